Background: an optimization exercise with open tools, aiming at small area. Do not read the settings as production practice. In this exercise RTL edits were held to simulation tests only and were not proved equivalent to the original. Runs are listed by start time; runs that overlapped did not see each other's results, and the first one shown may already differ from the original design. The series may have gaps, and a smaller design here may also do less where the tests do not look.

--- flow/design.v ---
`timescale 1ns / 1ps
module Reg_n# (parameter size=19)
	(
		input wire [size-1:0] In,
		input wire rst, clk, EN,
		output wire [size-1:0] Out
    );
reg [size-1:0] Reg;
always @(posedge clk or posedge rst)
begin
	if (rst) begin      
		Reg <= {size{1'b0}};
	end
	else if (EN) begin     
		Reg <= In;
	end
end
assign Out=Reg;
endmodule
`timescale 1ns / 1ps
module Sumador #(parameter size=21, parameter sign=1, parameter pf=15, parameter mag=5)
	(
		input wire signed [size-1:0] A,B,
		output wire signed [size-1:0] D  
    );
reg signed [size-1:0] R;
always @ *
begin
	R=A+B;
	if(A[size-1]==1'b0 && B[size-1]==1'b0 && R[size-1]==1'b1) begin
		R={{sign{1'b0}},{(size-1){1'b1}}}; end
	else if (A[size-1]==1'b1 && B[size-1]==1'b1 && R[size-1]==1'b0) begin
		R={{sign{1'b1}},{(size-1){1'b0}}}; end
end
assign D=R;
endmodule
`timescale 1ns / 1ps
module Multiplicacion #(parameter size=21, parameter sign=1, parameter pf=15, parameter mag=5)
	(
		input wire signed [size-1:0] A, B,
		output wire signed [size-1:0] Multi  
    );
reg signed[size*2-1:0] Multg;
always @ *
begin
	Multg=A*B;
	if (A=={size{1'b0}} | B=={size{1'b0}})
		Multg={(size*2){1'b0}};
	else
	begin
		if(A[size-1]==B[size-1]) 
		begin
			if(|Multg[size*2-1:size*2-1-sign*2-mag+1])
				Multg[size*2-sign*2-mag:pf]={1'b0,{(size-1){1'b1}}};
		end
		else 
		begin
			if(~&Multg[size*2-1:size*2-1-sign*2-mag+1])
				Multg[size*2-sign*2-mag:pf]={1'b1,{(size-1){1'b0}}};
		end
	end
end
assign Multi=Multg[size*2-sign*2-mag:pf];
endmodule
`timescale 1ns / 1ps
module Filtro #(parameter size=19, parameter sign=1, parameter pf=14, parameter mag=4)
	(
		input wire signed [size-1:0] u, a1, a2, b0, b1, b2,
		input clk, rst, EN,
		output wire signed [size-1:0] y
    );
wire signed [size-1:0] ma1, ma2, mb0, mb1, mb2, yk, fk, sa1, sb1, fk1, fk2;
Sumador #(size,sign,pf,mag)
	Sumador_uk(
    .A(u), 
    .B(sa1),
    .D(fk)
    );
Sumador #(size,sign,pf,mag)
	Sumador_a1(
    .A(ma1), 
    .B(ma2),
    .D(sa1)
    );
Sumador #(size,sign,pf,mag)
	Sumador_b0(
    .A(mb0), 
    .B(sb1), 
    .D(yk)
    );
Sumador #(size,sign,pf,mag)
	Sumador_b1(
    .A(mb1), 
    .B(mb2), 
    .D(sb1)
    );
Multiplicacion #(size,sign,pf,mag) 
	Multiplicacion_a1(
    .A(a1), 
    .B(fk1), 
    .Multi(ma1)
    );
Multiplicacion #(size,sign,pf,mag) 
	Multiplicacion_a2(
    .A(a2), 
    .B(fk2), 
    .Multi(ma2)
    );
Multiplicacion #(size,sign,pf,mag) 
	Multiplicacion_b0(
    .A(b0), 
    .B(fk), 
    .Multi(mb0)
    );
Multiplicacion #(size,sign,pf,mag) 
	Multiplicacion_b1(
    .A(b1), 
    .B(fk1), 
    .Multi(mb1)
    );
Multiplicacion #(size,sign,pf,mag) 
	Multiplicacion_b2(
    .A(b2), 
    .B(fk2), 
    .Multi(mb2)
    );
Reg_n # (size)
	Reg_fk1(
    .In(fk), 
    .rst(rst), 
    .clk(clk), 
    .EN(EN), 
    .Out(fk1)
    );
Reg_n # (size)
	Reg_fk2(
    .In(fk1), 
    .rst(rst), 
    .clk(clk), 
    .EN(EN), 
    .Out(fk2)
    );
Reg_n # (size)
	Reg_yk(
    .In(yk), 
    .rst(rst), 
    .clk(clk), 
    .EN(EN), 
    .Out(y)
    );
endmodule
`timescale 1ns / 1ps
module Paso_Banda #(parameter size=21, parameter sign=1, parameter pf=15, parameter mag=5)
	(
		input wire signed [size-1:0] u,
		input wire clk, rst, EN,
		output wire signed [size-1:0] y1,y2,y3
    );
wire signed [size-1:0] cy1;
wire signed [size-1:0] cy2;
wire signed [size-1:0] cy3;
localparam [size-1:0]
			a1_b1=21'h00FAE1,  
			a2_b1=21'hFF850E,  
			b0_b1=21'h000007,  
			b1_b1=21'h00000D,  
			b2_b1=21'h000007,  
			a1_a1=21'h00FF7D,  
			a2_a1=21'hFF8083,  
			b0_a1=21'h007fBE,  
			b1_a1=21'hFF00FF,  
			b2_a1=21'h007FBE,  
		   a1_b2=21'h00847B,   
			a2_b2=21'hFFD0EC,   
			b0_b2=21'h000AA5,   
			b1_b2=21'h001549,   
			b2_b2=21'h000AA5,   
			a1_a2=21'h00FAE1,   
			a2_a2=21'hFF850E,   
			b0_a2=21'h008000,   
			b1_a2=21'hFF0000,   
			b2_a2=21'h008000,   
			a1_b3=21'hFF345A,   
			a2_b3=21'hFFAB4D,   
			b0_b3=21'h006817,   
			b1_b3=21'h00D021,   
			b2_b3=21'h006817,   
			a1_a3=21'h00847B,   
			a2_a3=21'hFFD0EC,   
			b0_a3=21'h004CE4,   
			b1_a3=21'hFF6646,   
			b2_a3=21'h004CE4;   
Filtro #(size, sign, pf, mag)
	BPaso_Bajo (
    .u(u), 
    .a1(a1_b1), 
    .a2(a2_b1), 
    .b0(b0_b1), 
    .b1(b1_b1), 
    .b2(b2_b1), 
    .clk(clk), 
    .rst(rst), 
    .EN(EN), 
    .y(cy1)
    );
Filtro #(size, sign, pf, mag)
	BPaso_Alto (
    .u(cy1), 
    .a1(a1_a1), 
    .a2(a2_a1), 
    .b0(b0_a1), 
    .b1(b1_a1), 
    .b2(b2_a1), 
    .clk(clk), 
    .rst(rst), 
    .EN(EN), 
    .y(y1)
    );
Filtro #(size, sign, pf, mag)
	MPaso_Bajo (
    .u(u), 
    .a1(a1_b2), 
    .a2(a2_b2), 
    .b0(b0_b2), 
    .b1(b1_b2), 
    .b2(b2_b2), 
    .clk(clk), 
    .rst(rst), 
    .EN(EN), 
    .y(cy2)
    );
Filtro #(size, sign, pf, mag)
	MPaso_Alto (
    .u(cy2), 
    .a1(a1_a2), 
    .a2(a2_a2), 
    .b0(b0_a2), 
    .b1(b1_a2), 
    .b2(b2_a2), 
    .clk(clk), 
    .rst(rst), 
    .EN(EN), 
    .y(y2)
    );
Filtro #(size, sign, pf, mag)
	APaso_Bajo (
    .u(u), 
    .a1(a1_b3), 
    .a2(a2_b3), 
    .b0(b0_b3), 
    .b1(b1_b3), 
    .b2(b2_b3), 
    .clk(clk), 
    .rst(rst), 
    .EN(EN), 
    .y(cy3)
    );
Filtro #(size, sign, pf, mag)
	APaso_Alto (
    .u(cy3), 
    .a1(a1_a3), 
    .a2(a2_a3), 
    .b0(b0_a3), 
    .b1(b1_a3), 
    .b2(b2_a3), 
    .clk(clk), 
    .rst(rst), 
    .EN(EN), 
    .y(y3)
    );
endmodule
--- flow/run.sh ---
#!/bin/bash
# synth_recipe.tcl (not shown) runs the flow's synth.tcl, then flattens the netlist and writes it again
# the make line also repeats each setting of config.mk as NAME=value (left out here)
make -C /OpenROAD-flow-scripts/flow DESIGN_CONFIG=/design/flow/config.mk WORK_HOME=/design/flow/orfs CLKGATE_MAP_FILE= SYNTH_SCRIPT=/design/flow/synth_recipe.tcl finish
--- flow/config.mk ---
export PLATFORM = sky130hd
export DESIGN_NAME = Paso_Banda
export DESIGN_NICKNAME = Paso_Banda
export VERILOG_FILES = /design/flow/design.v
export SDC_FILE = /design/flow/constraint.sdc
export NUM_CORES = 4
export LEC_CHECK = 0
export CAP_MARGIN = 20
export CORE_MARGIN = 2
export CORE_UTILIZATION = 40
export SLEW_MARGIN = 20
--- flow/constraint.sdc ---
create_clock -name core_clock -period 25.0 [get_ports {clk}]
set_input_delay 5.0000 -clock core_clock [delete_from_list [all_inputs] [get_ports {clk}]]
set_output_delay 5.0000 -clock core_clock [all_outputs]
set_load 0.01 [all_outputs]
==> results.ini, run 1 <==
[status]
status=no timing/DRC/antenna violations

[yosys]
avgSynthCellArea_sq_um=8.94
ys_ff_latch=378
synthArstFlopShare=1.00
synth.distinct_cells=104
netlist_area_sq_mm=0.174
syn_inst=19500
synth_edf_count=0
ys_seq_area_frac=0.0543
synthFlopType=dfrtp_1
yosysWarnings=13
synth_nets=25900

[final_layout]
fillers=43300
fin_area_sq_mm=0.185
nets=25900
areaGrowthSynthToFinish_pct=6.29
layout_common_cells=4867 x inv_1, 3788 x ha_1, 2615 x fa_1, 1202 x a21oi_1, 900 x nor2_1
final_common_cell=inv_1
drive_gt1_frac=0.0294
instances_no_fill=25300

[grt]
grt_max_degree=148
antenna_found_initial=7
grt_util_all_layers=0.213
grtUsageMet1=0.305
met3_usage=0.0220
grt-ovfl-total=0
grt_pass1_wl_mm=749
busiest_layer=met2
grt_pass1_vias=134000
met2_usage=0.350

[detailed_routing]
wl_mm=462
viasPerCell=5.07
final_antenna_net_count=0
post_drt_wl_per_cell_um=18.3
via_count=128000
drc=0
drt-initial-drc-count=7316
detail_route.first_pass.iterations=6

[placed_design]
place_area_sq_mm=0.182
dp_hpwl_mm=403
gp_congestion=0.953
port_buffers=86
dp_cells=25100

[timing]
slew_headroom=0.241
worst_pin_slew_ns=1.13
clock_skew_ns=0.0509
tns_ns=0
finalSetupViolCount=0
fmax_mhz=42.2
final_hold_viol_count=0
min_period_ns=23.72
timing.final.crit_share=0.949
drv_slew=0

[critical_path]
cp_max_fo=20
path_delay_family=compound AO/OA/AOI/OAI gates
critPathLaunch=BPaso_Alto.Reg_fk1.Reg[11]$_DFFE_PP0P_
cp_slowest_cell=fa_1
max_stage_delay_ns=0.63
rr_endpoint=BPaso_Alto.Reg_yk.Reg[5]$_DFFE_PP0P_
crit_buf_inv=9
cp.depth=95
regToRegSetupSlack_ns=1.28
crit_type=flip-flop to flip-flop
critPathArrivalTime_ns=24.36
cp.required_ns=25.64
rr_worst_depth=95
path_common_cell=fa_1
critPathLaunchType=flip-flop
r2r_start=BPaso_Alto.Reg_fk1.Reg[11]$_DFFE_PP0P_
crit_path_end=BPaso_Alto.Reg_yk.Reg[5]$_DFFE_PP0P_
critPathCaptureType=flip-flop

[die]
die-area_sq_mm=0.441
start_util=0.401
die_w_um=664
core_area_sq_mm=0.434
rows=242
boundaryPins=87
die_y_um=664

[clocking]
postCtsHoldBufs=0
cts_root_buffer=clkbuf_16
cts_made_buffers=58
clock_latency_ns=0.80
path_clk_slew_ns=0.06
tritoncts=done
cts.htree.levels=2
cts_buffer_depth=3
clkSinkCount=378

[run]
timing.max_cap.violations=0

[min_path]
hp-class=flip-flop to flip-flop

==> how the worst min path moves through the flow <==
stage                                                from                                     to  slack (ns)  cells past startpoint
floorplan           BPaso_Bajo.Reg_yk.Reg[12]$_DFFE_PP0P_  BPaso_Bajo.Reg_yk.Reg[12]$_DFFE_PP0P_        0.50                      2
global placement    MPaso_Alto.Reg_yk.Reg[17]$_DFFE_PP0P_  MPaso_Alto.Reg_yk.Reg[17]$_DFFE_PP0P_        0.51                      2
detailed placement   MPaso_Alto.Reg_yk.Reg[7]$_DFFE_PP0P_   MPaso_Alto.Reg_yk.Reg[7]$_DFFE_PP0P_        0.51                      2
CTS                  MPaso_Alto.Reg_yk.Reg[7]$_DFFE_PP0P_   MPaso_Alto.Reg_yk.Reg[7]$_DFFE_PP0P_        0.52                      2
global route        APaso_Alto.Reg_yk.Reg[14]$_DFFE_PP0P_  APaso_Alto.Reg_yk.Reg[14]$_DFFE_PP0P_        0.54                      2
finish               MPaso_Alto.Reg_yk.Reg[0]$_DFFE_PP0P_   MPaso_Alto.Reg_yk.Reg[0]$_DFFE_PP0P_        0.52                      2
==> area by class of cell <==
| class | count | area [sq um] | area share |
|---|---|---|---|
| Antenna cell | 4 | 10.0 | 0.0000541 |
| Clock buffer | 68 | 1540 | 0.00831 |
| Clock inverter | 41 | 614 | 0.00332 |
| Inverter | 4881 | 18300 | 0.0990 |
| Multi-Input combinational cell | 13900 | 146000 | 0.786 |
| Sequential cell | 378 | 9520 | 0.0514 |
| Tap cell | 5734 | 7170 | 0.0387 |
| Timing Repair Buffer | 282 | 2380 | 0.0128 |
==> what timing repair did <==
item | 4_1_cts | 5_1_grt
setup endpoints to repair | 47 | 95
cloned | 0 | 3
pin swaps | 0 | 7
endpoints found under the hold margin | 0 | 0
gates resized for setup | 8 | 125
setup buffers | 0 | 15
==> synthesized netlist by cell type (25+ instances only) <==
| library cell | instances | area, sq um |
|---|---|---|
| nand2b_1 | 136 | 851 |
| xnor2_1 | 727 | 6370 |
| nor2b_1 | 146 | 913 |
| and2_1 | 77 | 482 |
| a31oi_1 | 107 | 669 |
| inv_1 | 4876 | 18300 |
| o21ai_0 | 811 | 4060 |
| a31o_2 | 25 | 219 |
| o21a_1 | 349 | 2620 |
| nor4_1 | 28 | 175 |
| clkbuf_1 | 304 | 1140 |
| a21o_1 | 357 | 2680 |
| nand2_1 | 710 | 2670 |
| o21bai_1 | 84 | 631 |
| a211oi_1 | 53 | 398 |
| nand3_1 | 184 | 921 |
| a21boi_0 | 43 | 323 |
| or3_1 | 58 | 363 |
| a21oi_1 | 1225 | 6130 |
| dfrtp_1 | 378 | 9460 |
| or2_2 | 56 | 350 |
| o31ai_1 | 48 | 360 |
| a211o_1 | 27 | 236 |
| mux2i_1 | 45 | 450 |
| and3_1 | 87 | 544 |
| xor2_1 | 421 | 3690 |
| ha_1 | 3790 | 47400 |
| o211ai_1 | 44 | 330 |
| fa_1 | 2619 | 52400 |
| nand4_1 | 99 | 619 |
| nor3_1 | 204 | 1020 |
| nor2_1 | 901 | 3380 |
==> kinds of logic after synthesis <==
kind of cell,count (synthesis),share of synthesized area
AOI/OAI and AO/OA,3485,0.124
xor gates and xnor gates,1149,0.0578
adders and majority gates,6414,0.573
buffers and inverters,5226,0.113
DFF,378,0.0543
muxes,52,0.00305
and+or+nand+nor,2779,0.0750
==> per-stage QoR <==
stage / setup slack, ns / util / hold WS (ns)
floorplan: 1.23 / - / 0.495
global placement: 0.317 / 0.420 / 0.508
detailed placement: -0.189 / 0.420 / 0.511
CTS: 0.0802 / 0.425 / 0.524
global route: -0.0388 / 0.426 / 0.543
finish: 1.28 / 0.426 / 0.521
==> routing by layer <==
metal | vias to the layer above | routed length, um
li1 | 62400 | -
met1 | 63100 | 220000
met2 | 2307 | 212000
met3 | 373 | 21600
met4 | 2 | 9250
met5 | - | 13
==> worst register-to-register path, delay by kind of cell (launching register included) <==
family | cells | cell delay [ns]
compound gates | 50 | 10.48
xor+xnor | 2 | 0.28
fa+ha+maj | 20 | 8.55
buf+inv | 9 | 1.44
flops | 1 | 0.46
simple gates | 14 | 2.37
Power of run 1 is left out: the tool's default activity adds up to more than one toggle a clock period on the data nets, which glitch-free logic cannot reach.
## Run 2: large edit since run 1, in outline
flow/design.v: 271 -> 6829 lines; modules unchanged: 0
  Sumador: edited, 16 -> 7 lines
  Filtro_low1: new, 810 lines, not shown
  Filtro_low2: new, 993 lines, not shown
  Filtro_mid1: new, 1277 lines, not shown
  Filtro_mid2: new, 687 lines, not shown
  Filtro_hi1: new, 1612 lines, shown in part
  Filtro_hi2: new, 1428 lines, not shown
  Paso_Banda: edited, 119 -> 15 lines
  removed: Reg_n, Multiplicacion, Filtro
  code outside the modules changed too, not shown
==> module Sumador as of run 2 <==
module Sumador (
  input  wire a, b, c,
  output wire s, co
);
  assign s = a ^ b ^ c;
  assign co = (a & b) | (a & c) | (b & c);
endmodule
==> module Filtro_hi1 as of run 2, first 49 of 1612 lines <==
module Filtro_hi1 (
  input  wire clk, rst, EN,
  input  wire [20:0] x,
  output wire [20:0] y
);
  reg [20:0] f1, f2;
  reg [20:0] t;
  wire hi1_n0 = ({~f1[20], f1[19:0]} <= 21'h5F186);
  wire hi1_n1 = ({~f1[20], f1[19:0]} >= 21'h1A0E7A);
  wire hi1_n2 = ~(hi1_n0 | hi1_n1);
  wire hi1_n3 = f1[0] & hi1_n2;
  wire hi1_n4 = f1[1] & hi1_n2;
  wire hi1_n5 = f1[2] & hi1_n2;
  wire hi1_n6 = f1[3] & hi1_n2;
  wire hi1_n7 = f1[4] & hi1_n2;
  wire hi1_n8 = f1[5] & hi1_n2;
  wire hi1_n9 = f1[6] & hi1_n2;
  wire hi1_n10 = f1[7] & hi1_n2;
  wire hi1_n11 = f1[8] & hi1_n2;
  wire hi1_n12 = f1[9] & hi1_n2;
  wire hi1_n13 = f1[10] & hi1_n2;
  wire hi1_n14 = f1[11] & hi1_n2;
  wire hi1_n15 = f1[12] & hi1_n2;
  wire hi1_n16 = f1[13] & hi1_n2;
  wire hi1_n17 = f1[14] & hi1_n2;
  wire hi1_n18 = f1[15] & hi1_n2;
  wire hi1_n19 = f1[16] & hi1_n2;
  wire hi1_n20 = f1[17] & hi1_n2;
  wire hi1_n21 = f1[18] & hi1_n2;
  wire hi1_n22 = f1[19] & hi1_n2;
  wire hi1_n23 = f1[20] & hi1_n2;
  wire hi1_n24 = hi1_n5 ^ hi1_n3;
  wire hi1_n25 = hi1_n5 | ~hi1_n3;
  wire hi1_n26 = ~hi1_n4;
  wire hi1_n27, hi1_n28;
  assign hi1_n28 = (hi1_n6 & hi1_n26) | (hi1_n6 & hi1_n25) | (hi1_n26 & hi1_n25);
  wire hi1_n29 = hi1_n7 ^ hi1_n5;
  wire hi1_n30 = hi1_n7 | ~hi1_n5;
  wire hi1_n31 = ~hi1_n3;
  wire hi1_n32, hi1_n33;
  assign hi1_n33 = (hi1_n31 & hi1_n29) | (hi1_n31 & hi1_n28) | (hi1_n29 & hi1_n28);
  wire hi1_n34, hi1_n35;
  Sumador u_hi1_n34 (.a(hi1_n8), .b(hi1_n30), .c(hi1_n33), .s(hi1_n34), .co(hi1_n35));
  wire hi1_n36 = ~hi1_n34;
  wire hi1_n37, hi1_n38;
  assign hi1_n38 = (hi1_n6 & hi1_n4) | (hi1_n6 & hi1_n36) | (hi1_n4 & hi1_n36);
  wire hi1_n39, hi1_n40;
  Sumador u_hi1_n39 (.a(hi1_n9), .b(hi1_n3), .c(hi1_n35), .s(hi1_n39), .co(hi1_n40));
  wire hi1_n41, hi1_n42;
==> module Paso_Banda as of run 2 <==
module Paso_Banda (
  input  wire signed [20:0] u,
  input  wire clk, rst, EN,
  output wire signed [20:0] y1, y2, y3
);
  wire [10:0] c_low;
  Filtro_low1 s_low1 (.clk(clk), .rst(rst), .EN(EN), .x(u), .y(c_low));
  Filtro_low2 s_low2 (.clk(clk), .rst(rst), .EN(EN), .x(c_low), .y(y1));
  wire [19:0] c_mid;
  Filtro_mid1 s_mid1 (.clk(clk), .rst(rst), .EN(EN), .x(u), .y(c_mid));
  Filtro_mid2 s_mid2 (.clk(clk), .rst(rst), .EN(EN), .x(c_mid), .y(y2));
  wire [20:0] c_hi;
  Filtro_hi1 s_hi1 (.clk(clk), .rst(rst), .EN(EN), .x(u), .y(c_hi));
  Filtro_hi2 s_hi2 (.clk(clk), .rst(rst), .EN(EN), .x(c_hi), .y(y3));
endmodule
--- a/flow/config.mk
+++ b/flow/config.mk
@@ -11 +11,2 @@
 export SLEW_MARGIN = 20
+export SYNTH_HIERARCHICAL = 1
==> run 2 against run 1 <==
Synthesized cell count shrank 67%. Die area is 55% lower. Maximum frequency rose by 17%. Via count is 63% lower. Setup slack gained 3.4 ns. Core utilization up 0.52 points. Sequential share of layout area increased by 5.9 points. Final cell count shrank 64%. Non-clock buffer count decreased by 68. Critical endpoint is now s_hi2.f1[13]$_DFFE_PP0P_. Largest cell class unchanged.
==> results.ini, run 2 <==
[clocking]
cts_root_buffer=clkbuf_16
postCtsHoldBufs=0  ; unchanged
cts_setup_buffers=0  ; unchanged
clkSinkCount=366  ; -3.2%
cts.htree.levels=2  ; unchanged
post_cts_resize_count=0  ; -8
cts_made_buffers=52  ; -10%
tritoncts=done
cts_buffer_depth=3  ; unchanged
clock_latency_ns=0.69  ; -0.11 ns
path_clk_slew_ns=0.06  ; about the same

[timing]
final_hold_viol_count=0  ; unchanged
finalSetupViolCount=0  ; unchanged
clock_skew_ns=0.0389  ; -0.0120 ns
timing.final.crit_share=0.812  ; -0.136
rsz0062_at_grt=no
slew_headroom=0.238  ; -0.00329
min_period_ns=20.31  ; -3.41 ns
worst_pin_slew_ns=1.14  ; +0.0168 ns
fmax_mhz=49.2  ; +17%
drv_slew=0  ; unchanged
tns_ns=0  ; unchanged

[min_path]
hold_depth=1  ; -1
min_from=s_mid1.t[8]$_DFFE_PP0P_
hold_end=s_mid1.t[8]$_DFFE_PP0P_
hp-class=flip-flop to flip-flop

[yosys]
synth_nets=9075  ; -65%
yosysWarnings=12  ; -1
synthTopCellsByCount=2192 x fa_1, 1124 x inv_1, 461 x ha_1, 366 x dfrtp_1, 306 x nand2_1
post-synth-top-count-cell=fa_1
avgSynthCellArea_sq_um=12.1  ; +35%
ys_ff_latch=366  ; -3.2%
synthFlopType=dfrtp_1
netlist_area_sq_mm=0.0771  ; -56%
synth.distinct_cells=101  ; -2.9%
synth_top_cell_by_area=fa_1
yosys-top-cells-area=fa_1 57%, dfrtp_1 12%, ha_1 7.5%
synth_top_cell_area_share=0.569  ; +0.268
synth_edf_count=0  ; unchanged
synthArstFlopShare=1.00  ; unchanged
ys_seq_area_frac=0.119  ; +0.0645
syn_inst=6398  ; -67%

[critical_path]
crit_buf_inv=4  ; -5
cp_max_fo=20  ; unchanged
r2r_start=s_hi1.f1[3]$_DFFE_PP0P_
crit_type=flip-flop to flip-flop
cp.required_ns=25.60  ; -0.04 ns
critPathCaptureType=flip-flop
rr_endpoint=s_hi2.f1[13]$_DFFE_PP0P_
rr_worst_depth=61  ; -36%
path_delay_family=adder cells
max_stage_delay_ns=0.81  ; +0.18 ns
critPathArrivalTime_ns=20.90  ; -3.46 ns
critPathLaunchType=flip-flop
path_common_cell=fa_1
regToRegSetupSlack_ns=4.69  ; +3.41 ns
cp_slowest_cell=dfrtp_1

[placed_design]
gp_congestion=0.895  ; -6.0%
port_buffers=86  ; unchanged
dp_hpwl_mm=161  ; -60%

[final_layout]
drive_gt1_frac=0.0623  ; +0.0329
nets=9104  ; -65%
layout_common_cells=2191 x fa_1, 1118 x inv_1, 461 x ha_1, 366 x dfrtp_1, 306 x nand2_1
areaGrowthSynthToFinish_pct=7.46
final_common_cell=fa_1
post-route-util=0.432  ; +0.00518

[die]
boundaryPins=87  ; unchanged
rows=161  ; -33%
core_area_sq_mm=0.192  ; -56%
die_w_um=443  ; -33%
die-area_sq_mm=0.196  ; -55%
die_y_um=443  ; -33%
start_util=0.402  ; +0.000446

[detailed_routing]
viasPerCell=5.29  ; +4.2%
via_count=47600  ; -63%
detail_route.first_pass.iterations=6  ; unchanged
drc=0  ; unchanged
post_drt_wl_per_cell_um=22.3  ; +22%
wl_mm=201  ; -57%
drt-initial-drc-count=3525  ; -52%
final_antenna_net_count=0  ; unchanged

[run]
timing.max_cap.violations=0  ; unchanged

[grt]
antenna_found_initial=6  ; -1
grt_max_degree=173  ; +17%
grt_util_all_layers=0.214  ; +0.000991
grt_pass1_vias=53900  ; -60%
grt-ovfl-total=0  ; unchanged
grt_pass1_wl_mm=323  ; -57%

[status]
status=no timing/DRC/antenna violations

## run 2: cell types whose count changed after synthesis, sizes merged, moves of 322 or more
cell | previous run | this run
a21oi | 1226 | 129
o21a | 349 | 27
a21o | 357 | 8
o21ai | 828 | 265
xor2 | 421 | 3
xnor2 | 728 | 11
fa | 2619 | 2192
nor2 | 901 | 187
nand2 | 711 | 309
ha | 3790 | 461
inv | 4877 | 1129
## run 2: worst register-to-register path, delay by kind of cell, from the launching register on
family / cells / cell delay [ns]
DFF: 1 / 0.81
adders and majority gates: 49 / 17.06
and+or+nand+nor: 1 / 0.09
buffers and inverters: 4 / 0.59
AOI/OAI and AO/OA: 6 / 1.54
muxes: 1 / 0.17
## run 2: through the flow
step	worst slack, ns	instance area (sq um)	hold WS (ns)	std cells
2_1_floorplan	6.69	77100	0.477	6398
6_report	4.69	82900	0.506	8997
3_5_place_dp	4.55	81000	0.498	8897
5_1_grt	3.64	82900	0.534	8996
3_3_place_gp	4.53	81000	0.488	8897
4_1_cts	4.54	82800	0.510	8993
## run 2: per-layer routing
layer	part of all wire	track usage	wire (um)
met5	0.00035	0	70
met4	0.028	0.0546	5560
met3	0.057	0.0390	11600
met2	0.48	0.345	96500
met1	0.43	0.300	87300
## run 2: logic make-up (layout without fill, tap and decap cells)
group,count (synthesis),in the layout,share of synthesized area
DFF,366,366,0.119
AOI/OAI and AO/OA,776,776,0.0659
adders and majority gates,2778,2778,0.660
other,0,2,0
xor gates and xnor gates,14,14,0.00193
and+or+nand+nor,924,924,0.0588
muxes,171,171,0.0245
buffers and inverters,1369,1440,0.0698
## run 2: final cells by class
cell class | instances | area, sq um
tap | 2526 | 3160
fill | 17900 | 109000
inverter | 1130 | 4240
multi-input combinational | 4663 | 62600
antenna | 2 | 5.00
sequential | 366 | 9160
clock buffer | 66 | 1460
timing repair buffer | 214 | 1840
clock inverter | 30 | 412
## run 2: worst max-delay path by stage
stage	from	endpoint	cells past startpoint
3_3_place_gp	s_hi1.f1[3]$_DFFE_PP0P_	s_hi2.f1[15]$_DFFE_PP0P_	61
2_1_floorplan	s_hi1.f1[8]$_DFFE_PP0P_	s_hi2.f1[15]$_DFFE_PP0P_	61
3_5_place_dp	s_hi1.f1[3]$_DFFE_PP0P_	s_hi2.f1[19]$_DFFE_PP0P_	61
6_report	s_hi1.f1[3]$_DFFE_PP0P_	s_hi2.f1[13]$_DFFE_PP0P_	61
5_1_grt	s_hi1.f1[3]$_DFFE_PP0P_	s_hi2.f1[13]$_DFFE_PP0P_	61
4_1_cts	s_hi1.f1[3]$_DFFE_PP0P_	s_hi2.f1[19]$_DFFE_PP0P_	61
## run 2: Yosys stat by module (local to each module, per instance), excerpt
module       cells  cell area [sq um]  times used
Filtro_mid1    538               4820           1
Sumador          1               20.0        2192
Filtro_low1    559               4460           1
Filtro_hi2     752               5900           1
Filtro_mid2    635               5100           1
Filtro_hi1     895               6760           1
Filtro_low2    827               6190           1
Power of run 2 is left out for the same reason.
--- run 3: outline of the changes from run 2 ---
flow/design.v: 6829 -> 5916 lines; modules unchanged: 2
  Filtro_low1: edited, 810 -> 812 lines, not shown
  Filtro_low2: edited, 993 -> 993 lines, not shown
  Filtro_mid1: edited, 1277 -> 963 lines, not shown
  Filtro_mid2: edited, 687 -> 689 lines, not shown
  Filtro_hi1: edited, 1612 -> 1236 lines, shown in part
  Filtro_hi2: edited, 1428 -> 1201 lines, not shown
==> module Filtro_hi1, changes in run 3, first 50 of 2654 lines <==
@@ -5,769 +5,684 @@
 );
-  reg [20:0] f1, f2;
+  reg [20:0] f1;
+  reg [20:0] f2;
   reg [20:0] t;
-  wire hi1_n0 = ({~f1[20], f1[19:0]} <= 21'h5F186);
-  wire hi1_n1 = ({~f1[20], f1[19:0]} >= 21'h1A0E7A);
-  wire hi1_n2 = ~(hi1_n0 | hi1_n1);
-  wire hi1_n3 = f1[0] & hi1_n2;
-  wire hi1_n4 = f1[1] & hi1_n2;
-  wire hi1_n5 = f1[2] & hi1_n2;
-  wire hi1_n6 = f1[3] & hi1_n2;
-  wire hi1_n7 = f1[4] & hi1_n2;
-  wire hi1_n8 = f1[5] & hi1_n2;
-  wire hi1_n9 = f1[6] & hi1_n2;
-  wire hi1_n10 = f1[7] & hi1_n2;
-  wire hi1_n11 = f1[8] & hi1_n2;
-  wire hi1_n12 = f1[9] & hi1_n2;
-  wire hi1_n13 = f1[10] & hi1_n2;
-  wire hi1_n14 = f1[11] & hi1_n2;
-  wire hi1_n15 = f1[12] & hi1_n2;
-  wire hi1_n16 = f1[13] & hi1_n2;
-  wire hi1_n17 = f1[14] & hi1_n2;
-  wire hi1_n18 = f1[15] & hi1_n2;
-  wire hi1_n19 = f1[16] & hi1_n2;
-  wire hi1_n20 = f1[17] & hi1_n2;
-  wire hi1_n21 = f1[18] & hi1_n2;
-  wire hi1_n22 = f1[19] & hi1_n2;
-  wire hi1_n23 = f1[20] & hi1_n2;
-  wire hi1_n24 = hi1_n5 ^ hi1_n3;
-  wire hi1_n25 = hi1_n5 | ~hi1_n3;
-  wire hi1_n26 = ~hi1_n4;
+  reg [20:0] mcr;
+  wire hi1_n0 = f1[1] ^ f1[0];
+  wire hi1_n1 = f1[1] | f1[0];
+  wire hi1_n2 = ~f1[0];
+  wire hi1_n3, hi1_n4;
+  Sumador u_hi1_n3 (.a(f1[2]), .b(hi1_n2), .c(hi1_n1), .s(hi1_n3), .co(hi1_n4));
+  wire hi1_n5 = ~f1[1];
+  wire hi1_n6, hi1_n7;
+  Sumador u_hi1_n6 (.a(f1[3]), .b(hi1_n5), .c(hi1_n4), .s(hi1_n6), .co(hi1_n7));
+  wire hi1_n8 = ~f1[2];
+  wire hi1_n9, hi1_n10;
+  Sumador u_hi1_n9 (.a(f1[4]), .b(hi1_n8), .c(hi1_n7), .s(hi1_n9), .co(hi1_n10));
+  wire hi1_n11 = ~f1[3];
+  wire hi1_n12, hi1_n13;
+  Sumador u_hi1_n12 (.a(f1[5]), .b(hi1_n11), .c(hi1_n10), .s(hi1_n12), .co(hi1_n13));
+  wire hi1_n14 = ~f1[4];
+  wire hi1_n15, hi1_n16;
==> run 3 against run 2 <==
Still clean on timing, DRC and antenna. Synthesized cell count shrank 3.3%. Flip-flop and latch count grew 60. Wire length shrank 11%. Clock-buffer cell count grew 7. Non-clock buffer count shrank 64. Sequential share of layout area grew 3.2 points. Maximum frequency shrank 12%. Critical endpoint is now s_hi2.f1[17]$_DFFE_PP0P_.
==> results.ini, run 3 <==
[die]
die-area_sq_mm=0.177  ; -10%
die_y_um=420  ; -5.1%
start_util=0.403  ; +0.00166
boundaryPins=87  ; unchanged
rows=152  ; -5.6%
die_w_um=420  ; -5.1%
core_area_sq_mm=0.172  ; -10%

[critical_path]
critPathCaptureType=flip-flop
critPathLaunchType=flip-flop
max_stage_delay_ns=0.65  ; -0.16 ns
critPathArrivalTime_ns=23.62  ; +2.72 ns
cp.required_ns=25.60  ; about the same
critPathLaunch=s_hi1.f1[0]$_DFFE_PP0P_
r2r_start=s_hi1.f1[0]$_DFFE_PP0P_
cp_max_fo=20  ; unchanged
crit_type=flip-flop to flip-flop
path_common_cell=fa_1
cp_slowest_cell=fa_1

[yosys]
synthTopCellsByCount=1666 x fa_1, 1201 x inv_1, 525 x ha_1, 426 x dfrtp_1, 382 x nand2_1
synth.distinct_cells=108  ; +6.9%
ys_seq_area_frac=0.154  ; +0.0350
netlist_area_sq_mm=0.0693  ; -10%
avgSynthCellArea_sq_um=11.2  ; -7.0%
synth_top_cell_area_share=0.481  ; -0.0881
yosys-top-cells-area=fa_1 48%, dfrtp_1 15%, ha_1 9.5%
synth_edf_count=0  ; unchanged
synthArstFlopShare=1.00  ; unchanged
synth_nets=8403  ; -7.4%
synthFlopType=dfrtp_1
yosysWarnings=12  ; unchanged
post-synth-top-count-cell=fa_1
ys_ff_latch=426  ; +16%
synth_top_cell_by_area=fa_1
syn_inst=6188  ; -3.3%

[timing]
final_hold_viol_count=0  ; unchanged
finalSetupViolCount=0  ; unchanged
slew_headroom=0.282  ; +0.0438
tns_ns=0  ; unchanged
timing.final.crit_share=0.921  ; +0.108
min_period_ns=23.02  ; +2.71 ns
holdWs_ns=0.518  ; +0.0124 ns
clock_skew_ns=0.0199  ; -0.0190 ns
rsz0062_at_grt=no
worst_pin_slew_ns=1.07  ; -0.0739 ns
fmax_mhz=43.4  ; -12%
drv_slew=0  ; unchanged

[clocking]
postCtsHoldBufs=0  ; unchanged
tritoncts=done
path_clk_slew_ns=0.06  ; about the same
clock_latency_ns=0.67  ; -0.02 ns
clkSinkCount=426  ; +16%
cts_buffer_depth=3  ; unchanged
cts.htree.levels=2  ; unchanged
cts_setup_buffers=0  ; unchanged
cts_made_buffers=56  ; +7.7%
post_cts_resize_count=0  ; unchanged
cts_root_buffer=clkbuf_16

[run]
timing.max_cap.violations=0  ; unchanged

[detailed_routing]
wl_mm=179  ; -11%
final_antenna_net_count=0  ; unchanged
post_drt_wl_per_cell_um=21.0  ; -6.0%
drc=0  ; unchanged
detail_route.first_pass.iterations=5  ; -1
viasPerCell=5.26  ; -0.61%
drt-initial-drc-count=3049  ; -14%
via_count=44700  ; -6.1%

[min_path]
min_from=s_hi1.mcr[20]$_DFFE_PP0P_
hp-class=flip-flop to flip-flop

[grt]
grt_pass1_wl_mm=292  ; -9.6%
grt-ovfl-total=0  ; unchanged
grt_max_degree=193  ; +12%
grt_pass1_vias=49800  ; -7.5%
antenna_found_initial=3  ; -3
grt_util_all_layers=0.213  ; -0.00154

[status]
status=no timing/DRC/antenna violations

[final_layout]
nets=8358  ; -8.2%
layout_common_cells=1666 x fa_1, 1195 x inv_1, 525 x ha_1, 426 x dfrtp_1, 382 x nand2_1
instances_no_fill=8503  ; -5.5%
final_common_cell=fa_1
drive_gt1_frac=0.0606  ; -0.00172
areaGrowthSynthToFinish_pct=7.48  ; about the same

[placed_design]
dp_hpwl_mm=146  ; -9.8%
port_buffers=86  ; unchanged
dp_cells=8395  ; -5.6%
gp_congestion=0.923  ; +3.1%

run 3: changes by cell type after synthesis, sizes merged, moves of 19 or more:
cell    delta
nand2b    -19
a21oi     -26
nand2     +85
nor2      +43
and3      +74
ha        +64
o21ai     +81
dfrtp     +60
and2      -83
fa       -526
inv       +73
clkbuf    +19
run 3: path summary, 6_finish.rpt:
kind	slack [ns]	cells after the start	endpoint
worst max-delay path	1.98	64	s_hi2.f1[17]$_DFFE_PP0P_
worst min-delay path	0.52	1	s_hi1.mcr[20]$_DFFE_PP0P_
worst max register to register	1.98	64	s_hi2.f1[17]$_DFFE_PP0P_
worst min register to register	0.52	1	s_hi1.mcr[20]$_DFFE_PP0P_
max in group asynchronous	18.83	4	s_hi2.mcr[4]$_DFFE_PP0P_
min in group asynchronous	4.96	3	s_mid1.mcr[5]$_DFFE_PP0P_
run 3: final cells by class:
class                   count  area (sq um)
clock buffers              73          1570
flip-flops and latches    426         10700
well taps                2310          2890
diodes                      3          7.51
inverters                1202          4520
repair buffers            150          1370
fillers                 16300         97400
multi-input cells        4307         53000
clock inverters            32           487
run 3: critical path: cells and delay by family, from the launching register on:
family,cells,cell delay (ns)
and+or+nand+nor,5,0.71
AOI/OAI and AO/OA,3,1.05
muxes,1,0.18
DFF,1,0.47
buffers and inverters,6,1.01
adders and majority gates,49,19.51
run 3: metrics by stage:
stage	setup WS (ns)	util	area, sq um
2_1_floorplan	4.11	-	69300
3_3_place_gp	2.51	0.421	72400
3_5_place_dp	2.21	0.421	72500
4_1_cts	2.15	0.433	74500
5_1_grt	1.09	0.433	74500
6_report	1.98	0.434	74500
run 3: Yosys stat by module, one instance, submodules excluded, a selection:
| module | flops+latches | cell area, sq um |
|---|---|---|
| Filtro_hi1 | 84 | 6950 |
| Filtro_hi2 | 84 | 7430 |
| Sumador | 0 | 20.0 |
| Filtro_mid1 | 79 | 5970 |
| Filtro_low2 | 63 | 6080 |
| Filtro_mid2 | 63 | 5120 |
| Filtro_low1 | 53 | 4450 |
run 3: logic make-up after synthesis:
kind of cell | synth area share
AO/OA/AOI/OAI | 0.0755
buffers and inverters | 0.0819
AND/OR/NAND/NOR | 0.0686
adder cells (fa/ha/maj) | 0.594
multiplexers | 0.0236
XOR/XNOR | 0.00314
flip-flops | 0.154
run 3: per-layer routing:
metal / vias to the layer above / global-route usage / wire (um) / part of all wire
met4: 0 / 0.0543 / 4680 / 0.026
met5: - / 0 / 0 / 0
met1: 23700 / 0.292 / 76400 / 0.43
li1: 19600 / - / - / -
met2: 1209 / 0.359 / 89000 / 0.50
met3: 249 / 0.0234 / 8510 / 0.048
Power of run 3 is left out for the same reason.
## Run 4: large edit since run 3, in outline
flow/design.v: 5916 -> 5302 lines; modules unchanged: 2
  Filtro_low1: edited, 812 -> 683 lines, not shown
  Filtro_low2: edited, 993 -> 819 lines, not shown
  Filtro_mid1: edited, 963 -> 906 lines, not shown
  Filtro_mid2: edited, 689 -> 653 lines, not shown
  Filtro_hi1: edited, 1236 -> 1087 lines, not shown
  Filtro_hi2: edited, 1201 -> 1132 lines, shown in part
==> module Filtro_hi2, changes in run 4, first 41 of 2156 lines <==
@@ -6,637 +6,638 @@
   reg [20:0] f1;
-  reg [20:0] f2;
   reg [20:0] t;
+  reg [19:0] m2r;
   reg [20:0] mcr;
-  wire hi2_n0 = f1[2] ^ f1[0];
-  wire hi2_n1 = f1[2] & f1[0];
-  wire hi2_n2, hi2_n3;
-  Sumador u_hi2_n2 (.a(f1[3]), .b(f1[1]), .c(hi2_n1), .s(hi2_n2), .co(hi2_n3));
-  wire hi2_n4, hi2_n5;
-  Sumador u_hi2_n4 (.a(f1[4]), .b(f1[2]), .c(hi2_n3), .s(hi2_n4), .co(hi2_n5));
-  wire hi2_n6, hi2_n7;
-  Sumador u_hi2_n6 (.a(f1[5]), .b(f1[3]), .c(hi2_n5), .s(hi2_n6), .co(hi2_n7));
+  wire hi2_n0 = ~f1[1];
+  wire hi2_n1 = ~f1[0];
+  wire hi2_n2 = hi2_n0 ^ hi2_n1;
+  wire hi2_n3 = hi2_n0 & hi2_n1;
+  wire hi2_n4 = ~f1[2];
+  wire hi2_n5, hi2_n6;
+  Sumador u_hi2_n5 (.a(f1[0]), .b(hi2_n3), .c(hi2_n4), .s(hi2_n5), .co(hi2_n6));
+  wire hi2_n7 = ~f1[3];
   wire hi2_n8, hi2_n9;
-  Sumador u_hi2_n8 (.a(f1[6]), .b(f1[4]), .c(hi2_n7), .s(hi2_n8), .co(hi2_n9));
-  wire hi2_n10, hi2_n11;
-  Sumador u_hi2_n10 (.a(f1[7]), .b(f1[5]), .c(hi2_n9), .s(hi2_n10), .co(hi2_n11));
-  wire hi2_n12, hi2_n13;
-  Sumador u_hi2_n12 (.a(f1[8]), .b(f1[6]), .c(hi2_n11), .s(hi2_n12), .co(hi2_n13));
+  Sumador u_hi2_n8 (.a(f1[1]), .b(hi2_n6), .c(hi2_n7), .s(hi2_n8), .co(hi2_n9));
+  wire hi2_n10 = ~f1[4];
+  wire hi2_n11, hi2_n12;
+  Sumador u_hi2_n11 (.a(f1[2]), .b(hi2_n9), .c(hi2_n10), .s(hi2_n11), .co(hi2_n12));
+  wire hi2_n13 = ~f1[5];
   wire hi2_n14, hi2_n15;
-  Sumador u_hi2_n14 (.a(f1[9]), .b(f1[7]), .c(hi2_n13), .s(hi2_n14), .co(hi2_n15));
-  wire hi2_n16, hi2_n17;
-  Sumador u_hi2_n16 (.a(f1[10]), .b(f1[8]), .c(hi2_n15), .s(hi2_n16), .co(hi2_n17));
-  wire hi2_n18, hi2_n19;
-  Sumador u_hi2_n18 (.a(f1[11]), .b(f1[9]), .c(hi2_n17), .s(hi2_n18), .co(hi2_n19));
+  Sumador u_hi2_n14 (.a(f1[3]), .b(hi2_n12), .c(hi2_n13), .s(hi2_n14), .co(hi2_n15));
+  wire hi2_n16 = ~f1[6];
==> run 4 against run 3 <==
Clock skew rose by 0.0075 ns. Still clean. Clock-buffer cell count increased by 17. Critical path type unchanged. Wire length fell by 5.3%. Cell area is 5.8% lower. Register-to-register slack worse by 0.83 ns.
==> results.ini, run 4 <==
[status]
status=no timing/DRC/antenna violations

[detailed_routing]
wl_mm=169  ; -5.3%
final_antenna_net_count=0  ; unchanged
post_drt_wl_per_cell_um=22.1  ; +5.4%
viasPerCell=5.40  ; +2.8%
detail_route.first_pass.iterations=5  ; unchanged
drt-initial-drc-count=3203  ; +5.1%
drc=0  ; unchanged
via_count=41300  ; -7.7%

[die]
die-area_sq_mm=0.165  ; -6.4%
die_w_um=407  ; -3.3%
die_y_um=407  ; -3.3%
rows=147  ; -3.3%
core_area_sq_mm=0.161  ; -6.5%
start_util=0.403  ; about the same
boundaryPins=87  ; unchanged

[run]
timing.max_cap.violations=0  ; unchanged

[timing]
worst_pin_slew_ns=1.02  ; -0.0516 ns
rsz0062_at_grt=no
slew_headroom=0.322  ; +0.0399
clock_skew_ns=0.0274  ; +0.00749 ns
fmax_mhz=41.9  ; -3.5%
min_period_ns=23.85  ; +0.828 ns
tns_ns=0  ; unchanged
finalSetupViolCount=0  ; unchanged
drv_slew=0  ; unchanged
final_hold_viol_count=0  ; unchanged
timing.final.crit_share=0.954  ; +0.0331

[grt]
grt-ovfl-total=0  ; unchanged
grt_pass1_vias=45900  ; -8.0%
grt_util_all_layers=0.215  ; +0.00255
grt_max_degree=115  ; -40%
antenna_found_initial=1  ; -2
grt_pass1_wl_mm=274  ; -6.3%

[clocking]
cts_setup_buffers=0  ; unchanged
postCtsHoldBufs=0  ; unchanged
clkSinkCount=454  ; +6.6%
clock_latency_ns=0.69  ; +0.02 ns
cts_root_buffer=clkbuf_16
tritoncts=done
cts_buffer_depth=3  ; unchanged
post_cts_resize_count=0  ; unchanged
cts_made_buffers=66  ; +18%
cts.htree.levels=3  ; +1
path_clk_slew_ns=0.06  ; about the same

[yosys]
syn_inst=5456  ; -12%
synth.distinct_cells=107  ; -0.93%
avgSynthCellArea_sq_um=11.9  ; +6.1%
yosysWarnings=12  ; unchanged
synth_nets=7323  ; -13%
ys_ff_latch=454  ; +6.6%
synthTopCellsByCount=1646 x fa_1, 768 x inv_1, 454 x dfrtp_1, 286 x nand2_1, 260 x o21ai_0
ys_seq_area_frac=0.175  ; +0.0214
synth_edf_count=0  ; unchanged
synth_top_cell_area_share=0.508  ; +0.0271
synth_top_cell_by_area=fa_1
netlist_area_sq_mm=0.0649  ; -6.5%
yosys-top-cells-area=fa_1 51%, dfrtp_1 18%, inv_1 4.4%
synthArstFlopShare=1.00  ; unchanged
post-synth-top-count-cell=fa_1
synthFlopType=dfrtp_1

[critical_path]
crit_type=flip-flop to flip-flop
cp.required_ns=25.55  ; -0.05 ns
max_stage_delay_ns=0.76  ; +0.11 ns
critPathCaptureType=flip-flop
cp_slowest_cell=fa_1
critPathLaunchType=flip-flop
cp_max_fo=20  ; unchanged
critPathArrivalTime_ns=24.39  ; +0.77 ns
path_common_cell=fa_1

[final_layout]
layout_common_cells=1646 x fa_1, 762 x inv_1, 454 x dfrtp_1, 286 x nand2_1, 260 x o21ai_0
fillers=15000  ; -8.0%
nets=7298  ; -13%
areaGrowthSynthToFinish_pct=8.20
multi_input_area_sq_mm=0.0494  ; -6.9%
final-seq-area_sq_mm=0.0114  ; +6.6%
final_common_cell=fa_1
drive_gt1_frac=0.0904  ; +0.0298

[placed_design]
gp_congestion=0.905  ; -2.0%
port_buffers=86  ; unchanged
dp_hpwl_mm=136  ; -6.8%

[min_path]
hp-class=flip-flop to flip-flop

-- run 4: cell type report --
class | count | area share
multi-input cells | 3962 | 0.704
flip-flops and latches | 454 | 0.162
inverters | 775 | 0.0416
well taps | 2160 | 0.0385
clock buffers | 90 | 0.0265
repair buffers | 172 | 0.0215
clock inverters | 25 | 0.00597
diodes | 1 | 0.0000357
-- run 4: worst paths after layout --
kind / from / end / slack (ns) / depth (start not counted)
max: s_hi1.f1[0]$_DFFE_PP0P_ / s_hi2.f1[5]$_DFFE_PP0P_ / 1.15 / 62
min: s_mid2.t[0]$_DFFE_PP0P_ / s_mid2.t[0]$_DFFE_PP0P_ / 0.52 / 1
max reg2reg: s_hi1.f1[0]$_DFFE_PP0P_ / s_hi2.f1[5]$_DFFE_PP0P_ / 1.15 / 62
min reg2reg: s_mid2.t[0]$_DFFE_PP0P_ / s_mid2.t[0]$_DFFE_PP0P_ / 0.52 / 1
max in group asynchronous: rst / s_hi1.f1[18]$_DFFE_PP0P_ / 18.86 / 4
min in group asynchronous: rst / s_mid2.f1[5]$_DFFE_PP0P_ / 4.76 / 3
-- run 4: kinds of logic (layout without fill, tap and decap cells) --
group / Yosys count / after routing / share of synthesized area
buffers and inverters: 1040 / 1062 / 0.0637
adder cells (fa/ha/maj): 1933 / 1933 / 0.560
flip-flops: 454 / 454 / 0.175
other: 0 / 1 / 0
multiplexers: 268 / 268 / 0.0458
AND/OR/NAND/NOR: 985 / 985 / 0.0763
AO/OA/AOI/OAI: 758 / 758 / 0.0765
XOR/XNOR: 18 / 18 / 0.00243
-- run 4: per-layer routing --
metal  GRT usage  up-vias  routed length [um]
met2       0.349     1110               82500
met4      0.0669        0                4870
met3      0.0288      227                7990
li1            -    17700                   -
met1       0.301    22300               73800
met5           0        -                   0
-- run 4: critical path: cells and delay by family, from the launching register on --
kind,cells,cell delay [ns]
AO/OA/AOI/OAI,3,0.66
adder cells (fa/ha/maj),50,20.36
buffers and inverters,5,0.74
flip-flops,1,0.62
AND/OR/NAND/NOR,4,1.30
-- run 4: Yosys stat by module (local to each module, per instance), a selection --
module	area [sq um]	flip-flops and latches
Filtro_mid2	4400	63
Filtro_low2	5190	84
Filtro_hi2	6520	83
Filtro_mid1	5030	78
Sumador	20.0	0
Filtro_hi1	6500	84
Filtro_low1	4260	62
-- run 4: per-stage QoR --
stage                     cells   util  area, sq um  hold WS, ns  setup slack (ns)
after CTS                  7638  0.436        70200        0.516              1.31
after detailed placement   7523  0.422        67900        0.504              1.40
after floorplan            5456      -        64900        0.485              3.28
after global routing       7639  0.437        70200        0.536             0.361
after global placement     7523  0.422        67900        0.497              1.63
final                      7639  0.437        70200        0.515              1.15
Power of run 4 is left out for the same reason.
## Run 5: large edit since run 4, in outline
flow/design.v: 5302 -> 5273 lines; modules unchanged: 2
  Filtro_low1: edited, 683 -> 682 lines, not shown
  Filtro_low2: edited, 819 -> 797 lines, not shown
  Filtro_mid1: edited, 906 -> 884 lines, not shown
  Filtro_mid2: edited, 653 -> 632 lines, not shown
  Filtro_hi1: edited, 1087 -> 1109 lines, not shown
  Filtro_hi2: edited, 1132 -> 1147 lines, shown in part
==> module Filtro_hi2 as of run 5, first 47 of 1147 lines <==
module Filtro_hi2 (
  input  wire clk, rst, EN,
  input  wire [20:0] x,
  output wire [20:0] y
);
  reg [20:0] f1;
  reg [20:0] t;
  reg [19:0] m2r;
  reg [20:0] mcr;
  wire hi2_n0 = ~f1[1];
  wire hi2_n1 = ~f1[0];
  wire hi2_n2 = hi2_n0 ^ hi2_n1;
  wire hi2_n3 = hi2_n0 & hi2_n1;
  wire hi2_n4 = ~f1[2];
  wire hi2_n5, hi2_n6;
  Sumador u_hi2_n5 (.a(f1[0]), .b(hi2_n3), .c(hi2_n4), .s(hi2_n5), .co(hi2_n6));
  wire hi2_n7 = ~f1[3];
  wire hi2_n8, hi2_n9;
  Sumador u_hi2_n8 (.a(f1[1]), .b(hi2_n6), .c(hi2_n7), .s(hi2_n8), .co(hi2_n9));
  wire hi2_n10 = ~f1[4];
  wire hi2_n11, hi2_n12;
  Sumador u_hi2_n11 (.a(f1[2]), .b(hi2_n9), .c(hi2_n10), .s(hi2_n11), .co(hi2_n12));
  wire hi2_n13 = ~f1[5];
  wire hi2_n14, hi2_n15;
  Sumador u_hi2_n14 (.a(f1[3]), .b(hi2_n12), .c(hi2_n13), .s(hi2_n14), .co(hi2_n15));
  wire hi2_n16 = ~f1[6];
  wire hi2_n17, hi2_n18;
  Sumador u_hi2_n17 (.a(f1[4]), .b(hi2_n15), .c(hi2_n16), .s(hi2_n17), .co(hi2_n18));
  wire hi2_n19 = ~f1[7];
  wire hi2_n20, hi2_n21;
  Sumador u_hi2_n20 (.a(f1[5]), .b(hi2_n18), .c(hi2_n19), .s(hi2_n20), .co(hi2_n21));
  wire hi2_n22 = ~f1[8];
  wire hi2_n23, hi2_n24;
  Sumador u_hi2_n23 (.a(f1[6]), .b(hi2_n21), .c(hi2_n22), .s(hi2_n23), .co(hi2_n24));
  wire hi2_n25 = ~f1[9];
  wire hi2_n26, hi2_n27;
  Sumador u_hi2_n26 (.a(f1[7]), .b(hi2_n24), .c(hi2_n25), .s(hi2_n26), .co(hi2_n27));
  wire hi2_n28 = ~f1[10];
  wire hi2_n29, hi2_n30;
  Sumador u_hi2_n29 (.a(f1[8]), .b(hi2_n27), .c(hi2_n28), .s(hi2_n29), .co(hi2_n30));
  wire hi2_n31 = ~f1[11];
  wire hi2_n32, hi2_n33;
  Sumador u_hi2_n32 (.a(f1[9]), .b(hi2_n30), .c(hi2_n31), .s(hi2_n32), .co(hi2_n33));
  wire hi2_n34 = ~f1[12];
  wire hi2_n35, hi2_n36;
  Sumador u_hi2_n35 (.a(f1[10]), .b(hi2_n33), .c(hi2_n34), .s(hi2_n35), .co(hi2_n36));
  wire hi2_n37 = ~f1[13];
==> run 5 against run 4 <==
Critical path depth is 4 higher. Clock-buffer cell count is 2 lower. Core utilization hardly changed. Via count is 3.3% lower. Global-route usage is 0.67 points lower. Die area is 1.5% lower. Maximum frequency is 0.22% lower. Critical path type unchanged. Critical endpoint is now s_hi2.f1[14]$_DFFE_PP0P_. Largest cell class unchanged. Highest routed layer unchanged.
==> results.ini, run 5 <==
[critical_path]
crit_path_end=s_hi2.f1[14]$_DFFE_PP0P_
crit_buf_inv=7  ; +2
cp_slowest_cell=dfrtp_1
path_delay_family=adder cells
critPathLaunchType=flip-flop
cp.depth=66  ; +6.5%
rr_endpoint=s_hi2.f1[14]$_DFFE_PP0P_
critPathArrivalTime_ns=24.46  ; +0.07 ns
cp_max_fo=19  ; -5.0%
r2r_start=s_hi1.f1[2]$_DFFE_PP0P_
regToRegSetupSlack_ns=1.10  ; -0.05 ns
max_stage_delay_ns=0.78  ; +0.02 ns
cp.required_ns=25.56  ; about the same
path_common_cell=fa_1
crit_type=flip-flop to flip-flop
critPathCaptureType=flip-flop
critPathLaunch=s_hi1.f1[2]$_DFFE_PP0P_
rr_worst_depth=66  ; +6.5%

[clocking]
cts_made_buffers=68  ; +3.0%
cts_buffer_depth=3  ; unchanged
tritoncts=done
path_clk_slew_ns=0.06  ; about the same
cts_root_buffer=clkbuf_16
clock_latency_ns=0.68  ; about the same
clkSinkCount=454  ; unchanged
cts_setup_buffers=0  ; unchanged
postCtsHoldBufs=0  ; unchanged
post_cts_resize_count=0  ; unchanged
cts.htree.levels=3  ; unchanged

[yosys]
post-synth-top-count-cell=fa_1
synth.distinct_cells=100  ; -6.5%
ys_ff_latch=454  ; unchanged
yosysWarnings=12  ; unchanged
synth_top_cell_area_share=0.516  ; +0.00752
yosys-top-cells-area=fa_1 52%, dfrtp_1 18%, inv_1 4.3%
avgSynthCellArea_sq_um=11.9  ; +0.38%
synthTopCellsByCount=1645 x fa_1, 734 x inv_1, 532 x nand2_1, 454 x dfrtp_1, 255 x o21ai_0
synth_edf_count=0  ; unchanged
synthFlopType=dfrtp_1
netlist_area_sq_mm=0.0639  ; -1.5%
synthArstFlopShare=1.00  ; unchanged
syn_inst=5353  ; -1.9%
synth_top_cell_by_area=fa_1
synth_nets=7226  ; -1.3%
ys_seq_area_frac=0.178  ; +0.00270

[final_layout]
post-route-util=0.437  ; about the same
instances_no_fill=7480  ; -2.1%
nets=7228  ; -0.96%
drive_gt1_frac=0.0903  ; -0.000108
fillers=14700  ; -2.1%
final_common_cell=fa_1
areaGrowthSynthToFinish_pct=8.47
layout_common_cells=1645 x fa_1, 728 x inv_1, 532 x nand2_1, 454 x dfrtp_1, 255 x o21ai_0

[timing]
final_hold_viol_count=0  ; unchanged
finalSetupViolCount=0  ; unchanged
rsz0062_at_grt=no
worst_pin_slew_ns=1.02  ; -0.000870 ns
clock_skew_ns=0.0338  ; +0.00642 ns
timing.final.crit_share=0.956  ; +0.00213
drv_slew=0  ; unchanged
fmax_mhz=41.8  ; -0.22%
tns_ns=0  ; unchanged
slew_headroom=0.322  ; +0.000580
min_period_ns=23.90  ; +0.0533 ns

[die]
die_w_um=404  ; -0.75%
core_area_sq_mm=0.159  ; -1.4%
start_util=0.403  ; -0.000639
die-area_sq_mm=0.163  ; -1.5%
die_y_um=404  ; -0.75%
boundaryPins=87  ; unchanged
rows=146  ; -0.68%

[placed_design]
dp_hpwl_mm=128  ; -5.4%
port_buffers=86  ; unchanged
dp_cells=7357  ; -2.2%
gp_congestion=0.895  ; -1.1%

[min_path]
hp-class=flip-flop to flip-flop

[detailed_routing]
via_count=39900  ; -3.3%
drc=0  ; unchanged
drt-initial-drc-count=2698  ; -16%
viasPerCell=5.33  ; -1.3%
final_antenna_net_count=0  ; unchanged
post_drt_wl_per_cell_um=21.6  ; -2.6%
wl_mm=161  ; -4.6%
detail_route.first_pass.iterations=8  ; +3

[grt]
grt_pass1_vias=44700  ; -2.6%
grt_max_degree=90  ; -22%
grt_pass1_wl_mm=263  ; -3.8%
grt-ovfl-total=0  ; unchanged
grt_util_all_layers=0.208  ; -0.00668
antenna_found_initial=0  ; -1

[run]
timing.max_cap.violations=0  ; unchanged

[status]
status=no timing/DRC/antenna violations

run 5: through the flow:
step	hold WS [ns]	worst slack, ns	cell area, sq um
floorplan	0.487	2.78	63900
global placement	0.501	1.45	66800
detailed placement	0.509	1.05	66800
CTS	0.522	1.07	69300
global route	0.543	0.0480	69300
finish	0.515	1.10	69300
run 5: cell families (layout without fill, tap and decap cells):
logic type,count (synthesis),in the layout,share of synthesized area
flops,454,454,0.178
simple gates,936,936,0.0650
fa+ha+maj,1944,1944,0.571
compound gates,773,773,0.0788
other cells,0,1,0
mux,250,250,0.0436
xor+xnor,22,22,0.00302
buf+inv,974,1028,0.0612
run 5: worst register-to-register path: cells and delay by family, from the launching register on:
family | cells | cell delay, ns
buffers and inverters | 7 | 0.78
adder cells (fa/ha/maj) | 50 | 19.96
AO/OA/AOI/OAI | 7 | 1.60
flip-flops | 1 | 0.78
AND/OR/NAND/NOR | 2 | 0.68
run 5: worst min path at each step:
stage | startpoint | endpoint | slack, ns | depth (start not counted)
3_3_place_gp | s_hi2.t[0]$_DFFE_PP0P_ | s_hi2.t[0]$_DFFE_PP0P_ | 0.50 | 1
6_report | s_hi2.t[0]$_DFFE_PP0P_ | s_hi2.t[0]$_DFFE_PP0P_ | 0.52 | 1
2_1_floorplan | s_hi2.t[0]$_DFFE_PP0P_ | s_hi2.t[0]$_DFFE_PP0P_ | 0.49 | 1
3_5_place_dp | s_low1.mcr[0]$_DFFE_PP0P_ | s_low1.mcr[0]$_DFFE_PP0P_ | 0.51 | 1
4_1_cts | s_hi2.t[0]$_DFFE_PP0P_ | s_hi2.t[0]$_DFFE_PP0P_ | 0.52 | 1
5_1_grt | s_low1.mcr[0]$_DFFE_PP0P_ | s_low1.mcr[0]$_DFFE_PP0P_ | 0.54 | 1
run 5: cell type report:
cell class / count / area, sq um / area share
Antenna cell: 1 / 2.50 / 0.0000361
Clock buffer: 88 / 1920 / 0.0277
Clock inverter: 34 / 490 / 0.00708
Inverter: 736 / 2770 / 0.0399
Multi-Input combinational cell: 3925 / 48700 / 0.702
Sequential cell: 454 / 11400 / 0.164
Tap cell: 2072 / 2590 / 0.0374
Timing Repair Buffer: 170 / 1500 / 0.0216
run 5: metal layers:
metal | routed length [um] | GRT usage | share of wire | vias up
met4 | 3450 | 0.0507 | 0.021 | 0
met3 | 8910 | 0.0307 | 0.055 | 189
met2 | 75500 | 0.325 | 0.47 | 1075
met5 | 0 | 0 | 0 | -
li1 | - | - | - | 17200
met1 | 73500 | 0.308 | 0.46 | 21500
run 5: modules after synthesis, one instance, submodules excluded, a selection:
module	area [sq um]	flip-flops and latches
Sumador	20.0	0
Filtro_mid2	4200	63
Filtro_mid1	4920	78
Filtro_hi2	6320	83
Filtro_low1	4130	62
Filtro_low2	5080	84
Filtro_hi1	6290	84
Power of run 5 is left out for the same reason.
==> run 6, diff against run 5 <==
--- a/flow/config.mk
+++ b/flow/config.mk
@@ -10,2 +10,5 @@
 export CORE_UTILIZATION = 40
+export CTS_BUF_LIST = sky130_fd_sc_hd__clkbuf_8
+export CTS_CLUSTER_DIAMETER = 60
+export CTS_CLUSTER_SIZE = 20
 export SLEW_MARGIN = 20
==> run 6 against run 5 <==
Still clean on timing, DRC and antenna. Via count about the same. Global-route usage about the same. Clock skew increased by 0.046 ns. Setup slack got worse by 0.039 ns. Cell area decreased by 0.80%. Critical endpoint unchanged.
==> results.ini, run 6 <==
[yosys]
synthArstFlopShare=1.00  ; unchanged
post-synth-top-count-cell=fa_1
yosys.area_share.simple=0.0650  ; unchanged
synthTopCellsByCount=1645 x fa_1, 734 x inv_1, 532 x nand2_1, 454 x dfrtp_1, 255 x o21ai_0
ys_seq_area_frac=0.178  ; unchanged
netlist_area_sq_mm=0.0639  ; unchanged
yosys-top-cells-area=fa_1 52%, dfrtp_1 18%, inv_1 4.3%
synthFlopType=dfrtp_1
ys_ff_latch=454  ; unchanged
yosys.area_share.xor_xnor=0.00302  ; unchanged
synth_fa_ha_area_frac=0.571  ; unchanged
synthMuxAreaShare=0.0436  ; unchanged
synth_top_family_by_area=adder cells
synth.distinct_cells=100  ; unchanged
yosysWarnings=12  ; unchanged
synth-compound-area-share=0.0788  ; unchanged
synth_nets=7226  ; unchanged
synth_top_cell_area_share=0.516  ; unchanged
syn_inst=5353  ; unchanged
synth_edf_count=0  ; unchanged
avgSynthCellArea_sq_um=11.9  ; unchanged
synth_top_cell_by_area=fa_1

[clocking]
tritoncts=done
cts.htree.levels=3  ; unchanged
path_clk_slew_ns=0.08  ; +0.02 ns
clkSinkCount=454  ; unchanged
clock_latency_ns=0.86  ; +0.18 ns
cts_root_buffer=clkbuf_8
cts_made_buffers=76  ; +12%
cts_setup_buffers=0  ; unchanged
cts_buffer_depth=3  ; unchanged
postCtsHoldBufs=0  ; unchanged
post_cts_resize_count=0  ; unchanged

[placed_design]
dp_cells=7357  ; unchanged
gp_congestion=0.895  ; unchanged
dp_hpwl_mm=128  ; unchanged
port_buffers=86  ; unchanged

[final_layout]
areaGrowthSynthToFinish_pct=7.60
instances_no_fill=7499  ; +0.25%
fillers=14700  ; +0.57%
drive_gt1_frac=0.0938  ; +0.00357
layout_common_cells=1645 x fa_1, 732 x inv_1, 532 x nand2_1, 454 x dfrtp_1, 255 x o21ai_0
final_common_cell=fa_1
nets=7236  ; +0.11%

[critical_path]
rr_endpoint=s_hi2.f1[14]$_DFFE_PP0P_
path_common_cell=fa_1
rr_worst_depth=66  ; unchanged
critPathArrivalTime_ns=24.60  ; +0.14 ns
cp_max_fo=19  ; unchanged
r2r_start=s_hi1.f1[2]$_DFFE_PP0P_
cp_slowest_cell=dfrtp_1
max_stage_delay_ns=0.78  ; about the same
regToRegSetupSlack_ns=1.06  ; -0.04 ns
critPathLaunchType=flip-flop
cp.required_ns=25.66  ; +0.10 ns
critPathCaptureType=flip-flop
crit_type=flip-flop to flip-flop

[timing]
timing.final.crit_share=0.958  ; +0.00155
tns_ns=0  ; unchanged
worst_pin_slew_ns=1.00  ; -0.0168 ns
clock_skew_ns=0.0800  ; +0.0462 ns
min_period_ns=23.94  ; +0.0386 ns
final_hold_viol_count=0  ; unchanged
fmax_mhz=41.8  ; -0.16%
finalSetupViolCount=0  ; unchanged
slew_headroom=0.333  ; +0.0112
rsz0062_at_grt=no
drv_slew=0  ; unchanged

[detailed_routing]
post_drt_wl_per_cell_um=21.5  ; -0.55%
final_antenna_net_count=0  ; unchanged
detail_route.first_pass.iterations=7  ; -1
drt-initial-drc-count=2763  ; +2.4%
viasPerCell=5.32  ; -0.28%
drc=0  ; unchanged
via_count=39900  ; -0.030%
wl_mm=161  ; -0.30%

[die]
die_w_um=404  ; unchanged
rows=146  ; unchanged
boundaryPins=87  ; unchanged
die_y_um=404  ; unchanged
core_area_sq_mm=0.159  ; unchanged
die-area_sq_mm=0.163  ; unchanged
start_util=0.403  ; unchanged

[min_path]
hp-class=flip-flop to flip-flop
hold_depth=1  ; unchanged
hold_end=s_hi2.t[0]$_DFFE_PP0P_
min_from=s_hi2.t[0]$_DFFE_PP0P_

[grt]
grt_util_all_layers=0.208  ; -0.000260
antenna_found_initial=3  ; +3
grt_pass1_wl_mm=263  ; -0.20%
grt_pass1_vias=44600  ; -0.096%
grt_max_degree=90  ; unchanged
grt-ovfl-total=0  ; unchanged

[status]
status=no timing/DRC/antenna violations

[run]
timing.max_cap.violations=0  ; unchanged

## run 6: final cells by class
cell class                 count  area [sq um]  share of cell area
inverter                     736          2770              0.0403
antenna                        2          5.00           0.0000728
multi-input combinational   3925         48700               0.708
timing repair buffer         170          1500              0.0218
clock inverter                60           752              0.0109
clock buffer                  80          1100              0.0160
sequential                   454         11400               0.165
tap                         2072          2590              0.0377
## run 6: cells by family after synthesis
logic type / count (synthesis)
adders and majority gates: 1944
buffers and inverters: 974
and+or+nand+nor: 936
AOI/OAI and AO/OA: 773
DFF: 454
muxes: 250
xor gates and xnor gates: 22
## run 6: modules after synthesis (local to each module, per instance), excerpt
module | flip-flops and latches | copies in the design | cell area, sq um
Filtro_low1 | 62 | 1 | 4130
Filtro_mid2 | 63 | 1 | 4200
Sumador | 0 | 1645 | 20.0
Filtro_low2 | 84 | 1 | 5080
Filtro_hi1 | 84 | 1 | 6290
Filtro_mid1 | 78 | 1 | 4920
Filtro_hi2 | 83 | 1 | 6320
## run 6: metal layers
metal | routed length (um) | GRT usage
met1 | 73900 | 0.307
met2 | 75500 | 0.326
met3 | 8170 | 0.0324
met4 | 3360 | 0.0462
met5 | 13 | 0
## run 6: worst max path at each step
stage / end / slack (ns) / cells past startpoint / from
5_1_grt: s_hi2.f1[8]$_DFFE_PP0P_ / 0.03 / 67 / s_hi1.f1[2]$_DFFE_PP0P_
6_report: s_hi2.f1[14]$_DFFE_PP0P_ / 1.06 / 66 / s_hi1.f1[2]$_DFFE_PP0P_
2_1_floorplan: s_hi2.f1[12]$_DFFE_PP0P_ / 2.78 / 66 / s_hi1.f1[2]$_DFFE_PP0P_
3_5_place_dp: s_hi2.f1[14]$_DFFE_PP0P_ / 1.05 / 65 / s_hi1.f1[3]$_DFFE_PP0P_
4_1_cts: s_hi2.f1[14]$_DFFE_PP0P_ / 1.05 / 65 / s_hi1.f1[3]$_DFFE_PP0P_
3_3_place_gp: s_hi2.f1[16]$_DFFE_PP0P_ / 1.45 / 66 / s_hi1.f1[2]$_DFFE_PP0P_
## run 6: worst max-delay path, delay by kind of cell (launching register included)
kind / cells / cell delay, ns
buffers and inverters: 7 / 0.76
DFF: 1 / 0.78
adders and majority gates: 50 / 19.94
AOI/OAI and AO/OA: 7 / 1.61
and+or+nand+nor: 2 / 0.68
## run 6: metrics by stage
stage / hold WS (ns) / setup slack (ns) / instance area, sq um / utilization
CTS: 0.528 / 1.05 / 68700 / 0.433
detailed placement: 0.509 / 1.05 / 66800 / 0.422
global route: 0.550 / 0.0281 / 68700 / 0.433
floorplan: 0.487 / 2.78 / 63900 / -
finish: 0.522 / 1.06 / 68700 / 0.433
global placement: 0.501 / 1.45 / 66800 / 0.422
Power of run 6 is left out for the same reason.
==> run 7, diff against run 6 <==
--- a/flow/config.mk
+++ b/flow/config.mk
@@ -10,5 +10,5 @@
 export CORE_UTILIZATION = 40
-export CTS_BUF_LIST = sky130_fd_sc_hd__clkbuf_8
-export CTS_CLUSTER_DIAMETER = 60
-export CTS_CLUSTER_SIZE = 20
+export CTS_BUF_LIST = sky130_fd_sc_hd__clkbuf_4
+export CTS_CLUSTER_DIAMETER = 45
+export CTS_CLUSTER_SIZE = 12
 export SLEW_MARGIN = 20
==> run 7 against run 6 <==
Register-to-register slack improved by 0.10 ns. Worst hold slack improved by 0.0041 ns. Global-route usage about the same. Final cell count increased by 0.77%. Maximum frequency increased by 0.43%. Critical path depth increased by 1. Die area unchanged. Cell area increased by 0.12%. Non-clock buffer count increased by 1. Largest cell class unchanged.
==> results.ini, run 7 <==
[status]
status=no timing/DRC/antenna violations

[detailed_routing]
post_drt_wl_per_cell_um=21.3  ; -0.56%
detail_route.first_pass.iterations=5  ; -2
drc=0  ; unchanged
drt-initial-drc-count=2621  ; -5.1%
final_antenna_net_count=0  ; unchanged
wl_mm=161  ; +0.21%
via_count=40100  ; +0.54%
viasPerCell=5.31  ; -0.23%

[die]
die_y_um=404  ; unchanged
core_area_sq_mm=0.159  ; unchanged
start_util=0.403  ; unchanged
die_w_um=404  ; unchanged
rows=146  ; unchanged
boundaryPins=87  ; unchanged
die-area_sq_mm=0.163  ; unchanged

[clocking]
tritoncts=done
cts_setup_buffers=0  ; unchanged
clock_latency_ns=1.12  ; +0.26 ns
cts.htree.levels=3  ; unchanged
postCtsHoldBufs=0  ; unchanged
clkSinkCount=454  ; unchanged
cts_buffer_depth=3  ; unchanged
cts_made_buffers=101  ; +33%
post_cts_resize_count=0  ; unchanged
path_clk_slew_ns=0.10  ; +0.02 ns
cts_root_buffer=clkbuf_4

[grt]
antenna_found_initial=7  ; +4
grt_util_all_layers=0.208  ; about the same
grt_max_degree=90  ; unchanged
grt_pass1_wl_mm=263  ; +0.20%
grt_pass1_vias=44900  ; +0.68%
grt-ovfl-total=0  ; unchanged

[critical_path]
critPathLaunchType=flip-flop
cp_max_fo=19  ; unchanged
crit_type=flip-flop to flip-flop
cp_slowest_cell=dfrtp_1
cp.required_ns=25.96  ; +0.30 ns
path_common_cell=fa_1
critPathCaptureType=flip-flop
max_stage_delay_ns=0.79  ; about the same
critPathArrivalTime_ns=24.80  ; +0.20 ns

[timing]
worst_pin_slew_ns=0.996  ; -0.00348 ns
min_period_ns=23.84  ; -0.103 ns
rsz0062_at_grt=no
timing.final.crit_share=0.953  ; -0.00411
tns_ns=0  ; unchanged
slew_headroom=0.336  ; +0.00232
drv_slew=0  ; unchanged
clock_skew_ns=0.103  ; +0.0227 ns
final_hold_viol_count=0  ; unchanged
finalSetupViolCount=0  ; unchanged
fmax_mhz=42.0  ; +0.43%

[yosys]
yosys-top-cells-area=fa_1 52%, dfrtp_1 18%, inv_1 4.3%
synth.distinct_cells=100  ; unchanged
post-synth-top-count-cell=fa_1
synthFlopType=dfrtp_1
synth_top_cell_by_area=fa_1
synthArstFlopShare=1.00  ; unchanged
ys_seq_area_frac=0.178  ; unchanged
synth_nets=7226  ; unchanged
yosysWarnings=12  ; unchanged
ys_ff_latch=454  ; unchanged
synth_top_cell_area_share=0.516  ; unchanged
synthTopCellsByCount=1645 x fa_1, 734 x inv_1, 532 x nand2_1, 454 x dfrtp_1, 255 x o21ai_0
netlist_area_sq_mm=0.0639  ; unchanged
syn_inst=5353  ; unchanged
synth_edf_count=0  ; unchanged
avgSynthCellArea_sq_um=11.9  ; unchanged

[final_layout]
fillers=14800  ; +0.24%
areaGrowthSynthToFinish_pct=7.74
layout_common_cells=1645 x fa_1, 728 x inv_1, 532 x nand2_1, 454 x dfrtp_1, 255 x o21ai_0
drive_gt1_frac=0.102  ; +0.00804
instances_no_fill=7557  ; +0.77%
nets=7262  ; +0.36%
final_common_cell=fa_1

[run]
timing.max_cap.violations=0  ; unchanged

[min_path]
hp-class=flip-flop to flip-flop

[placed_design]
gp_congestion=0.895  ; unchanged
dp_cells=7357  ; unchanged
port_buffers=86  ; unchanged
dp_hpwl_mm=128  ; unchanged

[run 7: critical path: cells and delay by family (launching register included)]
| family | cells | cell delay (ns) |
|---|---|---|
| adders and majority gates | 50 | 19.95 |
| AOI/OAI and AO/OA | 6 | 1.13 |
| and+or+nand+nor | 4 | 1.09 |
| DFF | 1 | 0.79 |
| buffers and inverters | 7 | 0.77 |
[run 7: worst paths after layout]
path / from / to / slack (ns) / cells past startpoint
setup / recovery: s_hi1.f1[2]$_DFFE_PP0P_ / s_hi2.f1[10]$_DFFE_PP0P_ / 1.16 / 67
max in group asynchronous: rst / s_hi1.mcr[8]$_DFFE_PP0P_ / 19.25 / 4
setup reg to reg: s_hi1.f1[2]$_DFFE_PP0P_ / s_hi2.f1[10]$_DFFE_PP0P_ / 1.16 / 67
hold reg to reg: s_hi2.t[0]$_DFFE_PP0P_ / s_hi2.t[0]$_DFFE_PP0P_ / 0.53 / 1
hold / removal: s_hi2.t[0]$_DFFE_PP0P_ / s_hi2.t[0]$_DFFE_PP0P_ / 0.53 / 1
min in group asynchronous: rst / s_hi2.f1[1]$_DFFE_PP0P_ / 4.37 / 3
[run 7: layer usage]
metal | up-vias | part of all wire | track usage
met5 | - | 0.00014 | 0
met4 | 4 | 0.025 | 0.0537
met3 | 244 | 0.055 | 0.0326
met2 | 1094 | 0.47 | 0.324
met1 | 21500 | 0.45 | 0.306
li1 | 17300 | - | -
[run 7: cell families (layout without fill, tap and decap cells)]
group | after synthesis | count (layout) | synth area share
flops | 454 | 454 | 0.178
simple gates | 936 | 936 | 0.0650
xor+xnor | 22 | 22 | 0.00302
compound gates | 773 | 773 | 0.0788
other cells | 0 | 7 | 0
buf+inv | 974 | 1099 | 0.0612
mux | 250 | 250 | 0.0436
fa+ha+maj | 1944 | 1944 | 0.571
[run 7: per-stage QoR]
step                      utilization  setup WS [ns]  hold WS (ns)  cell area [sq um]
final                           0.434           1.16         0.526              68800
after global routing            0.434          0.137         0.553              68800
after CTS                       0.434           1.11         0.533              68800
after detailed placement        0.422           1.05         0.509              66800
after global placement          0.422           1.45         0.501              66800
after floorplan                     -           2.78         0.487              63900
[run 7: area by class of cell]
type,count,area [sq um],area share
Clock buffer,105,788,0.0115
Sequential cell,454,11400,0.165
Tap cell,2072,2590,0.0377
Inverter,736,2770,0.0402
Antenna cell,7,17.5,0.000255
Multi-Input combinational cell,3925,48600,0.707
Timing Repair Buffer,171,1500,0.0219
Clock inverter,87,1130,0.0165
[run 7: per-module statistics from Yosys, one instance, submodules excluded, a selection]
module       cells  area (sq um)
Filtro_hi2     819          6320
Filtro_hi1     761          6290
Filtro_low2    583          5080
Filtro_mid1    535          4920
Filtro_mid2    494          4200
Filtro_low1    516          4130
Sumador          1          20.0
Power of run 7 is left out for the same reason.
==> run 8, diff against run 7 <==
--- a/flow/config.mk
+++ b/flow/config.mk
@@ -10,5 +10,5 @@
 export CORE_UTILIZATION = 40
-export CTS_BUF_LIST = sky130_fd_sc_hd__clkbuf_4
-export CTS_CLUSTER_DIAMETER = 45
-export CTS_CLUSTER_SIZE = 12
+export CTS_BUF_LIST = sky130_fd_sc_hd__clkbuf_8
+export CTS_CLUSTER_DIAMETER = 70
+export CTS_CLUSTER_SIZE = 24
 export SLEW_MARGIN = 20
==> run 8 against run 7 <==
Clock-buffer cell count shrank 32. Core utilization decreased by 0.20 points. Via count decreased by 0.50%. Critical endpoint is now s_hi2.f1[14]$_DFFE_PP0P_. Largest cell class unchanged.
==> results.ini, run 8 <==
[timing]
timing.final.crit_share=0.957  ; +0.00330
finalSetupViolCount=0  ; unchanged
min_period_ns=23.92  ; +0.0826 ns
final_hold_viol_count=0  ; unchanged
slew_headroom=0.332  ; -0.00388
worst_pin_slew_ns=1.00  ; +0.00581 ns
tns_ns=0  ; unchanged
fmax_mhz=41.8  ; -0.35%
rsz0062_at_grt=no
clock_skew_ns=0.0544  ; -0.0484 ns
drv_slew=0  ; unchanged

[yosys]
yosys-top-cells-area=fa_1 52%, dfrtp_1 18%, inv_1 4.3%
netlist_area_sq_mm=0.0639  ; unchanged
synth.distinct_cells=100  ; unchanged
synthFlopType=dfrtp_1
avgSynthCellArea_sq_um=11.9  ; unchanged
ys_ff_latch=454  ; unchanged
synth_top_cell_by_area=fa_1
synth_nets=7226  ; unchanged
yosysWarnings=12  ; unchanged
post-synth-top-count-cell=fa_1
ys_seq_area_frac=0.178  ; unchanged
syn_inst=5353  ; unchanged
synthArstFlopShare=1.00  ; unchanged
synth_top_cell_area_share=0.516  ; unchanged
synthTopCellsByCount=1645 x fa_1, 734 x inv_1, 532 x nand2_1, 454 x dfrtp_1, 255 x o21ai_0
synth_edf_count=0  ; unchanged

[clocking]
cts_root_buffer=clkbuf_8
post_cts_resize_count=0  ; unchanged
path_clk_slew_ns=0.08  ; -0.02 ns
tritoncts=done
cts_buffer_depth=3  ; unchanged
cts_made_buffers=70  ; -31%
clock_latency_ns=0.81  ; -0.31 ns
postCtsHoldBufs=0  ; unchanged
clkSinkCount=454  ; unchanged
cts.htree.levels=3  ; unchanged
cts_setup_buffers=0  ; unchanged

[run]
timing.max_cap.violations=0  ; unchanged

[detailed_routing]
drt-initial-drc-count=2583  ; -1.4%
final_antenna_net_count=0  ; unchanged
via_count=39900  ; -0.50%
detail_route.first_pass.iterations=6  ; +1
wl_mm=161  ; -0.25%
post_drt_wl_per_cell_um=21.5  ; +0.65%
viasPerCell=5.33  ; +0.41%
drc=0  ; unchanged

[final_layout]
drive_gt1_frac=0.0920  ; -0.00990
fin_area_sq_mm=0.0685  ; -0.47%
final_common_cell=fa_1
nets=7231  ; -0.43%
fillers=14800  ; -0.041%
layout_common_cells=1645 x fa_1, 732 x inv_1, 532 x nand2_1, 454 x dfrtp_1, 255 x o21ai_0
areaGrowthSynthToFinish_pct=7.23

[grt]
grt_pass1_vias=44700  ; -0.58%
grt_util_all_layers=0.208  ; about the same
grt-ovfl-total=0  ; unchanged
grt_max_degree=90  ; unchanged
antenna_found_initial=3  ; -4
grt_pass1_wl_mm=263  ; -0.18%

[critical_path]
critPathCaptureType=flip-flop
cp_slowest_cell=dfrtp_1
cp.required_ns=25.66  ; -0.30 ns
critPathLaunchType=flip-flop
regToRegSetupSlack_ns=1.08  ; -0.08 ns
cp_max_fo=19  ; unchanged
crit_buf_inv=7  ; unchanged
max_stage_delay_ns=0.75  ; -0.04 ns
crit_type=flip-flop to flip-flop
path_common_cell=fa_1
path_delay_family=adder cells
critPathArrivalTime_ns=24.58  ; -0.22 ns

[placed_design]
dp_hpwl_mm=128  ; unchanged
port_buffers=86  ; unchanged
place_area_sq_mm=0.0668  ; unchanged
gp_congestion=0.895  ; unchanged

[die]
die-area_sq_mm=0.163  ; unchanged
die_y_um=404  ; unchanged
start_util=0.403  ; unchanged
rows=146  ; unchanged
die_w_um=404  ; unchanged
boundaryPins=87  ; unchanged
core_area_sq_mm=0.159  ; unchanged

[status]
status=no timing/DRC/antenna violations

[min_path]
hp-class=flip-flop to flip-flop

-- run 8: cell counts after synthesis --
Identical to the previous run, type by type.
-- run 8: cell families (layout without fill, tap and decap cells) --
group / count (synthesis) / count (layout) / share of synthesized area
adder cells (fa/ha/maj): 1944 / 1944 / 0.571
other: 0 / 2 / 0
flip-flops: 454 / 454 / 0.178
buffers and inverters: 974 / 1036 / 0.0612
multiplexers: 250 / 250 / 0.0436
AO/OA/AOI/OAI: 773 / 773 / 0.0788
AND/OR/NAND/NOR: 936 / 936 / 0.0650
XOR/XNOR: 22 / 22 / 0.00302
-- run 8: layout make-up --
type                            count  area, sq um  area share
Multi-Input combinational cell   3925        48600       0.710
Clock inverter                     56          606     0.00884
Timing Repair Buffer              171         1500      0.0220
Sequential cell                   454        11400       0.166
Clock buffer                       73         1000      0.0147
Antenna cell                        2         5.00   0.0000731
Tap cell                         2072         2590      0.0379
Inverter                          736         2770      0.0404
-- run 8: worst reg2reg max path: cells and delay by family, from the launching register on --
family | cells | cell delay (ns)
AOI/OAI and AO/OA | 7 | 1.62
adders and majority gates | 49 | 19.82
buffers and inverters | 7 | 0.91
DFF | 1 | 0.75
and+or+nand+nor | 2 | 0.69
-- run 8: stage by stage --
step,hold slack (ns),cells,utilization,setup slack [ns]
2_1_floorplan,0.487,5353,-,2.78
3_3_place_gp,0.501,7357,0.422,1.45
3_5_place_dp,0.509,7357,0.422,1.05
4_1_cts,0.528,7486,0.432,1.05
5_1_grt,0.549,7489,0.432,0.0257
6_report,0.522,7489,0.432,1.08
-- run 8: worst paths after layout --
kind,to,depth (start not counted),start
max in group asynchronous,s_hi1.t[3]$_DFFE_PP0P_,4,rst
hold / removal,s_hi2.t[0]$_DFFE_PP0P_,1,s_hi2.t[0]$_DFFE_PP0P_
hold reg to reg,s_hi2.t[0]$_DFFE_PP0P_,1,s_hi2.t[0]$_DFFE_PP0P_
setup / recovery,s_hi2.f1[14]$_DFFE_PP0P_,65,s_hi1.f1[3]$_DFFE_PP0P_
min in group asynchronous,s_low2.f2[18]$_DFFE_PP0P_,3,rst
setup reg to reg,s_hi2.f1[14]$_DFFE_PP0P_,65,s_hi1.f1[3]$_DFFE_PP0P_
-- run 8: Yosys stat by module (local to each module, per instance), excerpt --
module,flip-flops and latches,cells
Filtro_hi1,84,761
Filtro_hi2,83,819
Filtro_low1,62,516
Filtro_low2,84,583
Filtro_mid1,78,535
Filtro_mid2,63,494
Sumador,0,1
-- run 8: per-layer routing --
metal  up-vias  part of all wire  track usage
met5         -          0.000081            0
met4         2             0.022       0.0517
met3       190             0.052       0.0307
met2      1055              0.47        0.325
met1     21500              0.46        0.307
li1      17200                 -            -
Power of run 8 is left out for the same reason.
==> run 9, diff against run 8 <==
--- a/flow/config.mk
+++ b/flow/config.mk
@@ -7,3 +7,3 @@
 export LEC_CHECK = 0
-export CAP_MARGIN = 20
+export CAP_MARGIN = 5
 export CORE_MARGIN = 2
@@ -13,3 +13,3 @@
 export CTS_CLUSTER_SIZE = 24
-export SLEW_MARGIN = 20
+export SLEW_MARGIN = 5
 export SYNTH_HIERARCHICAL = 1
==> run 9 against run 8 <==
Highest routed layer unchanged. Cell area is essentially flat. Final cell count is essentially flat. Synthesized cell count is the same. Largest cell class unchanged. Global-route usage is essentially flat. Flip-flop and latch count is the same. Setup slack gained 0.059 ns. Clock-buffer cell count grew 1.
==> results.ini, run 9 <==
[final_layout]
areaGrowthSynthToFinish_pct=7.17  ; about the same
fillers=14800  ; unchanged
drive_gt1_frac=0.0907  ; -0.00124
nets=7230  ; -0.014%
multi_input_area_sq_mm=0.0486  ; about the same
layout_common_cells=1645 x fa_1, 730 x inv_1, 532 x nand2_1, 454 x dfrtp_1, 255 x o21ai_0
final-seq-area_sq_mm=0.0114  ; unchanged
final_common_cell=fa_1

[clocking]
clkSinkCount=454  ; unchanged
post_cts_resize_count=0  ; unchanged
cts_root_buffer=clkbuf_8
postCtsHoldBufs=0  ; unchanged
cts_setup_buffers=0  ; unchanged
cts.htree.levels=3  ; unchanged
clock_latency_ns=0.81  ; about the same
cts_buffer_depth=3  ; unchanged
cts_made_buffers=69  ; -1.4%
path_clk_slew_ns=0.08  ; about the same
tritoncts=done

[run]
timing.max_cap.violations=0  ; unchanged

[detailed_routing]
post_drt_wl_per_cell_um=21.5  ; +0.22%
drt-initial-drc-count=2857  ; +11%
via_count=39900  ; +0.090%
final_antenna_net_count=0  ; unchanged
wl_mm=161  ; +0.18%
detail_route.first_pass.iterations=6  ; unchanged
viasPerCell=5.33  ; +0.13%
drc=0  ; unchanged

[die]
rows=146  ; unchanged
die-area_sq_mm=0.163  ; unchanged
die_w_um=404  ; unchanged
boundaryPins=87  ; unchanged
start_util=0.403  ; unchanged
core_area_sq_mm=0.159  ; unchanged
die_y_um=404  ; unchanged

[critical_path]
path_common_cell=fa_1
r2r_start=s_hi1.f1[3]$_DFFE_PP0P_
crit_type=flip-flop to flip-flop
max_stage_delay_ns=0.75  ; about the same
cp_max_fo=19  ; unchanged
cp_slowest_cell=dfrtp_1
critPathLaunch=s_hi1.f1[3]$_DFFE_PP0P_
critPathLaunchType=flip-flop
critPathArrivalTime_ns=24.52  ; -0.06 ns
critPathCaptureType=flip-flop
cp.required_ns=25.66  ; about the same

[yosys]
avgSynthCellArea_sq_um=11.9  ; unchanged
post-synth-top-count-cell=fa_1
synthTopCellsByCount=1645 x fa_1, 734 x inv_1, 532 x nand2_1, 454 x dfrtp_1, 255 x o21ai_0
ys_seq_area_frac=0.178  ; unchanged
synthArstFlopShare=1.00  ; unchanged
ys_ff_latch=454  ; unchanged
yosys-top-cells-area=fa_1 52%, dfrtp_1 18%, inv_1 4.3%
synth_top_cell_by_area=fa_1
netlist_area_sq_mm=0.0639  ; unchanged
syn_inst=5353  ; unchanged
synth_edf_count=0  ; unchanged
synth_top_cell_area_share=0.516  ; unchanged
synth_nets=7226  ; unchanged
synthFlopType=dfrtp_1
synth.distinct_cells=100  ; unchanged
yosysWarnings=12  ; unchanged

[grt]
grt_pass1_wl_mm=263  ; about the same
grt-ovfl-total=0  ; unchanged
grt_util_all_layers=0.208  ; about the same
grt_pass1_vias=44600  ; -0.11%
grt_max_degree=90  ; unchanged
antenna_found_initial=2  ; -1

[timing]
rsz0062_at_grt=no
drv_slew=0  ; unchanged
clock_skew_ns=0.0548  ; +0.000438 ns
min_period_ns=23.86  ; -0.0586 ns
slew_headroom=0.196  ; -0.135
fmax_mhz=41.9  ; +0.25%
tns_ns=0  ; unchanged
finalSetupViolCount=0  ; unchanged
worst_pin_slew_ns=1.21  ; +0.203 ns
timing.final.crit_share=0.954  ; -0.00234
final_hold_viol_count=0  ; unchanged

[placed_design]
dp_hpwl_mm=128  ; about the same
gp_congestion=0.895  ; unchanged
port_buffers=86  ; unchanged

[min_path]
min_from=s_hi2.t[0]$_DFFE_PP0P_
hp-class=flip-flop to flip-flop

[status]
status=no timing/DRC/antenna violations

run 9: critical path: cells and delay by family (launching register included):
family | cells | cell delay (ns)
buf+inv | 7 | 0.89
fa+ha+maj | 49 | 19.80
simple gates | 2 | 0.67
compound gates | 7 | 1.60
flops | 1 | 0.75
run 9: cells by family after synthesis:
kind of cell / share of synthesized area
AO/OA/AOI/OAI: 0.0788
XOR/XNOR: 0.00302
adder cells (fa/ha/maj): 0.571
buffers and inverters: 0.0612
flip-flops: 0.178
multiplexers: 0.0436
AND/OR/NAND/NOR: 0.0650
run 9: per-module statistics from Yosys (local to each module, per instance), a selection:
module	flops+latches	copies in the design	area (sq um)	cells
Filtro_low2	84	1	5080	583
Filtro_hi1	84	1	6290	761
Filtro_hi2	83	1	6320	819
Filtro_mid1	78	1	4920	535
Sumador	0	1645	20.0	1
Filtro_mid2	63	1	4200	494
Filtro_low1	62	1	4130	516
run 9: metal layers:
layer / up-vias / wire length (um) / global-route usage
met3: 199 / 8950 / 0.0307
met5: - / 13 / 0
met4: 2 / 3580 / 0.0515
met1: 21500 / 73400 / 0.308
li1: 17200 / - / -
met2: 1096 / 75200 / 0.324
run 9: cell type report:
class                   instances  share of cell area
well taps                    2072              0.0379
clock buffers                  74              0.0149
diodes                          2           0.0000731
clock inverters                52             0.00837
flip-flops and latches        454               0.166
repair buffers                171              0.0220
inverters                     736              0.0404
multi-input cells            3925               0.710
run 9: per-stage QoR:
stage          std cells  hold slack [ns]  area, sq um   util  setup slack (ns)
6_report            7486            0.522        68500  0.432              1.14
5_1_grt             7485            0.550        68400  0.432            0.0772
4_1_cts             7483            0.527        68400  0.432              1.09
3_5_place_dp        7357            0.507        66800  0.422              1.10
3_3_place_gp        7357            0.501        66800  0.422              1.45
2_1_floorplan       5353            0.487        63900      -              2.78
run 9: path summary, 6_finish.rpt:
check	end	slack, ns	depth (start not counted)
max	s_hi2.f1[14]$_DFFE_PP0P_	1.14	65
min	s_hi2.t[0]$_DFFE_PP0P_	0.52	1
max reg2reg	s_hi2.f1[14]$_DFFE_PP0P_	1.14	65
min reg2reg	s_hi2.t[0]$_DFFE_PP0P_	0.52	1
max in group asynchronous	s_hi1.t[3]$_DFFE_PP0P_	18.95	4
min in group asynchronous	s_low2.f2[15]$_DFFE_PP0P_	4.69	3
Power of run 9 is left out for the same reason.
==> run 10: too many edits to list; what changed since run 9 <==
flow/design.v: 5273 -> 5175 lines; modules unchanged: 2
  Filtro_low1: edited, 682 -> 684 lines, not shown
  Filtro_low2: edited, 797 -> 799 lines, not shown
  Filtro_mid1: edited, 884 -> 886 lines, not shown
  Filtro_mid2: edited, 632 -> 634 lines, not shown
  Filtro_hi1: edited, 1109 -> 1007 lines, not shown
  Filtro_hi2: edited, 1147 -> 1143 lines, shown in part
==> module Filtro_hi2, changes in run 10, first 39 of 2075 lines <==
@@ -9,470 +9,453 @@
   reg [20:0] mcr;
-  wire hi2_n0 = ~f1[1];
-  wire hi2_n1 = ~f1[0];
-  wire hi2_n2 = hi2_n0 ^ hi2_n1;
-  wire hi2_n3 = hi2_n0 & hi2_n1;
-  wire hi2_n4 = ~f1[2];
-  wire hi2_n5, hi2_n6;
-  Sumador u_hi2_n5 (.a(f1[0]), .b(hi2_n3), .c(hi2_n4), .s(hi2_n5), .co(hi2_n6));
-  wire hi2_n7 = ~f1[3];
+  wire hi2_n0 = f1[1] ^ f1[0];
+  wire hi2_n1 = f1[1] & f1[0];
+  wire hi2_n2, hi2_n3;
+  Sumador u_hi2_n2 (.a(f1[2]), .b(f1[1]), .c(hi2_n1), .s(hi2_n2), .co(hi2_n3));
+  wire hi2_n4, hi2_n5;
+  Sumador u_hi2_n4 (.a(f1[3]), .b(f1[2]), .c(hi2_n3), .s(hi2_n4), .co(hi2_n5));
+  wire hi2_n6, hi2_n7;
+  Sumador u_hi2_n6 (.a(f1[4]), .b(f1[3]), .c(hi2_n5), .s(hi2_n6), .co(hi2_n7));
   wire hi2_n8, hi2_n9;
-  Sumador u_hi2_n8 (.a(f1[1]), .b(hi2_n6), .c(hi2_n7), .s(hi2_n8), .co(hi2_n9));
-  wire hi2_n10 = ~f1[4];
-  wire hi2_n11, hi2_n12;
-  Sumador u_hi2_n11 (.a(f1[2]), .b(hi2_n9), .c(hi2_n10), .s(hi2_n11), .co(hi2_n12));
-  wire hi2_n13 = ~f1[5];
+  Sumador u_hi2_n8 (.a(f1[5]), .b(f1[4]), .c(hi2_n7), .s(hi2_n8), .co(hi2_n9));
+  wire hi2_n10, hi2_n11;
+  Sumador u_hi2_n10 (.a(f1[6]), .b(f1[5]), .c(hi2_n9), .s(hi2_n10), .co(hi2_n11));
+  wire hi2_n12, hi2_n13;
+  Sumador u_hi2_n12 (.a(f1[7]), .b(f1[6]), .c(hi2_n11), .s(hi2_n12), .co(hi2_n13));
   wire hi2_n14, hi2_n15;
-  Sumador u_hi2_n14 (.a(f1[3]), .b(hi2_n12), .c(hi2_n13), .s(hi2_n14), .co(hi2_n15));
-  wire hi2_n16 = ~f1[6];
-  wire hi2_n17, hi2_n18;
-  Sumador u_hi2_n17 (.a(f1[4]), .b(hi2_n15), .c(hi2_n16), .s(hi2_n17), .co(hi2_n18));
-  wire hi2_n19 = ~f1[7];
+  Sumador u_hi2_n14 (.a(f1[8]), .b(f1[7]), .c(hi2_n13), .s(hi2_n14), .co(hi2_n15));
+  wire hi2_n16, hi2_n17;
+  Sumador u_hi2_n16 (.a(f1[9]), .b(f1[8]), .c(hi2_n15), .s(hi2_n16), .co(hi2_n17));
+  wire hi2_n18, hi2_n19;
--- a/flow/config.mk
+++ b/flow/config.mk
@@ -7,3 +7,3 @@
 export LEC_CHECK = 0
-export CAP_MARGIN = 5
+export CAP_MARGIN = 20
 export CORE_MARGIN = 2
@@ -13,3 +13,3 @@
 export CTS_CLUSTER_SIZE = 24
-export SLEW_MARGIN = 5
+export SLEW_MARGIN = 20
 export SYNTH_HIERARCHICAL = 1
==> run 10 against run 9 <==
Still clean on timing, DRC and antenna. Sequential share of layout area up 0.11 points. Core utilization down 0.14 points. Die area down 0.67%. Clock skew down 0.0040 ns. Non-clock buffer count up 9. Global-route usage down 0.092 points. Area after synthesis down 0.68%. Critical endpoint is now s_hi2.f1[12]$_DFFE_PP0P_. Via count down 0.35%. First-iteration DRC count down 7.9%. Wire length down 1.2%. Maximum frequency down 0.43%.
==> results.ini, run 10 <==
[grt]
antenna_found_initial=2  ; unchanged
grt_pass1_vias=44600  ; -0.13%
grt_pass1_wl_mm=261  ; -0.56%
grt_max_degree=98  ; +8.9%
grtUsageMet1=0.302  ; -0.00541
busiest_layer=met2
met2_usage=0.329  ; +0.00514
grt_util_all_layers=0.207  ; -0.000921
grt-ovfl-total=0  ; unchanged
met3_usage=0.0298  ; -0.000894

[timing]
slew_headroom=0.322  ; +0.125
final_hold_viol_count=0  ; unchanged
holdWs_ns=0.521  ; -0.00119 ns
tns_ns=0  ; unchanged
min_period_ns=23.96  ; +0.102 ns
worst_pin_slew_ns=1.02  ; -0.188 ns
rsz0062_at_grt=no
fmax_mhz=41.7  ; -0.43%
clock_skew_ns=0.0508  ; -0.00404 ns
finalSetupViolCount=0  ; unchanged
drv_slew=0  ; unchanged
timing.final.crit_share=0.958  ; +0.00409

[die]
rows=146  ; unchanged
die-area_sq_mm=0.162  ; -0.67%
boundaryPins=87  ; unchanged
core_area_sq_mm=0.158  ; -0.35%
die_w_um=402  ; -0.34%
start_util=0.401  ; -0.00134
die_y_um=402  ; -0.34%

[final_layout]
multi_input_area_sq_mm=0.0483  ; -0.59%
final_common_cell=fa_1
instances_no_fill=7534  ; +0.64%
drive_gt1_frac=0.0859  ; -0.00478
fillers=14800  ; +0.41%
final-seq-area_sq_mm=0.0114  ; unchanged
areaGrowthSynthToFinish_pct=7.18  ; about the same
fin_area_sq_mm=0.0680  ; -0.67%
layout_common_cells=1626 x fa_1, 701 x inv_1, 543 x nand2_1, 454 x dfrtp_1, 258 x o21ai_0
nets=7253  ; +0.32%

[yosys]
avgSynthCellArea_sq_um=11.7  ; -1.8%
ys_seq_area_frac=0.179  ; +0.00121
synth.distinct_cells=98  ; -2.0%
ys_ff_latch=454  ; unchanged
netlist_area_sq_mm=0.0634  ; -0.68%
synthTopCellsByCount=1627 x fa_1, 700 x inv_1, 543 x nand2_1, 454 x dfrtp_1, 259 x o21ai_0
synth_nets=7263  ; +0.51%
synth_top_cell_by_area=fa_1
syn_inst=5416  ; +1.2%
post-synth-top-count-cell=fa_1
synth_edf_count=0  ; unchanged
yosysWarnings=12  ; unchanged
synth_top_cell_area_share=0.513  ; -0.00216
synthFlopType=dfrtp_1
yosys-top-cells-area=fa_1 51%, dfrtp_1 18%, inv_1 4.1%
synthArstFlopShare=1.00  ; unchanged

[critical_path]
critPathLaunchType=flip-flop
crit_type=flip-flop to flip-flop
rr_worst_depth=64  ; -1.5%
cp_slowest_cell=fa_2
critPathCaptureType=flip-flop
max_stage_delay_ns=0.70  ; -0.05 ns
cp_max_fo=20  ; +1
critPathArrivalTime_ns=24.64  ; +0.12 ns
cp.required_ns=25.68  ; +0.02 ns
path_common_cell=fa_1
regToRegSetupSlack_ns=1.04  ; -0.10 ns

[min_path]
hp-class=flip-flop to flip-flop
hold_depth=1  ; unchanged

[clocking]
cts_made_buffers=67  ; -2.9%
tritoncts=done
clock_latency_ns=0.81  ; about the same
clkSinkCount=454  ; unchanged
cts_setup_buffers=0  ; unchanged
cts_root_buffer=clkbuf_8
cts.htree.levels=3  ; unchanged
path_clk_slew_ns=0.09  ; about the same
cts_buffer_depth=3  ; unchanged

[status]
status=no timing/DRC/antenna violations

[detailed_routing]
wl_mm=159  ; -1.2%
final_antenna_net_count=0  ; unchanged
drt-initial-drc-count=2632  ; -7.9%
viasPerCell=5.28  ; -0.98%
drc=0  ; unchanged
via_count=39800  ; -0.35%
detail_route.first_pass.iterations=7  ; +1
post_drt_wl_per_cell_um=21.1  ; -1.9%

[placed_design]
port_buffers=86  ; unchanged
gp_congestion=0.905  ; +1.1%
place_area_sq_mm=0.0665  ; -0.54%
dp_cells=7409  ; +0.71%
dp_hpwl_mm=127  ; -0.83%

[run]
timing.max_cap.violations=0  ; unchanged

-- run 10: cell count changes in the layout (fill, tap and decap cells not counted), moves of 13 or more --
| cell | delta |
|---|---|
| inv_1 | -29 |
| a21oi_1 | +78 |
| fa_1 | -19 |
| and2_1 | -13 |
| nor2_1 | +60 |
| nand2b_1 | +21 |
| a211oi_1 | +35 |
| a32oi_1 | -76 |
| mux2_2 | -24 |
| o21ai_1 | -13 |
| a221oi_1 | -13 |
-- run 10: cells by family after synthesis --
logic type,synth area share
AND/OR/NAND/NOR,0.0712
XOR/XNOR,0.00249
multiplexers,0.0413
buffers and inverters,0.0599
adder cells (fa/ha/maj),0.567
flip-flops,0.179
AO/OA/AOI/OAI,0.0787
-- run 10: path summary, 6_finish.rpt --
path,endpoint,from
worst max-delay path,s_hi2.f1[12]$_DFFE_PP0P_,s_hi1.f1[2]$_DFFE_PP0P_
worst min register to register,s_low2.t[0]$_DFFE_PP0P_,s_low2.t[0]$_DFFE_PP0P_
worst min-delay path,s_low2.t[0]$_DFFE_PP0P_,s_low2.t[0]$_DFFE_PP0P_
worst max register to register,s_hi2.f1[12]$_DFFE_PP0P_,s_hi1.f1[2]$_DFFE_PP0P_
min in group asynchronous,s_hi1.f1[10]$_DFFE_PP0P_,rst
max in group asynchronous,s_hi1.m2r[20]$_DFFE_PP0P_,rst
-- run 10: stage by stage --
step	setup WS, ns	utilization
after global routing	0.0613	0.430
after detailed placement	0.964	0.421
after floorplan	2.60	-
after CTS	0.936	0.430
after global placement	1.32	0.421
final	1.04	0.430
-- run 10: cell type report --
| class | count | share of cell area |
|---|---|---|
| diodes | 5 | 0.000184 |
| clock buffers | 72 | 0.0146 |
| clock inverters | 48 | 0.00710 |
| inverters | 701 | 0.0388 |
| multi-input cells | 4002 | 0.711 |
| flip-flops and latches | 454 | 0.167 |
| well taps | 2072 | 0.0381 |
| repair buffers | 180 | 0.0231 |
-- run 10: per-layer routing --
layer | vias to the layer above | share of wire | routed length, um
met5 | - | 0 | 0
met4 | 0 | 0.023 | 3740
met3 | 197 | 0.048 | 7580
met2 | 986 | 0.48 | 76000
met1 | 21400 | 0.45 | 71800
li1 | 17300 | - | -
-- run 10: critical path: cells and delay by family, from the launching register on --
kind                     cells  cell delay [ns]
buffers and inverters        3             0.56
AO/OA/AOI/OAI                4             0.71
adder cells (fa/ha/maj)     52            21.41
flip-flops                   1             0.59
AND/OR/NAND/NOR              5             0.58
-- run 10: modules after synthesis (local to each module, per instance), a selection --
module | times used | area, sq um
Filtro_hi1 | 1 | 5970
Filtro_hi2 | 1 | 6220
Filtro_low1 | 1 | 4280
Filtro_low2 | 1 | 5260
Filtro_mid1 | 1 | 4900
Filtro_mid2 | 1 | 4240
Sumador | 1627 | 20.0
-- run 10: repair_timing --
action,in CTS,in global routing
hold buffers,0,0
hold endpoints to repair,0,0
endpoints found under the setup margin,0,8
resized for setup,0,1
Power of run 10 is left out for the same reason.
==> run 11, diff against run 10 <==
--- a/flow/design.v
+++ b/flow/design.v
@@ -10,2 +10,3 @@
   input  wire [20:0] x,
+  input  wire [20:0] xm,
   output wire [10:0] y
@@ -449,9 +450,2 @@
   wire [20:0] xs = x;
-  wire [20:0] xz;
-  assign xz[0] = 1'b1;
-  genvar gi;
-  generate for (gi = 1; gi < 21; gi = gi + 1) begin : dz
-    assign xz[gi] = xz[gi-1] & ~xs[gi-1];
-  end endgenerate
-  wire [20:0] xm = {xz[20], xs[19:0] ^ xz[19:0]};
   wire So = (~S[21] & (|S[20:20]));
@@ -1493,2 +1487,3 @@
   input  wire [20:0] x,
+  input  wire [20:0] xm,
   output wire [19:0] y
@@ -1902,9 +1897,2 @@
   wire [20:0] xs = x;
-  wire [20:0] xz;
-  assign xz[0] = 1'b1;
-  genvar gi;
-  generate for (gi = 1; gi < 21; gi = gi + 1) begin : dz
-    assign xz[gi] = xz[gi-1] & ~xs[gi-1];
-  end endgenerate
-  wire [20:0] xm = {xz[20], xs[19:0] ^ xz[19:0]};
   wire So = (~S[21] & (|S[20:20]));
@@ -3013,2 +3001,3 @@
   input  wire [20:0] x,
+  input  wire [20:0] xm,
   output wire [20:0] y
@@ -3445,9 +3434,2 @@
   wire [20:0] xs = x;
-  wire [20:0] xz;
-  assign xz[0] = 1'b1;
-  genvar gi;
-  generate for (gi = 1; gi < 21; gi = gi + 1) begin : dz
-    assign xz[gi] = xz[gi-1] & ~xs[gi-1];
-  end endgenerate
-  wire [20:0] xm = {xz[20], xs[19:0] ^ xz[19:0]};
   wire So = (~S[21] & (|S[20:20]));
@@ -5165,10 +5147,17 @@
 );
+  wire [20:0] uz;
+  assign uz[0] = 1'b1;
+  genvar gi;
+  generate for (gi = 1; gi < 21; gi = gi + 1) begin : dz
+    assign uz[gi] = uz[gi-1] & ~u[gi-1];
+  end endgenerate
+  wire [20:0] um = {uz[20], u[19:0] ^ uz[19:0]};
   wire [10:0] c_low;
-  Filtro_low1 s_low1 (.clk(clk), .rst(rst), .EN(EN), .x(u), .y(c_low));
+  Filtro_low1 s_low1 (.clk(clk), .rst(rst), .EN(EN), .x(u), .xm(um), .y(c_low));
   Filtro_low2 s_low2 (.clk(clk), .rst(rst), .EN(EN), .x(c_low), .y(y1));
   wire [19:0] c_mid;
-  Filtro_mid1 s_mid1 (.clk(clk), .rst(rst), .EN(EN), .x(u), .y(c_mid));
+  Filtro_mid1 s_mid1 (.clk(clk), .rst(rst), .EN(EN), .x(u), .xm(um), .y(c_mid));
   Filtro_mid2 s_mid2 (.clk(clk), .rst(rst), .EN(EN), .x(c_mid), .y(y2));
   wire [20:0] c_hi;
-  Filtro_hi1 s_hi1 (.clk(clk), .rst(rst), .EN(EN), .x(u), .y(c_hi));
+  Filtro_hi1 s_hi1 (.clk(clk), .rst(rst), .EN(EN), .x(u), .xm(um), .y(c_hi));
   Filtro_hi2 s_hi2 (.clk(clk), .rst(rst), .EN(EN), .x(c_hi), .y(y3));
==> run 11 against run 10 <==
Flip-flop and latch count unchanged. Clock skew decreased by 0.018 ns. Worst hold slack improved by 0.0019 ns. Register-to-register slack got worse by 0.03 ns. Largest cell class unchanged.
==> results.ini, run 11 <==
[status]
status=no timing/DRC/antenna violations

[yosys]
yosys-top-cells-area=fa_1 52%, dfrtp_1 18%, inv_1 4.1%
ys_ff_latch=454  ; unchanged
yosysWarnings=12  ; unchanged
synthTopCellsByCount=1627 x fa_1, 692 x inv_1, 471 x nand2_1, 454 x dfrtp_1, 275 x a21oi_1
avgSynthCellArea_sq_um=11.9  ; +1.3%
ys_seq_area_frac=0.181  ; +0.00212
synthFlopType=dfrtp_1
post-synth-top-count-cell=fa_1
synth_top_cell_by_area=fa_1
netlist_area_sq_mm=0.0627  ; -1.2%
syn_inst=5286  ; -2.4%
synth_edf_count=0  ; unchanged
synth.distinct_cells=104  ; +6.1%
synth_top_cell_area_share=0.520  ; +0.00607
synthArstFlopShare=1.00  ; unchanged
synth_nets=7095  ; -2.3%

[critical_path]
path_delay_family=adder cells
r2r_start=s_hi1.f1[2]$_DFFE_PP0P_
crit_type=flip-flop to flip-flop
path_common_cell=fa_1
critPathArrivalTime_ns=24.69  ; +0.05 ns
crit_buf_inv=2  ; -1
rr_worst_depth=66  ; +3.1%
cp.required_ns=25.70  ; +0.02 ns
regToRegSetupSlack_ns=1.01  ; -0.03 ns
cp_slowest_cell=fa_2
critPathLaunchType=flip-flop
rr_endpoint=s_hi2.f1[12]$_DFFE_PP0P_
critPathCaptureType=flip-flop
max_stage_delay_ns=0.66  ; -0.04 ns
cp_max_fo=20  ; unchanged

[die]
boundaryPins=87  ; unchanged
start_util=0.402  ; about the same
die_w_um=400  ; -0.58%
core_area_sq_mm=0.156  ; -1.3%
rows=145  ; -0.68%
die_y_um=400  ; -0.58%
die-area_sq_mm=0.160  ; -1.2%

[timing]
slew_headroom=0.309  ; -0.0126
finalSetupViolCount=0  ; unchanged
drv_slew=0  ; unchanged
timing.final.crit_share=0.960  ; +0.00123
worst_pin_slew_ns=1.04  ; +0.0188 ns
fmax_mhz=41.7  ; -0.13%
rsz0062_at_grt=no
tns_ns=0  ; unchanged
min_period_ns=23.99  ; +0.0308 ns
final_hold_viol_count=0  ; unchanged
clock_skew_ns=0.0327  ; -0.0181 ns
holdWs_ns=0.523  ; +0.00185 ns

[detailed_routing]
detail_route.first_pass.iterations=5  ; -2
viasPerCell=5.30  ; +0.40%
final_antenna_net_count=0  ; unchanged
drc=0  ; unchanged
via_count=39100  ; -1.7%
wl_mm=158  ; -0.79%
drt-initial-drc-count=2709  ; +2.9%
post_drt_wl_per_cell_um=21.4  ; +1.3%

[placed_design]
gp_congestion=0.916  ; +1.2%
port_buffers=86  ; unchanged
dp_cells=7266  ; -1.9%
dp_hpwl_mm=127  ; -0.62%
place_area_sq_mm=0.0656  ; -1.3%

[final_layout]
layout_common_cells=1626 x fa_1, 687 x inv_1, 470 x nand2_1, 454 x dfrtp_1, 273 x a21oi_1
nets=7079  ; -2.4%
instances_no_fill=7380  ; -2.0%
final_common_cell=fa_1
fin_area_sq_mm=0.0672  ; -1.2%
areaGrowthSynthToFinish_pct=7.14  ; about the same
drive_gt1_frac=0.0883  ; +0.00238

[clocking]
cts_root_buffer=clkbuf_8
tritoncts=done
cts_buffer_depth=3  ; unchanged
cts_setup_buffers=0  ; unchanged
cts.htree.levels=2  ; -1
path_clk_slew_ns=0.08  ; about the same
cts_made_buffers=60  ; -10%
clock_latency_ns=0.81  ; about the same
post_cts_resize_count=0  ; unchanged
clkSinkCount=454  ; unchanged
postCtsHoldBufs=0  ; unchanged

[grt]
grt-ovfl-total=0  ; unchanged
grt_max_degree=104  ; +6.1%
grt_pass1_vias=43400  ; -2.5%
grt_pass1_wl_mm=258  ; -1.3%
antenna_found_initial=2  ; unchanged
grt_util_all_layers=0.209  ; +0.00168

[min_path]
hold_end=s_hi2.t[0]$_DFFE_PP0P_
min_from=s_hi2.t[0]$_DFFE_PP0P_
hp-class=flip-flop to flip-flop
hold_depth=1  ; unchanged

[run]
timing.max_cap.violations=0  ; unchanged

[run 11: cell types whose count changed after synthesis, moves of 13 or more]
cell / previous run / this run
nor2_1: 233 / 193
o221ai_1: 17 / 37
clkbuf_1: 178 / 165
a211oi_1: 44 / 11
ha_1: 196 / 158
nand2_1: 543 / 471
mux2_2: 200 / 174
a21oi_1: 230 / 275
o22ai_1: 20 / 36
nand2_2: 1 / 20
o21ai_0: 259 / 227
o211ai_1: 60 / 92
[run 11: worst max path at each step]
stage,cells past startpoint,slack [ns],to,from
2_1_floorplan,66,2.44,s_hi2.f1[10]$_DFFE_PP0P_,s_hi1.f1[1]$_DFFE_PP0P_
3_3_place_gp,66,1.07,s_hi2.f1[18]$_DFFE_PP0P_,s_hi1.f1[2]$_DFFE_PP0P_
3_5_place_dp,66,0.78,s_hi2.f1[16]$_DFFE_PP0P_,s_hi1.f1[2]$_DFFE_PP0P_
4_1_cts,66,0.71,s_hi2.f1[16]$_DFFE_PP0P_,s_hi1.f1[2]$_DFFE_PP0P_
5_1_grt,66,0.04,s_hi2.f1[13]$_DFFE_PP0P_,s_hi1.f1[2]$_DFFE_PP0P_
6_report,66,1.01,s_hi2.f1[12]$_DFFE_PP0P_,s_hi1.f1[2]$_DFFE_PP0P_
[run 11: layout make-up]
cell class              count  area (sq um)
clock buffers              63           867
repair buffers            179          1570
inverters                 694          2610
well taps                2058          2570
multi-input cells        3881         47600
fillers                 14700         88900
diodes                      1          2.50
flip-flops and latches    454         11400
clock inverters            50           621
[run 11: cell families after synthesis]
family                   after synthesis  synth area share
AND/OR/NAND/NOR                      913            0.0663
XOR/XNOR                              18           0.00251
multiplexers                         210            0.0370
AO/OA/AOI/OAI                        864            0.0862
adder cells (fa/ha/maj)             1876             0.566
flip-flops                           454             0.181
buffers and inverters                951            0.0611
[run 11: per-module statistics from Yosys (local to each module, per instance)]
module / flops+latches / area, sq um / times used
Filtro_hi1: 84 / 5630 / 1
Filtro_hi2: 83 / 6220 / 1
Filtro_low1: 62 / 3960 / 1
Filtro_low2: 84 / 5260 / 1
Filtro_mid1: 78 / 4440 / 1
Filtro_mid2: 63 / 4240 / 1
Paso_Banda: 0 / 384 / 1
Sumador: 0 / 20.0 / 1627
[run 11: routing by layer]
metal  wire [um]  GRT usage
met2       75200      0.335
met3        8270     0.0262
met4        3810     0.0480
met1       70700      0.305
met5           0          0
[run 11: stage by stage]
stage                     utilization  worst slack [ns]
after global placement          0.421              1.07
after CTS                       0.430             0.714
final                           0.431              1.01
after detailed placement        0.421             0.785
after global routing            0.431            0.0434
after floorplan                     -              2.44
[run 11: worst reg2reg max path: cells and delay by family, from the launching register on]
family,cells,cell delay (ns)
buffers and inverters,2,0.36
AO/OA/AOI/OAI,7,1.03
adder cells (fa/ha/maj),51,20.71
AND/OR/NAND/NOR,6,1.18
flip-flops,1,0.58
Power of run 11 is left out for the same reason.
==> run 12, diff against run 11 <==
--- a/flow/config.mk
+++ b/flow/config.mk
@@ -9,6 +9,6 @@
 export CORE_MARGIN = 2
-export CORE_UTILIZATION = 40
+export CORE_UTILIZATION = 55
 export CTS_BUF_LIST = sky130_fd_sc_hd__clkbuf_8
-export CTS_CLUSTER_DIAMETER = 70
-export CTS_CLUSTER_SIZE = 24
+export CTS_CLUSTER_DIAMETER = 60
+export CTS_CLUSTER_SIZE = 20
 export SLEW_MARGIN = 20
==> run 12 against run 11 <==
Register-to-register slack about the same. Largest cell class unchanged. Via count up 0.46%. Flip-flop and latch count unchanged. Worst hold slack better by 0.0041 ns. Sequential share of layout area up 0.15 points. Highest routed layer unchanged. Cell area down 0.84%. Die area down 27%. Maximum frequency about the same. Core utilization up 16 points. Synthesized cell count unchanged. Clock skew up 0.035 ns.
==> results.ini, run 12 <==
[status]
status=no timing/DRC/antenna violations

[clocking]
clkSinkCount=454  ; unchanged
cts_setup_buffers=0  ; unchanged
cts_buffer_depth=3  ; unchanged
path_clk_slew_ns=0.09  ; about the same
clock_latency_ns=0.75  ; -0.06 ns
cts.htree.levels=3  ; +1
cts_root_buffer=clkbuf_8
tritoncts=done
cts_made_buffers=69  ; +15%

[critical_path]
crit_type=flip-flop to flip-flop
path_delay_family=adder cells
max_stage_delay_ns=0.65  ; about the same
crit_buf_inv=4  ; +2
critPathLaunchType=flip-flop
cp.required_ns=25.61  ; -0.09 ns
critPathCaptureType=flip-flop
path_common_cell=fa_1
critPathArrivalTime_ns=24.59  ; -0.10 ns
cp_max_fo=20  ; unchanged
cp_slowest_cell=fa_2

[die]
die_y_um=342  ; -15%
boundaryPins=87  ; unchanged
start_util=0.556  ; +0.154
die-area_sq_mm=0.117  ; -27%
rows=123  ; -15%
die_w_um=342  ; -15%
core_area_sq_mm=0.113  ; -28%

[placed_design]
detailedPlace.worstSlack_ns=0.859  ; +0.0743 ns
port_buffers=86  ; unchanged
dp_hpwl_mm=126  ; -0.26%
gp_congestion=0.919  ; +0.33%

[yosys]
synth_top_cell_area_share=0.520  ; unchanged
synthFlopType=dfrtp_1
yosysWarnings=12  ; unchanged
syn_inst=5286  ; unchanged
synth_nets=7095  ; unchanged
synth.distinct_cells=104  ; unchanged
netlist_area_sq_mm=0.0627  ; unchanged
synthTopCellsByCount=1627 x fa_1, 692 x inv_1, 471 x nand2_1, 454 x dfrtp_1, 275 x a21oi_1
synthArstFlopShare=1.00  ; unchanged
post-synth-top-count-cell=fa_1
ys_seq_area_frac=0.181  ; unchanged
synth_top_cell_by_area=fa_1
yosys-top-cells-area=fa_1 52%, dfrtp_1 18%, inv_1 4.1%
avgSynthCellArea_sq_um=11.9  ; unchanged
ys_ff_latch=454  ; unchanged
synth_edf_count=0  ; unchanged

[timing]
finalSetupViolCount=0  ; unchanged
min_period_ns=23.99  ; -0.00418 ns
drv_slew=0  ; unchanged
clock_skew_ns=0.0679  ; +0.0352 ns
fin_ws_ns=1.01  ; +0.00418 ns
final_hold_viol_count=0  ; unchanged
tns_ns=0  ; unchanged
holdWs_ns=0.527  ; +0.00415 ns
slew_headroom=0.249  ; -0.0600
timing.final.crit_share=0.960  ; about the same
fmax_mhz=41.7  ; about the same
worst_pin_slew_ns=1.12  ; +0.0876 ns
rsz0062_at_grt=no

[detailed_routing]
detail_route.first_pass.iterations=6  ; +1
via_count=39300  ; +0.46%
drc=0  ; unchanged
viasPerCell=5.74  ; +8.3%
drt-initial-drc-count=2797  ; +3.2%
post_drt_wl_per_cell_um=23.3  ; +9.0%
wl_mm=160  ; +1.1%
final_antenna_net_count=0  ; unchanged

[grt]
grt_max_degree=194  ; +87%
grt-ovfl-total=0  ; unchanged
grt_util_all_layers=0.293  ; +0.0839
antenna_found_initial=1  ; -1
grt_pass1_vias=43600  ; +0.40%
grt_pass1_wl_mm=260  ; +0.84%

[final_layout]
nets=7098  ; +0.27%
final_common_cell=fa_1
post-route-util=0.590  ; +0.160
areaGrowthSynthToFinish_pct=6.23
layout_common_cells=1625 x fa_1, 693 x inv_1, 470 x nand2_1, 453 x dfrtp_1, 273 x a21oi_1
drive_gt1_frac=0.0908  ; +0.00243

[min_path]
hp-class=flip-flop to flip-flop

[run]
timing.max_cap.violations=0  ; unchanged

run 12: routing by layer:
| metal | wire [um] | track usage | share of wire | vias to the layer above |
|---|---|---|---|---|
| met3 | 9020 | 0.0428 | 0.056 | 216 |
| met1 | 70100 | 0.430 | 0.44 | 21000 |
| met4 | 3740 | 0.0725 | 0.023 | 0 |
| met2 | 76800 | 0.465 | 0.48 | 1099 |
| li1 | - | - | - | 17000 |
| met5 | 0 | 0 | 0 | - |
run 12: worst paths after layout:
kind,startpoint,to,slack [ns],cells after the start
worst max-delay path,s_hi1.f1[0]$_DFFE_PP0P_,s_hi2.f1[14]$_DFFE_PP0P_,1.01,68
worst min register to register,s_hi2.t[20]$_DFFE_PP0P_,s_hi2.t[20]$_DFFE_PP0P_,0.53,2
min in group asynchronous,rst,s_hi2.t[3]$_DFFE_PP0P_,5.35,2
max in group asynchronous,rst,s_hi1.m2r[6]$_DFFE_PP0P_,18.29,3
worst max register to register,s_hi1.f1[0]$_DFFE_PP0P_,s_hi2.f1[14]$_DFFE_PP0P_,1.01,68
worst min-delay path,s_hi2.t[20]$_DFFE_PP0P_,s_hi2.t[20]$_DFFE_PP0P_,0.53,2
run 12: modules after synthesis (local to each module, per instance):
module	flops+latches	times used
Sumador	0	1627
Filtro_mid2	63	1
Filtro_low2	84	1
Filtro_mid1	78	1
Filtro_hi2	83	1
Paso_Banda	0	1
Filtro_low1	62	1
Filtro_hi1	84	1
run 12: area by class of cell:
cell class | count | area, sq um
antenna | 1 | 2.50
clock buffer | 75 | 1030
clock inverter | 51 | 505
fill | 9397 | 46200
inverter | 694 | 2610
multi-input combinational | 3881 | 47500
sequential | 454 | 11400
tap | 1500 | 1880
timing repair buffer | 189 | 1670
run 12: what timing repair did:
item / in CTS / in global routing
hold buffers: 0 / 0
endpoints found under the setup margin: 0 / 21
resized for setup: 0 / 4
run 12: cell families after synthesis:
| kind of cell | count (synthesis) | share of synthesized area |
|---|---|---|
| AO/OA/AOI/OAI | 864 | 0.0862 |
| adder cells (fa/ha/maj) | 1876 | 0.566 |
| flip-flops | 454 | 0.181 |
| buffers and inverters | 951 | 0.0611 |
| AND/OR/NAND/NOR | 913 | 0.0663 |
| XOR/XNOR | 18 | 0.00251 |
| multiplexers | 210 | 0.0370 |
run 12: through the flow:
stage	cells	area, sq um
6_report	6845	66600
5_1_grt	6845	66600
4_1_cts	6844	66600
3_5_place_dp	6718	65000
3_3_place_gp	6718	65000
2_1_floorplan	5286	62700
run 12: tightest hold or removal path: stages, from the launching register on:
cell and delay [ns]:
dfrtp_1 0.35, nor2_1 0.04, a21oi_1 0.10
Power of run 12 is left out for the same reason.
==> run 13, diff against run 12 <==
--- a/flow/config.mk
+++ b/flow/config.mk
@@ -9,6 +9,6 @@
 export CORE_MARGIN = 2
-export CORE_UTILIZATION = 55
+export CORE_UTILIZATION = 65
 export CTS_BUF_LIST = sky130_fd_sc_hd__clkbuf_8
-export CTS_CLUSTER_DIAMETER = 60
-export CTS_CLUSTER_SIZE = 20
+export CTS_CLUSTER_DIAMETER = 50
+export CTS_CLUSTER_SIZE = 18
 export SLEW_MARGIN = 20
==> run 13 against run 12 <==
First-iteration DRC count up 12%. Maximum frequency down 0.35%. Critical endpoint is now s_hi2.f1[15]$_DFFE_PP0P_. Area after synthesis unchanged. Global-route usage up 5.0 points. Critical path depth down 1. Still clean. Core utilization up 11 points. Wire length down 0.98%. Clock-buffer cell count up 18. Register-to-register slack worse by 0.08 ns. Setup slack worse by 0.084 ns. Synthesized cell count unchanged.
==> results.ini, run 13 <==
[status]
status=no timing/DRC/antenna violations

[yosys]
syn_inst=5286  ; unchanged
synthFlopType=dfrtp_1
synthTopCellsByCount=1627 x fa_1, 692 x inv_1, 471 x nand2_1, 454 x dfrtp_1, 275 x a21oi_1
avgSynthCellArea_sq_um=11.9  ; unchanged
synthArstFlopShare=1.00  ; unchanged
netlist_area_sq_mm=0.0627  ; unchanged
yosys-top-cells-area=fa_1 52%, dfrtp_1 18%, inv_1 4.1%
ys_seq_area_frac=0.181  ; unchanged
yosysWarnings=12  ; unchanged
synth_edf_count=0  ; unchanged
synth_top_cell_by_area=fa_1
synth.distinct_cells=104  ; unchanged
post-synth-top-count-cell=fa_1
ys_ff_latch=454  ; unchanged
synth_top_cell_area_share=0.520  ; unchanged
synth_nets=7095  ; unchanged

[die]
die-area_sq_mm=0.0990  ; -15%
die_y_um=315  ; -7.9%
rows=113  ; -8.1%
die_w_um=315  ; -7.9%
boundaryPins=87  ; unchanged
start_util=0.658  ; +0.102
core_area_sq_mm=0.0953  ; -16%

[final_layout]
areaGrowthSynthToFinish_pct=6.51
layout_common_cells=1626 x fa_1, 689 x inv_1, 470 x nand2_1, 453 x dfrtp_1, 273 x a21oi_1
fin_area_sq_mm=0.0668  ; +0.26%
nets=7103  ; +0.070%
final_common_cell=fa_1
drive_gt1_frac=0.0951  ; +0.00430

[detailed_routing]
detail_route.first_pass.iterations=6  ; unchanged
post_drt_wl_per_cell_um=23.8  ; +2.2%
via_count=39800  ; +1.2%
drc=0  ; unchanged
final_antenna_net_count=0  ; unchanged
drt-initial-drc-count=3133  ; +12%
wl_mm=158  ; -0.98%
viasPerCell=6.00  ; +4.5%

[timing]
final_hold_viol_count=0  ; unchanged
min_period_ns=24.07  ; +0.0841 ns
tns_ns=0  ; unchanged
clock_skew_ns=0.0490  ; -0.0189 ns
fmax_mhz=41.5  ; -0.35%
slew_headroom=0.288  ; +0.0384
finalSetupViolCount=0  ; unchanged
holdWs_ns=0.520  ; -0.00731 ns
timing.final.crit_share=0.963  ; +0.00336
worst_pin_slew_ns=1.07  ; -0.0554 ns
rsz0062_at_grt=no
drv_slew=0  ; unchanged

[placed_design]
dp_hpwl_mm=124  ; -1.5%
port_buffers=86  ; unchanged
gp_congestion=0.937  ; +1.9%
place_area_sq_mm=0.0647  ; -0.59%

[grt]
grt-ovfl-total=0  ; unchanged
grt_max_degree=211  ; +8.8%
grt_pass1_wl_mm=256  ; -1.4%
grt_pass1_vias=43900  ; +0.69%
antenna_found_initial=3  ; +2
grt_util_all_layers=0.343  ; +0.0503

[critical_path]
cp_max_fo=20  ; unchanged
critPathCaptureType=flip-flop
crit_buf_inv=3  ; -1
max_stage_delay_ns=0.64  ; about the same
critPathLaunchType=flip-flop
cp_slowest_cell=fa_2
critPathArrivalTime_ns=24.63  ; +0.04 ns
path_common_cell=fa_1
path_delay_family=adder cells
crit_type=flip-flop to flip-flop
cp.required_ns=25.56  ; -0.05 ns

[clocking]
cts.htree.levels=3  ; unchanged
path_clk_slew_ns=0.08  ; about the same
postCtsHoldBufs=0  ; unchanged
cts_root_buffer=clkbuf_8
clock_latency_ns=0.76  ; about the same
clkSinkCount=454  ; unchanged
cts_buffer_depth=3  ; unchanged
cts_made_buffers=85  ; +23%
tritoncts=done

[min_path]
hp-class=flip-flop to flip-flop

[run]
timing.max_cap.violations=0  ; unchanged

run 13: cell counts after synthesis:
No cell type changed its count.
run 13: area by class of cell:
cell class                 count  area [sq um]
tap                         1265          1580
inverter                     694          2610
timing repair buffer         178          1580
fill                        7064         28500
sequential                   454         11400
multi-input combinational   3881         47600
antenna                        2          5.00
clock buffer                  93          1280
clock inverter                65           810
run 13: path summary, 6_finish.rpt:
| kind | from | endpoint | slack, ns | cells after the start |
|---|---|---|---|---|
| hold reg to reg | s_mid1.m2r[8]$_DFFE_PP0P_ | s_mid1.m2r[8]$_DFFE_PP0P_ | 0.52 | 1 |
| max in group asynchronous | rst | s_hi1.m2r[4]$_DFFE_PP0P_ | 18.33 | 3 |
| setup / recovery | s_hi1.f1[2]$_DFFE_PP0P_ | s_hi2.f1[15]$_DFFE_PP0P_ | 0.93 | 67 |
| setup reg to reg | s_hi1.f1[2]$_DFFE_PP0P_ | s_hi2.f1[15]$_DFFE_PP0P_ | 0.93 | 67 |
| min in group asynchronous | rst | s_hi2.mcr[4]$_DFFE_PP0P_ | 5.26 | 2 |
| hold / removal | s_mid1.m2r[8]$_DFFE_PP0P_ | s_mid1.m2r[8]$_DFFE_PP0P_ | 0.52 | 1 |
run 13: cells by family (layout without fill, tap and decap cells):
logic type	Yosys count	count (layout)	share of synthesized area
adders and majority gates	1876	1876	0.566
AOI/OAI and AO/OA	864	864	0.0862
muxes	210	210	0.0370
DFF	454	454	0.181
buffers and inverters	951	1030	0.0611
and+or+nand+nor	913	913	0.0663
xor gates and xnor gates	18	18	0.00251
other	0	2	0
run 13: per-stage QoR:
step	worst slack (ns)	instances	utilization
6_report	0.927	6632	0.701
2_1_floorplan	2.44	5286	-
5_1_grt	0.0461	6632	0.701
4_1_cts	0.702	6630	0.700
3_5_place_dp	0.820	6472	0.679
3_3_place_gp	1.08	6472	0.678
run 13: timing repair:
| action | CTS | global route |
|---|---|---|
| endpoints found under the setup margin | 0 | 21 |
| resized for setup | 0 | 3 |
| buffers inserted | 0 | 0 |
run 13: Yosys stat by module, one instance, submodules excluded:
module	area, sq um	copies in the design	cells	flip-flops and latches
Filtro_mid2	4240	1	532	63
Filtro_mid1	4440	1	467	78
Filtro_low2	5260	1	638	84
Sumador	20.0	1627	1	0
Paso_Banda	384	1	58	0
Filtro_hi1	5630	1	688	84
Filtro_low1	3960	1	480	62
Filtro_hi2	6220	1	796	83
run 13: per-layer routing:
layer / vias to the layer above / wire (um) / GRT usage
met5: - / 13 / 0
met1: 21100 / 66400 / 0.497
met2: 1364 / 75900 / 0.542
li1: 17000 / - / -
met4: 2 / 5170 / 0.0979
met3: 313 / 10500 / 0.0635
Power of run 13 is left out for the same reason.
==> run 14, diff against run 13 <==
--- a/flow/config.mk
+++ b/flow/config.mk
@@ -9,6 +9,6 @@
 export CORE_MARGIN = 2
-export CORE_UTILIZATION = 65
+export CORE_UTILIZATION = 60
 export CTS_BUF_LIST = sky130_fd_sc_hd__clkbuf_8
-export CTS_CLUSTER_DIAMETER = 50
-export CTS_CLUSTER_SIZE = 18
+export CTS_CLUSTER_DIAMETER = 70
+export CTS_CLUSTER_SIZE = 24
 export SLEW_MARGIN = 20
==> run 14 against run 13 <==
Still clean. Global-route usage shrank 2.6 points. Maximum frequency grew 0.30%. Worst hold slack gained 0.0045 ns. Setup slack gained 0.071 ns. Register-to-register slack gained 0.07 ns. Wire length grew 0.75%. Via count shrank 1.3%. Core utilization shrank 6.2 points. Clock-buffer cell count shrank 32. Critical endpoint unchanged.
==> results.ini, run 14 <==
[critical_path]
rr_worst_depth=68  ; +1.5%
path_common_cell=fa_1
crit_path_end=s_hi2.f1[15]$_DFFE_PP0P_
critPathCaptureType=flip-flop
critPathLaunchType=flip-flop
critPathLaunch=s_hi1.f1[0]$_DFFE_PP0P_
rr_endpoint=s_hi2.f1[15]$_DFFE_PP0P_
cp_slowest_cell=fa_2
crit_buf_inv=4  ; +1
r2r_start=s_hi1.f1[0]$_DFFE_PP0P_
crit_type=flip-flop to flip-flop
critPathArrivalTime_ns=24.69  ; +0.06 ns
path_delay_family=adder cells
cp.required_ns=25.68  ; +0.12 ns
cp_max_fo=20  ; unchanged
cp.depth=68  ; +1.5%
regToRegSetupSlack_ns=1.0  ; +0.07 ns
max_stage_delay_ns=0.64  ; about the same

[placed_design]
place_area_sq_mm=0.0648  ; +0.26%
port_buffers=86  ; unchanged
gp_congestion=0.934  ; -0.27%
dp_hpwl_mm=126  ; +1.0%

[timing]
final_hold_viol_count=0  ; unchanged
fmax_mhz=41.7  ; +0.30%
tns_ns=0  ; unchanged
holdWs_ns=0.524  ; +0.00451 ns
slew_headroom=0.299  ; +0.0116
min_period_ns=24.00  ; -0.0715 ns
timing.final.crit_share=0.960  ; -0.00286
clock_skew_ns=0.0654  ; +0.0164 ns
finalSetupViolCount=0  ; unchanged
drv_slew=0  ; unchanged
worst_pin_slew_ns=1.05  ; -0.0175 ns
rsz0062_at_grt=no

[yosys]
synthArstFlopShare=1.00  ; unchanged
avgSynthCellArea_sq_um=11.9  ; unchanged
synth.distinct_cells=104  ; unchanged
netlist_area_sq_mm=0.0627  ; unchanged
synthTopCellsByCount=1627 x fa_1, 692 x inv_1, 471 x nand2_1, 454 x dfrtp_1, 275 x a21oi_1
syn_inst=5286  ; unchanged
synthFlopType=dfrtp_1
synth_edf_count=0  ; unchanged
synth_top_cell_area_share=0.520  ; unchanged
synth_top_cell_by_area=fa_1
synth_nets=7095  ; unchanged
yosys-top-cells-area=fa_1 52%, dfrtp_1 18%, inv_1 4.1%
post-synth-top-count-cell=fa_1
yosysWarnings=12  ; unchanged
ys_seq_area_frac=0.181  ; unchanged
ys_ff_latch=454  ; unchanged

[grt]
grt_max_degree=199  ; -5.7%
grt_pass1_vias=43100  ; -1.9%
grt_pass1_wl_mm=256  ; -0.15%
grt-ovfl-total=0  ; unchanged
grt_util_all_layers=0.317  ; -0.0265
antenna_found_initial=3  ; unchanged

[die]
die-area_sq_mm=0.107  ; +8.2%
start_util=0.605  ; -0.0530
die_w_um=327  ; +4.0%
core_area_sq_mm=0.104  ; +8.8%
die_y_um=327  ; +4.0%
boundaryPins=87  ; unchanged
rows=118  ; +4.4%

[final_layout]
nets=7076  ; -0.38%
areaGrowthSynthToFinish_pct=5.67
fin_area_sq_mm=0.0663  ; -0.79%
post-route-util=0.639  ; -0.0615
final_common_cell=fa_1
layout_common_cells=1625 x fa_1, 689 x inv_1, 470 x nand2_1, 453 x dfrtp_1, 273 x a21oi_1
drive_gt1_frac=0.0867  ; -0.00832

[clocking]
tritoncts=done
cts_made_buffers=56  ; -34%
cts_root_buffer=clkbuf_8
cts_buffer_depth=3  ; unchanged
path_clk_slew_ns=0.11  ; +0.03 ns
cts.htree.levels=2  ; -1
clock_latency_ns=0.82  ; +0.06 ns
clkSinkCount=454  ; unchanged

[run]
timing.max_cap.violations=0  ; unchanged

[detailed_routing]
drt-initial-drc-count=3083  ; -1.6%
final_antenna_net_count=0  ; unchanged
wl_mm=159  ; +0.75%
via_count=39300  ; -1.3%
post_drt_wl_per_cell_um=23.8  ; -0.23%
detail_route.first_pass.iterations=7  ; +1
viasPerCell=5.87  ; -2.2%
drc=0  ; unchanged

[min_path]
hp-class=flip-flop to flip-flop

[status]
status=no timing/DRC/antenna violations

==> run 14: final cells by class <==
class                   instances  area [sq um]
diodes                          2          5.00
clock buffers                  61           840
clock inverters                45           553
fillers                      8342         37400
inverters                     694          2610
multi-input cells            3881         47600
flip-flops and latches        454         11400
well taps                    1380          1730
repair buffers                180          1600
==> run 14: per-layer routing <==
layer | track usage | routed length, um | up-vias
met5 | 0 | 0 | -
met4 | 0.0946 | 5430 | 0
met3 | 0.0558 | 9880 | 299
met2 | 0.495 | 75400 | 1234
met1 | 0.462 | 68600 | 20800
li1 | - | - | 16900
==> run 14: modules after synthesis, one instance, submodules excluded <==
module / cells / flops+latches / times used
Filtro_hi1: 688 / 84 / 1
Filtro_hi2: 796 / 83 / 1
Filtro_low1: 480 / 62 / 1
Filtro_low2: 638 / 84 / 1
Filtro_mid1: 467 / 78 / 1
Filtro_mid2: 532 / 63 / 1
Paso_Banda: 58 / 0 / 1
Sumador: 1 / 0 / 1627
==> run 14: how the worst min path moves through the flow <==
stage / from / endpoint / slack (ns) / cells after the start
after global routing: s_hi2.t[0]$_DFFE_PP0P_ / s_hi2.t[0]$_DFFE_PP0P_ / 0.54 / 1
after detailed placement: s_hi2.t[0]$_DFFE_PP0P_ / s_hi2.t[0]$_DFFE_PP0P_ / 0.50 / 1
after floorplan: s_mid1.m2r[8]$_DFFE_PP0P_ / s_mid1.m2r[8]$_DFFE_PP0P_ / 0.49 / 1
after global placement: s_mid1.m2r[8]$_DFFE_PP0P_ / s_mid1.m2r[8]$_DFFE_PP0P_ / 0.50 / 1
final: s_low1.mcr[0]$_DFFE_PP0P_ / s_low1.mcr[0]$_DFFE_PP0P_ / 0.52 / 1
after CTS: s_low1.mcr[0]$_DFFE_PP0P_ / s_low1.mcr[0]$_DFFE_PP0P_ / 0.53 / 1
==> run 14: cell families (layout without fill, tap and decap cells) <==
kind of cell	count (synthesis)	in the layout	share of synthesized area
adder cells (fa/ha/maj)	1876	1876	0.566
buffers and inverters	951	980	0.0611
AND/OR/NAND/NOR	913	913	0.0663
AO/OA/AOI/OAI	864	864	0.0862
flip-flops	454	454	0.181
multiplexers	210	210	0.0370
XOR/XNOR	18	18	0.00251
other	0	2	0
==> run 14: timing repair <==
action	in CTS	in global routing
setup endpoints to repair	0	21
resized for setup	0	4
buffers inserted	0	0
hold buffers	0	0
==> run 14: per-stage QoR <==
stage          std cells  setup WS (ns)
6_report            6697          0.998
5_1_grt             6697         0.0953
2_1_floorplan       5286           2.44
3_3_place_gp        6589           1.13
3_5_place_dp        6589          0.811
4_1_cts             6695          0.743
Power of run 14 is left out for the same reason.
==> run 15, diff against run 14 <==
==> flow/flow/run.sh (new file) <==
#!/bin/bash
# The standard layout (standard.sh: ORFS synthesis through finish), with
# one change: the input and output port buffers that global placement adds
# use the smallest buffer cell (buf_1) instead of the default delay buffer.
# make's full output goes to standard.log; ORFS keeps each step's log under
# orfs/logs/.
set -euo pipefail
export BUFFER_PORTS_ARGS="-buffer_cell sky130_fd_sc_hd__buf_1"
bash standard.sh > standard.log 2>&1
==> flow/standard.sh (new file) <==
#!/bin/bash
# synth_recipe.tcl (not shown) runs the flow's synth.tcl, then flattens the netlist and writes it again
# the make line also repeats each setting of config.mk as NAME=value (left out here)
make -C /OpenROAD-flow-scripts/flow DESIGN_CONFIG=/design/flow/config.mk WORK_HOME=/design/flow/orfs CLKGATE_MAP_FILE= SYNTH_SCRIPT=/design/flow/synth_recipe.tcl "${@:-finish}"
--- a/flow/config.mk
+++ b/flow/config.mk
@@ -9,6 +9,6 @@
 export CORE_MARGIN = 2
-export CORE_UTILIZATION = 60
+export CORE_UTILIZATION = 40
 export CTS_BUF_LIST = sky130_fd_sc_hd__clkbuf_8
-export CTS_CLUSTER_DIAMETER = 70
-export CTS_CLUSTER_SIZE = 24
+export CTS_CLUSTER_DIAMETER = 64
+export CTS_CLUSTER_SIZE = 22
 export SLEW_MARGIN = 20
removed: flow/run.sh
==> run 15 against run 14 <==
Synthesized cell count unchanged. Highest routed layer is now met5. Critical endpoint is now s_hi2.f1[16]$_DFFE_PP0P_. Worst hold slack better by 0.0020 ns. Largest cell class unchanged. Still clean. Non-clock buffer count grew 4.
==> results.ini, run 15 <==
[die]
core_area_sq_mm=0.156  ; +51%
start_util=0.402  ; -0.203
rows=145  ; +23%
die_y_um=400  ; +22%
die-area_sq_mm=0.160  ; +49%
boundaryPins=87  ; unchanged
die_w_um=400  ; +22%

[clocking]
path_clk_slew_ns=0.09  ; -0.02 ns
cts_made_buffers=70  ; +25%
clkSinkCount=454  ; unchanged
cts_root_buffer=clkbuf_8
cts.htree.levels=3  ; +1
cts_buffer_depth=3  ; unchanged
cts_setup_buffers=0  ; unchanged
clock_latency_ns=0.82  ; about the same
tritoncts=done

[critical_path]
path_common_cell=fa_1
crit_type=flip-flop to flip-flop
cp_max_fo=20  ; unchanged
max_stage_delay_ns=0.79  ; +0.15 ns
cp_slowest_cell=fa_1
critPathCaptureType=flip-flop
critPathArrivalTime_ns=24.59  ; -0.10 ns
critPathLaunchType=flip-flop
cp.required_ns=25.66  ; -0.02 ns

[detailed_routing]
final_antenna_net_count=0  ; unchanged
drt-initial-drc-count=2534  ; -18%
detail_route.first_pass.iterations=6  ; -1
drc=0  ; unchanged
post_drt_wl_per_cell_um=21.3  ; -10%
via_count=39200  ; -0.22%
wl_mm=158  ; -1.1%
viasPerCell=5.30  ; -9.7%

[final_layout]
drive_gt1_frac=0.0901  ; +0.00336
areaGrowthSynthToFinish_pct=6.48
final_common_cell=fa_1
nets=7094  ; +0.25%
fillers=14600  ; +75%
layout_common_cells=1627 x fa_1, 691 x inv_1, 470 x nand2_1, 454 x dfrtp_1, 274 x a21oi_1

[grt]
grt_pass1_wl_mm=257  ; +0.26%
antenna_found_initial=8  ; +5
grt_pass1_vias=43300  ; +0.54%
grt_max_degree=98  ; -51%
grt_util_all_layers=0.208  ; -0.108
grt-ovfl-total=0  ; unchanged

[yosys]
synth_edf_count=0  ; unchanged
syn_inst=5286  ; unchanged
post-synth-top-count-cell=fa_1
avgSynthCellArea_sq_um=11.9  ; unchanged
yosysWarnings=12  ; unchanged
synthTopCellsByCount=1627 x fa_1, 692 x inv_1, 471 x nand2_1, 454 x dfrtp_1, 275 x a21oi_1
yosys-top-cells-area=fa_1 52%, dfrtp_1 18%, inv_1 4.1%
synth.distinct_cells=104  ; unchanged
ys_ff_latch=454  ; unchanged
synth_top_cell_by_area=fa_1
ys_seq_area_frac=0.181  ; unchanged
synth_nets=7095  ; unchanged
synthFlopType=dfrtp_1
netlist_area_sq_mm=0.0627  ; unchanged
synthArstFlopShare=1.00  ; unchanged
synth_top_cell_area_share=0.520  ; unchanged

[timing]
min_period_ns=23.93  ; -0.0682 ns
rsz0062_at_grt=no
final_hold_viol_count=0  ; unchanged
timing.final.crit_share=0.957  ; -0.00273
clock_skew_ns=0.0567  ; -0.00866 ns
slew_headroom=0.301  ; +0.00218
drv_slew=0  ; unchanged
worst_pin_slew_ns=1.05  ; -0.00328 ns
finalSetupViolCount=0  ; unchanged
fmax_mhz=41.8  ; +0.28%
tns_ns=0  ; unchanged

[placed_design]
gp_congestion=0.910  ; -2.6%
dp_hpwl_mm=126  ; about the same
port_buffers=86  ; unchanged

[min_path]
hp-class=flip-flop to flip-flop

[run]
timing.max_cap.violations=0  ; unchanged

[status]
status=no timing/DRC/antenna violations

-- run 15: cell counts after synthesis --
Identical to the previous run, type by type.
-- run 15: routing by layer --
layer  up-vias  track usage  routed length (um)
met5         -            0                  41
met1     20900        0.299               69700
met3       226       0.0350                8740
met2      1094        0.331               75100
met4         6       0.0519                4030
li1      16900            -                   -
-- run 15: per-module statistics from Yosys (local to each module, per instance) --
module / copies in the design / flip-flops and latches / area (sq um) / cells
Sumador: 1627 / 0 / 20.0 / 1
Filtro_mid2: 1 / 63 / 4240 / 532
Filtro_low1: 1 / 62 / 3960 / 480
Filtro_low2: 1 / 84 / 5260 / 638
Paso_Banda: 1 / 0 / 384 / 58
Filtro_hi1: 1 / 84 / 5630 / 688
Filtro_mid1: 1 / 78 / 4440 / 467
Filtro_hi2: 1 / 83 / 6220 / 796
-- run 15: cell families after synthesis --
family	after synthesis	share of synthesized area
xor gates and xnor gates	18	0.00251
and+or+nand+nor	913	0.0663
muxes	210	0.0370
AOI/OAI and AO/OA	864	0.0862
DFF	454	0.181
buffers and inverters	951	0.0611
adders and majority gates	1876	0.566
-- run 15: final cells by class --
class,instances,area [sq um],share of cell area
Multi-Input combinational cell,3881,47600,0.712
Sequential cell,454,11400,0.170
Inverter,694,2610,0.0391
Tap cell,2058,2570,0.0386
Timing Repair Buffer,184,1070,0.0160
Clock buffer,71,977,0.0146
Clock inverter,55,603,0.00903
Antenna cell,3,7.51,0.000112
-- run 15: final timing paths --
kind                                              start                         to  slack (ns)  cells past startpoint
worst max-delay path            s_hi1.f1[2]$_DFFE_PP0P_   s_hi2.f1[16]$_DFFE_PP0P_        1.07                     63
worst min-delay path            s_low2.t[0]$_DFFE_PP0P_    s_low2.t[0]$_DFFE_PP0P_        0.53                      1
worst max register to register  s_hi1.f1[2]$_DFFE_PP0P_   s_hi2.f1[16]$_DFFE_PP0P_        1.07                     63
worst min register to register  s_low2.t[0]$_DFFE_PP0P_    s_low2.t[0]$_DFFE_PP0P_        0.53                      1
max in group asynchronous                           rst  s_hi1.m2r[15]$_DFFE_PP0P_       19.32                      4
min in group asynchronous                           rst    s_hi1.f1[3]$_DFFE_PP0P_        4.43                      3
-- run 15: worst max-delay path: cells and delay by family, from the launching register on --
family,cells,cell delay (ns)
buffers and inverters,2,0.33
AO/OA/AOI/OAI,4,0.56
flip-flops,1,0.59
adder cells (fa/ha/maj),52,21.43
AND/OR/NAND/NOR,5,0.89
-- run 15: timing repair --
item	4_1_cts	5_1_grt
endpoints found under the setup margin	0	20
hold buffers	0	0
endpoints found under the hold margin	0	0
gates resized for setup	0	1
-- run 15: per-stage QoR --
stage | hold WS (ns) | setup slack, ns | instance area [sq um] | utilization | std cells
finish | 0.526 | 1.07 | 66800 | 0.428 | 7400
global route | 0.536 | 0.00535 | 66800 | 0.428 | 7400
CTS | 0.523 | 0.928 | 66700 | 0.428 | 7397
detailed placement | 0.503 | 0.896 | 65100 | 0.418 | 7271
global placement | 0.502 | 1.18 | 65100 | 0.417 | 7270
floorplan | 0.487 | 2.44 | 62700 | - | 5286
Power of run 15 is left out for the same reason.
## Run 16: large edit since run 15, in outline
flow/design.v: 5164 -> 5132 lines; modules unchanged: 7
  Filtro_hi2: edited, 1143 -> 1111 lines, shown in part
==> module Filtro_hi2, changes in run 16, first 34 of 1625 lines <==
@@ -233,229 +233,217 @@
   Sumador u_hi2_n222 (.a(hi2_n102), .b(hi2_n99), .c(hi2_n94), .s(hi2_n222), .co(hi2_n223));
-  wire hi2_n224 = ~m2r[4];
-  wire hi2_n225, hi2_n226;
-  Sumador u_hi2_n225 (.a(hi2_n224), .b(hi2_n212), .c(hi2_n222), .s(hi2_n225), .co(hi2_n226));
-  wire hi2_n227, hi2_n228;
-  Sumador u_hi2_n227 (.a(hi2_n225), .b(hi2_n214), .c(hi2_n218), .s(hi2_n227), .co(hi2_n228));
-  wire hi2_n229, hi2_n230;
-  Sumador u_hi2_n229 (.a(hi2_n131), .b(hi2_n216), .c(hi2_n221), .s(hi2_n229), .co(hi2_n230));
-  wire hi2_n231 = ~hi2_n229;
-  wire hi2_n232 = hi2_n231 ^ hi2_n227;
-  wire hi2_n233 = hi2_n231 & hi2_n227;
-  wire hi2_n234, hi2_n235;
-  Sumador u_hi2_n234 (.a(hi2_n103), .b(hi2_n100), .c(hi2_n95), .s(hi2_n234), .co(hi2_n235));
-  wire hi2_n236, hi2_n237;
-  Sumador u_hi2_n236 (.a(hi2_n223), .b(hi2_n234), .c(hi2_n226), .s(hi2_n236), .co(hi2_n237));
-  wire hi2_n238 = ~hi2_n236;
-  wire hi2_n239, hi2_n240;
-  Sumador u_hi2_n239 (.a(m2r[5]), .b(hi2_n238), .c(hi2_n132), .s(hi2_n239), .co(hi2_n240));
-  wire hi2_n241 = hi2_n228 ^ hi2_n233;
-  wire hi2_n242 = hi2_n228 & hi2_n233;
-  wire hi2_n243 = ~hi2_n241;
+  wire hi2_n224, hi2_n225;
+  Sumador u_hi2_n224 (.a(hi2_n212), .b(hi2_n222), .c(hi2_n214), .s(hi2_n224), .co(hi2_n225));
+  wire hi2_n226, hi2_n227;
+  Sumador u_hi2_n226 (.a(m2r[4]), .b(hi2_n131), .c(hi2_n216), .s(hi2_n226), .co(hi2_n227));
+  wire hi2_n228 = hi2_n224 ^ hi2_n218;
+  wire hi2_n229 = hi2_n224 & hi2_n218;
+  wire hi2_n230 = ~hi2_n228;
+  wire hi2_n231, hi2_n232;
+  Sumador u_hi2_n231 (.a(hi2_n226), .b(hi2_n221), .c(hi2_n230), .s(hi2_n231), .co(hi2_n232));
+  wire hi2_n233, hi2_n234;
+  Sumador u_hi2_n233 (.a(hi2_n103), .b(hi2_n100), .c(hi2_n95), .s(hi2_n233), .co(hi2_n234));
+  wire hi2_n235, hi2_n236;
removed: flow/flow/run.sh
removed: flow/standard.sh
==> flow/run.sh (new file) <==
#!/bin/bash
# synth_recipe.tcl (not shown) runs the flow's synth.tcl, then flattens the netlist and writes it again
# the make line also repeats each setting of config.mk as NAME=value (left out here)
make -C /OpenROAD-flow-scripts/flow DESIGN_CONFIG=/design/flow/config.mk WORK_HOME=/design/flow/orfs CLKGATE_MAP_FILE= SYNTH_SCRIPT=/design/flow/synth_recipe.tcl finish
==> run 16 against run 15 <==
Still clean. Clock skew is 0.023 ns higher. Setup slack worse by 0.21 ns. Maximum frequency is 0.87% lower. Clock-buffer cell count is 3 higher. Register-to-register slack worse by 0.21 ns. Final cell count is 0.31% lower. Via count is 0.27% lower. Non-clock buffer count is 19 lower. Worst hold slack better by 0.00065 ns. Sequential share of layout area is 0.068 points lower. First-iteration DRC count is 21% higher. Cell area is 0.45% higher. Critical path type unchanged. Critical endpoint is now s_hi2.f1[0]$_DFFE_PP0P_. Largest cell class unchanged. Highest routed layer unchanged.
==> results.ini, run 16 <==
[final_layout]
final_common_cell=fa_1
instances_no_fill=7377  ; -0.31%
areaGrowthSynthToFinish_pct=7.19
drive_gt1_frac=0.0907  ; +0.000612
multi_input_area_sq_mm=0.0475  ; about the same
fillers=14500  ; -0.91%
nets=7069  ; -0.35%
final-seq-area_sq_mm=0.0114  ; about the same
layout_common_cells=1626 x fa_1, 666 x inv_1, 454 x nand2_1, 450 x dfrtp_1, 269 x a21oi_1

[timing]
timing.final.crit_share=0.966  ; +0.00840
final_hold_viol_count=0  ; unchanged
finalSetupViolCount=0  ; unchanged
slew_headroom=0.340  ; +0.0386
tns_ns=0  ; unchanged
worst_pin_slew_ns=0.990  ; -0.0580 ns
min_period_ns=24.14  ; +0.210 ns
holdWs_ns=0.527  ; +0.000654 ns
drv_slew=0  ; unchanged
rsz0062_at_grt=no
fmax_mhz=41.4  ; -0.87%
clock_skew_ns=0.0801  ; +0.0234 ns

[placed_design]
port_buffers=86  ; unchanged
gp_congestion=0.901  ; -0.96%
dp_cells=7246  ; -0.34%
dp_hpwl_mm=126  ; +0.35%

[critical_path]
crit_buf_inv=4  ; +2
crit_type=flip-flop to flip-flop
cp_slowest_cell=fa_1
max_stage_delay_ns=0.70  ; -0.09 ns
path_common_cell=fa_1
critPathArrivalTime_ns=24.74  ; +0.15 ns
cp_max_fo=18  ; -10%
cp.required_ns=25.59  ; -0.07 ns
path_delay_family=adder cells
regToRegSetupSlack_ns=0.86  ; -0.21 ns
critPathCaptureType=flip-flop
critPathLaunchType=flip-flop

[yosys]
netlist_area_sq_mm=0.0626  ; -0.22%
synthArstFlopShare=1.00  ; unchanged
synth_top_cell_area_share=0.520  ; +0.000802
synth_top_cell_by_area=fa_1
avgSynthCellArea_sq_um=11.9  ; about the same
ys_seq_area_frac=0.182  ; +0.000391
yosys-top-cells-area=fa_1 52%, dfrtp_1 18%, inv_1 4.0%
synthTopCellsByCount=1626 x fa_1, 668 x inv_1, 455 x nand2_1, 454 x dfrtp_1, 271 x a21oi_1
post-synth-top-count-cell=fa_1
synth.distinct_cells=96  ; -7.7%
yosysWarnings=12  ; unchanged
syn_inst=5274  ; -0.23%
ys_ff_latch=454  ; unchanged
synth_nets=7083  ; -0.17%
synth_edf_count=0  ; unchanged
synthFlopType=dfrtp_1

[grt]
grt_max_degree=206  ; +110%
grt-ovfl-total=0  ; unchanged
grt_pass1_wl_mm=258  ; +0.63%
antenna_found_initial=7  ; -1
grt_pass1_vias=43400  ; +0.27%
grt_util_all_layers=0.210  ; +0.00128

[detailed_routing]
drc=0  ; unchanged
viasPerCell=5.30  ; about the same
wl_mm=158  ; +0.42%
final_antenna_net_count=0  ; unchanged
drt-initial-drc-count=3065  ; +21%
post_drt_wl_per_cell_um=21.4  ; +0.73%
via_count=39100  ; -0.27%
detail_route.first_pass.iterations=6  ; unchanged

[run]
timing.max_cap.violations=0  ; unchanged

[die]
die_w_um=399  ; -0.11%
die_y_um=399  ; -0.11%
boundaryPins=87  ; unchanged
core_area_sq_mm=0.156  ; -0.12%
start_util=0.401  ; about the same
die-area_sq_mm=0.160  ; -0.21%
rows=145  ; unchanged

[min_path]
hp-class=flip-flop to flip-flop

[clocking]
clock_latency_ns=0.80  ; -0.02 ns
cts_made_buffers=70  ; unchanged
tritoncts=done
path_clk_slew_ns=0.10  ; about the same
cts_buffer_depth=3  ; unchanged
clkSinkCount=454  ; unchanged
cts_root_buffer=clkbuf_8
cts_setup_buffers=0  ; unchanged
cts.htree.levels=3  ; unchanged

[status]
status=no timing/DRC/antenna violations

[run 16: cell count changes in the layout (fill, tap and decap cells not counted), moves of 5 or more]
cell and change:
buf_1 -85, maj3_2 +5, maj3_1 -29, inv_6 -7, a21oi_1 -5, nand2_1 -16, mux2i_1 +5, mux2_2 +7
clkdlybuf4s50_1 +85, o21ai_0 +6, nor2_1 +31, inv_1 -25, nand3_1 +7, buf_4 -19
[run 16: per-module statistics from Yosys, one instance, submodules excluded, a selection]
module       flops+latches  cells inside  copies in the design
Filtro_mid2             63           532                     1
Paso_Banda               0            58                     1
Sumador                  0             1                  1626
Filtro_mid1             78           467                     1
Filtro_hi2              83           779                     1
Filtro_low2             84           638                     1
[run 16: layout make-up]
cell class / count / area share
Clock inverter: 52 / 0.00819
Antenna cell: 5 / 0.000187
Inverter: 671 / 0.0376
Sequential cell: 454 / 0.169
Clock buffer: 74 / 0.0152
Timing Repair Buffer: 165 / 0.0219
Tap cell: 2058 / 0.0384
Multi-Input combinational cell: 3898 / 0.709
[run 16: metrics by stage]
step	area, sq um	util	worst slack (ns)
CTS	67000	0.430	0.159
global route	67100	0.430	0.0635
detailed placement	65400	0.420	0.605
global placement	65400	0.420	0.993
finish	67100	0.430	0.857
floorplan	62600	-	2.24
[run 16: worst min-delay path, stage by stage, from the launching register on]
cell	delay [ns]
dfrtp_1	0.39
inv_1	0.05
mux2i_1	0.05
[run 16: path summary, 6_finish.rpt]
| check | from | to | depth (start not counted) |
|---|---|---|---|
| max in group asynchronous | rst | s_hi2.mcr[0]$_DFFE_PP0P_ | 3 |
| worst min-delay path | s_low1.t[0]$_DFFE_PP0P_ | s_low1.t[0]$_DFFE_PP0P_ | 2 |
| worst max register to register | s_hi1.f1[0]$_DFFE_PP0P_ | s_hi2.f1[0]$_DFFE_PP0P_ | 67 |
| worst max-delay path | s_hi1.f1[0]$_DFFE_PP0P_ | s_hi2.f1[0]$_DFFE_PP0P_ | 67 |
| min in group asynchronous | rst | s_low2.f2[0]$_DFFE_PP0P_ | 2 |
| worst min register to register | s_low1.t[0]$_DFFE_PP0P_ | s_low1.t[0]$_DFFE_PP0P_ | 2 |
[run 16: repair_timing]
item / in CTS / in global routing
hold buffers: 0 / 0
endpoints found under the setup margin: 0 / 41
resized for setup: 0 / 10
hold endpoints to repair: 0 / 0
[run 16: layer usage]
layer	up-vias	GRT usage	share of wire	wire length (um)
li1	16900	-	-	-
met1	20900	0.308	0.45	71800
met2	1047	0.326	0.47	74400
met3	204	0.0316	0.054	8520
met4	2	0.0546	0.022	3550
met5	-	0	0.000082	13
[run 16: cell families (layout without fill, tap and decap cells)]
logic type	count (synthesis)	after routing	synth area share
muxes	222	222	0.0391
and+or+nand+nor	949	949	0.0685
other	0	5	0
xor gates and xnor gates	18	18	0.00252
adders and majority gates	1852	1852	0.563
buffers and inverters	922	962	0.0600
AOI/OAI and AO/OA	857	857	0.0853
DFF	454	454	0.182
Power of run 16 is left out for the same reason.
==> run 17, diff against run 16 <==
==> flow/flow/run.sh (new file) <==
#!/bin/bash
# The standard layout (standard.sh: ORFS synthesis through finish), with
# one change: the input and output port buffers that global placement adds
# use the smallest buffer cell (buf_1) instead of the default delay buffer.
# make's full output goes to standard.log; ORFS keeps each step's log under
# orfs/logs/.
set -euo pipefail
export BUFFER_PORTS_ARGS="-buffer_cell sky130_fd_sc_hd__buf_1"
bash standard.sh > standard.log 2>&1
==> flow/standard.sh (new file) <==
#!/bin/bash
# synth_recipe.tcl (not shown) runs the flow's synth.tcl, then flattens the netlist and writes it again
# the make line also repeats each setting of config.mk as NAME=value (left out here)
make -C /OpenROAD-flow-scripts/flow DESIGN_CONFIG=/design/flow/config.mk WORK_HOME=/design/flow/orfs CLKGATE_MAP_FILE= SYNTH_SCRIPT=/design/flow/synth_recipe.tcl "${@:-finish}"
removed: flow/run.sh
==> run 17 against run 16 <==
Final cell count grew 0.28%. Global-route usage barely moved. Synthesized cell count unchanged. Area after synthesis stayed put. Flip-flop and latch count unchanged. Via count is 0.48% higher. Critical endpoint is now y3[1].
==> results.ini, run 17 <==
[grt]
antenna_found_initial=11  ; +4
grt_pass1_vias=43300  ; -0.24%
grt_max_degree=171  ; -17%
grt-ovfl-total=0  ; unchanged
grt_util_all_layers=0.210  ; +0.000334
grt_pass1_wl_mm=257  ; -0.28%

[die]
core_area_sq_mm=0.156  ; unchanged
die_w_um=399  ; unchanged
rows=145  ; unchanged
boundaryPins=87  ; unchanged
die-area_sq_mm=0.160  ; unchanged
die_y_um=399  ; unchanged
start_util=0.401  ; unchanged

[final_layout]
final_common_cell=fa_1
layout_common_cells=1626 x fa_1, 666 x inv_1, 454 x nand2_1, 453 x dfrtp_1, 269 x a21oi_1
nets=7086  ; +0.24%
drive_gt1_frac=0.0930  ; +0.00230
areaGrowthSynthToFinish_pct=6.67

[detailed_routing]
post_drt_wl_per_cell_um=21.5  ; +0.38%
viasPerCell=5.31  ; +0.19%
wl_mm=159  ; +0.67%
drt-initial-drc-count=2915  ; -4.9%
detail_route.first_pass.iterations=5  ; -1
via_count=39300  ; +0.48%
drc=0  ; unchanged
final_antenna_net_count=0  ; unchanged

[timing]
clock_skew_ns=0.0598  ; -0.0203 ns
worst_pin_slew_ns=1.08  ; +0.0899 ns
tns_ns=0  ; unchanged
drv_slew=0  ; unchanged
fmax_mhz=41.4  ; -0.14%
rsz0062_at_grt=no
min_period_ns=24.18  ; +0.0345 ns
slew_headroom=0.280  ; -0.0600
finalSetupViolCount=0  ; unchanged
timing.final.crit_share=0.967  ; +0.00138
holdWs_ns=0.504  ; -0.0231 ns
final_hold_viol_count=0  ; unchanged

[placed_design]
gp_congestion=0.911  ; +1.1%
dp_hpwl_mm=127  ; +0.77%
port_buffers=86  ; unchanged

[critical_path]
path_common_cell=fa_1
crit_buf_inv=3  ; -1
path_delay_family=adder cells
critPathLaunchType=flip-flop
max_stage_delay_ns=0.72  ; +0.02 ns
crit_type=flip-flop to output port
cp.required_ns=20.00  ; -5.59 ns
cp_max_fo=20  ; +2
critPathArrivalTime_ns=19.18  ; -5.56 ns
critPathCaptureType=output port
cp_slowest_cell=dfrtp_1

[clocking]
cts_root_buffer=clkbuf_8
clkSinkCount=454  ; unchanged
clock_latency_ns=0.82  ; +0.02 ns
cts_buffer_depth=3  ; unchanged
cts.htree.levels=3  ; unchanged
cts_made_buffers=70  ; unchanged
cts_setup_buffers=0  ; unchanged
path_clk_slew_ns=0.07  ; -0.03 ns
tritoncts=done

[yosys]
synth_edf_count=0  ; unchanged
yosys-top-cells-area=fa_1 52%, dfrtp_1 18%, inv_1 4.0%
ys_ff_latch=454  ; unchanged
avgSynthCellArea_sq_um=11.9  ; unchanged
syn_inst=5274  ; unchanged
synth.distinct_cells=96  ; unchanged
ys_seq_area_frac=0.182  ; unchanged
synth_top_cell_by_area=fa_1
synthTopCellsByCount=1626 x fa_1, 668 x inv_1, 455 x nand2_1, 454 x dfrtp_1, 271 x a21oi_1
yosysWarnings=12  ; unchanged
synthFlopType=dfrtp_1
synth_nets=7083  ; unchanged
netlist_area_sq_mm=0.0626  ; unchanged
synthArstFlopShare=1.00  ; unchanged
post-synth-top-count-cell=fa_1
synth_top_cell_area_share=0.520  ; unchanged

[min_path]
hp-class=flip-flop to flip-flop

[run]
timing.max_cap.violations=0  ; unchanged

[status]
status=no timing/DRC/antenna violations

run 17: changes by cell type in the layout (fill, tap and decap cells not counted), sizes merged:
cell / before / now
buf: 80 / 181
bufinv: 4 / 7
clkbuf: 74 / 73
clkdlybuf4s50: 85 / 0
clkinv: 23 / 12
diode: 5 / 7
inv: 688 / 700
run 17: final timing paths:
kind,startpoint,to,slack [ns],cells after the start
setup / recovery,s_hi2.f1[4]$_DFFE_PP0P_,y3[1],0.82,45
hold / removal,s_hi2.f1[17]$_DFFE_PP0P_,s_hi2.f1[17]$_DFFE_PP0P_,0.50,2
setup reg to reg,s_hi1.f1[2]$_DFFE_PP0P_,s_hi2.f1[0]$_DFFE_PP0P_,0.88,66
hold reg to reg,s_hi2.f1[17]$_DFFE_PP0P_,s_hi2.f1[17]$_DFFE_PP0P_,0.50,2
max in group asynchronous,rst,s_hi1.m2r[15]$_DFFE_PP0P_,19.29,4
min in group asynchronous,rst,s_hi2.f1[2]$_DFFE_PP0P_,4.36,3
run 17: per-stage QoR:
step	cells	cell area, sq um	util	setup slack, ns
final	7398	66700	0.428	0.822
after global routing	7396	66700	0.428	0.0351
after detailed placement	7262	65000	0.417	0.722
after floorplan	5274	62600	-	2.24
after CTS	7390	66700	0.428	0.498
after global placement	7262	65000	0.417	1.13
run 17: final cells by class:
| class | count | area (sq um) |
|---|---|---|
| Antenna cell | 7 | 17.5 |
| Inverter | 671 | 2520 |
| Sequential cell | 454 | 11400 |
| Clock inverter | 56 | 659 |
| Multi-Input combinational cell | 3898 | 47500 |
| Fill cell | 14500 | 89100 |
| Tap cell | 2058 | 2570 |
| Clock buffer | 72 | 991 |
| Timing Repair Buffer | 182 | 1080 |
run 17: what timing repair did:
| item | 4_1_cts | 5_1_grt |
|---|---|---|
| hold buffers | 0 | 0 |
| resized for setup | 0 | 4 |
| setup endpoints to repair | 0 | 41 |
run 17: modules after synthesis (local to each module, per instance), excerpt:
module	copies in the design	flip-flops and latches	cells
Filtro_hi2	1	83	779
Filtro_hi1	1	84	688
Filtro_low2	1	84	638
Filtro_low1	1	62	486
Paso_Banda	1	0	58
Sumador	1626	0	1
run 17: logic make-up after synthesis:
logic type	synth area share
AND/OR/NAND/NOR	0.0685
adder cells (fa/ha/maj)	0.563
flip-flops	0.182
XOR/XNOR	0.00252
multiplexers	0.0391
AO/OA/AOI/OAI	0.0853
buffers and inverters	0.0600
run 17: worst register-to-register path, delay by kind of cell, from the launching register on:
kind,cells,cell delay (ns)
adders and majority gates,51,20.74
AOI/OAI and AO/OA,8,1.32
and+or+nand+nor,4,0.87
DFF,1,0.53
buffers and inverters,3,0.53
run 17: per-layer routing:
metal / routed length (um) / vias to the layer above / GRT usage
met2: 74100 / 1089 / 0.325
met4: 4110 / 8 / 0.0616
li1: - / 16900 / -
met3: 9590 / 243 / 0.0382
met5: 47 / - / 0
met1: 71500 / 21000 / 0.303
Power of run 17 is left out for the same reason.
==> run 18, diff against run 17 <==
--- a/flow/flow/run.sh
+++ b/flow/flow/run.sh
@@ -8,2 +8,3 @@
 export BUFFER_PORTS_ARGS="-buffer_cell sky130_fd_sc_hd__buf_1"
+export CTS_BUF_DISTANCE=150
 bash standard.sh > standard.log 2>&1
==> run 18 against run 17 <==
Flip-flop and latch count unchanged. Area after synthesis unchanged. Setup slack got worse by 0.041 ns. Critical path depth shrank 1. Global-route usage down 0.13 points. Critical path type unchanged. Largest cell class unchanged. Highest routed layer unchanged.
==> results.ini, run 18 <==
[clocking]
postCtsHoldBufs=0  ; unchanged
path_clk_slew_ns=0.07  ; about the same
tritoncts=done
cts_root_buffer=clkbuf_8
cts_made_buffers=74  ; +5.7%
cts_buffer_depth=4  ; +1
clkSinkCount=454  ; unchanged
cts.htree.levels=3  ; unchanged
clock_latency_ns=0.79  ; -0.03 ns

[grt]
grt-ovfl-total=0  ; unchanged
antenna_found_initial=11  ; unchanged
grt_max_degree=171  ; unchanged
grt_util_all_layers=0.209  ; -0.00130
grt_pass1_vias=43300  ; +0.0092%
grt_pass1_wl_mm=258  ; about the same

[final_layout]
layout_common_cells=1626 x fa_1, 666 x inv_1, 454 x nand2_1, 453 x dfrtp_1, 269 x a21oi_1
areaGrowthSynthToFinish_pct=6.71  ; about the same
nets=7090  ; +0.056%
fillers=14500  ; -0.034%
final_common_cell=fa_1
drive_gt1_frac=0.0932  ; +0.000170

[yosys]
synthTopCellsByCount=1626 x fa_1, 668 x inv_1, 455 x nand2_1, 454 x dfrtp_1, 271 x a21oi_1
synth_top_cell_by_area=fa_1
yosysWarnings=12  ; unchanged
netlist_area_sq_mm=0.0626  ; unchanged
synth_top_cell_area_share=0.520  ; unchanged
post-synth-top-count-cell=fa_1
synth_edf_count=0  ; unchanged
syn_inst=5274  ; unchanged
synthFlopType=dfrtp_1
ys_ff_latch=454  ; unchanged
synthArstFlopShare=1.00  ; unchanged
yosys-top-cells-area=fa_1 52%, dfrtp_1 18%, inv_1 4.0%
avgSynthCellArea_sq_um=11.9  ; unchanged
synth.distinct_cells=96  ; unchanged
ys_seq_area_frac=0.182  ; unchanged
synth_nets=7083  ; unchanged

[timing]
final_hold_viol_count=0  ; unchanged
slew_headroom=0.282  ; +0.00219
fmax_mhz=41.3  ; -0.17%
timing.final.crit_share=0.969  ; +0.00164
holdWs_ns=0.504  ; +0.0000780 ns
finalSetupViolCount=0  ; unchanged
drv_slew=0  ; unchanged
clock_skew_ns=0.0815  ; +0.0218 ns
worst_pin_slew_ns=1.08  ; -0.00329 ns
min_period_ns=24.22  ; +0.0409 ns

[critical_path]
cp.required_ns=20.00  ; about the same
crit_type=flip-flop to output port
r2r_start=s_hi1.f1[2]$_DFFE_PP0P_
crit_buf_inv=3  ; unchanged
rr_endpoint=s_hi2.f1[0]$_DFFE_PP0P_
regToRegSetupSlack_ns=0.90  ; +0.02 ns
path_common_cell=fa_1
path_delay_family=adder cells
rr_worst_depth=66  ; unchanged
critPathLaunchType=flip-flop
cp_max_fo=20  ; unchanged
cp_slowest_cell=dfrtp_1
critPathCaptureType=output port
max_stage_delay_ns=0.72  ; about the same
critPathArrivalTime_ns=19.22  ; +0.04 ns

[detailed_routing]
post_drt_wl_per_cell_um=21.5  ; about the same
wl_mm=159  ; about the same
drt-initial-drc-count=2724  ; -6.6%
detail_route.first_pass.iterations=6  ; +1
via_count=39300  ; -0.031%
viasPerCell=5.31  ; about the same
final_antenna_net_count=0  ; unchanged
drc=0  ; unchanged

[placed_design]
port_buffers=86  ; unchanged
dp_hpwl_mm=127  ; unchanged
gp_congestion=0.911  ; unchanged

[die]
die_w_um=399  ; unchanged
die_y_um=399  ; unchanged
rows=145  ; unchanged
core_area_sq_mm=0.156  ; unchanged
boundaryPins=87  ; unchanged
start_util=0.401  ; unchanged
die-area_sq_mm=0.160  ; unchanged

[min_path]
hp-class=flip-flop to flip-flop
min_from=s_hi2.f1[17]$_DFFE_PP0P_
hold_depth=2  ; unchanged
hold_end=s_hi2.f1[17]$_DFFE_PP0P_

[run]
timing.max_cap.violations=0  ; unchanged

[status]
status=no timing/DRC/antenna violations

## run 18: cell counts after synthesis
Identical to the previous run, type by type.
## run 18: Yosys stat by module, one instance, submodules excluded
| module | cells inside | flip-flops and latches |
|---|---|---|
| Filtro_hi2 | 779 | 83 |
| Filtro_hi1 | 688 | 84 |
| Filtro_low2 | 638 | 84 |
| Filtro_mid1 | 467 | 78 |
| Filtro_mid2 | 532 | 63 |
| Filtro_low1 | 486 | 62 |
| Paso_Banda | 58 | 0 |
| Sumador | 1 | 0 |
## run 18: metal layers
| layer | GRT usage | vias up | part of all wire |
|---|---|---|---|
| met5 | 0 | - | 0.00036 |
| met4 | 0.0524 | 10 | 0.024 |
| met3 | 0.0352 | 216 | 0.059 |
| met2 | 0.325 | 1066 | 0.47 |
| met1 | 0.304 | 21000 | 0.45 |
| li1 | - | 16900 | - |
## run 18: worst max path at each step
stage | from | end | slack, ns | cells past startpoint
after floorplan | s_hi1.f1[1]$_DFFE_PP0P_ | s_hi2.f1[13]$_DFFE_PP0P_ | 2.24 | 65
after global placement | s_hi1.f1[2]$_DFFE_PP0P_ | s_hi2.f1[0]$_DFFE_PP0P_ | 1.13 | 65
after detailed placement | s_hi1.f1[2]$_DFFE_PP0P_ | s_hi2.f1[18]$_DFFE_PP0P_ | 0.72 | 65
after CTS | s_hi2.f1[4]$_DFFE_PP0P_ | y3[1] | 0.55 | 45
after global routing | s_hi2.f1[4]$_DFFE_PP0P_ | y3[1] | -0.006 | 44
final | s_hi2.f1[4]$_DFFE_PP0P_ | y3[1] | 0.78 | 44
## run 18: cells by family after synthesis
group | Yosys count | synth area share
adders and majority gates | 1852 | 0.563
and+or+nand+nor | 949 | 0.0685
buffers and inverters | 922 | 0.0600
AOI/OAI and AO/OA | 857 | 0.0853
DFF | 454 | 0.182
muxes | 222 | 0.0391
xor gates and xnor gates | 18 | 0.00252
## run 18: area by class of cell
cell class / instances / area, sq um / share of cell area
diodes: 6 / 15.0 / 0.000225
clock buffers: 78 / 1070 / 0.0161
clock inverters: 51 / 612 / 0.00916
inverters: 671 / 2520 / 0.0378
multi-input cells: 3898 / 47500 / 0.712
flip-flops and latches: 454 / 11400 / 0.170
well taps: 2058 / 2570 / 0.0386
repair buffers: 182 / 1080 / 0.0162
## run 18: timing repair
action	in CTS	in global routing
endpoints found under the setup margin	0	41
setup buffers	0	0
resized for setup	0	3
## run 18: per-stage QoR
step            TNS, ns  utilization  instances  setup slack (ns)  cell area, sq um
2_1_floorplan         0            -       5274              2.24             62600
3_5_place_dp          0        0.417       7262             0.722             65000
3_3_place_gp          0        0.417       7262              1.13             65000
6_report              0        0.428       7398             0.781             66800
5_1_grt        -0.00602        0.428       7397          -0.00602             66800
4_1_cts               0        0.428       7391             0.549             66700
## run 18: worst register-to-register path: cells and delay by family (launching register included)
kind,cells,cell delay (ns)
fa+ha+maj,51,20.67
compound gates,8,1.32
simple gates,4,0.87
buf+inv,3,0.54
flops,1,0.53
Power of run 18 is left out for the same reason.
==> run 19, diff against run 18 <==
--- a/flow/flow/run.sh
+++ b/flow/flow/run.sh
@@ -8,3 +8,2 @@
 export BUFFER_PORTS_ARGS="-buffer_cell sky130_fd_sc_hd__buf_1"
-export CTS_BUF_DISTANCE=150
 bash standard.sh > standard.log 2>&1
--- a/flow/config.mk
+++ b/flow/config.mk
@@ -9,3 +9,3 @@
 export CORE_MARGIN = 2
-export CORE_UTILIZATION = 40
+export CORE_UTILIZATION = 55
 export CTS_BUF_LIST = sky130_fd_sc_hd__clkbuf_8
==> run 19 against run 18 <==
Die area down 27%. Final cell count down 7.7%. Flip-flop and latch count unchanged. Sequential share of layout area up 0.25 points. Register-to-register slack better by 0.10 ns. Largest cell class unchanged. Area after synthesis unchanged. Maximum frequency up 0.93%. Critical endpoint is now s_hi2.f1[6]$_DFFE_PP0P_. First-iteration DRC count up 4.3%. Still clean. Core utilization up 16 points. Setup slack better by 0.22 ns. Clock-buffer cell count down 8. Via count up 0.20%.
==> results.ini, run 19 <==
[min_path]
hold_end=s_mid1.t[0]$_DFFE_PP0P_
hp-class=flip-flop to flip-flop
min_from=s_mid1.t[0]$_DFFE_PP0P_
hold_depth=1  ; -1

[yosys]
synth_top_cell_by_area=fa_1
synthTopCellsByCount=1626 x fa_1, 668 x inv_1, 455 x nand2_1, 454 x dfrtp_1, 271 x a21oi_1
synth_edf_count=0  ; unchanged
yosys-top-cells-area=fa_1 52%, dfrtp_1 18%, inv_1 4.0%
synth_top_cell_area_share=0.520  ; unchanged
ys_seq_area_frac=0.182  ; unchanged
synthArstFlopShare=1.00  ; unchanged
avgSynthCellArea_sq_um=11.9  ; unchanged
synth.distinct_cells=96  ; unchanged
ys_ff_latch=454  ; unchanged
synthFlopType=dfrtp_1
netlist_area_sq_mm=0.0626  ; unchanged
syn_inst=5274  ; unchanged
yosysWarnings=12  ; unchanged
post-synth-top-count-cell=fa_1
synth_nets=7083  ; unchanged

[final_layout]
areaGrowthSynthToFinish_pct=5.15
fillers=9558  ; -34%
layout_common_cells=1626 x fa_1, 669 x inv_1, 454 x nand2_1, 453 x dfrtp_1, 269 x a21oi_1
nets=7079  ; -0.16%
drive_gt1_frac=0.0904  ; -0.00278
final_common_cell=fa_1

[critical_path]
critPathLaunchType=flip-flop
crit_type=flip-flop to flip-flop
critPathCaptureType=flip-flop
cp_max_fo=20  ; unchanged
rr_worst_depth=67  ; +1.5%
max_stage_delay_ns=0.69  ; -0.03 ns
path_common_cell=fa_1
cp.required_ns=25.58  ; +5.58 ns
cp_slowest_cell=fa_1
r2r_start=s_hi1.f1[0]$_DFFE_PP0P_
path_delay_family=adder cells
critPathArrivalTime_ns=24.57  ; +5.35 ns
regToRegSetupSlack_ns=1.00  ; +0.10 ns
crit_buf_inv=5  ; +2
rr_endpoint=s_hi2.f1[6]$_DFFE_PP0P_

[status]
status=no timing/DRC/antenna violations

[timing]
drv_slew=0  ; unchanged
slew_headroom=0.290  ; +0.00817
rsz0062_at_grt=no
finalSetupViolCount=0  ; unchanged
min_period_ns=24.00  ; -0.223 ns
final_hold_viol_count=0  ; unchanged
clock_skew_ns=0.0525  ; -0.0290 ns
fmax_mhz=41.7  ; +0.93%
tns_ns=0  ; unchanged
timing.final.crit_share=0.960  ; -0.00894
worst_pin_slew_ns=1.06  ; -0.0144 ns

[detailed_routing]
post_drt_wl_per_cell_um=23.5  ; +8.9%
final_antenna_net_count=0  ; unchanged
drt-initial-drc-count=2842  ; +4.3%
viasPerCell=5.76  ; +8.6%
drc=0  ; unchanged
via_count=39400  ; +0.20%
detail_route.first_pass.iterations=5  ; -1
wl_mm=160  ; +0.53%

[clocking]
cts_made_buffers=67  ; -9.5%
clkSinkCount=454  ; unchanged
clock_latency_ns=0.74  ; -0.05 ns
post_cts_resize_count=0  ; unchanged
cts.htree.levels=3  ; unchanged
postCtsHoldBufs=0  ; unchanged
cts_setup_buffers=0  ; unchanged
path_clk_slew_ns=0.08  ; about the same
cts_buffer_depth=3  ; -1
cts_root_buffer=clkbuf_8
tritoncts=done

[placed_design]
dp_hpwl_mm=127  ; -0.17%
gp_congestion=0.925  ; +1.5%
port_buffers=86  ; unchanged

[die]
core_area_sq_mm=0.113  ; -28%
start_util=0.555  ; +0.154
rows=123  ; -15%
boundaryPins=87  ; unchanged
die_y_um=341  ; -15%
die_w_um=341  ; -15%
die-area_sq_mm=0.116  ; -27%

[grt]
grt_pass1_wl_mm=260  ; +0.76%
grt_max_degree=183  ; +7.0%
grt_pass1_vias=43300  ; -0.11%
grt_util_all_layers=0.294  ; +0.0852
antenna_found_initial=4  ; -7
grt-ovfl-total=0  ; unchanged

[run]
timing.max_cap.violations=0  ; unchanged

[run 19: worst reg2reg max path: cells and delay by family, from the launching register on]
kind / cells / cell delay (ns)
fa+ha+maj: 51 / 20.71
compound gates: 7 / 1.05
simple gates: 4 / 0.91
buf+inv: 5 / 0.79
flops: 1 / 0.36
[run 19: how the worst max path moves through the flow]
| stage | from | end | slack, ns | depth (start not counted) |
|---|---|---|---|---|
| finish | s_hi1.f1[0]$_DFFE_PP0P_ | s_hi2.f1[6]$_DFFE_PP0P_ | 1.00 | 67 |
| global route | s_hi1.f1[0]$_DFFE_PP0P_ | s_hi2.f1[17]$_DFFE_PP0P_ | 0.04 | 66 |
| CTS | s_hi1.f1[2]$_DFFE_PP0P_ | s_hi2.f1[6]$_DFFE_PP0P_ | 0.58 | 65 |
| detailed placement | s_hi1.f1[2]$_DFFE_PP0P_ | s_hi2.f1[6]$_DFFE_PP0P_ | 0.60 | 65 |
| global placement | s_hi1.f1[2]$_DFFE_PP0P_ | s_hi2.f1[19]$_DFFE_PP0P_ | 0.97 | 65 |
| floorplan | s_hi1.f1[1]$_DFFE_PP0P_ | s_hi2.f1[13]$_DFFE_PP0P_ | 2.24 | 65 |
[run 19: area by class of cell]
type | instances | area, sq um | area share
Inverter | 671 | 2520 | 0.0384
Sequential cell | 454 | 11400 | 0.173
Antenna cell | 7 | 17.5 | 0.000266
Clock inverter | 50 | 490 | 0.00746
Tap cell | 1500 | 1880 | 0.0285
Clock buffer | 70 | 963 | 0.0146
Multi-Input combinational cell | 3898 | 47500 | 0.722
Timing Repair Buffer | 178 | 1030 | 0.0157
[run 19: Yosys stat by module (local to each module, per instance)]
module | cells inside | cell area, sq um | copies in the design
Filtro_mid2 | 532 | 4240 | 1
Filtro_mid1 | 467 | 4440 | 1
Sumador | 1 | 20.0 | 1626
Filtro_low1 | 486 | 3990 | 1
Filtro_low2 | 638 | 5260 | 1
Filtro_hi2 | 779 | 6070 | 1
Paso_Banda | 58 | 384 | 1
Filtro_hi1 | 688 | 5630 | 1
[run 19: cells by family after synthesis]
logic type	Yosys count	synth area share
fa+ha+maj	1852	0.563
simple gates	949	0.0685
buf+inv	922	0.0600
compound gates	857	0.0853
flops	454	0.182
mux	222	0.0391
xor+xnor	18	0.00252
[run 19: routing by layer]
layer  routed length (um)  GRT usage
met1                69900      0.428
met2                77100      0.470
met3                 8600     0.0416
met4                 4630     0.0770
met5                    0          0
[run 19: per-stage QoR]
stage / worst slack (ns) / cells / hold slack (ns) / util / instance area (sq um)
final: 1.00 / 6828 / 0.519 / 0.584 / 65800
after floorplan: 2.24 / 5274 / 0.487 / - / 62600
after global placement: 0.965 / 6701 / 0.499 / 0.571 / 64300
after CTS: 0.583 / 6821 / 0.525 / 0.584 / 65700
after global routing: 0.0414 / 6827 / 0.549 / 0.584 / 65800
after detailed placement: 0.600 / 6701 / 0.504 / 0.571 / 64300
Power of run 19 is left out for the same reason.
==> run 20, diff against run 19 <==
--- a/flow/config.mk
+++ b/flow/config.mk
@@ -9,6 +9,6 @@
 export CORE_MARGIN = 2
-export CORE_UTILIZATION = 55
+export CORE_UTILIZATION = 50
 export CTS_BUF_LIST = sky130_fd_sc_hd__clkbuf_8
 export CTS_CLUSTER_DIAMETER = 64
-export CTS_CLUSTER_SIZE = 22
+export CTS_CLUSTER_SIZE = 26
 export SLEW_MARGIN = 20
==> run 20 against run 19 <==
Synthesized cell count unchanged. Clock-buffer cell count increased by 7. Clock skew increased by 0.0063 ns. Final cell count increased by 2.3%. Largest cell class unchanged. Sequential share of layout area decreased by 0.11 points. Maximum frequency decreased by 0.39%. Critical endpoint is now y3[6]. Still clean on timing, DRC and antenna. Wire length increased by 1.7%.
==> results.ini, run 20 <==
[timing]
final_hold_viol_count=0  ; unchanged
worst_pin_slew_ns=1.01  ; -0.0556 ns
fmax_mhz=41.5  ; -0.39%
drv_slew=0  ; unchanged
rsz0062_at_grt=no
min_period_ns=24.09  ; +0.0937 ns
slew_headroom=0.329  ; +0.0385
clock_skew_ns=0.0589  ; +0.00634 ns
timing.final.crit_share=0.964  ; +0.00375
tns_ns=0  ; unchanged
fin_ws_ns=0.911  ; -0.0937 ns
finalSetupViolCount=0  ; unchanged

[critical_path]
cp.required_ns=20.00  ; -5.58 ns
max_stage_delay_ns=0.71  ; +0.02 ns
cp_max_fo=20  ; unchanged
path_common_cell=fa_1
crit_type=flip-flop to output port
cp_slowest_cell=dfrtp_1
critPathLaunchType=flip-flop
regToRegSetupSlack_ns=0.93  ; -0.07 ns
critPathArrivalTime_ns=19.09  ; -5.48 ns
critPathCaptureType=output port

[clocking]
clock_latency_ns=0.79  ; +0.05 ns
cts_setup_buffers=0  ; unchanged
cts_root_buffer=clkbuf_8
tritoncts=done
clkSinkCount=454  ; unchanged
postCtsHoldBufs=0  ; unchanged
path_clk_slew_ns=0.07  ; about the same
cts_buffer_depth=3  ; unchanged
post_cts_resize_count=0  ; unchanged
cts_made_buffers=73  ; +9.0%
cts.htree.levels=3  ; unchanged

[final_layout]
nets=7101  ; +0.31%
fillers=10800  ; +13%
fin_area_sq_mm=0.0662  ; +0.67%
final_common_cell=fa_1
layout_common_cells=1625 x fa_1, 665 x inv_1, 455 x nand2_1, 453 x dfrtp_1, 270 x a21oi_1
areaGrowthSynthToFinish_pct=5.85
instances_no_fill=6987  ; +2.3%
drive_gt1_frac=0.0957  ; +0.00532

[placed_design]
port_buffers=86  ; unchanged
place_area_sq_mm=0.0646  ; +0.44%
detailedPlace.worstSlack_ns=0.894  ; +0.294 ns
dp_cells=6854  ; +2.3%
gp_congestion=0.899  ; -2.8%
dp_hpwl_mm=129  ; +1.9%

[yosys]
netlist_area_sq_mm=0.0626  ; unchanged
yosys-top-cells-area=fa_1 52%, dfrtp_1 18%, inv_1 4.0%
syn_inst=5274  ; unchanged
ys_ff_latch=454  ; unchanged
post-synth-top-count-cell=fa_1
synth_edf_count=0  ; unchanged
avgSynthCellArea_sq_um=11.9  ; unchanged
ys_seq_area_frac=0.182  ; unchanged
synth_top_cell_by_area=fa_1
synth_nets=7083  ; unchanged
synthArstFlopShare=1.00  ; unchanged
synthFlopType=dfrtp_1
synth_top_cell_area_share=0.520  ; unchanged
synthTopCellsByCount=1626 x fa_1, 668 x inv_1, 455 x nand2_1, 454 x dfrtp_1, 271 x a21oi_1
yosysWarnings=12  ; unchanged
synth.distinct_cells=96  ; unchanged

[grt]
grt-ovfl-total=0  ; unchanged
grt_pass1_vias=44200  ; +2.1%
grt_max_degree=101  ; -45%
antenna_found_initial=1  ; -3
grt_util_all_layers=0.272  ; -0.0214
grt_pass1_wl_mm=264  ; +1.7%

[detailed_routing]
post_drt_wl_per_cell_um=23.3  ; -0.63%
via_count=39400  ; +0.12%
detail_route.first_pass.iterations=5  ; unchanged
final_antenna_net_count=0  ; unchanged
drc=0  ; unchanged
wl_mm=163  ; +1.7%
drt-initial-drc-count=3062  ; +7.7%
viasPerCell=5.64  ; -2.2%

[min_path]
hp-class=flip-flop to flip-flop

[die]
boundaryPins=87  ; unchanged
die_w_um=358  ; +4.8%
rows=129  ; +4.9%
start_util=0.505  ; -0.0507
die-area_sq_mm=0.128  ; +9.9%
core_area_sq_mm=0.124  ; +10%
die_y_um=358  ; +4.8%

[status]
status=no timing/DRC/antenna violations

[run]
timing.max_cap.violations=0  ; unchanged

-- run 20: cell counts after synthesis --
No cell type changed its count.
-- run 20: worst paths after layout --
| kind | endpoint | start | cells past startpoint |
|---|---|---|---|
| max | y3[6] | s_hi2.f1[4]$_DFFE_PP0P_ | 45 |
| min | s_hi2.f1[16]$_DFFE_PP0P_ | s_hi2.f1[16]$_DFFE_PP0P_ | 2 |
| max reg2reg | s_hi2.f1[18]$_DFFE_PP0P_ | s_hi1.f1[2]$_DFFE_PP0P_ | 66 |
| min reg2reg | s_hi2.f1[16]$_DFFE_PP0P_ | s_hi2.f1[16]$_DFFE_PP0P_ | 2 |
| max in group asynchronous | s_hi1.m2r[18]$_DFFE_PP0P_ | rst | 3 |
| min in group asynchronous | s_hi2.f1[15]$_DFFE_PP0P_ | rst | 2 |
-- run 20: Yosys stat by module (local to each module, per instance) --
module	flops+latches	cells	copies in the design
Sumador	0	1	1626
Paso_Banda	0	58	1
Filtro_hi1	84	688	1
Filtro_low1	62	486	1
Filtro_low2	84	638	1
Filtro_mid1	78	467	1
Filtro_mid2	63	532	1
Filtro_hi2	83	779	1
-- run 20: metrics by stage --
stage	hold WS, ns	utilization
after global routing	0.546	0.534
after floorplan	0.487	-
after CTS	0.505	0.534
after detailed placement	0.481	0.521
after global placement	0.484	0.521
final	0.504	0.534
-- run 20: layout make-up --
type                    count  area (sq um)  share of cell area
clock buffers              77          1060              0.0160
diodes                      1          2.50           0.0000378
repair buffers            194          1140              0.0172
inverters                 671          2520              0.0381
multi-input cells        3898         47500               0.717
well taps                1637          2050              0.0309
flip-flops and latches    454         11400               0.172
clock inverters            55           579             0.00875
-- run 20: worst max-delay path, delay by kind of cell, from the launching register on --
kind | cells | cell delay [ns]
adder cells (fa/ha/maj) | 35 | 16.08
AND/OR/NAND/NOR | 4 | 0.74
flip-flops | 1 | 0.71
buffers and inverters | 3 | 0.39
AO/OA/AOI/OAI | 3 | 0.37
-- run 20: logic make-up after synthesis --
family                     after synthesis  synth area share
adders and majority gates             1852             0.563
DFF                                    454             0.182
buffers and inverters                  922            0.0600
AOI/OAI and AO/OA                      857            0.0853
and+or+nand+nor                        949            0.0685
xor gates and xnor gates                18           0.00252
muxes                                  222            0.0391
-- run 20: layer usage --
metal  share of wire  vias to the layer above  track usage
li1                -                    17000            -
met1            0.43                    21100        0.386
met2            0.49                     1025        0.445
met3           0.047                      268       0.0401
met4           0.030                        0       0.0727
met5               0                        -            0
Power of run 20 is left out for the same reason.
==> run 21, diff against run 20 <==
--- a/flow/config.mk
+++ b/flow/config.mk
@@ -9,6 +9,6 @@
 export CORE_MARGIN = 2
-export CORE_UTILIZATION = 50
-export CTS_BUF_LIST = sky130_fd_sc_hd__clkbuf_8
+export CORE_UTILIZATION = 55
+export CTS_BUF_LIST = sky130_fd_sc_hd__clkbuf_4 sky130_fd_sc_hd__clkbuf_8
 export CTS_CLUSTER_DIAMETER = 64
-export CTS_CLUSTER_SIZE = 26
+export CTS_CLUSTER_SIZE = 22
 export SLEW_MARGIN = 20
==> run 21 against run 20 <==
Global-route usage rose by 2.1 points. Setup slack improved by 0.095 ns. Cell area fell by 0.63%. Core utilization rose by 5.0 points. Synthesized cell count did not move. Maximum frequency rose by 0.40%. Critical path type unchanged.
==> results.ini, run 21 <==
[status]
status=no timing/DRC/antenna violations

[timing]
final_hold_viol_count=0  ; unchanged
fmax_mhz=41.7  ; +0.40%
drv_slew=0  ; unchanged
min_period_ns=23.99  ; -0.0954 ns
worst_pin_slew_ns=1.06  ; +0.0522 ns
timing.final.crit_share=0.960  ; -0.00382
tns_ns=0  ; unchanged
slew_headroom=0.293  ; -0.0363
rsz0062_at_grt=no
holdWs_ns=0.519  ; +0.0148 ns
clock_skew_ns=0.0523  ; -0.00652 ns
finalSetupViolCount=0  ; unchanged

[yosys]
avgSynthCellArea_sq_um=11.9  ; unchanged
ys_seq_area_frac=0.182  ; unchanged
synthArstFlopShare=1.00  ; unchanged
yosysWarnings=12  ; unchanged
synthFlopType=dfrtp_1
synth.distinct_cells=96  ; unchanged
synth_top_cell_by_area=fa_1
ys_ff_latch=454  ; unchanged
yosys-top-cells-area=fa_1 52%, dfrtp_1 18%, inv_1 4.0%
netlist_area_sq_mm=0.0626  ; unchanged
syn_inst=5274  ; unchanged
synth_top_cell_area_share=0.520  ; unchanged
synthTopCellsByCount=1626 x fa_1, 668 x inv_1, 455 x nand2_1, 454 x dfrtp_1, 271 x a21oi_1
synth_edf_count=0  ; unchanged
synth_nets=7083  ; unchanged
post-synth-top-count-cell=fa_1

[clocking]
cts_buffer_depth=3  ; unchanged
clkSinkCount=454  ; unchanged
tritoncts=done
clock_latency_ns=0.74  ; -0.05 ns
cts_root_buffer=clkbuf_8
path_clk_slew_ns=0.07  ; about the same
cts.htree.levels=3  ; unchanged
cts_made_buffers=67  ; -8.2%

[final_layout]
post-route-util=0.584  ; +0.0499
areaGrowthSynthToFinish_pct=5.19
final_common_cell=fa_1
nets=7079  ; -0.31%
drive_gt1_frac=0.0917  ; -0.00401
fillers=9553  ; -12%
final-seq-area_sq_mm=0.0114  ; unchanged
multi_input_area_sq_mm=0.0475  ; about the same
layout_common_cells=1626 x fa_1, 662 x inv_1, 454 x nand2_1, 453 x dfrtp_1, 269 x a21oi_1

[critical_path]
critPathLaunch=s_hi2.f1[4]$_DFFE_PP0P_
r2r_start=s_hi1.f1[0]$_DFFE_PP0P_
critPathCaptureType=output port
cp_slowest_cell=dfrtp_1
crit_type=flip-flop to output port
path_common_cell=fa_1
cp_max_fo=20  ; unchanged
max_stage_delay_ns=0.71  ; about the same
cp.required_ns=20.00  ; about the same
critPathArrivalTime_ns=18.99  ; -0.10 ns
critPathLaunchType=flip-flop

[die]
die_y_um=341  ; -4.6%
start_util=0.555  ; +0.0507
core_area_sq_mm=0.113  ; -9.1%
die-area_sq_mm=0.116  ; -9.0%
boundaryPins=87  ; unchanged
rows=123  ; -4.7%
die_w_um=341  ; -4.6%

[run]
timing.max_cap.violations=0  ; unchanged

[detailed_routing]
viasPerCell=5.76  ; +2.1%
wl_mm=160  ; -1.7%
detail_route.first_pass.iterations=6  ; +1
final_antenna_net_count=0  ; unchanged
drt-initial-drc-count=2798  ; -8.6%
drc=0  ; unchanged
via_count=39300  ; -0.21%
post_drt_wl_per_cell_um=23.5  ; +0.61%

[placed_design]
port_buffers=86  ; unchanged
dp_hpwl_mm=127  ; -1.8%
gp_congestion=0.925  ; +2.9%

[min_path]
hp-class=flip-flop to flip-flop
min_from=s_mid1.t[0]$_DFFE_PP0P_

[grt]
grt-ovfl-total=0  ; unchanged
antenna_found_initial=4  ; +3
grt_pass1_vias=43300  ; -2.0%
grt_util_all_layers=0.294  ; +0.0214
grt_max_degree=183  ; +81%
grt_pass1_wl_mm=260  ; -1.6%

==> run 21: final timing paths <==
kind / endpoint / slack [ns] / cells past startpoint
min reg2reg: s_mid1.t[0]$_DFFE_PP0P_ / 0.52 / 1
max: y3[0] / 1.01 / 45
min in group asynchronous: s_low2.f2[9]$_DFFE_PP0P_ / 4.51 / 3
min: s_mid1.t[0]$_DFFE_PP0P_ / 0.52 / 1
max in group asynchronous: s_hi2.f1[17]$_DFFE_PP0P_ / 19.24 / 4
max reg2reg: s_hi2.f1[6]$_DFFE_PP0P_ / 1.02 / 67
==> run 21: cell type report <==
| cell class | instances | area share |
|---|---|---|
| multi-input cells | 3898 | 0.722 |
| flip-flops and latches | 454 | 0.173 |
| inverters | 671 | 0.0383 |
| well taps | 1500 | 0.0285 |
| repair buffers | 178 | 0.0157 |
| clock buffers | 77 | 0.0154 |
| clock inverters | 43 | 0.00705 |
| diodes | 6 | 0.000228 |
==> run 21: what timing repair did <==
item	4_1_cts	5_1_grt
setup buffers	0	0
hold buffers	0	0
hold endpoints to repair	0	0
gates resized for setup	0	4
setup endpoints to repair	0	41
==> run 21: cells by family (layout without fill, tap and decap cells) <==
family	after synthesis	count (layout)	synth area share
and+or+nand+nor	949	949	0.0685
AOI/OAI and AO/OA	857	857	0.0853
xor gates and xnor gates	18	18	0.00252
adders and majority gates	1852	1852	0.563
muxes	222	222	0.0391
buffers and inverters	922	969	0.0600
other	0	6	0
DFF	454	454	0.182
==> run 21: routing by layer <==
metal | vias to the layer above | wire length, um | GRT usage
met1 | 21000 | 69800 | 0.428
met4 | 0 | 4600 | 0.0770
met3 | 225 | 8570 | 0.0416
met2 | 1165 | 77200 | 0.470
li1 | 16900 | - | -
met5 | - | 0 | 0
==> run 21: per-stage QoR <==
step | cell area, sq um | setup WS, ns | std cells
after global routing | 65800 | 0.0414 | 6827
after detailed placement | 64300 | 0.600 | 6701
final | 65800 | 1.01 | 6827
after floorplan | 62600 | 2.24 | 5274
after CTS | 65800 | 0.583 | 6821
after global placement | 64300 | 0.965 | 6701
==> run 21: per-module statistics from Yosys (local to each module, per instance), a selection <==
module / area, sq um / times used / flops+latches / cells
Filtro_hi2: 6070 / 1 / 83 / 779
Filtro_hi1: 5630 / 1 / 84 / 688
Filtro_low2: 5260 / 1 / 84 / 638
Filtro_mid1: 4440 / 1 / 78 / 467
Filtro_mid2: 4240 / 1 / 63 / 532
Filtro_low1: 3990 / 1 / 62 / 486
==> run 21: critical path, delay by kind of cell, from the launching register on <==
family	cells	cell delay [ns]
AOI/OAI and AO/OA	3	0.35
adders and majority gates	35	16.06
buffers and inverters	3	0.41
DFF	1	0.71
and+or+nand+nor	4	0.74
Power of run 21 is left out for the same reason.

re-timing with driven ports:
How much do the figures lean on ideal ports? The routed layouts below were timed once more, with nothing changed but the port constraints.
Step 1 assumes that a clkbuf_16 drives the clock port and a buf_2 every other input.
Step 2 times the ports against the registers' clock, not the clock port: input delays grow and output delays shrink by t, the midpoint of the rising clock arrivals with the driver on.
Slacks: no drivers / after step 1 / after step 2; pairs: no drivers / after step 1.
| run | shift t [ns] | setup slack, ns | hold slack, ns | latest minus earliest clock arrival (ns) | pins driven straight from the clock port |
|---|---|---|---|---|---|
| run 1 | 0.881 | 1.281 / 1.281 / 1.281 | 0.521 / 0.521 / 0.521 | 0.057 / 0.057 | 1 |
| run 2 | 0.752 | 4.693 / 4.693 / 4.693 | 0.506 / 0.506 / 0.506 | 0.039 / 0.039 | 1 |
| run 3 | 0.746 | 1.981 / 1.981 / 1.981 | 0.518 / 0.518 / 0.518 | 0.029 / 0.029 | 1 |
| run 4 | 0.754 | 1.153 / 1.153 / 1.153 | 0.515 / 0.515 / 0.515 | 0.033 / 0.033 | 1 |
| run 5 | 0.742 | 1.100 / 1.100 / 1.100 | 0.515 / 0.515 / 0.515 | 0.034 / 0.034 | 1 |
| run 6 | 0.870 | 1.061 / 1.061 / 1.061 | 0.522 / 0.522 / 0.522 | 0.125 / 0.125 | 1 |
| run 7 | 1.159 | 1.164 / 1.164 / 1.164 | 0.526 / 0.526 / 0.526 | 0.138 / 0.137 | 1 |
| run 8 | 0.860 | 1.081 / 1.081 / 1.081 | 0.522 / 0.522 / 0.522 | 0.064 / 0.064 | 1 |
| run 9 | 0.860 | 1.140 / 1.140 / 1.140 | 0.522 / 0.522 / 0.522 | 0.064 / 0.064 | 1 |
| run 10 | 0.871 | 1.038 / 1.038 / 1.038 | 0.521 / 0.521 / 0.521 | 0.051 / 0.051 | 1 |
| run 11 | 0.865 | 1.007 / 1.007 / 1.007 | 0.523 / 0.523 / 0.523 | 0.041 / 0.041 | 1 |
| run 12 | 0.793 | 1.011 / 1.011 / 1.011 | 0.527 / 0.527 / 0.527 | 0.070 / 0.070 | 1 |
| run 13 | 0.802 | 0.927 / 0.927 / 0.927 | 0.520 / 0.520 / 0.520 | 0.061 / 0.060 | 1 |
| run 14 | 0.866 | 0.998 / 0.998 / 0.998 | 0.524 / 0.524 / 0.524 | 0.068 / 0.068 | 1 |
| run 15 | 0.871 | 1.067 / 1.067 / 1.067 | 0.526 / 0.526 / 0.526 | 0.060 / 0.060 | 1 |
| run 16 | 0.844 | 0.857 / 0.807 / 0.857 | 0.527 / 0.527 / 0.527 | 0.089 / 0.089 | 1 |
| run 17 | 0.867 | 0.822 / 0.742 / 0.880 | 0.504 / 0.504 / 0.504 | 0.065 / 0.065 | 1 |
| run 18 | 0.827 | 0.781 / 0.704 / 0.899 | 0.504 / 0.504 / 0.504 | 0.088 / 0.089 | 1 |
| run 19 | 0.782 | 1.005 / 0.936 / 1.005 | 0.519 / 0.519 / 0.519 | 0.054 / 0.054 | 1 |
| run 20 | 0.830 | 0.911 / 0.841 / 0.931 | 0.504 / 0.504 / 0.504 | 0.059 / 0.059 | 1 |
| run 21 | 0.783 | 1.006 / 0.936 / 1.020 | 0.519 / 0.519 / 0.519 | 0.054 / 0.054 | 1 |
After both steps setup and hold are still met in every run listed.
